From an optimization exercise on the open Yosys and OpenROAD flow, aimed at small area; shortcuts taken in it are not production practice.
At most, simulation tests tie the RTL to the original design; equivalence was not proved.
The runs stand in the order in which they began. Some may have run side by side, so a run need not build on the results above it, and the first need not be the original design.
Some runs may be left out. An edit can pass the tests and still lose a function that they never use.
The RTL of runs 3 to 5 was laid out without a check of its function.
Power and IR drop assume default switching activity.

File: config.mk
export PLATFORM = sky130hd
export DESIGN_NAME = Cricket
export DESIGN_NICKNAME = Cricket
export VERILOG_FILES = /design/flow/design.v
export SDC_FILE = /design/flow/constraint.sdc
export NUM_CORES = 4
export LEC_CHECK = 0
export CAP_MARGIN = 20
export CORE_MARGIN = 2
export CORE_UTILIZATION = 40
export SLEW_MARGIN = 20
File: constraint.sdc
create_clock -name core_clock -period 12.0 [get_ports {clk_fpga}]
set_input_delay 2.4000 -clock core_clock [delete_from_list [all_inputs] [get_ports {clk_fpga}]]
set_output_delay 2.4000 -clock core_clock [all_outputs]
set_load 0.01 [all_outputs]
File: design.v
`timescale 1ns / 1ps
module lfsr(
    input clk_fpga,
	input reset,
	output [3:0] q
	);
	reg [5:0] shift;  
	wire xor_sum;	
	assign xor_sum = shift[1] ^ shift[4];  
	always @ (posedge clk_fpga) begin	   
	   if(reset)
	       shift <= 6'b111111;
	   else 
	       shift <= {xor_sum, shift[5:1]};  
	end
	assign q = shift[3:0];  
endmodule
`timescale 1ns / 1ps
module score_and_wickets(
    input clk_fpga,     
    input reset,    
    input delivery, 
    input teamSwitch,
    input [3:0] lfsr_out, 
    input gameOver,      
    output reg[7:0] runs,
    output reg [3:0] wickets,  
    output reg [11:0] team1Data,  
    output reg [11:0] team2Data  
    );      
    localparam single = 16;
    localparam double = 32;
    localparam triple = 48;
    localparam four = 64;
    localparam six = 96; 
    always @ (posedge clk_fpga, posedge reset) begin        
        if (reset)
            begin
            runs <= 0; 
            wickets <= 0;
            team1Data <= 0;
            team2Data <= 0;
            end       
        else if (gameOver)
            begin            
            runs <= runs; 
            wickets <= wickets;
            team1Data <= team1Data;
            team2Data <= team2Data;
            end
        else if(delivery)
            begin
            if((~teamSwitch) && (wickets < 10))  
                begin                
                case (lfsr_out)  
                    0,1,2:  team1Data <= team1Data;  
                    3,4,5,6:  team1Data <= team1Data + single;
                    7,8,9:    team1Data <= team1Data + double;                 
                    10:    team1Data <= team1Data + triple;  
                    11:    team1Data <= team1Data + four;   
                    12:  team1Data <= team1Data + six;   
                    13,14:  team1Data <= team1Data;    
                    15: team1Data <= team1Data + 1;    
                endcase
                runs <= team1Data[11:4];
                wickets <= team1Data[3:0];
                end
            else if((teamSwitch) && (wickets < 10))  
                begin
                case (lfsr_out)  
                    0,1,2:  team2Data <= team2Data;  
                    3,4,5,6:  team2Data <= team2Data + single; 
                    7,8,9:    team2Data <= team2Data + double;              
                    10:    team2Data <= team2Data + triple;   
                    11:    team2Data <= team2Data + four;  
                    12:  team2Data <= team2Data + six;   
                    13,14:  team2Data <= team2Data;              
                    15: team2Data <= team2Data + 1;    
                endcase
                runs <= team2Data[11:4];
                wickets <= team2Data[3:0];
                end
            end
        else     
            begin            
            case (teamSwitch)
            0:  begin
                runs <= team1Data[11:4];
                wickets <= team1Data[3:0];
                end 
            1: begin
               runs <= team2Data[11:4];
               wickets <= team2Data[3:0];
               end
            endcase
            end
    end 
endmodule
`timescale 1ns / 1ps
module score_comparator( 
    input clk_fpga, 
    input reset,
    input [11:0] team1Data,
    input [11:0] team2Data,
    input [6:0] team1Balls,
    input [6:0] team2Balls,
    input [3:0] wickets,
    input [15:0] balls,
    output reg inningOver,    
    output reg gameOver,
    output reg winnerLocked    
    );  
    always @ (posedge clk_fpga) begin                            
        if((wickets >= 10) || (balls >= 120))          
            inningOver  <= 1;  
        else
            inningOver <= 0;                 
    end            
    always @ (posedge clk_fpga, posedge reset) begin        
        if (reset)                
            gameOver <= 0;                         
        else if(((team1Data[3:0] >= 10) || (team1Balls >= 120)) && ((team2Data[3:0] >= 10) || (team2Balls >= 120)))               
            gameOver <= 1;              
        else               
            gameOver <= gameOver;               
    end 
    always @ (posedge clk_fpga) begin       
        if (~gameOver && ((team1Data[3:0] >= 10) || (team1Balls >= 120)) && ((team2Data[3:0] >= 10) || (team2Balls >= 120)))
            begin
            if (team1Data[11:4] > team2Data[11:4])  
                winnerLocked  <= 0;  
            else
                winnerLocked  <= 1;  
            end
    end 
endmodule
`timescale 1ns / 1ps
module slowClock_10Hz(
    input clk_fpga,  
    input reset,
    output reg clk_10Hz,  
    output tick     
    );    
    localparam clkdiv = 50_000 - 1;  
    reg [15:0] period_count;  
    assign tick = (period_count == clkdiv) & ~clk_10Hz;  
    always@(posedge clk_fpga, posedge reset) begin
        if (reset)
            begin
            period_count <= 0;
            clk_10Hz <= 0;
            end
        else       
        if (period_count == clkdiv) 
            begin
            period_count <= 0;
            clk_10Hz <= ~clk_10Hz;
            end
        else
            begin
            period_count <= period_count + 1'b1;
            clk_10Hz <= clk_10Hz;
            end
    end      
endmodule
`timescale 1ns / 1ps
module scroll_Leds(
    input clk_fpga,      
    input reset,
    output reg [15:0] led
    );  
    wire clk_10Hz;  
    wire tick_10Hz;  
    always @ (posedge clk_fpga, posedge reset) begin
        if (reset)
            led <= 16'h0000;
        else if (~tick_10Hz)
            led <= led;
        else if (led == 16'hffff)
            led <= 16'hfffe;  
        else
            led <= {led[14:0], 1'b1};  
    end
    slowClock_10Hz c0(clk_fpga, reset, clk_10Hz, tick_10Hz);  
endmodule
`timescale 1ns / 1ps
module led_controller(
    input clk_fpga,
    input reset,
    input teamSwitch,
    input delivery,
    input [3:0] lfsr_out,
    input inningOver,
    input gameOver,      
    output reg [15:0] leds,
    output reg [6:0] team1Balls,
    output reg [6:0] team2Balls   
    );    
    wire [15:0] scroll;  
    always @ (posedge clk_fpga, posedge reset) begin        
        if (reset)
            begin
            leds <= 0;
            team1Balls <= 0;
            team2Balls <= 0;
            end
        else if(gameOver)           
            leds <= scroll;  
        else if(delivery)
            begin                  
            if((teamSwitch == 0) && (inningOver == 0))  
                begin
                case (lfsr_out)  
                    13,14: team1Balls <= team1Balls ;  
                    default: team1Balls <= team1Balls + 1;    
                endcase
                leds <= team1Balls;
                end
            else if ((teamSwitch) && (inningOver == 0))    
                begin
                case (lfsr_out)  
                    13,14: team2Balls <= team2Balls ;  
                    default: team2Balls <= team2Balls + 1;    
                endcase
                leds <= team2Balls;
                end
            end
        else if(~teamSwitch)                       
            leds <= team1Balls;          
        else                       
            leds <= team2Balls;             
    end 
    scroll_Leds g5(clk_fpga, reset, scroll);                   
endmodule
`timescale 1ns / 1ps
module cricketGame(
    input clk_fpga,     
    input reset,    
    input delivery, 
    input teamSwitch,       
    output [7:0] runs,
    output [3:0] wickets, 
    output [15:0] leds, 
    output inningOver,    
    output gameOver,
    output winner  
    );
    wire [11:0] team1Data;  
    wire [11:0] team2Data;  
    wire [6:0] team1Balls;  
    wire [6:0] team2Balls;  
    wire [3:0] lfsr_out;  
    lfsr g1(clk_fpga, reset, lfsr_out);
    score_and_wickets g2(clk_fpga, reset, delivery, teamSwitch, lfsr_out, gameOver, runs, wickets, team1Data, team2Data);                
    score_comparator g3(clk_fpga, reset, team1Data, team2Data, team1Balls, team2Balls, wickets,leds, inningOver, gameOver, winner);
    led_controller g4(clk_fpga, reset, teamSwitch, delivery, lfsr_out, inningOver, gameOver, leds, team1Balls, team2Balls );  
endmodule
`timescale 1ns / 1ps
module debounce(	
	input clk,
	input reset,
	input button_press,
	output pulse_out);
	reg [11:0] count;
	reg new_press;
	reg stable;
	reg now_stable;
	always @(posedge clk, posedge reset) begin
		if (reset) begin
			count <= 0;
			new_press <= 0;
			stable <= 0;
		end
		else if (button_press == new_press) begin
			if (count == 4095)
				stable <= button_press;
			else
				count <= count + 1;
		end
		else begin
			count <= 0;
			new_press <= button_press;
		end
   end
   always @(posedge clk, posedge reset) begin
         if (reset)
            now_stable <= 0;
         else
            now_stable <= stable;
   end
   assign pulse_out = (now_stable == 0 & stable == 1);
endmodule
`timescale 1ns / 1ps
module binary_to_BCD(
    input [7:0] binaryRuns, 
    input [3:0] binaryWickets,  
    input inningOver,    
    input gameOver,
    input winner,          
    output reg [3:0] wickets, ones, tens, hundreds
    );        
    reg [7:0] data;   
    always@(binaryRuns,binaryWickets,inningOver, gameOver,winner) begin               
        data = binaryRuns;
        if(~gameOver)    
            begin  
            if(inningOver)                
                begin               
                hundreds <= 4'b1100;  
                tens <= 4'b1101;  
                ones <= 4'b0000;  
                wickets <= 4'b1110;  
                end                             
            else  
                begin
                data = binaryRuns;          
                hundreds <= data / 100;
                data = data % 100;
                tens <= data / 10;
                ones <= data % 10;                              
                wickets <= (binaryWickets % 10); 
                end  
             end          
        else    
            begin
            case (winner)  
            0:  begin    
                hundreds <= 4'b1111;
                tens <= 4'b0000;
                ones <= 4'b0001;
                wickets <= 4'b0000;
                end                                    
            1:  begin    
                hundreds <= 4'b1111;
                tens <= 4'b0000;
                ones <= 4'b0010;
                wickets <= 4'b0000;
                end                                               
            endcase
            end
    end
endmodule 
`timescale 1ns / 1ps
module slowClock_1kHz(
    input clk_fpga,  
    input reset,
    output reg clk_1kHz,  
    output tick     
    );    
    localparam clkdiv = 500 - 1;  
    reg [8:0] period_count;  
    assign tick = (period_count == clkdiv) & ~clk_1kHz;  
    always@(posedge clk_fpga, posedge reset)   begin
        if (reset)
            begin
            period_count <= 0;
            clk_1kHz <= 0;
            end
        else        
        if (period_count == clkdiv) 
            begin
            period_count <= 0;
            clk_1kHz <= ~clk_1kHz;
            end
        else
            begin
            period_count <= period_count + 1'b1;
            clk_1kHz <= clk_1kHz;
            end
        end      
endmodule
`timescale 1ns / 1ps
module two_bit_counter(
    input clk,   
    input reset,
    input en,    
    output reg [1:0] Q  
    );   
    always @(posedge clk, posedge reset) begin              
        if (reset)
            Q <= 2'b00;
        else if (en)
            Q <= Q + 1'b1; 
    end     
endmodule
`timescale 1ns / 1ps
module decoder2to4(
    input [1:0] en,
    output reg dp,
    output reg [3:0] an
    );    
    always@(en) begin     
        case (en)
            0:  begin
                an = 4'b1110;
                dp = 1'b1;                    
                end
            1:  begin
                an = 4'b1101;                     
                dp = 1'b0;  
                end 
            2:  begin
                an = 4'b1011;
                dp = 1'b1;                    
                end
            3:  begin
                an = 4'b0111;
                dp = 1'b1;                    
                end                
        endcase
    end
endmodule    
`timescale 1ns / 1ps
module mux4to1(
    input [1:0] sel,
    input [3:0] A,B,C,D,
    output [3:0] Y
    );
    assign Y = (sel==0)?A : (sel==1)?B : (sel==2)?C : D;
endmodule
`timescale 1ns / 1ps
module bcd7seg(
    input [3:0] y, 
    output reg [6:0] segs       
    );    
    always @ (y) begin  
        case (y)   
            0: segs = 7'b100_0000;  
            1: segs = 7'b111_1001;  
            2: segs = 7'b010_0100;  
            3: segs = 7'b011_0000;  
            4: segs = 7'b001_1001;  
            5: segs = 7'b001_0010;  
            6: segs = 7'b000_0010;  
            7: segs = 7'b111_1000;  
            8: segs = 7'b000_0000;  
            9: segs = 7'b001_0000;  
            10: segs = 7'b000_1000;  
            11: segs = 7'b000_0011;  
            12: segs = 7'b101_1111;  
            13: segs = 7'b100_1111;  
            14: segs = 7'b111_1101;  
            15: segs = 7'b000_0111;  
        endcase 
   end 
endmodule
`timescale 1ns / 1ps
module bcdDisplay(
    input clk_fpga,               
    input reset,                  
    input [7:0] binaryRuns,       
    input [3:0] binaryWickets,    
    input inningOver,             
    input gameOver,               
    input winner,                 
    output [3:0] an,              
    output dp,                    
    output [6:0] seg              
    ); 
    wire clk_1kHz;      
    wire tick_1kHz;     
    wire [3:0] mux_out;   
    wire [1:0] counter_out;   
    wire [3:0] wickets,ones,tens,hundreds;  
    binary_to_BCD b1(binaryRuns,binaryWickets, inningOver, gameOver,winner, wickets,ones,tens,hundreds);     
    slowClock_1kHz b2(clk_fpga, reset, clk_1kHz, tick_1kHz);   
    two_bit_counter b3(clk_fpga, reset, tick_1kHz, counter_out); 
    decoder2to4  b4(counter_out, dp, an);            
    mux4to1 b5(counter_out,wickets,ones,tens,hundreds,mux_out);     
    bcd7seg b6(mux_out,seg);    
endmodule
`timescale 1ns / 1ps
module Cricket(
    input clk_fpga,      
    input reset,         
    input btnU,          
    input sw,            
    output dp,           
    output [6:0] seg,    
    output [3:0] an,     
    output [15:0] led    
    );     
    wire delivery;   
    wire [7:0] binaryRuns;   
    wire [3:0] binaryWickets;  
    wire inningOver;  
    wire gameOver;   
    wire winner;     
    debounce d0(clk_fpga, reset, btnU, delivery);   
    cricketGame g0(clk_fpga, reset, delivery, sw, binaryRuns, binaryWickets, led, inningOver, gameOver, winner);       
    bcdDisplay b0(clk_fpga, reset, binaryRuns, binaryWickets, inningOver, gameOver, winner, an, dp, seg);    
endmodule
File: run.sh
#!/bin/bash
# synth_recipe.tcl (not shown) runs the flow's synth.tcl, then flattens the netlist and writes it again
# the make line also repeats each setting of config.mk as NAME=value (left out here)
make -C /OpenROAD-flow-scripts/flow DESIGN_CONFIG=/design/flow/config.mk WORK_HOME=/design/flow/orfs CLKGATE_MAP_FILE= SYNTH_SCRIPT=/design/flow/synth_recipe.tcl finish
==> results.toml, run 1 <==
[layout]
fin_util_pct = 45.8
num_antenna_cells = 0
fin_cells = 1280
n_fill_cell = 2128
area.growth.synth_to_final_pct = 12.6
fin_nets = 1036
drive_above_1_share_pct = 9.50

[power_and_ir_drop]
leakage_nw = 4.35
p_clk_share_pct = 49.7
switchingPower_uw = 264
p_seq_share_pct = 43.1
power_frac_comb_pct = 7.2
power.total_mw = 1.09
cellInternalPower_uw = 827
peakVddDrop_mv = 0.0985
p_sw_share_pct = 24.2
power.density_nw_per_um2 = 110

[synthesis]
syn_avg_cell_area_um2 = 9.03
ys_warn_count = 12
synth-main-ff-cell = "dfrtp_1"
synthTopCellsByCount = "127 x dfrtp_1, 96 x nor2_1, 72 x nand2_1, 59 x a21oi_1, 52 x o21ai_0"
synth-seq-area-share_pct = 37.9
synth_top_area_cell = "dfrtp_1"
ys_ff_latch = 135
synth.top_cell.area_share_pct = 35.9
synth_edf_count = 1
synthesis.nets = 1028
syn_inst = 979
yosys.cell_types.count = 92
synth.most_common_cell = "dfrtp_1"
syn-cell-area_um2 = 8840
synth-async-reset-ratio_pct = 94.1
synth_area_leaders = "dfrtp_1 36%, ha_1 5.8%, nor2_1 4.1%"

[timing]
setup_viol_count_final = 0
tightest_slew_ps = 1090
min_period_ps = 9920
max_freq_ghz = 0.101
fin_skew_ps = 7.07
post-route-period-util_pct = 82.6
rsz0062_at_grt = "no"
maxSlewHeadroom_pct = 27.1
final.setup.tns_ps = 0
hold_viol_final = 0
drv_slew = 0

[route]
drt_pre_antenna_iters = 5
wire_per_inst_um = 15.7
drc = 0
drtIter0Drc = 506
vias = 7162
ant_nets = 0
vias_per_cell = 5.60
drt_wl_total_mm = 20.1

[cts]
cts_setup_buffers = 0
root_buffer = "clkbuf_16"
holdBufCountCts = 0
clock_latency_ps = 420
cts_tree = "done"
cts_resized = 0
numCtsBuffers = 17
clk_pin_slew_ps = 60
clock_sinks = 135
cts-htree-levels = 4
ctsLongestPathBuffers = 2

[critical_path]
worstSetupPathType = "reg -> out"
path_max_fanout = 15
crit_path_end_kind = "output port"
cp.required_ps = 9600
cp.arrival_ps = 7520
startpoint_type = "register"

[place]
dp_cells = 1248
place_congestion = 0.846
port-buffer-count = 31
hpwl_mm = 14.1

[job]
cap_violations = 0

[global_route]
grt_max_degree = 76
grt_pass1_vias = 6983
antenna_found_initial = 0
grt_pass1_wl_mm = 35.3
grt-ovfl-total = 0
grtUsageTotal_pct = 17.9

[floorplanning]
design.core.area_um2 = 21800
dieArea_um2 = 23300
die_x_um = 153
io_pins = 32
rows = 54
die_h_um = 153
initial_core_util_pct = 40.6

[worst_hold_path]
hold_class = "reg -> reg"

[status]
status = "no timing/DRC/antenna violations"
-- metrics by stage --
stage / hold slack (ps) / setup slack, ps / cell area [um^2]
detailed placement: 400 / 2620 / 9350
finish: 415 / 2080 / 9960
global route: 438 / 1410 / 9960
global placement: 392 / 2860 / 9340
floorplan: 389 / 3990 / 8840
CTS: 415 / 2170 / 9960
-- cell families after synthesis --
logic type | synth area share (%)
XOR/XNOR | 6.34
buffers and inverters | 4.63
multiplexers | 5.46
adder cells (fa/ha/maj) | 6.71
AO/OA/AOI/OAI | 18.7
AND/OR/NAND/NOR | 20.3
flip-flops | 37.9
-- final cells by class --
cell class	count	area (um^2)	share of cell area, %
clock buffer	19	443	4.45
tap	280	350	3.52
inverter	48	185	1.86
clock inverter	13	169	1.70
multi-input combinational	745	5090	51.1
timing repair buffer	40	375	3.77
sequential	135	3350	33.6
-- worst max-delay path: stages, from the launching register on --
cell,delay (ps)
dfrtp_1,560
o31ai_2,470
inv_2,90
ha_1,320
nand2b_1,190
o21ai_1,330
a21oi_1,140
xnor2_1,170
ha_1,230
nand2b_1,150
ha_1,290
a21o_1,190
a22oi_1,860
o21ai_0,280
a221oi_2,530
a31oi_1,90
or4b_1,520
and3_1,240
inv_1,160
ha_1,250
nor2_1,60
mux2_1,270
mux2i_1,150
clkdlybuf4s50_1,560
-- metal layers --
| metal | vias up | wire, um | part of all wire (%) | global-route usage, % |
|---|---|---|---|---|
| li1 | 3553 | - | - | - |
| met2 | 143 | 9130 | 45 | 28.1 |
| met5 | - | 0 | 0 | 0 |
| met1 | 3441 | 10100 | 50 | 25.7 |
| met4 | 0 | 231 | 1.1 | 5.11 |
| met3 | 25 | 647 | 3.2 | 2.79 |
-- power by group through the flow --
stage	clock [mW]	combinational, mW	sequential, mW
after floorplan	0	0.0597	0.476
after global placement	0	0.0793	0.478
after detailed placement	0	0.0793	0.478
after CTS	0.556	0.0797	0.470
after global routing	0.574	0.0898	0.471
final	0.542	0.0790	0.470
-- cells in the final DEF (no fill, tap or decap), types with 4 or more instances in the layout --
cell type,count
nand4_1,25
or2_2,8
clkdlybuf4s50_1,31
o21ai_1,4
nor2b_1,18
a31oi_1,11
o22ai_1,10
nand2b_1,11
mux2_2,16
nor4_1,6
a22o_1,10
nand3_1,40
dfxtp_1,7
nor2_1,96
and3_1,13
xnor2_1,40
inv_1,46
o31ai_1,6
a21oi_1,59
a21o_1,6
nor4b_1,4
fa_1,4
inv_6,5
or3_1,4
nor3_1,28
nand2_1,72
xor2_1,24
ha_1,41
buf_4,8
o21ai_0,52
a211o_1,4
o211ai_1,12
mux2i_1,28
clkbuf_16,17
a211oi_1,7
dfrtp_1,127
o31a_1,4
a41oi_1,6
-- registers in the layout (all words and copies together) (netlist names), 6 cells and up --
register                  flops
g0.g4.g5.led                 16
g0.g2.team1Data              12
g0.g4.g5.c0.period_count     16
g0.g2.team2Data              12
b0.b2.period_count            9
g0.g1.shift                   6
g0.g4.leds                   16
g0.g4.team2Balls              7
g0.g4.team1Balls              7
d0.count                     12
g0.g2.runs                    8
-- final timing paths --
path / from / end / slack [ps] / cells after the start
min: g0.g1.shift[5] / g0.g1.shift[4] / 420 / 1
max reg2reg: g0.g1.shift[1] / g0.g2.team2Data[11] / 9010 / 9
max: g0.g2.runs[3] / seg[4] / 2080 / 23
max in group asynchronous: reset / d0.count[10] / 8280 / 3
min reg2reg: g0.g1.shift[5] / g0.g1.shift[4] / 420 / 1
min in group asynchronous: reset / g0.g4.g5.c0.period_count[7] / 2560 / 2
==> run 2: changes to the inputs <==
==> design.v (replaced) <==
`timescale 1ns / 1ps
module Cricket(
    input clk_fpga,
    input reset,
    input btnU,
    input sw,
    output dp,
    output [6:0] seg,
    output [3:0] an,
    output [15:0] led
    );
    reg [11:0] count;
    reg new_press, stable, now_stable;
    always @(posedge clk_fpga, posedge reset) begin
        if (reset) begin
            count <= 0;
            new_press <= 0;
            stable <= 0;
        end else if (btnU == new_press) begin
            if (count == 4095)
                stable <= btnU;
            else
                count <= count + 1'b1;
        end else begin
            count <= 0;
            new_press <= btnU;
        end
    end
    always @(posedge clk_fpga, posedge reset)
        if (reset) now_stable <= 0;
        else now_stable <= stable;
    wire delivery = stable & ~now_stable;
    reg [5:0] shift;
    reg shift0_d;    
    always @(posedge clk_fpga) begin
        if (reset) shift <= 6'b111111;
        else shift <= {shift[1] ^ shift[4], shift[5:1]};
        shift0_d <= shift[0];
    end
    wire [3:0] q  = shift[3:0];
    wire [3:0] qp = {shift[2:0], shift0_d};    
    reg [8:0] cnt;      
    reg [7:0] half;     
    wire cnt_end = (cnt == 9'd499);
    always @(posedge clk_fpga, posedge reset) begin
        if (reset) begin
            cnt <= 0;
            half <= 0;
        end else if (cnt_end) begin
            cnt <= 0;
            half <= (half == 8'd199) ? 8'd0 : half + 1'b1;
        end else
            cnt <= cnt + 1'b1;
    end
    wire [2:0] half_p1 = half[2:0] + 1'b1;
    wire [1:0] digit = half_p1[2:1];
    reg [4:0] sc;
    wire sc_step = (half == 8'd100) && (cnt == 9'd0);
    always @(posedge clk_fpga, posedge reset) begin
        if (reset)
            sc <= 0;
        else if (sc_step)
            sc <= (sc == 5'd14) ? 5'd31 : (sc == 5'd31) ? 5'd15 : sc + 1'b1;
    end
    reg [15:0] scroll;
    integer i;
    always @(*) begin
        for (i = 0; i < 16; i = i + 1)
            scroll[i] = sc[4] ? (sc[3:0] != i) : ((sc[3:0] > i) || (sc[3:0] == 4'd15));
    end
    reg [1:0] t1h, t2h;          
    reg [3:0] t1t, t2t;          
    reg [3:0] t1o, t2o;          
    reg [3:0] t1w, t2w;          
    reg [6:0] b1, b2;            
    reg selD;                    
    reg selL;                    
    reg pend;                    
    reg pendb;                   
    reg G;                       
    reg inningOver;
    wire [1:0] ch = selD ? t2h : t1h;
    wire [3:0] ct = selD ? t2t : t1t;
    wire [3:0] co = selD ? t2o : t1o;
    wire [3:0] cw = selD ? t2w : t1w;
    wire [6:0] cb = selL ? b2 : b1;
    wire over1 = (t1w >= 4'd10) || (b1 >= 7'd120);
    wire over2 = (t2w >= 4'd10) || (b2 >= 7'd120);
    wire gameOver = G | (over1 & over2);
    wire winner = ~({t1h, t1t, t1o} > {t2h, t2t, t2o});
    reg [2:0] d;
    always @(*) begin
        case (qp)
            3, 4, 5, 6: d = 3'd1;
            7, 8, 9:    d = 3'd2;
            10:         d = 3'd3;
            11:         d = 3'd4;
            12:         d = 3'd6;
            default:    d = 3'd0;
        endcase
    end
    wire wk = (qp == 4'd15);
    wire [4:0] o_sum = co + d;
    wire o_carry = (o_sum >= 5'd10);
    wire wrap = (ch == 2'd2) && (ct == 4'd5) && (o_sum >= 5'd6);
    wire [3:0] n_o = wrap ? o_sum - 5'd6 : o_carry ? o_sum - 5'd10 : o_sum[3:0];
    wire t_carry = o_carry && (ct == 4'd9);
    wire [3:0] n_t = (wrap || t_carry) ? 4'd0 : ct + o_carry;
    wire [1:0] n_h = wrap ? 2'd0 : ch + t_carry;
    wire [3:0] n_w = cw + wk;
    always @(posedge clk_fpga, posedge reset) begin
        if (reset) begin
            t1h <= 0; t1t <= 0; t1o <= 0; t1w <= 0;
            t2h <= 0; t2t <= 0; t2o <= 0; t2w <= 0;
            b1 <= 0; b2 <= 0;
            selD <= 0; selL <= 0;
            pend <= 0; pendb <= 0;
            G <= 0;
        end else begin
            if (pend && !selD) begin
                t1h <= n_h; t1t <= n_t; t1o <= n_o; t1w <= n_w;
            end
            if (pend && selD) begin
                t2h <= n_h; t2t <= n_t; t2o <= n_o; t2w <= n_w;
            end
            if (pendb && !selL) b1 <= cb + 1'b1;
            if (pendb && selL) b2 <= cb + 1'b1;
            if (!(delivery && cw >= 4'd10)) selD <= sw;
            if (!(delivery && inningOver)) selL <= sw;
            pend <= delivery && !gameOver && (cw < 4'd10);
            pendb <= delivery && !gameOver && !inningOver && (q != 4'd13) && (q != 4'd14);
            G <= gameOver;
        end
    end
    always @(posedge clk_fpga)
        inningOver <= (cw >= 4'd10) || (cb >= 7'd120);
    assign led = G ? scroll : {9'd0, cb};
    reg [3:0] dig;
    always @(*) begin
        if (gameOver)
            case (digit)
                2'd0: dig = 4'd0;
                2'd1: dig = winner ? 4'd2 : 4'd1;
                2'd2: dig = 4'd0;
                2'd3: dig = 4'd15;
            endcase
        else if (inningOver)
            case (digit)
                2'd0: dig = 4'd14;
                2'd1: dig = 4'd0;
                2'd2: dig = 4'd13;
                2'd3: dig = 4'd12;
            endcase
        else
            case (digit)
                2'd0: dig = (cw >= 4'd10) ? cw - 4'd10 : cw;
                2'd1: dig = co;
                2'd2: dig = ct;
                2'd3: dig = {2'b00, ch};
            endcase
    end
    reg [6:0] segs;
    always @(*) begin
        case (dig)
            0: segs = 7'b100_0000;
            1: segs = 7'b111_1001;
            2: segs = 7'b010_0100;
            3: segs = 7'b011_0000;
            4: segs = 7'b001_1001;
            5: segs = 7'b001_0010;
            6: segs = 7'b000_0010;
            7: segs = 7'b111_1000;
            8: segs = 7'b000_0000;
            9: segs = 7'b001_0000;
            10: segs = 7'b000_1000;
            11: segs = 7'b000_0011;
            12: segs = 7'b101_1111;
            13: segs = 7'b100_1111;
            14: segs = 7'b111_1101;
            15: segs = 7'b000_0111;
        endcase
    end
    assign seg = segs;
    assign an = ~(4'b0001 << digit);
    assign dp = ~(digit == 2'd1);
endmodule
==> results.toml, run 2 <==
[synthesis]
synth_top_area_cell = "dfrtp_1"
synth_area_leaders = "dfrtp_1 35%, ha_1 8.4%, nand2_1 4.6%"
synth_edf_count = 0
syn_avg_cell_area_um2 = 9.16
syn-cell-area_um2 = 5970
synthTopCellsByCount = "84 x dfrtp_1, 73 x nand2_1, 62 x nor2_1, 40 x ha_1, 39 x inv_1"
ys_ff_latch = 92
ys_warn_count = 1
yosys.cell_types.count = 75
syn_inst = 652
synth.most_common_cell = "dfrtp_1"
synth-async-reset-ratio_pct = 91.3
synth-seq-area-share_pct = 37.9
synth-main-ff-cell = "dfrtp_1"
synthesis.nets = 697
synth.top_cell.area_share_pct = 35.2

[critical_path]
cp.buffers_inverters = 1
path_max_fanout = 21
startpoint_type = "register"
cp_top_family = "flip-flops"
cp.arrival_ps = 4040
slowest_stage = "dfrtp_1"
path_cells = "mux2_2, or2b_2, a31oi_1, o31a_1, nand2_1, ha_1, or3_1, o211ai_1, clkdlybuf4s50_1"
crit_path_end_kind = "output port"
critPathMaxStageDelay_ps = 1050
worstSetupPathType = "reg -> out"
cp.required_ps = 9600

[cts]
cts_resized = 0
ctsLongestPathBuffers = 2
cts_setup_buffers = 0
clk_pin_slew_ps = 70
numCtsBuffers = 9
holdBufCountCts = 0
cts_tree = "done"
clock_sinks = 92
cts-htree-levels = 3
clock_latency_ps = 350
root_buffer = "clkbuf_16"

[power_and_ir_drop]
peakVddDrop_mv = 0.0733
power.density_nw_per_um2 = 91.1
leakage_nw = 2.90

[layout]
largest_reg_flops = 12
mostFrequentLayoutCell = "dfrtp_1"
regMostFlops = "count"
final_cell_mix = "84 x dfrtp_1, 73 x nand2_1, 62 x nor2_1"
fin_nets = 715
num_antenna_cells = 0
drive_above_1_share_pct = 9.78
largestRegisters = "count (12), cnt (9), half (8)"
area.growth.synth_to_final_pct = 11.6

[route]
drt_wl_total_mm = 12.9
ant_nets = 0
wire_per_inst_um = 15.1
vias = 4613
drtIter0Drc = 377
drt_pre_antenna_iters = 5
drc = 0
vias_per_cell = 5.37

[timing]
drv_slew = 0
min_period_ps = 6440
post-route-period-util_pct = 53.6
rsz0062_at_grt = "no"
tightest_slew_ps = 1070
hold_slack_ps = 415
hold_viol_final = 0
setup_viol_count_final = 0
maxSlewHeadroom_pct = 28.6
final.setup.tns_ps = 0
max_freq_ghz = 0.155
fin_skew_ps = 8.62

[worst_hold_path]
hold_class = "reg -> reg"

[global_route]
grtUsageTotal_pct = 17.0
grt-ovfl-total = 0
grt_pass1_vias = 4626
grt_pass1_wl_mm = 22.4
grt_max_degree = 87
antenna_found_initial = 0

[floorplanning]
initial_core_util_pct = 41.1
dieArea_um2 = 15900
rows = 44
design.core.area_um2 = 14500
io_pins = 32
die_x_um = 126
die_h_um = 126

[place]
port-buffer-count = 31
place_congestion = 0.874
hpwl_mm = 9.25

[status]
status = "no timing/DRC/antenna violations"

[job]
cap_violations = 0
-- run 2: layer usage --
| layer | up-vias | global-route usage [%] | wire [um] |
|---|---|---|---|
| li1 | 2322 | - | - |
| met1 | 2203 | 24.3 | 6600 |
| met5 | - | 0 | 0 |
| met4 | 0 | 5.11 | 163 |
| met2 | 74 | 25.8 | 5730 |
| met3 | 14 | 3.91 | 445 |
-- run 2: layout make-up --
cell class | instances | area, um^2
inverters | 39 | 148
multi-input cells | 496 | 3430
fillers | 1389 | 7870
well taps | 184 | 230
repair buffers | 32 | 322
clock buffers | 10 | 229
flip-flops and latches | 92 | 2260
clock inverters | 6 | 47.5
-- run 2: power by group --
| group | internal (mW) | switching, mW | leakage [nW] |
|---|---|---|---|
| Combinational | 0.00803 | 0.0122 | 1.55 |
| Sequential | 0.313 | 0.00539 | 1.22 |
| Clock | 0.142 | 0.126 | 0.133 |
| Total | 0.463 | 0.144 | 2.90 |
-- run 2: logic make-up (layout without fill, tap and decap cells) --
logic type	after synthesis	after routing	share of synthesized area, %
fa+ha+maj	41	41	8.72
flops	92	92	37.9
mux	32	32	6.01
buf+inv	64	87	4.73
compound gates	135	135	15.6
xor+xnor	44	44	6.89
simple gates	244	244	20.2
-- run 2: stage by stage --
stage	cell area [um^2]	power [mW]	setup WS, ps	cells	util, %
2_1_floorplan	5970	0.339	7050	652	-
3_3_place_gp	6380	0.343	6080	843	43.9
3_5_place_dp	6380	0.345	5970	843	43.9
4_1_cts	6660	0.616	5570	859	45.8
5_1_grt	6670	0.634	5390	859	45.9
6_report	6670	0.607	5560	859	45.9
-- run 2: path summary, 6_finish.rpt --
kind,startpoint,endpoint,slack (ps),cells after the start
setup / recovery,selD,seg[6],5560,9
hold / removal,shift[5],shift[4],410,1
setup reg to reg,selD,t2t[2],7760,12
hold reg to reg,shift[5],shift[4],410,1
max in group asynchronous,reset,t2t[2],8770,3
min in group asynchronous,reset,cnt[7],2660,3
==> run 3: changes to the inputs <==
--- a/design.v
+++ b/design.v
@@ -11,16 +11,18 @@
     );
     reg [11:0] count;
     reg new_press, stable, now_stable;
+    wire cnt_low0 = (count[10:0] == 11'd0);
+    wire cnt_term = count[11] & cnt_low0;
     always @(posedge clk_fpga, posedge reset) begin
         if (reset) begin
             count <= 0;
             new_press <= 0;
             stable <= 0;
         end else if (btnU == new_press) begin
-            if (count == 4095)
+            if (cnt_term)
                 stable <= btnU;
             else
-                count <= count + 1'b1;
+                count <= {count[10:0], count[11] ^ count[7] ^ count[1] ^ count[0] ^ cnt_low0};
         end else begin
             count <= 0;
             new_press <= btnU;
@@ -40,22 +42,24 @@
     wire [3:0] q  = shift[3:0];
     wire [3:0] qp = {shift[2:0], shift0_d};    
     reg [8:0] cnt;      
-    reg [7:0] half;     
-    wire cnt_end = (cnt == 9'd499);
+    reg [2:0] ph;       
+    reg [4:0] hb;       
+    wire cnt_end = (cnt == 9'd33);      
     always @(posedge clk_fpga, posedge reset) begin
         if (reset) begin
             cnt <= 0;
-            half <= 0;
+            ph <= 3'd1;
+            hb <= 0;
         end else if (cnt_end) begin
             cnt <= 0;
-            half <= (half == 8'd199) ? 8'd0 : half + 1'b1;
+            ph <= ph + 1'b1;
+            hb <= (hb == 5'd20) ? 5'd0 : {hb[3:0], ~(hb[4] ^ hb[2])};    
         end else
-            cnt <= cnt + 1'b1;
+            cnt <= {cnt[7:0], ~(cnt[8] ^ cnt[4])};
     end
-    wire [2:0] half_p1 = half[2:0] + 1'b1;
-    wire [1:0] digit = half_p1[2:1];
+    wire [1:0] digit = ph[2:1];
     reg [4:0] sc;
-    wire sc_step = (half == 8'd100) && (cnt == 9'd0);
+    wire sc_step = (ph == 3'd5) && (hb == 5'd0) && (cnt == 9'd0);    
     always @(posedge clk_fpga, posedge reset) begin
         if (reset)
             sc <= 0;
==> results.toml, run 3 <==
[route]
vias = 4369
vias_per_cell = 5.50
drtIter0Drc = 419
drt_wl_total_mm = 12.4
wire_per_inst_um = 15.6
drc = 0
drt_pre_antenna_iters = 5
ant_nets = 0

[critical_path]
cp.required_ps = 9600
worstSetupPathType = "reg -> out"
cp_top_family = "compound AO/OA/AOI/OAI gates"
cp.buffers_inverters = 3
slowest_stage = "a2111oi_0"
path_max_fanout = 5
cp.arrival_ps = 4180
crit_path_end_kind = "output port"
startpoint_type = "register"
critPathMaxStageDelay_ps = 700
path_cells = "inv_1, ha_1, a21oi_1, o21ai_0, a2111oi_0, nor3_1, o21ai_0, inv_1, ha_1, or3b_1, o211ai_1, clkdlybuf4s50_1"

[synthesis]
synth.top_cell.area_share_pct = 37.2
synth_top_area_cell = "dfrtp_1"
ys_warn_count = 1
yosys.cell_types.count = 70
syn_avg_cell_area_um2 = 9.34
synthesis.nets = 638
synth-seq-area-share_pct = 40.6
synth-main-ff-cell = "dfrtp_1"
synth.most_common_cell = "dfrtp_1"
synthTopCellsByCount = "83 x dfrtp_1, 62 x nand2_1, 40 x inv_1"
syn-cell-area_um2 = 5580
synth_area_leaders = "dfrtp_1 37%, ha_1 8.1%, nand2_1 4.2%"
syn_inst = 597
ys_ff_latch = 92
synth-async-reset-ratio_pct = 91.3
synth_edf_count = 0

[cts]
cts_resized = 0
ctsLongestPathBuffers = 2
clk_pin_slew_ps = 70
numCtsBuffers = 9
root_buffer = "clkbuf_16"
clock_latency_ps = 350
clock_sinks = 92
cts-htree-levels = 3
cts_setup_buffers = 0
cts_tree = "done"
holdBufCountCts = 0

[power_and_ir_drop]
cellInternalPower_uw = 473
p_sw_share_pct = 24.5
p_seq_share_pct = 51.1
leakage_nw = 2.85
power.total_uw = 626
switchingPower_uw = 154
power_frac_comb_pct = 5.0
power.density_nw_per_um2 = 99.8
peakVddDrop_mv = 0.0685
p_clk_share_pct = 43.9

[global_route]
grt_pass1_vias = 4192
grt_max_degree = 68
grtUsageTotal_pct = 17.9
grt-ovfl-total = 0
antenna_found_initial = 0
grt_pass1_wl_mm = 21.2

[timing]
fin_ws_ps = 5420
tightest_slew_ps = 979
drv_slew = 0
max_freq_ghz = 0.152
fin_skew_ps = 5.06
min_period_ps = 6580
rsz0062_at_grt = "no"
hold_viol_final = 0
setup_viol_count_final = 0
post-route-period-util_pct = 54.9
final.setup.tns_ps = 0
maxSlewHeadroom_pct = 34.7

[floorplanning]
initial_core_util_pct = 40.5
die_h_um = 122
dieArea_um2 = 14900
design.core.area_um2 = 13800
io_pins = 32
rows = 43
die_x_um = 122

[job]
cap_violations = 0

[layout]
final_cell_mix = "83 x dfrtp_1, 62 x nand2_1, 39 x inv_1"
largest_reg_flops = 12
drive_above_1_share_pct = 8.78
area.growth.synth_to_final_pct = 12.5
fin_cells = 795
regMostFlops = "count"
mostFrequentLayoutCell = "dfrtp_1"
fin_nets = 651
largestRegisters = "count (12), cnt (9)"
num_antenna_cells = 0

[place]
port-buffer-count = 31
place_congestion = 0.897
hpwl_mm = 8.99
dp_cells = 779
place_worst_setup_slack_ps = 5820

[worst_hold_path]
hold_class = "reg -> reg"

[status]
status = "no timing/DRC/antenna violations"
-- run 3: cell count changes in the layout (fill, tap and decap cells not counted), moves of 4 or more --
cell	delta
ha_1	-4
nand3_1	-10
nand4_1	-5
xor2_1	-9
a31oi_1	+6
nor2_1	-26
nand2_1	-11
and2_1	+15
nor3_1	-4
a21oi_1	-6
nor2b_1	+5
-- run 3: path summary, 6_finish.rpt --
kind	from	to	slack [ps]	cells after the start
hold / removal	cnt[6]	cnt[7]	380	0
max in group asynchronous	reset	hb[0]	8400	3
hold reg to reg	cnt[6]	cnt[7]	380	0
min in group asynchronous	reset	t1o[0]	2450	2
setup / recovery	t2t[1]	seg[6]	5420	12
setup reg to reg	selD	t1h[1]	7920	11
-- run 3: logic make-up after synthesis --
| kind of cell | synth area share (%) |
|---|---|
| adders and majority gates | 8.43 |
| buffers and inverters | 5.09 |
| muxes | 7.00 |
| DFF | 40.6 |
| xor gates and xnor gates | 4.71 |
| and+or+nand+nor | 17.6 |
| AOI/OAI and AO/OA | 16.6 |
-- run 3: metrics by stage --
stage          util, %  area, um^2  hold slack, ps
2_1_floorplan        -        5580             388
3_3_place_gp      43.5        5990             358
3_5_place_dp      43.5        5990             368
4_1_cts           45.6        6270             384
5_1_grt           45.6        6270             396
6_report          45.6        6270             380
-- run 3: layout make-up --
type / count / area, um^2
Timing Repair Buffer: 32 / 318
Sequential cell: 92 / 2260
Inverter: 41 / 155
Multi-Input combinational cell: 434 / 3030
Tap cell: 180 / 225
Clock inverter: 6 / 53.8
Clock buffer: 10 / 229
Fill cell: 1340 / 7500
-- run 3: power groups by stage --
stage / registers, mW / logic (mW) / clock network (mW)
6_report: 0.320 / 0.0313 / 0.275
5_1_grt: 0.321 / 0.0358 / 0.298
4_1_cts: 0.320 / 0.0323 / 0.284
3_5_place_dp: 0.326 / 0.0323 / 0
3_3_place_gp: 0.326 / 0.0312 / 0
2_1_floorplan: 0.323 / 0.0263 / 0
-- run 3: layer usage --
metal	wire, um	GRT usage, %	share of wire, %	vias up
li1	-	-	-	2135
met1	6080	25.5	49	2118
met2	5690	27.9	46	102
met3	509	3.51	4.1	14
met4	152	4.67	1.2	0
met5	0	0	0	-
==> run 4: changes to the inputs <==
--- a/design.v
+++ b/design.v
@@ -13,7 +13,7 @@
     reg new_press, stable, now_stable;
     wire cnt_low0 = (count[10:0] == 11'd0);
     wire cnt_term = count[11] & cnt_low0;
-    always @(posedge clk_fpga, posedge reset) begin
+    always @(posedge clk_fpga) begin
         if (reset) begin
             count <= 0;
             new_press <= 0;
@@ -28,7 +28,7 @@
             new_press <= btnU;
         end
     end
-    always @(posedge clk_fpga, posedge reset)
+    always @(posedge clk_fpga)
         if (reset) now_stable <= 0;
         else now_stable <= stable;
     wire delivery = stable & ~now_stable;
@@ -45,7 +45,7 @@
     reg [2:0] ph;       
     reg [4:0] hb;       
     wire cnt_end = (cnt == 9'd33);      
-    always @(posedge clk_fpga, posedge reset) begin
+    always @(posedge clk_fpga) begin
         if (reset) begin
             cnt <= 0;
             ph <= 3'd1;
@@ -60,7 +60,7 @@
     wire [1:0] digit = ph[2:1];
     reg [4:0] sc;
     wire sc_step = (ph == 3'd5) && (hb == 5'd0) && (cnt == 9'd0);    
-    always @(posedge clk_fpga, posedge reset) begin
+    always @(posedge clk_fpga) begin
         if (reset)
             sc <= 0;
         else if (sc_step)
@@ -112,7 +112,7 @@
     wire [3:0] n_t = (wrap || t_carry) ? 4'd0 : ct + o_carry;
     wire [1:0] n_h = wrap ? 2'd0 : ch + t_carry;
     wire [3:0] n_w = cw + wk;
-    always @(posedge clk_fpga, posedge reset) begin
+    always @(posedge clk_fpga) begin
         if (reset) begin
             t1h <= 0; t1t <= 0; t1o <= 0; t1w <= 0;
             t2h <= 0; t2t <= 0; t2o <= 0; t2w <= 0;
@@ -137,7 +137,7 @@
         end
     end
     always @(posedge clk_fpga)
-        inningOver <= (cw >= 4'd10) || (cb >= 7'd120);
+        inningOver <= !reset && ((cw >= 4'd10) || (cb >= 7'd120));
     assign led = G ? scroll : {9'd0, cb};
     reg [3:0] dig;
     always @(*) begin
==> results.toml, run 4 <==
[route]
ant_nets = 0
wire_per_inst_um = 14.9
drc = 0
vias_per_cell = 5.42
vias = 4721
drt_wl_total_mm = 13.0
drt_pre_antenna_iters = 4
drtIter0Drc = 332

[synthesis]
synth-async-reset-ratio_pct = 0
synth_edf_count = 0
synth.most_common_cell = "dfxtp_1"
synth-main-ff-cell = "dfxtp_1"
synth.top_cell.area_share_pct = 32.4
syn_avg_cell_area_um2 = 8.31
ys_ff_latch = 92
syn-cell-area_um2 = 5680
synth_top_area_cell = "dfxtp_1"
syn_inst = 683
synth_area_leaders = "dfxtp_1 32%, ha_1 7.9%, a21oi_1 4.3%"
ys_warn_count = 1
yosys.cell_types.count = 75
synthTopCellsByCount = "92 x dfxtp_1, 61 x nand2_1, 61 x nor2_1, 49 x a21oi_1, 39 x inv_1"
synth-seq-area-share_pct = 32.4
synthesis.nets = 724

[critical_path]
path_max_fanout = 31
cp.required_ps = 9600
crit_path_end_kind = "output port"
rrSetupSlack_ps = 7590
worstSetupPathType = "reg -> out"
cp.arrival_ps = 3820
startpoint_type = "register"

[floorplanning]
dieArea_um2 = 15200
rows = 43
design.core.area_um2 = 13900
io_pins = 32
initial_core_util_pct = 40.9
die_h_um = 123
die_x_um = 123

[global_route]
grt-ovfl-total = 0
grt_pass1_vias = 4584
grtUsageTotal_pct = 18.4
antenna_found_initial = 0
grt_pass1_wl_mm = 22.4
grt_max_degree = 82

[power_and_ir_drop]
p_seq_share_pct = 46.3
p_sw_share_pct = 21.9
power_frac_comb_pct = 4.5
leakage_nw = 2.42
p_clk_share_pct = 49.2
cellInternalPower_uw = 526
power.density_nw_per_um2 = 106
power.total_uw = 674
peakVddDrop_mv = 0.103
switchingPower_uw = 148

[timing]
max_freq_ghz = 0.161
maxSlewHeadroom_pct = 45.1
final.setup.tns_ps = 0
fin_skew_ps = 11.4
rsz0062_at_grt = "no"
post-route-period-util_pct = 51.9
tightest_slew_ps = 824
min_period_ps = 6220
drv_slew = 0
hold_viol_final = 0
setup_viol_count_final = 0

[cts]
root_buffer = "clkbuf_16"
numCtsBuffers = 9
cts-htree-levels = 3
clock_latency_ps = 350
cts_resized = 0
holdBufCountCts = 0
cts_tree = "done"
clk_pin_slew_ps = 70
clock_sinks = 92
cts_setup_buffers = 0
ctsLongestPathBuffers = 2

[layout]
final_cell_mix = "92 x dfxtp_1, 61 x nand2_1, 61 x nor2_1"
regMostFlops = "count"
drive_above_1_share_pct = 7.67
fin_nets = 727
largestRegisters = "count (12), cnt (9)"
area.growth.synth_to_final_pct = 11.9
num_antenna_cells = 0
n_fill_cell = 1408
largest_reg_flops = 12
mostFrequentLayoutCell = "dfxtp_1"

[worst_hold_path]
hold_class = "reg -> reg"

[place]
port-buffer-count = 31
place_congestion = 0.874
hpwl_mm = 9.25

[job]
cap_violations = 0

[status]
status = "no timing/DRC/antenna violations"
==> run 4: final cells by class <==
type | count | area [um^2] | area share [%]
well taps | 180 | 225 | 3.55
repair buffers | 33 | 320 | 5.04
inverters | 39 | 146 | 2.30
clock buffers | 9 | 225 | 3.55
clock inverters | 7 | 121 | 1.91
flip-flops and latches | 92 | 1840 | 29.0
multi-input cells | 511 | 3470 | 54.7
==> run 4: power by group through the flow <==
stage,Combinational [mW],Clock (mW),Sequential (mW)
final,0.0302,0.331,0.312
after global routing,0.0335,0.352,0.313
after CTS,0.0302,0.337,0.312
after detailed placement,0.0302,0,0.319
after global placement,0.0296,0,0.319
after floorplan,0.0250,0,0.317
==> run 4: worst paths after layout <==
path,from,end,cells past startpoint
setup / recovery,selD,seg[4],11
hold / removal,shift[5],shift[4],1
setup reg to reg,shift[2],t2t[2],17
hold reg to reg,shift[5],shift[4],1
==> run 4: cells by family after synthesis <==
group / share of synthesized area [%]
compound gates: 18.0
simple gates: 23.8
mux: 6.72
fa+ha+maj: 8.29
flops: 32.4
buf+inv: 6.44
xor+xnor: 4.30
==> run 4: through the flow <==
stage,hold slack (ps),cells,setup WS (ps),util [%],cell area (um^2)
final,411,871,5780,45.8,6350
after global routing,430,871,5530,45.8,6350
after CTS,414,871,5760,45.8,6350
after detailed placement,397,855,6180,43.3,6010
after global placement,398,855,6250,43.2,6000
after floorplan,389,683,6900,-,5680
==> run 4: per-layer routing <==
metal	routed length [um]	global-route usage, %	vias to the layer above
met4	229	5.75	0
met5	0	0	-
li1	-	-	2405
met2	6110	28.9	57
met1	6150	24.7	2241
met3	511	4.94	18
==> run 4: worst max-delay path, cell delays in order, from the launching register on <==
cell and delay, ps:
dfxtp_1 330, buf_4 340, mux2_2 430, a32oi_1 200
a32o_1 230, nor2_1 60, a31oi_1 350, inv_1 120
ha_1 270, or4_1 530, o211a_1 140, clkdlybuf4s50_1 480
==> run 5: changes to the inputs <==
==> flow/run.sh (new file) <==
#!/bin/bash
# Own layout flow: the standard ORFS flow (standard.sh), with the synthesis
# mapped for area instead of speed (the 12 ns clock leaves ample slack):
#  - abc maps the combinational logic with an area-oriented script (amap),
#  - Yosys's adder cells (ha/fa) are not pre-placed, so abc maps adders too,
#  - the port buffers are the smallest buffer, sky130_fd_sc_hd__buf_1.
# Registers, their names and cell types are the standard synthesis's.
# Every tool's output goes to the ORFS logs under orfs/logs/ and to flow.log here.
set -euo pipefail
WORK=$(pwd)
SC="$WORK/scripts_own"
rm -rf "$SC"
cp -r "$FLOW_HOME/scripts" "$SC"
cp "$WORK/flow/abc_area_own.script" "$SC/abc_speed.script"
bash "$WORK/standard.sh" \
    "SCRIPTS_DIR=$SC" \
    "ADDER_MAP_FILE=" \
    "BUFFER_PORTS_ARGS=-buffer_cell sky130_fd_sc_hd__buf_1" \
    finish > "$WORK/flow.log" 2>&1
==> flow/abc_area_own.script (new file) <==
strash
dch -f
amap
topo
==> standard.sh (new file) <==
#!/bin/bash
# synth_recipe.tcl (not shown) runs the flow's synth.tcl, then flattens the netlist and writes it again
# the make line also repeats each setting of config.mk as NAME=value (left out here)
make -C /OpenROAD-flow-scripts/flow DESIGN_CONFIG=/design/flow/config.mk WORK_HOME=/design/flow/orfs CLKGATE_MAP_FILE= SYNTH_SCRIPT=/design/flow/synth_recipe.tcl "${@:-finish}"
removed: run.sh
==> results.toml, run 5 <==
[status]
status = "no timing/DRC/antenna violations"

[power_and_ir_drop]
p_clk_share_pct = 34.0
switchingPower_uw = 144
power.density_nw_per_um2 = 109
p_seq_share_pct = 57.4
power_frac_comb_pct = 8.6
leakage_nw = 1.67
cellInternalPower_uw = 397
p_sw_share_pct = 26.5
peakVddDrop_mv = 0.0757
power.total_uw = 541

[synthesis]
syn_avg_cell_area_um2 = 7.30
synth_adder_area_share_pct = 0
synth_compound_area_share_pct = 27.7
syn-cell-area_um2 = 4480
ys_warn_count = 1
synth.most_common_cell = "nor2_1"
synth-seq-area-share_pct = 41.1
synth_top_family_by_area = "compound AO/OA/AOI/OAI gates"
synth-main-ff-cell = "dfxtp_1"
yosys.cell_types.count = 37
muxShareOfSynthArea_pct = 0
synth_edf_count = 0
synth_area_leaders = "dfxtp_1 41%, nor2_1 13%, a22oi_1 7.4%"
synthTopCellsByCount = "154 x nor2_1, 92 x dfxtp_1, 82 x clkinv_1, 44 x a22oi_1, 39 x nand2_1"
synth.top_cell.area_share_pct = 41.1
synth_xor_area_share_pct = 0
synth-simple-area-share_pct = 24.1
synth_top_area_cell = "dfxtp_1"
synthesis.nets = 618
synth-async-reset-ratio_pct = 0
syn_inst = 614
ys_ff_latch = 92

[layout]
num_antenna_cells = 0
drive_above_1_share_pct = 2.72
ff_latch_area_um2 = 1840
n_fill_cell = 1098
final_cell_mix = "154 x nor2_1, 92 x dfxtp_1, 82 x clkinv_1"
largestRegisters = "count (12), cnt (9)"
largest_reg_flops = 12
regMostFlops = "count"
mostFrequentLayoutCell = "nor2_1"
fin_nets = 662
design_area_um2 = 4960
fin_cells = 802
area.growth.synth_to_final_pct = 10.6
multi_input_area_um2 = 2330

[cts]
holdBufCountCts = 0
cts_setup_buffers = 0
clock_latency_ps = 380
numCtsBuffers = 9
root_buffer = "clkbuf_8"
cts_tree = "done"
cts-htree-levels = 3
cts_resized = 0
clk_pin_slew_ps = 90
clock_sinks = 92
ctsLongestPathBuffers = 2

[route]
drc = 0
drt_wl_total_mm = 11.0
drtIter0Drc = 334
wire_per_inst_um = 13.7
ant_nets = 0
vias = 4349
vias_per_cell = 5.42
drt_pre_antenna_iters = 5

[timing]
fin_skew_ps = 17.0
setup_viol_count_final = 0
hold_viol_final = 0
final.setup.tns_ps = 0
max_freq_ghz = 0.152
maxSlewHeadroom_pct = 36.2
fin_ws_ps = 5410
tightest_slew_ps = 948
post-route-period-util_pct = 54.9
drv_slew = 0
rsz0062_at_grt = "no"
min_period_ps = 6590

[floorplanning]
io_pins = 32
rows = 38
die_h_um = 110
design.core.area_um2 = 10900
die_x_um = 110
dieArea_um2 = 12100
initial_core_util_pct = 41.2

[global_route]
grt_max_degree = 67
grt_pass1_wl_mm = 18.5
grtUsageTotal_pct = 19.5
grt_pass1_vias = 3946
grt-ovfl-total = 0
antenna_found_initial = 0

[critical_path]
cp_top_family = "buffers and inverters"
cp.arrival_ps = 4190
ff2ff_path_depth = 17
slowest_stage = "dfxtp_1"
cp.buffers_inverters = 4
cp.required_ps = 9600
crit_path_end_kind = "output port"
critPathMaxStageDelay_ps = 710
cp_num_cells = 15
worstSetupPathType = "reg -> out"
path_max_fanout = 17
path_cells = "clkinv_1, o22ai_1, clkinv_1, nor2_1, or3_1, nor2_1, nor3_1, o21ai_0, o21ai_0, clkinv_1, nor3_1, or2_0, nor2_1, a31oi_1, buf_1"
startpoint_type = "register"

[place]
hpwl_mm = 7.94
place_congestion = 0.868
port-buffer-count = 31
place_worst_setup_slack_ps = 5930
placed_area_um2 = 4790
dp_cells = 787

[worst_hold_path]
hold_class = "reg -> reg"
worstHoldPathCells = 0

[job]
cap_violations = 0
[run 5: cell types whose count changed after synthesis, moves of 13 or more]
cell / before / now
xor2_1: 17 / 0
a22oi_1: 3 / 44
clkbuf_1: 25 / 0
mux2i_1: 22 / 0
nor2_1: 61 / 154
clkinv_1: 0 / 82
o22ai_1: 3 / 28
nand2_1: 61 / 39
nand3_1: 33 / 2
a21oi_1: 49 / 36
ha_1: 36 / 0
inv_1: 39 / 0
[run 5: cells by family after synthesis]
group           Yosys count
compound gates          186
buf+inv                  83
flops                    92
simple gates            253
[run 5: worst register-to-register path, cell delays in order, from the launching register on]
cell      delay (ps)
dfxtp_1          710
clkinv_1         570
o22ai_1          390
clkinv_1         180
o21ai_0          240
nor2_1            90
a21oi_1          170
nor2_1            80
a21oi_1          150
or2_0            180
nand2_1          110
o21ai_0          380
clkinv_1         230
nor4_1           370
nand2_1          140
a221oi_1         360
a22oi_1          110
nor2_1           100
[run 5: power groups by stage]
stage	Sequential, mW	Clock, mW	Combinational [mW]
after floorplan	0.317	0	0.0325
after detailed placement	0.317	0	0.0463
after global placement	0.317	0	0.0452
after global routing	0.311	0.204	0.0531
after CTS	0.310	0.192	0.0465
final	0.310	0.184	0.0468
[run 5: area by class of cell]
cell class / instances / area share, %
inverters: 82 / 6.21
repair buffers: 34 / 2.83
multi-input cells: 439 / 46.9
flip-flops and latches: 92 / 37.1
clock inverters: 5 / 0.807
clock buffers: 10 / 2.57
well taps: 140 / 3.53
[run 5: worst paths after layout]
kind                            slack, ps      from        to
worst max-delay path                 5410      selD    seg[3]
worst min-delay path                  400  shift[0]  shift0_d
worst max register to register       7400      selD    t2h[1]
worst min register to register        400  shift[0]  shift0_d
[run 5: stage by stage]
stage	util (%)	hold WS, ps
after floorplan	-	368
after global placement	44.0	389
after detailed placement	44.0	392
after CTS	45.5	405
after global routing	45.5	438
final	45.5	398
[run 5: metal layers]
metal	GRT usage [%]	vias to the layer above	wire length (um)
met1	26.4	1972	5420
met3	4.86	22	438
li1	-	2270	-
met2	29.1	85	4840
met5	0	-	0
met4	9.22	0	255
==> run 6: changes to the inputs <==
--- a/design.v
+++ b/design.v
@@ -139,51 +139,49 @@
     always @(posedge clk_fpga)
         inningOver <= !reset && ((cw >= 4'd10) || (cb >= 7'd120));
     assign led = G ? scroll : {9'd0, cb};
-    reg [3:0] dig;
+    reg [3:0] nd;
     always @(*) begin
-        if (gameOver)
-            case (digit)
-                2'd0: dig = 4'd0;
-                2'd1: dig = winner ? 4'd2 : 4'd1;
-                2'd2: dig = 4'd0;
-                2'd3: dig = 4'd15;
-            endcase
-        else if (inningOver)
-            case (digit)
-                2'd0: dig = 4'd14;
-                2'd1: dig = 4'd0;
-                2'd2: dig = 4'd13;
-                2'd3: dig = 4'd12;
-            endcase
-        else
-            case (digit)
-                2'd0: dig = (cw >= 4'd10) ? cw - 4'd10 : cw;
-                2'd1: dig = co;
-                2'd2: dig = ct;
-                2'd3: dig = {2'b00, ch};
-            endcase
-    end
-    reg [6:0] segs;
-    always @(*) begin
-        case (dig)
-            0: segs = 7'b100_0000;
-            1: segs = 7'b111_1001;
-            2: segs = 7'b010_0100;
-            3: segs = 7'b011_0000;
-            4: segs = 7'b001_1001;
-            5: segs = 7'b001_0010;
-            6: segs = 7'b000_0010;
-            7: segs = 7'b111_1000;
-            8: segs = 7'b000_0000;
-            9: segs = 7'b001_0000;
-            10: segs = 7'b000_1000;
-            11: segs = 7'b000_0011;
-            12: segs = 7'b101_1111;
-            13: segs = 7'b100_1111;
-            14: segs = 7'b111_1101;
-            15: segs = 7'b000_0111;
+        case (digit)
+            2'd0: nd = (cw >= 4'd10) ? cw - 4'd10 : cw;
+            2'd1: nd = co;
+            2'd2: nd = ct;
+            2'd3: nd = {2'b00, ch};
         endcase
     end
+    reg [6:0] seg_n;        
+    always @(*) begin
+        case (nd)
+            0: seg_n = 7'b100_0000;
+            1: seg_n = 7'b111_1001;
+            2: seg_n = 7'b010_0100;
+            3: seg_n = 7'b011_0000;
+            4: seg_n = 7'b001_1001;
+            5: seg_n = 7'b001_0010;
+            6: seg_n = 7'b000_0010;
+            7: seg_n = 7'b111_1000;
+            8: seg_n = 7'b000_0000;
+            9: seg_n = 7'b001_0000;
+            default: seg_n = 7'b000_1000;
+        endcase
+    end
+    reg [6:0] seg_go;       
+    always @(*) begin
+        case (digit)
+            2'd1: seg_go = winner ? 7'b010_0100 : 7'b111_1001;
+            2'd3: seg_go = 7'b000_0111;
+            default: seg_go = 7'b100_0000;
+        endcase
+    end
+    reg [6:0] seg_io;       
+    always @(*) begin
+        case (digit)
+            2'd0: seg_io = 7'b111_1101;
+            2'd1: seg_io = 7'b100_0000;
+            2'd2: seg_io = 7'b100_1111;
+            2'd3: seg_io = 7'b101_1111;
+        endcase
+    end
+    wire [6:0] segs = gameOver ? seg_go : inningOver ? seg_io : seg_n;
     assign seg = segs;
     assign an = ~(4'b0001 << digit);
     assign dp = ~(digit == 2'd1);
==> results.toml, run 6 <==
[critical_path]
worstSetupPathType = "reg -> out"
reg2reg_to = "t2t[3]"
path_max_fanout = 17
crit_path_end_kind = "output port"
path_cells = "clkinv_1, o22ai_1, clkinv_1, nor2_1, a21oi_1, o21ai_0, clkinv_1, nor2_1, nor2_1, o21ai_0, a21o_1, a21oi_1, o21ai_0, buf_1"
critPathMaxStageDelay_ps = 690
cp.required_ps = 9600
reg2reg_from = "selD"
ff2ff_path_depth = 16
startpoint_type = "register"
slowest_stage = "dfxtp_1"
cp.arrival_ps = 3990
rrSetupSlack_ps = 7680

[route]
vias = 4407
ant_nets = 0
drtIter0Drc = 299
drt_wl_total_mm = 11.5
drt_pre_antenna_iters = 5
wire_per_inst_um = 14.4
vias_per_cell = 5.52
drc = 0

[layout]
mostFrequentLayoutCell = "nor2_1"
num_antenna_cells = 0
largestRegisters = "count (12), cnt (9)"
final_cell_mix = "166 x nor2_1, 92 x dfxtp_1, 77 x clkinv_1"
drive_above_1_share_pct = 3.34
regMostFlops = "count"
area.growth.synth_to_final_pct = 11.7
fin_nets = 658
largest_reg_flops = 12

[floorplanning]
rows = 38
initial_core_util_pct = 41.0
die_x_um = 109
die_h_um = 109
dieArea_um2 = 12000
io_pins = 32
design.core.area_um2 = 10800

[cts]
root_buffer = "clkbuf_8"
numCtsBuffers = 9
clock_latency_ps = 390
ctsLongestPathBuffers = 2
cts_setup_buffers = 0
cts_resized = 0
holdBufCountCts = 0
cts_tree = "done"
cts-htree-levels = 3
clk_pin_slew_ps = 90
clock_sinks = 92

[synthesis]
synth-main-ff-cell = "dfxtp_1"
synth.top_cell.area_share_pct = 41.5
synth_area_leaders = "dfxtp_1 41%, nor2_1 14%, a22oi_1 8.5%"
synthTopCellsByCount = "166 x nor2_1, 92 x dfxtp_1, 77 x clkinv_1, 50 x a22oi_1, 31 x a21oi_1"
yosys.cell_types.count = 35
synth_edf_count = 0
synth-async-reset-ratio_pct = 0
syn_inst = 608
synthesis.nets = 612
synth-seq-area-share_pct = 41.5
syn_avg_cell_area_um2 = 7.30
ys_warn_count = 1
synth.most_common_cell = "nor2_1"
synth_top_area_cell = "dfxtp_1"
ys_ff_latch = 92
syn-cell-area_um2 = 4440

[timing]
post-route-period-util_pct = 53.3
final.setup.tns_ps = 0
min_period_ps = 6390
rsz0062_at_grt = "no"
max_freq_ghz = 0.156
fin_ws_ps = 5610
hold_viol_final = 0
setup_viol_count_final = 0
tightest_slew_ps = 703
drv_slew = 0
fin_skew_ps = 11.3
maxSlewHeadroom_pct = 53.0

[place]
port-buffer-count = 31
place_congestion = 0.942
place_worst_setup_slack_ps = 6120
hpwl_mm = 8.39

[global_route]
grt_pass1_vias = 4039
grt_max_degree = 68
grt-ovfl-total = 0
antenna_found_initial = 0
grt_pass1_wl_mm = 19.2
grtUsageTotal_pct = 20.7

[power_and_ir_drop]
power_frac_comb_pct = 7.8
switchingPower_uw = 148
power.density_nw_per_um2 = 114
leakage_nw = 1.68
p_sw_share_pct = 26.1
cellInternalPower_uw = 420
p_seq_share_pct = 54.7
peakVddDrop_mv = 0.0524
p_clk_share_pct = 37.5

[worst_hold_path]
hold_class = "reg -> reg"
worstHoldPathCells = 0
hold_start = "shift[0]"
hold-path-endpoint = "shift0_d"

[job]
cap_violations = 0

[status]
status = "no timing/DRC/antenna violations"
==> run 6: changes by cell type after synthesis, moves of 5 or more <==
cell,delta
nor2_1,+12
nand2_1,-10
a22oi_1,+6
a21oi_1,-5
clkinv_1,-5
o221a_1,-5
==> run 6: cell families after synthesis <==
family | share of synthesized area, %
AOI/OAI and AO/OA | 27.0
buffers and inverters | 6.68
DFF | 41.5
and+or+nand+nor | 24.9
==> run 6: final cells by class <==
type                    instances  area, um^2
clock inverters                 7        73.8
multi-input cells             438        2300
well taps                     140         175
flip-flops and latches         92        1840
clock buffers                   9         124
inverters                      77         289
fillers                      1111        5880
repair buffers                 36         155
==> run 6: metrics by stage <==
stage | power [mW] | area (um^2) | utilization (%) | hold WS, ps | instances
after floorplan | 0.347 | 4440 | - | 368 | 608
final | 0.568 | 4960 | 45.8 | 400 | 799
after CTS | 0.574 | 4960 | 45.8 | 403 | 799
after global routing | 0.595 | 4960 | 45.8 | 414 | 799
after global placement | 0.361 | 4760 | 43.9 | 379 | 783
after detailed placement | 0.362 | 4760 | 43.9 | 386 | 783
==> run 6: how the worst max path moves through the flow <==
stage / start / endpoint / slack (ps) / depth (start not counted)
global placement: selD / seg[3] / 6360 / 17
global route: selD / seg[3] / 5270 / 17
detailed placement: selD / seg[3] / 6120 / 14
floorplan: selD / seg[3] / 6860 / 13
CTS: selD / seg[3] / 5710 / 14
finish: selD / seg[3] / 5610 / 14
==> run 6: per-layer routing <==
metal | vias to the layer above | GRT usage, % | part of all wire, %
met4 | 0 | 8.14 | 1.8
met3 | 20 | 5.81 | 5.4
met1 | 2032 | 29.1 | 48
met2 | 107 | 30.0 | 45
met5 | - | 0 | 0
li1 | 2248 | - | -
==> run 6: power by group through the flow <==
stage	Combinational, mW	Clock [mW]	Sequential [mW]
2_1_floorplan	0.0302	0	0.317
3_3_place_gp	0.0434	0	0.317
3_5_place_dp	0.0441	0	0.317
4_1_cts	0.0444	0.219	0.310
5_1_grt	0.0505	0.233	0.311
6_report	0.0445	0.213	0.310
==> run 6: critical path, delay by kind of cell, from the launching register on <==
family / cells / cell delay [ps]
AOI/OAI and AO/OA: 7 / 1350
buffers and inverters: 4 / 1140
DFF: 1 / 690
and+or+nand+nor: 3 / 430
==> run 7: changes to the inputs <==
==> flow/abc_area_own.script (replaced) <==
strash
dch -f
amap
strash
dch -f
amap
topo
--- a/config.mk
+++ b/config.mk
@@ -8,4 +8,6 @@
 export CAP_MARGIN = 20
 export CORE_MARGIN = 2
 export CORE_UTILIZATION = 40
+export CTS_CLUSTER_DIAMETER = 200
+export CTS_CLUSTER_SIZE = 50
 export SLEW_MARGIN = 20
==> results.toml, run 7 <==
[status]
status = "no timing/DRC/antenna violations"

[job]
cap_violations = 0

[critical_path]
ff2ff_path_depth = 15
worstSetupPathType = "reg -> out"
crit_path_end_kind = "output port"
startpoint_type = "register"
path_max_fanout = 18
cp.required_ps = 9600
reg2reg_from = "selD"
startpoint = "selD"
cp.arrival_ps = 4130

[synthesis]
ys_warn_count = 1
synth_edf_count = 0
synth-main-ff-cell = "dfxtp_1"
synth-async-reset-ratio_pct = 0
ys_ff_latch = 92
synth_area_leaders = "dfxtp_1 42%, nor2_1 13%, a22oi_1 7.5%"
yosys.cell_types.count = 32
synth.top_cell.area_share_pct = 42.0
syn-cell-area_um2 = 4390
synth_top_area_cell = "dfxtp_1"
synthTopCellsByCount = "154 x nor2_1, 92 x dfxtp_1, 85 x clkinv_1, 44 x a22oi_1, 38 x a21oi_1"
synth-seq-area-share_pct = 42.0
synthesis.nets = 609
synth.most_common_cell = "nor2_1"
syn_inst = 605
syn_avg_cell_area_um2 = 7.25

[cts]
clk_pin_slew_ps = 100
cts_setup_buffers = 0
holdBufCountCts = 0
clock_latency_ps = 380
ctsLongestPathBuffers = 2
cts_resized = 0
root_buffer = "clkbuf_8"
clock_sinks = 92
cts-htree-levels = 3
cts_tree = "done"
numCtsBuffers = 9

[timing]
final.setup.tns_ps = 0
fin_skew_ps = 13.8
rsz0062_at_grt = "no"
drv_slew = 0
setup_viol_count_final = 0
tightest_slew_ps = 837
min_period_ps = 6530
max_freq_ghz = 0.153
post-route-period-util_pct = 54.4
maxSlewHeadroom_pct = 43.7
hold_viol_final = 0
hold_slack_ps = 427

[global_route]
grt_max_degree = 65
grt_pass1_wl_mm = 19.0
grt-ovfl-total = 0
grtUsageTotal_pct = 20.4
grt_pass1_vias = 3985
antenna_found_initial = 0

[layout]
design_area_um2 = 4900
largestRegisters = "count (12), cnt (9)"
largest_reg_flops = 12
final_cell_mix = "154 x nor2_1, 92 x dfxtp_1, 85 x clkinv_1"
regMostFlops = "count"
drive_above_1_share_pct = 3.21
mostFrequentLayoutCell = "nor2_1"
num_antenna_cells = 0
fin_nets = 654
area.growth.synth_to_final_pct = 11.8
fin_cells = 795

[route]
wire_per_inst_um = 14.5
vias_per_cell = 5.45
ant_nets = 0
drt_pre_antenna_iters = 4
drc = 0
drtIter0Drc = 271
vias = 4334
drt_wl_total_mm = 11.5

[place]
dp_cells = 779
port-buffer-count = 31
placed_area_um2 = 4700
place_congestion = 0.931
hpwl_mm = 8.41

[floorplanning]
io_pins = 32
initial_core_util_pct = 40.8
dieArea_um2 = 11800
die_x_um = 109
rows = 38
design.core.area_um2 = 10700
die_h_um = 109

[power_and_ir_drop]
p_seq_share_pct = 56.4
power.density_nw_per_um2 = 112
p_clk_share_pct = 38.1
peakVddDrop_mv = 0.0484
leakage_nw = 1.62
power.total_uw = 551
switchingPower_uw = 151
power_frac_comb_pct = 5.6
p_sw_share_pct = 27.4
cellInternalPower_uw = 400

[worst_hold_path]
worstHoldPathCells = 1
hold_start = "shift[5]"
hold_class = "reg -> reg"
## run 7: cell count changes after synthesis, moves of 4 or more
cell / before / now
nand3_1: 5 / 10
a31oi_1: 3 / 7
clkinv_1: 77 / 85
nor2_1: 166 / 154
o22ai_1: 26 / 30
or3_1: 6 / 2
a22oi_1: 50 / 44
nor3_1: 18 / 14
a21oi_1: 31 / 38
a221oi_1: 6 / 2
## run 7: power groups by stage
stage	Combinational [mW]	Clock, mW	Sequential [mW]
2_1_floorplan	0.0202	0	0.317
6_report	0.0306	0.210	0.310
4_1_cts	0.0306	0.215	0.310
3_5_place_dp	0.0304	0	0.317
3_3_place_gp	0.0300	0	0.317
5_1_grt	0.0343	0.231	0.311
## run 7: area by class of cell
| type | count | area [um^2] |
|---|---|---|
| fill | 1116 | 5840 |
| multi-input combinational | 427 | 2220 |
| sequential | 92 | 1840 |
| inverter | 85 | 319 |
| tap | 140 | 175 |
| timing repair buffer | 35 | 148 |
| clock buffer | 9 | 124 |
| clock inverter | 7 | 76.3 |
## run 7: final timing paths
| kind | end | slack [ps] |
|---|---|---|
| worst min-delay path | shift[4] | 430 |
| worst max register to register | t2t[0] | 7790 |
| worst min register to register | shift[4] | 430 |
| worst max-delay path | seg[3] | 5470 |
## run 7: cells by family (layout without fill, tap and decap cells)
group,Yosys count,in the layout,share of synthesized area (%)
compound gates,181,181,26.7
buf+inv,86,136,7.45
simple gates,246,246,23.9
flops,92,92,42.0
## run 7: metal layers
layer  vias up  share of wire [%]  global-route usage, %
met1      1989                 45                   24.6
met2        93                 47                   34.5
met5         -                  0                      0
met3        32                4.0                   4.18
li1       2220                  -                      -
met4         0                3.6                   10.2
## run 7: critical path: stages, from the launching register on
cell and delay, ps:
dfxtp_1 720, clkinv_1 550, o22ai_1 430, clkinv_1 170, nor2_1 260, nand2_1 100
a31oi_1 280, clkinv_1 190, nor2_1 210, nor2_1 60, nor2_1 140, a21oi_1 70
o22ai_1 160, a21oi_1 90, o21ai_0 160, buf_1 170
## run 7: metrics by stage
| step | setup slack (ps) | util (%) |
|---|---|---|
| final | 5470 | 45.6 |
| after CTS | 5590 | 45.6 |
| after global placement | 6230 | 43.7 |
| after global routing | 5100 | 45.6 |
| after floorplan | 6680 | - |
| after detailed placement | 6010 | 43.7 |
==> run 8: changes to the inputs <==
--- a/config.mk
+++ b/config.mk
@@ -7,7 +7,8 @@
 export LEC_CHECK = 0
 export CAP_MARGIN = 20
 export CORE_MARGIN = 2
-export CORE_UTILIZATION = 40
+export CORE_UTILIZATION = 65
+export CTS_BUF_LIST = sky130_fd_sc_hd__clkbuf_8
 export CTS_CLUSTER_DIAMETER = 200
 export CTS_CLUSTER_SIZE = 50
 export SLEW_MARGIN = 20
==> results.toml, run 8 <==
[critical_path]
path_max_fanout = 18
path_cells = "clkinv_1, o22ai_1, clkinv_1, nor2_1, nand2_1, a31oi_1, clkinv_1, nor2_1, nor2_1, nor2_1, a21oi_1, o22ai_1, a21oi_1, o21ai_0, buf_1"
crit_path_end_kind = "output port"
slowest_stage = "dfxtp_1"
cp.arrival_ps = 4280
cp.required_ps = 9600
cp_common_cell = "nor2_1"
worstSetupPathType = "reg -> out"
startpoint_type = "register"
critPathMaxStageDelay_ps = 750

[power_and_ir_drop]
peakVddDrop_mv = 0.102
p_sw_share_pct = 23.8
p_clk_share_pct = 40.6
p_seq_share_pct = 54.1
switchingPower_uw = 136
power.total_uw = 574
power.density_nw_per_um2 = 119
cellInternalPower_uw = 438
power_frac_comb_pct = 5.4
leakage_nw = 1.63

[cts]
clock_sinks = 92
cts_setup_buffers = 0
root_buffer = "clkbuf_8"
ctsLongestPathBuffers = 2
cts_tree = "done"
holdBufCountCts = 0
clock_latency_ps = 360
cts-htree-levels = 3
clk_pin_slew_ps = 90
cts_resized = 0
numCtsBuffers = 9

[synthesis]
yosys.cell_types.count = 32
ys_ff_latch = 92
synth-async-reset-ratio_pct = 0
synth_area_leaders = "dfxtp_1 42%, nor2_1 13%, a22oi_1 7.5%"
synth-main-ff-cell = "dfxtp_1"
synth_edf_count = 0
syn-cell-area_um2 = 4390
synthesis.nets = 609
synth_top_area_cell = "dfxtp_1"
synth.most_common_cell = "nor2_1"
synthTopCellsByCount = "154 x nor2_1, 92 x dfxtp_1, 85 x clkinv_1, 44 x a22oi_1, 38 x a21oi_1"
synth.top_cell.area_share_pct = 42.0
synth-seq-area-share_pct = 42.0
ys_warn_count = 1
syn_inst = 605
syn_avg_cell_area_um2 = 7.25

[floorplanning]
io_pins = 32
dieArea_um2 = 7420
rows = 29
die_x_um = 86.1
die_h_um = 86.1
initial_core_util_pct = 68.3
design.core.area_um2 = 6420

[place]
hpwl_mm = 7.81
place_congestion = 0.923
port-buffer-count = 31

[route]
drtIter0Drc = 339
drt_pre_antenna_iters = 5
wire_per_inst_um = 14.8
drc = 0
vias_per_cell = 6.13
vias = 4482
drt_wl_total_mm = 10.8
ant_nets = 0

[status]
status = "no timing/DRC/antenna violations"

[timing]
post-route-period-util_pct = 55.7
hold_slack_ps = 423
fin_skew_ps = 13.5
hold_viol_final = 0
min_period_ps = 6680
tightest_slew_ps = 882
max_freq_ghz = 0.150
setup_viol_count_final = 0
maxSlewHeadroom_pct = 40.7
rsz0062_at_grt = "no"
final.setup.tns_ps = 0
drv_slew = 0

[worst_hold_path]
hold_class = "reg -> reg"

[layout]
mostFrequentLayoutCell = "nor2_1"
fin_util_pct = 75.4
regMostFlops = "count"
fin_nets = 653
drive_above_1_share_pct = 3.06
area.growth.synth_to_final_pct = 10.4
n_fill_cell = 526
num_antenna_cells = 0
final_cell_mix = "154 x nor2_1, 92 x dfxtp_1, 85 x clkinv_1"
largestRegisters = "count (12), cnt (9)"
largest_reg_flops = 12

[global_route]
antenna_found_initial = 0
grt_pass1_wl_mm = 17.7
grt_max_degree = 65
grt-ovfl-total = 0
grtUsageTotal_pct = 29.7
grt_pass1_vias = 4017

[job]
cap_violations = 0
run 8: cell counts after synthesis:
Identical to the previous run, type by type.
run 8: critical path: cells and delay by family, from the launching register on:
| kind | cells | cell delay, ps |
|---|---|---|
| flops | 1 | 750 |
| buf+inv | 4 | 1130 |
| compound gates | 6 | 1290 |
| simple gates | 5 | 770 |
run 8: path summary, 6_finish.rpt:
check	start	endpoint	slack [ps]	cells after the start
setup / recovery	selD	seg[3]	5320	15
hold / removal	shift[0]	shift0_d	420	0
setup reg to reg	selD	t1t[3]	7780	16
hold reg to reg	shift[0]	shift0_d	420	0
run 8: metrics by stage:
step	cells	worst slack (ps)	instance area (um^2)
global placement	715	6130	4610
global route	731	5030	4840
CTS	731	5520	4840
detailed placement	715	5940	4610
finish	731	5320	4840
floorplan	605	6680	4390
run 8: power groups by stage:
stage,Sequential [mW],Clock (mW),Combinational [mW]
after global routing,0.311,0.247,0.0344
after floorplan,0.317,0,0.0202
after detailed placement,0.317,0,0.0301
final,0.310,0.233,0.0309
after global placement,0.317,0,0.0288
after CTS,0.310,0.237,0.0304
run 8: logic make-up after synthesis:
family	count (synthesis)	share of synthesized area (%)
AOI/OAI and AO/OA	181	26.7
DFF	92	42.0
buffers and inverters	86	7.45
and+or+nand+nor	246	23.9
run 8: cell type report:
| class | count | area, um^2 | area share, % |
|---|---|---|---|
| Multi-Input combinational cell | 427 | 2220 | 45.8 |
| Sequential cell | 92 | 1840 | 38.0 |
| Inverter | 85 | 319 | 6.59 |
| Timing Repair Buffer | 34 | 140 | 2.89 |
| Clock buffer | 9 | 124 | 2.56 |
| Clock inverter | 7 | 103 | 2.12 |
| Tap cell | 77 | 96.3 | 1.99 |
run 8: metal layers:
metal / vias up / global-route usage (%) / share of wire (%)
li1: 2228 / - / -
met1: 2059 / 36.7 / 44
met2: 171 / 51.6 / 49
met3: 24 / 5.58 / 5.6
met4: 0 / 10.8 / 2.0
met5: - / 0 / 0
==> run 9: changes to the inputs <==
==> flow/run.sh (replaced) <==
#!/bin/bash
# Own layout flow: the standard ORFS flow (standard.sh), with the synthesis
# mapped for area instead of speed (the 12 ns clock leaves ample slack):
#  - abc maps the combinational logic with an area-oriented script
#    (abc_area_own.script, used in place of ORFS's abc_speed.script),
#  - Yosys's adder cells (ha/fa) are not pre-placed, so abc maps adders too,
#  - the port buffers are the smallest buffer, sky130_fd_sc_hd__buf_1,
#  - CTS arguments from cts_args.txt, if present.
# Registers, their names and cell types are the standard synthesis's.
# Every tool's output goes to the ORFS logs under orfs/logs/ and to flow.log here.
set -euo pipefail
WORK=$(pwd)
SC="$WORK/scripts_own"
rm -rf "$SC"
cp -r "$FLOW_HOME/scripts" "$SC"
cp "$WORK/flow/abc_area_own.script" "$SC/abc_speed.script"
ARGS=("SCRIPTS_DIR=$SC" "ADDER_MAP_FILE=" "BUFFER_PORTS_ARGS=-buffer_cell sky130_fd_sc_hd__buf_1")
if [[ -f "$WORK/flow/cts_args.txt" ]]; then
    ARGS+=("CTS_ARGS=$(cat "$WORK/flow/cts_args.txt")")
fi
bash "$WORK/standard.sh" "${ARGS[@]}" finish > "$WORK/flow.log" 2>&1
==> flow/cts_args.txt (new file) <==
-sink_clustering_enable -repair_clock_nets -dont_use_dummy_load -sink_clustering_size 50 -sink_clustering_max_diameter 200
--- a/config.mk
+++ b/config.mk
@@ -7,8 +7,7 @@
 export LEC_CHECK = 0
 export CAP_MARGIN = 20
 export CORE_MARGIN = 2
-export CORE_UTILIZATION = 65
-export CTS_BUF_LIST = sky130_fd_sc_hd__clkbuf_8
+export CORE_UTILIZATION = 40
 export CTS_CLUSTER_DIAMETER = 200
 export CTS_CLUSTER_SIZE = 50
 export SLEW_MARGIN = 20
==> results.toml, run 9 <==
[status]
status = "no timing/DRC/antenna violations"

[synthesis]
ys_warn_count = 1
synth_area_leaders = "dfxtp_1 42%, nor2_1 13%, a22oi_1 7.5%"
syn_avg_cell_area_um2 = 7.25
synthTopCellsByCount = "154 x nor2_1, 92 x dfxtp_1, 85 x clkinv_1, 44 x a22oi_1, 38 x a21oi_1"
yosys.cell_types.count = 32
synthesis.nets = 609
syn-cell-area_um2 = 4390
synth-main-ff-cell = "dfxtp_1"
synth-seq-area-share_pct = 42.0
syn_inst = 605
synth-async-reset-ratio_pct = 0
ys_ff_latch = 92
synth.most_common_cell = "nor2_1"
synth.top_cell.area_share_pct = 42.0
synth_top_area_cell = "dfxtp_1"
synth_edf_count = 0

[power_and_ir_drop]
peakVddDrop_mv = 0.0481
power.total_uw = 504
switchingPower_uw = 120
power_frac_comb_pct = 6.1
cellInternalPower_uw = 384
p_clk_share_pct = 32.4
p_seq_share_pct = 61.6
p_sw_share_pct = 23.8
leakage_nw = 1.59
power.density_nw_per_um2 = 104

[route]
wire_per_inst_um = 14.5
drc = 0
ant_nets = 0
drtIter0Drc = 260
drt_pre_antenna_iters = 5
drt_wl_total_mm = 11.5
vias = 4299
vias_per_cell = 5.46

[timing]
post-route-period-util_pct = 53.8
fin_skew_ps = 34.2
rsz0062_at_grt = "no"
setup_viol_count_final = 0
fin_ws_ps = 5540
hold_viol_final = 0
final.setup.tns_ps = 0
maxSlewHeadroom_pct = 42.7
min_period_ps = 6460
tightest_slew_ps = 852
drv_slew = 0
max_freq_ghz = 0.155

[cts]
cts_resized = 0
holdBufCountCts = 0
clock_latency_ps = 390
ctsLongestPathBuffers = 2
clock_sinks = 92
cts_tree = "done"
cts_setup_buffers = 0
cts-htree-levels = 3
numCtsBuffers = 9
clk_pin_slew_ps = 80
root_buffer = "clkbuf_8"

[critical_path]
cp.required_ps = 9600
cp.arrival_ps = 4060
path_max_fanout = 18
worstSetupPathType = "reg -> out"
startpoint_type = "register"
crit_path_end_kind = "output port"

[layout]
final_cell_mix = "154 x nor2_1, 92 x dfxtp_1, 85 x clkinv_1"
regMostFlops = "count"
num_antenna_cells = 0
area.growth.synth_to_final_pct = 10.0
largestRegisters = "count (12), cnt (9)"
mostFrequentLayoutCell = "nor2_1"
fin_nets = 654
n_fill_cell = 1117
drive_above_1_share_pct = 2.16
largest_reg_flops = 12

[floorplanning]
rows = 38
design.core.area_um2 = 10700
die_x_um = 109
io_pins = 32
initial_core_util_pct = 40.8
die_h_um = 109
dieArea_um2 = 11800

[place]
port-buffer-count = 31
place_congestion = 0.931
hpwl_mm = 8.41
place_worst_setup_slack_ps = 6010

[global_route]
antenna_found_initial = 0
grt-ovfl-total = 0
grt_pass1_wl_mm = 18.9
grtUsageTotal_pct = 20.3
grt_max_degree = 65
grt_pass1_vias = 3980

[worst_hold_path]
hold_class = "reg -> reg"

[job]
cap_violations = 0
run 9: logic make-up (layout without fill, tap and decap cells):
group | Yosys count | count (layout) | share of synthesized area (%)
AND/OR/NAND/NOR | 246 | 246 | 23.9
AO/OA/AOI/OAI | 181 | 181 | 26.7
flip-flops | 92 | 92 | 42.0
buffers and inverters | 86 | 129 | 7.45
run 9: cell type report:
type | instances | area, um^2 | area share [%]
Inverter | 85 | 319 | 6.61
Multi-Input combinational cell | 427 | 2220 | 46.0
Tap cell | 140 | 175 | 3.63
Sequential cell | 92 | 1840 | 38.2
Clock buffer | 9 | 124 | 2.57
Timing Repair Buffer | 35 | 148 | 3.06
run 9: worst max-delay path, stage by stage (launching register included):
cell and delay, ps:
dfxtp_1 700, clkinv_1 540, o22ai_1 440, clkinv_1 170, nor2_1 260, nand2_1 100
a31oi_1 280, clkinv_1 190, nor2_1 200, nor2_1 60, nor2_1 130, a21oi_1 70
o22ai_1 160, a21oi_1 90, o21ai_0 160, buf_1 170
run 9: worst paths after layout:
path / from / cells past startpoint / slack, ps / endpoint
worst max-delay path: selD / 15 / 5540 / seg[3]
worst min-delay path: shift[5] / 1 / 410 / shift[4]
worst max register to register: selD / 15 / 7830 / t2t[0]
worst min register to register: shift[5] / 1 / 410 / shift[4]
run 9: routing by layer:
metal	GRT usage (%)	wire length [um]	share of wire, %	up-vias
met3	4.18	567	4.9	27
met4	10.2	336	2.9	0
met1	24.2	5170	45	1965
met2	34.7	5390	47	95
li1	-	-	-	2212
met5	0	0	0	-
run 9: power groups by stage:
stage / Sequential (mW) / Combinational [mW] / Clock [mW]
2_1_floorplan: 0.317 / 0.0202 / 0
3_3_place_gp: 0.317 / 0.0300 / 0
3_5_place_dp: 0.317 / 0.0304 / 0
4_1_cts: 0.310 / 0.0306 / 0.168
5_1_grt: 0.311 / 0.0344 / 0.182
6_report: 0.310 / 0.0307 / 0.163
run 9: metrics by stage:
stage	instance area [um^2]	cells	hold slack (ps)	utilization (%)
2_1_floorplan	4390	605	380	-
3_3_place_gp	4700	779	400	43.7
3_5_place_dp	4700	779	400	43.7
4_1_cts	4820	788	414	44.9
5_1_grt	4820	788	429	44.9
6_report	4820	788	413	44.9
==> run 10: changes to the inputs <==
==> flow/cts_args.txt (replaced) <==
-sink_clustering_enable -repair_clock_nets -dont_use_dummy_load -sink_clustering_size 30 -sink_clustering_max_diameter 100 -buf_list sky130_fd_sc_hd__clkbuf_8
==> results.toml, run 10 <==
[timing]
hold_slack_ps = 413
rsz0062_at_grt = "no"
post-route-period-util_pct = 53.8
fin_ws_ps = 5540
drv_slew = 0
final.setup.tns_ps = 0
tightest_slew_ps = 852
max_freq_ghz = 0.155
fin_skew_ps = 34.2
hold_viol_final = 0
min_period_ps = 6460
maxSlewHeadroom_pct = 42.7
setup_viol_count_final = 0

[layout]
mostFrequentLayoutCell = "nor2_1"
num_antenna_cells = 0
fin_cells = 788
area.growth.synth_to_final_pct = 10.0
largestRegisters = "count (12), cnt (9)"
n_fill_cell = 1117
largest_reg_flops = 12
final_cell_mix = "154 x nor2_1, 92 x dfxtp_1, 85 x clkinv_1"
fin_nets = 654
drive_above_1_share_pct = 2.16
regMostFlops = "count"

[floorplanning]
initial_core_util_pct = 40.8
dieArea_um2 = 11800
die_h_um = 109
die_x_um = 109
rows = 38
io_pins = 32
design.core.area_um2 = 10700

[critical_path]
cp.required_ps = 9600
worstSetupPathType = "reg -> out"
startpoint_type = "register"
path_max_fanout = 18
crit_path_end_kind = "output port"
path_cells = "clkinv_1, o22ai_1, clkinv_1, nor2_1, nand2_1, a31oi_1, clkinv_1, nor2_1, nor2_1, nor2_1, a21oi_1, o22ai_1, a21oi_1, o21ai_0, buf_1"
cp_common_cell = "nor2_1"
slowest_stage = "dfxtp_1"
critPathMaxStageDelay_ps = 700
cp.arrival_ps = 4060

[global_route]
grtUsageTotal_pct = 20.3
grt_max_degree = 65
grt_pass1_wl_mm = 18.9
grt_pass1_vias = 3980
use_met3_pct = 4.18
met1_usage_pct = 24.2
grt_busiest_layer = "met2"
grt-ovfl-total = 0
gr-usage-met2_pct = 34.7
antenna_found_initial = 0

[cts]
root_buffer = "clkbuf_8"
cts_resized = 0
clk_pin_slew_ps = 80
clock_latency_ps = 390
holdBufCountCts = 0
cts_tree = "done"
cts-htree-levels = 3
clock_sinks = 92
numCtsBuffers = 9
cts_setup_buffers = 0
ctsLongestPathBuffers = 2

[route]
drt_wl_total_mm = 11.5
ant_nets = 0
drtIter0Drc = 260
wire_per_inst_um = 14.5
vias_per_cell = 5.46
drt_pre_antenna_iters = 5
vias = 4299
drc = 0

[synthesis]
synth_edf_count = 0
yosys.cell_types.count = 32
synth.most_common_cell = "nor2_1"
synthesis.nets = 609
ys_warn_count = 1
synth_top_area_cell = "dfxtp_1"
syn_avg_cell_area_um2 = 7.25
synth_area_leaders = "dfxtp_1 42%, nor2_1 13%, a22oi_1 7.5%"
synth-async-reset-ratio_pct = 0
synth-main-ff-cell = "dfxtp_1"
syn_inst = 605
syn-cell-area_um2 = 4390
synth-seq-area-share_pct = 42.0
ys_ff_latch = 92
synth.top_cell.area_share_pct = 42.0
synthTopCellsByCount = "154 x nor2_1, 92 x dfxtp_1, 85 x clkinv_1, 44 x a22oi_1, 38 x a21oi_1"

[power_and_ir_drop]
leakage_nw = 1.59
peakVddDrop_mv = 0.0481
power.density_nw_per_um2 = 104

[job]
cap_violations = 0

[place]
place_congestion = 0.931
dp_cells = 779
port-buffer-count = 31
hpwl_mm = 8.41
place_worst_setup_slack_ps = 6010

[worst_hold_path]
hold_class = "reg -> reg"

[status]
status = "no timing/DRC/antenna violations"
==> run 10: cell counts in the layout (fill, tap and decap cells not counted) <==
No cell type changed its count.
==> run 10: through the flow <==
step                power, mW  utilization (%)  area [um^2]
floorplan               0.337                -         4390
global placement        0.347             43.7         4700
detailed placement      0.348             43.7         4700
CTS                     0.509             44.9         4820
global route            0.527             44.9         4820
finish                  0.504             44.9         4820
==> run 10: cells by family (layout without fill, tap and decap cells) <==
group,after synthesis,in the layout,share of synthesized area [%]
and+or+nand+nor,246,246,23.9
buffers and inverters,86,129,7.45
DFF,92,92,42.0
AOI/OAI and AO/OA,181,181,26.7
==> run 10: layer usage <==
layer | wire length [um] | part of all wire (%) | vias to the layer above
li1 | - | - | 2212
met1 | 5170 | 45 | 1965
met2 | 5390 | 47 | 95
met3 | 567 | 4.9 | 27
met4 | 336 | 2.9 | 0
met5 | 0 | 0 | -
==> run 10: cell type report <==
class	count	area, um^2	share of cell area [%]
sequential	92	1840	38.2
clock buffer	9	124	2.57
timing repair buffer	35	148	3.06
inverter	85	319	6.61
multi-input combinational	427	2220	46.0
tap	140	175	3.63
==> run 10: where the power goes <==
| part | total, mW | internal [mW] | leakage, nW | switching (mW) |
|---|---|---|---|---|
| sequential | 0.310 | 0.308 | 0.744 | 0.00260 |
| combinational | 0.0307 | 0.00935 | 0.778 | 0.0213 |
| clock | 0.163 | 0.0673 | 0.0647 | 0.0958 |
| total | 0.504 | 0.384 | 1.59 | 0.120 |
==> run 10: worst paths after layout <==
kind	from	endpoint	slack, ps	cells past startpoint
worst max register to register	selD	t2t[0]	7830	15
worst min-delay path	shift[5]	shift[4]	410	1
worst min register to register	shift[5]	shift[4]	410	1
worst max-delay path	selD	seg[3]	5540	15
==> run 10: worst max-delay path, delay by kind of cell (launching register included) <==
family	cells	cell delay [ps]
compound gates	6	1200
buf+inv	4	1070
simple gates	5	750
flops	1	700
==> run 11: changes to the inputs <==
==> flow/cts_args.txt (replaced) <==
-repair_clock_nets -dont_use_dummy_load
==> results.toml, run 11 <==
[critical_path]
critPathMaxStageDelay_ps = 700
crit_path_end_kind = "output port"
cp_common_cell = "nor2_1"
cp.buffers_inverters = 4
path_cells = "clkinv_1, o22ai_1, clkinv_1, nor2_1, nand2_1, a31oi_1, clkinv_1, nor2_1, nor2_1, nor2_1, a21oi_1, o22ai_1, a21oi_1, o21ai_0, buf_1"
startpoint_type = "register"
worstSetupPathType = "reg -> out"
slowest_stage = "dfxtp_1"
cp.required_ps = 9600
cp.arrival_ps = 4060
cp_top_family = "compound AO/OA/AOI/OAI gates"
path_max_fanout = 18

[timing]
fin_skew_ps = 34.2
final.setup.tns_ps = 0
max_freq_ghz = 0.155
fin_ws_ps = 5540
drv_slew = 0
rsz0062_at_grt = "no"
maxSlewHeadroom_pct = 42.7
min_period_ps = 6460
tightest_slew_ps = 852
setup_viol_count_final = 0
hold_viol_final = 0
post-route-period-util_pct = 53.8

[floorplanning]
initial_core_util_pct = 40.8
rows = 38
dieArea_um2 = 11800
die_h_um = 109
design.core.area_um2 = 10700
die_x_um = 109
io_pins = 32

[layout]
design_area_um2 = 4820
drive_above_1_share_pct = 2.16
largestRegisters = "count (12), cnt (9)"
final_cell_mix = "154 x nor2_1, 92 x dfxtp_1, 85 x clkinv_1"
regMostFlops = "count"
fin_nets = 654
largest_reg_flops = 12
n_fill_cell = 1117
area.growth.synth_to_final_pct = 10.0
mostFrequentLayoutCell = "nor2_1"
num_antenna_cells = 0

[power_and_ir_drop]
leakage_nw = 1.59
power.density_nw_per_um2 = 104
p_clk_share_pct = 32.4
switchingPower_uw = 120
cellInternalPower_uw = 384
peakVddDrop_mv = 0.0481
power_frac_comb_pct = 6.1
p_sw_share_pct = 23.8
p_seq_share_pct = 61.6

[route]
drt_wl_total_mm = 11.5
vias_per_cell = 5.46
wire_per_inst_um = 14.5
drc = 0
drt_pre_antenna_iters = 5
vias = 4299
drtIter0Drc = 260
ant_nets = 0

[place]
hpwl_mm = 8.41
place_congestion = 0.931
port-buffer-count = 31
placed_area_um2 = 4700
place_worst_setup_slack_ps = 6010

[global_route]
grt_max_degree = 65
antenna_found_initial = 0
grt_pass1_wl_mm = 18.9
grt_pass1_vias = 3980
grt-ovfl-total = 0
grtUsageTotal_pct = 20.3

[synthesis]
yosys.cell_types.count = 32
synth_area_leaders = "dfxtp_1 42%, nor2_1 13%, a22oi_1 7.5%"
syn-cell-area_um2 = 4390
synth_edf_count = 0
synthTopCellsByCount = "154 x nor2_1, 92 x dfxtp_1, 85 x clkinv_1, 44 x a22oi_1, 38 x a21oi_1"
ys_warn_count = 1
syn_inst = 605
synth-main-ff-cell = "dfxtp_1"
ys_ff_latch = 92
synth-async-reset-ratio_pct = 0
synth-seq-area-share_pct = 42.0
synth_top_area_cell = "dfxtp_1"
synth.top_cell.area_share_pct = 42.0
synthesis.nets = 609
syn_avg_cell_area_um2 = 7.25
synth.most_common_cell = "nor2_1"

[cts]
cts_resized = 0
cts_tree = "done"
numCtsBuffers = 9
ctsLongestPathBuffers = 2
holdBufCountCts = 0
clock_latency_ps = 390
clk_pin_slew_ps = 80
cts-htree-levels = 3
clock_sinks = 92
cts_setup_buffers = 0
root_buffer = "clkbuf_8"

[worst_hold_path]
hold_class = "reg -> reg"

[status]
status = "no timing/DRC/antenna violations"

[job]
cap_violations = 0
run 11: cell counts in the layout (fill, tap and decap cells not counted):
No cell type changed its count.
run 11: cell type report:
cell class                      count  area (um^2)  area share (%)
Clock buffer                        9          124            2.57
Inverter                           85          319            6.61
Tap cell                          140          175            3.63
Multi-Input combinational cell    427         2220            46.0
Timing Repair Buffer               35          148            3.06
Sequential cell                    92         1840            38.2
run 11: final timing paths:
path	startpoint	end	slack (ps)	depth (start not counted)
max	selD	seg[3]	5540	15
min reg2reg	shift[5]	shift[4]	410	1
max reg2reg	selD	t2t[0]	7830	15
min	shift[5]	shift[4]	410	1
run 11: power by group through the flow:
stage	combinational (mW)	sequential (mW)	clock (mW)
2_1_floorplan	0.0202	0.317	0
3_3_place_gp	0.0300	0.317	0
3_5_place_dp	0.0304	0.317	0
4_1_cts	0.0306	0.310	0.168
5_1_grt	0.0344	0.311	0.182
6_report	0.0307	0.310	0.163
run 11: cells by family after synthesis:
group,after synthesis,synth area share [%]
simple gates,246,23.9
buf+inv,86,7.45
flops,92,42.0
compound gates,181,26.7
run 11: routing by layer:
metal | GRT usage [%] | vias up | wire [um]
li1 | - | 2212 | -
met1 | 24.2 | 1965 | 5170
met2 | 34.7 | 95 | 5390
met3 | 4.18 | 27 | 567
met4 | 10.2 | 0 | 336
met5 | 0 | - | 0
run 11: per-stage QoR:
stage	hold slack, ps	power (mW)	std cells	util, %
floorplan	380	0.337	605	-
global placement	400	0.347	779	43.7
detailed placement	400	0.348	779	43.7
CTS	414	0.509	788	44.9
global route	429	0.527	788	44.9
finish	413	0.504	788	44.9
==> run 12: changes to the inputs <==
--- a/design.v
+++ b/design.v
@@ -12,35 +12,30 @@
     reg [11:0] count;
     reg new_press, stable, now_stable;
     wire cnt_low0 = (count[10:0] == 11'd0);
-    wire cnt_term = count[11] & cnt_low0;
+    wire cnt_term = ~count[11] & cnt_low0;
+    wire cnt_fb = (count[11] & ~cnt_low0) ^ count[7] ^ count[1] ^ count[0];
+    wire cnt_clr = reset | (btnU != new_press);
     always @(posedge clk_fpga) begin
+        count <= cnt_clr ? 12'h001 : {count[10:0], cnt_fb};
         if (reset) begin
-            count <= 0;
             new_press <= 0;
             stable <= 0;
         end else if (btnU == new_press) begin
             if (cnt_term)
                 stable <= btnU;
-            else
-                count <= {count[10:0], count[11] ^ count[7] ^ count[1] ^ count[0] ^ cnt_low0};
-        end else begin
-            count <= 0;
+        end else
             new_press <= btnU;
-        end
     end
     always @(posedge clk_fpga)
-        if (reset) now_stable <= 0;
-        else now_stable <= stable;
+        now_stable <= stable;
     wire delivery = stable & ~now_stable;
-    reg [5:0] shift;
-    reg shift0_d;    
+    reg [5:1] shift;
     always @(posedge clk_fpga) begin
-        if (reset) shift <= 6'b111111;
-        else shift <= {shift[1] ^ shift[4], shift[5:1]};
-        shift0_d <= shift[0];
+        if (reset) shift <= 5'b11111;
+        else shift <= {shift[1] ^ shift[4], shift[5:2]};
     end
-    wire [3:0] q  = shift[3:0];
-    wire [3:0] qp = {shift[2:0], shift0_d};    
+    wire [3:0] q  = {shift[3:1], shift[5] ^ shift[3]};
+    wire [3:0] qp = {shift[2:1], shift[5] ^ shift[3], shift[4] ^ shift[2]};    
     reg [8:0] cnt;      
     reg [2:0] ph;       
     reg [4:0] hb;       
==> flow/cts_args.txt (replaced) <==
-sink_clustering_enable -repair_clock_nets -dont_use_dummy_load -sink_clustering_size 50 -sink_clustering_max_diameter 200
==> results.toml, run 12 <==
[status]
status = "no timing/DRC/antenna violations"

[synthesis]
yosys.cell_types.count = 39
synthesis.nets = 604
synth.most_common_cell = "nor2_1"
synth_edf_count = 0
synth-seq-area-share_pct = 41.2
synth_area_leaders = "dfxtp_1 41%, nor2_1 11%, a22oi_1 7.6%"
synth-main-ff-cell = "dfxtp_1"
syn-cell-area_um2 = 4370
synthTopCellsByCount = "134 x nor2_1, 90 x dfxtp_1, 85 x clkinv_1, 44 x a22oi_1, 39 x a21oi_1"
synth_top_area_cell = "dfxtp_1"
ys_ff_latch = 90
synth-async-reset-ratio_pct = 0
ys_warn_count = 1
syn_inst = 600
syn_avg_cell_area_um2 = 7.29
synth.top_cell.area_share_pct = 41.2

[critical_path]
crit_path_end_kind = "output port"
worstSetupPathType = "reg -> out"
cp.required_ps = 9600
startpoint_type = "register"
path_max_fanout = 16
cp.arrival_ps = 4340

[floorplanning]
dieArea_um2 = 11800
initial_core_util_pct = 40.7
die_h_um = 109
die_x_um = 109
design.core.area_um2 = 10700
rows = 38
io_pins = 32

[cts]
ctsLongestPathBuffers = 2
cts_setup_buffers = 0
cts_tree = "done"
cts-htree-levels = 3
clock_sinks = 90
numCtsBuffers = 9
clk_pin_slew_ps = 80
holdBufCountCts = 0
clock_latency_ps = 370
cts_resized = 0
root_buffer = "clkbuf_8"

[global_route]
grtUsageTotal_pct = 20.0
grt-ovfl-total = 0
antenna_found_initial = 0
grt_pass1_wl_mm = 18.9
grt_pass1_vias = 4079
grt_max_degree = 62

[layout]
drive_above_1_share_pct = 2.18
area.growth.synth_to_final_pct = 10.0
largest_reg_flops = 12
mostFrequentLayoutCell = "nor2_1"
final_cell_mix = "134 x nor2_1, 90 x dfxtp_1, 85 x clkinv_1"
largestRegisters = "count (12), cnt (9)"
fin_nets = 649
fin_util_pct = 44.8
regMostFlops = "count"
num_antenna_cells = 0

[route]
drt_wl_total_mm = 11.3
drtIter0Drc = 370
ant_nets = 0
vias_per_cell = 5.63
drt_pre_antenna_iters = 8
wire_per_inst_um = 14.4
vias = 4410
drc = 0

[timing]
post-route-period-util_pct = 56.2
final.setup.tns_ps = 0
fin_skew_ps = 27.8
drv_slew = 0
fin_ws_ps = 5260
maxSlewHeadroom_pct = 55.5
tightest_slew_ps = 665
rsz0062_at_grt = "no"
setup_viol_count_final = 0
min_period_ps = 6740
max_freq_ghz = 0.148
hold_slack_ps = 383
hold_viol_final = 0

[job]
cap_violations = 0

[place]
place_worst_setup_slack_ps = 5760
hpwl_mm = 8.23
place_congestion = 0.947
port-buffer-count = 31

[power_and_ir_drop]
leakage_nw = 1.57
peakVddDrop_mv = 0.0423
power.density_nw_per_um2 = 104

[worst_hold_path]
hold_class = "reg -> reg"
-- run 12: cell count changes after synthesis, moves of 3 or more --
cell and delta:
nor2_1 -20, nor2b_1 +6, or2_0 -6, or3_1 +5, o22ai_1 +4, o32ai_1 -4
nor3_1 +3
-- run 12: layout make-up --
| class | count | area [um^2] |
|---|---|---|
| Fill cell | 1126 | 5930 |
| Inverter | 85 | 319 |
| Clock buffer | 9 | 124 |
| Timing Repair Buffer | 35 | 148 |
| Sequential cell | 90 | 1800 |
| Multi-Input combinational cell | 424 | 2250 |
| Tap cell | 140 | 175 |
-- run 12: path summary, 6_finish.rpt --
kind                 to  cells after the start  slack, ps    from
max              seg[3]                     16       5260    selD
min          now_stable                      0        380  stable
min reg2reg  now_stable                      0        380  stable
max reg2reg      t1t[0]                     13       7870    selD
-- run 12: layer usage --
layer | track usage (%) | up-vias | wire length (um)
met1 | 26.3 | 2077 | 5360
met4 | 7.60 | 0 | 206
met2 | 32.6 | 96 | 5180
met5 | 0 | - | 0
li1 | - | 2219 | -
met3 | 3.38 | 18 | 502
-- run 12: metrics by stage --
stage / power, mW / area [um^2] / cells
2_1_floorplan: 0.336 / 4370 / 600
3_3_place_gp: 0.347 / 4690 / 774
3_5_place_dp: 0.348 / 4690 / 774
4_1_cts: 0.510 / 4810 / 783
5_1_grt: 0.529 / 4810 / 783
6_report: 0.502 / 4810 / 783
-- run 12: power by group --
| group | leakage (nW) | internal (mW) | total (mW) | switching, mW |
|---|---|---|---|---|
| clock | 0.0647 | 0.0672 | 0.160 | 0.0925 |
| combinational | 0.781 | 0.0107 | 0.0367 | 0.0259 |
| sequential | 0.728 | 0.302 | 0.305 | 0.00328 |
| total | 1.57 | 0.380 | 0.502 | 0.122 |
-- run 12: cell families after synthesis --
group                  Yosys count  share of synthesized area (%)
AO/OA/AOI/OAI                  188                           27.9
buffers and inverters           86                           7.47
flip-flops                      90                           41.2
AND/OR/NAND/NOR                236                           23.5
-- run 12: critical path, cell delays in order (launching register included) --
cell and delay (ps):
dfxtp_1 670, clkinv_1 530, o22ai_1 500, nor2_1 120
nor2_1 200, clkinv_1 110, nor2_1 130, nor2_1 60
a222oi_1 570, clkinv_1 180, nor2b_1 210, nor2_1 70
a31oi_1 170, nor2_1 60, nor2_1 80, o21ai_0 150
buf_1 170
==> run 13: changes to the inputs <==
==> flow/cts_args.txt (replaced) <==
-sink_clustering_enable -repair_clock_nets -dont_use_dummy_load -sink_buffer_max_cap_derate 1 -buf_list sky130_fd_sc_hd__clkbuf_8
==> results.toml, run 13 <==
[route]
vias_per_cell = 5.63
wire_per_inst_um = 14.4
drt_pre_antenna_iters = 8
ant_nets = 0
drc = 0
drt_wl_total_mm = 11.3
vias = 4410
drtIter0Drc = 370

[power_and_ir_drop]
leakage_nw = 1.57
peakVddDrop_mv = 0.0423
power.density_nw_per_um2 = 104

[critical_path]
rrSetupSlack_ps = 7870
startpoint = "selD"
worstSetupPathType = "reg -> out"
path_max_fanout = 16
crit_path_end_kind = "output port"
reg2reg_to = "t1t[0]"
cp_common_cell = "nor2_1"
cp.arrival_ps = 4340
startpoint_type = "register"
path_cells = "clkinv_1, o22ai_1, nor2_1, nor2_1, clkinv_1, nor2_1, nor2_1, a222oi_1, clkinv_1, nor2b_1, nor2_1, a31oi_1, nor2_1, nor2_1, o21ai_0, buf_1"
cp.required_ps = 9600
critPathMaxStageDelay_ps = 670
endpoint = "seg[3]"
reg2reg_from = "selD"
slowest_stage = "dfxtp_1"
ff2ff_path_depth = 13

[synthesis]
synth.top_cell.area_share_pct = 41.2
synth_xor_area_share_pct = 0
synth-async-reset-ratio_pct = 0
synth.most_common_cell = "nor2_1"
synth-main-ff-cell = "dfxtp_1"
synth_compound_area_share_pct = 27.9
ys_ff_latch = 90
synth_area_leaders = "dfxtp_1 41%, nor2_1 11%, a22oi_1 7.6%"
muxShareOfSynthArea_pct = 0
synth-simple-area-share_pct = 23.5
syn_inst = 600
synth_top_family_by_area = "compound AO/OA/AOI/OAI gates"
synth_adder_area_share_pct = 0
synthTopCellsByCount = "134 x nor2_1, 90 x dfxtp_1, 85 x clkinv_1, 44 x a22oi_1, 39 x a21oi_1"
synth-seq-area-share_pct = 41.2
yosys.cell_types.count = 39
ys_warn_count = 1
synth_top_area_cell = "dfxtp_1"
synth_edf_count = 0
syn-cell-area_um2 = 4370
synthesis.nets = 604
syn_avg_cell_area_um2 = 7.29

[cts]
root_buffer = "clkbuf_8"
clock_sinks = 90
numCtsBuffers = 9
ctsLongestPathBuffers = 2
cts_setup_buffers = 0
clk_pin_slew_ps = 80
clock_latency_ps = 370
cts_resized = 0
holdBufCountCts = 0
cts_tree = "done"
cts-htree-levels = 3

[place]
placed_area_um2 = 4690
port-buffer-count = 31
hpwl_mm = 8.23
place_congestion = 0.947

[timing]
max_freq_ghz = 0.148
fin_skew_ps = 27.8
final.setup.tns_ps = 0
maxSlewHeadroom_pct = 55.5
setup_viol_count_final = 0
hold_viol_final = 0
drv_slew = 0
min_period_ps = 6740
post-route-period-util_pct = 56.2
tightest_slew_ps = 665
rsz0062_at_grt = "no"

[global_route]
met1_usage_pct = 26.3
grt_pass1_vias = 4079
grt_busiest_layer = "met2"
grtUsageTotal_pct = 20.0
grt_pass1_wl_mm = 18.9
grt-ovfl-total = 0
gr-usage-met2_pct = 32.6
grt_max_degree = 62
use_met3_pct = 3.38
antenna_found_initial = 0

[floorplanning]
initial_core_util_pct = 40.7
rows = 38
io_pins = 32
die_h_um = 109
die_x_um = 109
design.core.area_um2 = 10700
dieArea_um2 = 11800

[layout]
largest_reg_flops = 12
final_cell_mix = "134 x nor2_1, 90 x dfxtp_1, 85 x clkinv_1"
mostFrequentLayoutCell = "nor2_1"
fin_nets = 649
regMostFlops = "count"
n_fill_cell = 1126
design_area_um2 = 4810
num_antenna_cells = 0
drive_above_1_share_pct = 2.18
largestRegisters = "count (12), cnt (9)"
multi_input_area_um2 = 2250
ff_latch_area_um2 = 1800
area.growth.synth_to_final_pct = 10.0

[worst_hold_path]
hold_class = "reg -> reg"
hold_start = "stable"

[status]
status = "no timing/DRC/antenna violations"

[job]
cap_violations = 0
[run 13: cell counts after synthesis]
Identical to the previous run, type by type.
[run 13: worst min path at each step]
| stage | depth (start not counted) | slack [ps] | end |
|---|---|---|---|
| after floorplan | 0 | 350 | now_stable |
| after global placement | 0 | 370 | now_stable |
| after detailed placement | 0 | 380 | now_stable |
| after CTS | 0 | 390 | now_stable |
| after global routing | 0 | 390 | now_stable |
| final | 0 | 380 | now_stable |
[run 13: metal layers]
metal	vias to the layer above	wire (um)
met2	96	5180
met4	0	206
li1	2219	-
met3	18	502
met5	-	0
met1	2077	5360
[run 13: critical path, delay by kind of cell (launching register included)]
family                 cells  cell delay [ps]
AOI/OAI and AO/OA          4             1390
buffers and inverters      4              990
and+or+nand+nor            8              930
DFF                        1              670
[run 13: power breakdown]
group	switching [mW]	internal, mW
combinational	0.0259	0.0107
sequential	0.00328	0.302
clock	0.0925	0.0672
total	0.122	0.380
[run 13: cell type report]
| cell class | instances | share of cell area (%) |
|---|---|---|
| clock buffers | 9 | 2.57 |
| inverters | 85 | 6.63 |
| flip-flops and latches | 90 | 37.4 |
| multi-input cells | 424 | 46.7 |
| well taps | 140 | 3.64 |
| repair buffers | 35 | 3.07 |
[run 13: cell families after synthesis]
group | Yosys count
AND/OR/NAND/NOR | 236
AO/OA/AOI/OAI | 188
flip-flops | 90
buffers and inverters | 86
[run 13: through the flow]
stage	total power [mW]	std cells	worst slack (ps)	utilization, %	hold slack, ps
2_1_floorplan	0.336	600	6560	-	351
3_3_place_gp	0.347	774	5970	43.6	372
3_5_place_dp	0.348	774	5760	43.6	379
4_1_cts	0.510	783	5350	44.8	389
5_1_grt	0.529	783	4880	44.8	391
6_report	0.502	783	5260	44.8	383
==> run 14: changes to the inputs <==
==> flow/cts_args.txt (replaced) <==
-sink_clustering_enable -repair_clock_nets -dont_use_dummy_load -sink_clustering_size 100 -sink_clustering_max_diameter 500 -sink_buffer_max_cap_derate 1 -buf_list sky130_fd_sc_hd__clkbuf_16 -root_buf sky130_fd_sc_hd__clkbuf_16
==> results.toml, run 14 <==
[status]
status = "no timing/DRC/antenna violations"

[worst_hold_path]
hold_start = "stable"
hold-path-endpoint = "now_stable"
hold_class = "reg -> reg"
worstHoldPathCells = 0

[cts]
cts_setup_buffers = 0
ctsLongestPathBuffers = 2
numCtsBuffers = 9
root_buffer = "clkbuf_16"
holdBufCountCts = 0
clock_sinks = 90
cts_tree = "done"
cts_resized = 0
clk_pin_slew_ps = 60
clock_latency_ps = 350
cts-htree-levels = 3

[timing]
max_freq_ghz = 0.149
post-route-period-util_pct = 55.9
hold_slack_ps = 379
final.setup.tns_ps = 0
fin_skew_ps = 20.2
drv_slew = 0
rsz0062_at_grt = "no"
tightest_slew_ps = 663
setup_viol_count_final = 0
fin_ws_ps = 5300
min_period_ps = 6700
maxSlewHeadroom_pct = 55.6
hold_viol_final = 0

[floorplanning]
design.core.area_um2 = 10700
io_pins = 32
dieArea_um2 = 11800
rows = 38
initial_core_util_pct = 40.7
die_h_um = 109
die_x_um = 109

[critical_path]
cp.required_ps = 9600
cp_common_cell = "nor2_1"
reg2reg_from = "selD"
critPathMaxStageDelay_ps = 660
path_cells = "clkinv_1, o22ai_1, nor2_1, nor2_1, clkinv_1, nor2_1, nor2_1, a222oi_1, clkinv_1, nor2b_1, nor2_1, a31oi_1, nor2_1, nor2_1, o21ai_0, buf_1"
worstSetupPathType = "reg -> out"
cp.arrival_ps = 4300
ff2ff_path_depth = 13
path_max_fanout = 16
reg2reg_to = "t1t[0]"
startpoint = "selD"
slowest_stage = "dfxtp_1"
startpoint_type = "register"
rrSetupSlack_ps = 7890
crit_path_end_kind = "output port"

[layout]
final_cell_mix = "134 x nor2_1, 90 x dfxtp_1, 85 x clkinv_1"
fin_cells = 783
design_area_um2 = 4910
fin_nets = 649
regMostFlops = "count"
area.growth.synth_to_final_pct = 12.4
largest_reg_flops = 12
drive_above_1_share_pct = 2.18
largestRegisters = "count (12), cnt (9)"
mostFrequentLayoutCell = "nor2_1"
num_antenna_cells = 0
fin_util_pct = 45.7

[synthesis]
synth_area_leaders = "dfxtp_1 41%, nor2_1 11%, a22oi_1 7.6%"
synth_edf_count = 0
synth_top_area_cell = "dfxtp_1"
syn-cell-area_um2 = 4370
synth.top_cell.area_share_pct = 41.2
synth-async-reset-ratio_pct = 0
syn_inst = 600
ys_ff_latch = 90
synth-seq-area-share_pct = 41.2
synthesis.nets = 604
syn_avg_cell_area_um2 = 7.29
ys_warn_count = 1
synth-main-ff-cell = "dfxtp_1"
yosys.cell_types.count = 39
synth.most_common_cell = "nor2_1"
synthTopCellsByCount = "134 x nor2_1, 90 x dfxtp_1, 85 x clkinv_1, 44 x a22oi_1, 39 x a21oi_1"

[global_route]
grt_pass1_vias = 4077
grt_max_degree = 62
grtUsageTotal_pct = 20.1
grt-ovfl-total = 0
antenna_found_initial = 0
grt_pass1_wl_mm = 19.0

[power_and_ir_drop]
power.density_nw_per_um2 = 117
leakage_nw = 1.62
power.total_uw = 576
peakVddDrop_mv = 0.0558

[route]
vias_per_cell = 5.65
drt_wl_total_mm = 11.3
drc = 0
vias = 4427
drt_pre_antenna_iters = 6
drtIter0Drc = 425
ant_nets = 0
wire_per_inst_um = 14.5

[place]
hpwl_mm = 8.23
place_congestion = 0.947
port-buffer-count = 31
placed_area_um2 = 4690
place_worst_setup_slack_ps = 5760
dp_cells = 774

[job]
cap_violations = 0
[run 14: cell count changes in the layout (fill, tap and decap cells not counted)]
cell       change
clkbuf_8       -9
clkbuf_16      +9
[run 14: area by class of cell]
| class | instances | area (um^2) |
|---|---|---|
| Timing Repair Buffer | 35 | 148 |
| Sequential cell | 90 | 1800 |
| Tap cell | 140 | 175 |
| Clock buffer | 9 | 225 |
| Fill cell | 1120 | 5830 |
| Inverter | 85 | 319 |
| Multi-Input combinational cell | 424 | 2250 |
[run 14: routing by layer]
layer	up-vias	global-route usage, %	share of wire (%)
met3	22	3.86	5.6
met5	-	0	0
met4	0	7.05	2.0
li1	2217	-	-
met2	125	32.7	47
met1	2063	26.6	46
[run 14: how the worst max path moves through the flow]
stage	end	slack [ps]	depth (start not counted)
global placement	seg[3]	5970	16
CTS	seg[3]	5390	16
detailed placement	seg[3]	5760	16
global route	seg[3]	4910	16
finish	seg[3]	5300	16
floorplan	seg[3]	6560	15
[run 14: worst max-delay path, delay by kind of cell (launching register included)]
kind                   cells  cell delay (ps)
buffers and inverters      4              990
AOI/OAI and AO/OA          4             1380
DFF                        1              660
and+or+nand+nor            8              920
[run 14: power breakdown]
part | total [mW] | switching, mW | internal (mW) | leakage, nW
combinational | 0.0368 | 0.0260 | 0.0107 | 0.781
sequential | 0.306 | 0.00329 | 0.303 | 0.728
clock | 0.233 | 0.101 | 0.132 | 0.111
[run 14: logic make-up after synthesis]
kind of cell	Yosys count	share of synthesized area, %
and+or+nand+nor	236	23.5
AOI/OAI and AO/OA	188	27.9
DFF	90	41.2
buffers and inverters	86	7.47
==> run 15: changes to the inputs <==
==> flow/cts_args.txt (replaced) <==
-repair_clock_nets -dont_use_dummy_load -buf_list sky130_fd_sc_hd__clkbuf_4 -root_buf sky130_fd_sc_hd__clkbuf_8 -sink_clustering_enable -sink_clustering_size 12 -sink_clustering_max_diameter 60
==> results.toml, run 15 <==
[critical_path]
worstSetupPathType = "reg -> out"
crit_path_end_kind = "output port"
startpoint_type = "register"
cp.arrival_ps = 4340
rrSetupSlack_ps = 7870
cp_common_cell = "nor2_1"
cp.required_ps = 9600
cp_top_family = "compound AO/OA/AOI/OAI gates"
reg2reg_from = "selD"
cp.buffers_inverters = 4
ff2ff_path_depth = 13
slowest_stage = "dfxtp_1"
critPathMaxStageDelay_ps = 670
reg2reg_to = "t1t[0]"
path_cells = "clkinv_1, o22ai_1, nor2_1, nor2_1, clkinv_1, nor2_1, nor2_1, a222oi_1, clkinv_1, nor2b_1, nor2_1, a31oi_1, nor2_1, nor2_1, o21ai_0, buf_1"
path_max_fanout = 16

[synthesis]
ys_ff_latch = 90
syn_avg_cell_area_um2 = 7.29
synth.top_cell.area_share_pct = 41.2
syn_inst = 600
ys_warn_count = 1
synth-main-ff-cell = "dfxtp_1"
synth_area_leaders = "dfxtp_1 41%, nor2_1 11%, a22oi_1 7.6%"
synthTopCellsByCount = "134 x nor2_1, 90 x dfxtp_1, 85 x clkinv_1, 44 x a22oi_1, 39 x a21oi_1"
yosys.cell_types.count = 39
synth_edf_count = 0
synth_top_area_cell = "dfxtp_1"
synth-async-reset-ratio_pct = 0
synth.most_common_cell = "nor2_1"
synthesis.nets = 604
synth-seq-area-share_pct = 41.2
syn-cell-area_um2 = 4370

[layout]
mostFrequentLayoutCell = "nor2_1"
final_cell_mix = "134 x nor2_1, 90 x dfxtp_1, 85 x clkinv_1"
fin_nets = 649
regMostFlops = "count"
largestRegisters = "count (12), cnt (9)"
fin_cells = 783
n_fill_cell = 1126
largest_reg_flops = 12
num_antenna_cells = 0
drive_above_1_share_pct = 2.18
fin_util_pct = 44.8
area.growth.synth_to_final_pct = 10.0

[job]
cap_violations = 0

[place]
hpwl_mm = 8.23
place_congestion = 0.947
dp_cells = 774
port-buffer-count = 31

[floorplanning]
dieArea_um2 = 11800
io_pins = 32
rows = 38
die_h_um = 109
design.core.area_um2 = 10700
die_x_um = 109
initial_core_util_pct = 40.7

[status]
status = "no timing/DRC/antenna violations"

[worst_hold_path]
hold-path-endpoint = "now_stable"
hold_start = "stable"
worstHoldPathCells = 0
hold_class = "reg -> reg"

[global_route]
grtUsageTotal_pct = 20.0
grt-ovfl-total = 0
antenna_found_initial = 0
grt_max_degree = 62
grt_pass1_vias = 4079
grt_pass1_wl_mm = 18.9

[timing]
final.setup.tns_ps = 0
fin_skew_ps = 27.8
rsz0062_at_grt = "no"
maxSlewHeadroom_pct = 55.5
tightest_slew_ps = 665
hold_viol_final = 0
post-route-period-util_pct = 56.2
hold_slack_ps = 383
setup_viol_count_final = 0
drv_slew = 0
max_freq_ghz = 0.148
min_period_ps = 6740

[power_and_ir_drop]
power.density_nw_per_um2 = 104
leakage_nw = 1.57
peakVddDrop_mv = 0.0423

[cts]
cts_setup_buffers = 0
ctsLongestPathBuffers = 2
clk_pin_slew_ps = 80
cts-htree-levels = 3
clock_sinks = 90
holdBufCountCts = 0
numCtsBuffers = 9
clock_latency_ps = 370
root_buffer = "clkbuf_8"
cts_tree = "done"
cts_resized = 0

[route]
drtIter0Drc = 370
vias = 4410
wire_per_inst_um = 14.4
drt_wl_total_mm = 11.3
drt_pre_antenna_iters = 8
vias_per_cell = 5.63
ant_nets = 0
drc = 0
## run 15: per-stage QoR
stage               area, um^2  worst slack (ps)  power, mW
floorplan                 4370              6560      0.336
detailed placement        4690              5760      0.348
finish                    4810              5260      0.502
CTS                       4810              5350      0.510
global route              4810              4880      0.529
global placement          4690              5970      0.347
## run 15: layer usage
metal | wire length, um | vias up | track usage (%)
met4 | 206 | 0 | 7.60
met1 | 5360 | 2077 | 26.3
met2 | 5180 | 96 | 32.6
met5 | 0 | - | 0
li1 | - | 2219 | -
met3 | 502 | 18 | 3.38
## run 15: power breakdown
part,internal [mW],switching [mW],total [mW]
Clock,0.0672,0.0925,0.160
Sequential,0.302,0.00328,0.305
Combinational,0.0107,0.0259,0.0367
## run 15: layout make-up
class | instances | area (um^2) | area share (%)
tap | 140 | 175 | 3.64
clock buffer | 9 | 124 | 2.57
multi-input combinational | 424 | 2250 | 46.7
inverter | 85 | 319 | 6.63
timing repair buffer | 35 | 148 | 3.07
sequential | 90 | 1800 | 37.4
## run 15: kinds of logic (layout without fill, tap and decap cells)
kind of cell	Yosys count	in the layout	share of synthesized area, %
and+or+nand+nor	236	236	23.5
AOI/OAI and AO/OA	188	188	27.9
DFF	90	90	41.2
buffers and inverters	86	129	7.47
## run 15: worst max path at each step
stage	slack [ps]	to	cells after the start	startpoint
2_1_floorplan	6560	seg[3]	15	selD
3_3_place_gp	5970	seg[3]	16	selD
3_5_place_dp	5760	seg[3]	16	selD
4_1_cts	5350	seg[3]	16	selD
5_1_grt	4880	seg[3]	16	selD
6_report	5260	seg[3]	16	selD
## run 15: worst reg2reg max path, stage by stage, from the launching register on
cell and delay, ps:
dfxtp_1 670, clkinv_1 530, o22ai_1 470, nor2_1 110
a21oi_1 200, a21oi_1 130, o21ai_0 420, a21oi_1 170
nor2_1 330, nor4_1 140, or2_0 310, a211oi_1 360
a22oi_1 120, nor2_1 90
==> run 16: changes to the inputs <==
==> flow/cts_args.txt (replaced) <==
-sink_clustering_enable -repair_clock_nets -dont_use_dummy_load -sink_clustering_levels 1 -sink_clustering_size 32 -sink_clustering_max_diameter 300 -buf_list sky130_fd_sc_hd__clkbuf_8
==> results.toml, run 16 <==
[status]
status = "no timing/DRC/antenna violations"

[global_route]
grt-ovfl-total = 0
antenna_found_initial = 0
grtUsageTotal_pct = 20.0
grt_pass1_vias = 4079
grt_max_degree = 62
grt_pass1_wl_mm = 18.9

[synthesis]
synth_top_area_cell = "dfxtp_1"
synth-main-ff-cell = "dfxtp_1"
syn_avg_cell_area_um2 = 7.29
synth_area_leaders = "dfxtp_1 41%, nor2_1 11%, a22oi_1 7.6%"
synth-async-reset-ratio_pct = 0
ys_warn_count = 1
syn-cell-area_um2 = 4370
synthesis.nets = 604
ys_ff_latch = 90
synth.most_common_cell = "nor2_1"
syn_inst = 600
synthTopCellsByCount = "134 x nor2_1, 90 x dfxtp_1, 85 x clkinv_1, 44 x a22oi_1, 39 x a21oi_1"
yosys.cell_types.count = 39
synth_edf_count = 0
synth.top_cell.area_share_pct = 41.2
synth-seq-area-share_pct = 41.2

[cts]
clk_pin_slew_ps = 80
clock_latency_ps = 370
root_buffer = "clkbuf_8"
cts_tree = "done"
ctsLongestPathBuffers = 2
cts-htree-levels = 3
clock_sinks = 90
cts_setup_buffers = 0
numCtsBuffers = 9
cts_resized = 0
holdBufCountCts = 0

[timing]
maxSlewHeadroom_pct = 55.5
setup_viol_count_final = 0
fin_skew_ps = 27.8
rsz0062_at_grt = "no"
post-route-period-util_pct = 56.2
tightest_slew_ps = 665
min_period_ps = 6740
fin_ws_ps = 5260
hold_viol_final = 0
final.setup.tns_ps = 0
max_freq_ghz = 0.148
drv_slew = 0

[critical_path]
critPathMaxStageDelay_ps = 670
slowest_stage = "dfxtp_1"
path_max_fanout = 16
cp.required_ps = 9600
cp_common_cell = "nor2_1"
worstSetupPathType = "reg -> out"
path_cells = "clkinv_1, o22ai_1, nor2_1, nor2_1, clkinv_1, nor2_1, nor2_1, a222oi_1, clkinv_1, nor2b_1, nor2_1, a31oi_1, nor2_1, nor2_1, o21ai_0, buf_1"
startpoint_type = "register"
cp.arrival_ps = 4340
crit_path_end_kind = "output port"

[floorplanning]
die_h_um = 109
initial_core_util_pct = 40.7
design.core.area_um2 = 10700
dieArea_um2 = 11800
io_pins = 32
rows = 38
die_x_um = 109

[power_and_ir_drop]
leakage_nw = 1.57
p_seq_share_pct = 60.9
p_sw_share_pct = 24.3
switchingPower_uw = 122
power.density_nw_per_um2 = 104
power_frac_comb_pct = 7.3
cellInternalPower_uw = 380
p_clk_share_pct = 31.8
power.total_uw = 502
peakVddDrop_mv = 0.0423

[worst_hold_path]
hold_class = "reg -> reg"

[route]
drc = 0
vias_per_cell = 5.63
drtIter0Drc = 370
drt_wl_total_mm = 11.3
ant_nets = 0
wire_per_inst_um = 14.4
drt_pre_antenna_iters = 8
vias = 4410

[layout]
mostFrequentLayoutCell = "nor2_1"
area.growth.synth_to_final_pct = 10.0
fin_util_pct = 44.8
design_area_um2 = 4810
num_antenna_cells = 0
multi_input_area_um2 = 2250
final_cell_mix = "134 x nor2_1, 90 x dfxtp_1, 85 x clkinv_1"
drive_above_1_share_pct = 2.18
ff_latch_area_um2 = 1800
regMostFlops = "count"
fin_nets = 649
n_fill_cell = 1126
largestRegisters = "count (12), cnt (9)"
largest_reg_flops = 12

[place]
place_congestion = 0.947
hpwl_mm = 8.23
place_worst_setup_slack_ps = 5760
port-buffer-count = 31
placed_area_um2 = 4690

[job]
cap_violations = 0
-- run 16: cell counts after synthesis --
Identical to the previous run, type by type.
-- run 16: worst paths after layout --
check / to / from / depth (start not counted) / slack, ps
worst max-delay path: seg[3] / selD / 16 / 5260
worst min-delay path: now_stable / stable / 0 / 380
worst max register to register: t1t[0] / selD / 13 / 7870
worst min register to register: now_stable / stable / 0 / 380
-- run 16: per-stage QoR --
stage          std cells  hold WS [ps]
6_report             783           383
3_3_place_gp         774           372
3_5_place_dp         774           379
5_1_grt              783           391
4_1_cts              783           389
2_1_floorplan        600           351
-- run 16: cell type report --
class	count	area share, %
clock buffer	9	2.57
inverter	85	6.63
multi-input combinational	424	46.7
sequential	90	37.4
tap	140	3.64
timing repair buffer	35	3.07
-- run 16: layer usage --
layer / vias up / global-route usage [%] / share of wire [%]
met5: - / 0 / 0
met4: 0 / 7.60 / 1.8
li1: 2219 / - / -
met2: 96 / 32.6 / 46
met3: 18 / 3.38 / 4.5
met1: 2077 / 26.3 / 48
-- run 16: cell families (layout without fill, tap and decap cells) --
family	count (synthesis)	after routing	share of synthesized area (%)
buf+inv	86	129	7.47
simple gates	236	236	23.5
compound gates	188	188	27.9
flops	90	90	41.2
-- run 16: worst max-delay path: cells and delay by family, from the launching register on --
kind	cells	cell delay [ps]
AO/OA/AOI/OAI	4	1390
buffers and inverters	4	990
AND/OR/NAND/NOR	8	930
flip-flops	1	670
-- run 16: power by group through the flow --
| stage | Clock (mW) | Combinational [mW] | Sequential, mW |
|---|---|---|---|
| finish | 0.160 | 0.0367 | 0.305 |
| global route | 0.182 | 0.0413 | 0.306 |
| global placement | 0 | 0.0349 | 0.312 |
| CTS | 0.168 | 0.0363 | 0.305 |
| floorplan | 0 | 0.0246 | 0.311 |
| detailed placement | 0 | 0.0360 | 0.312 |
==> run 17: changes to the inputs <==
--- a/design.v
+++ b/design.v
@@ -99,13 +99,13 @@
         endcase
     end
     wire wk = (qp == 4'd15);
-    wire [4:0] o_sum = co + d;
-    wire o_carry = (o_sum >= 5'd10);
-    wire wrap = (ch == 2'd2) && (ct == 4'd5) && (o_sum >= 5'd6);
-    wire [3:0] n_o = wrap ? o_sum - 5'd6 : o_carry ? o_sum - 5'd10 : o_sum[3:0];
-    wire t_carry = o_carry && (ct == 4'd9);
-    wire [3:0] n_t = (wrap || t_carry) ? 4'd0 : ct + o_carry;
-    wire [1:0] n_h = wrap ? 2'd0 : ch + t_carry;
+    wire [3:0] o_sum = co + d;
+    wire top = ch[1] && (ct == 4'd5);             
+    wire o_carry = top ? (o_sum >= 4'd6) : (o_sum >= 4'd10);
+    wire [3:0] n_o = o_carry ? o_sum - (top ? 4'd6 : 4'd10) : o_sum;
+    wire t_carry = o_carry && (top || ct == 4'd9);
+    wire [3:0] n_t = t_carry ? 4'd0 : ct + o_carry;
+    wire [1:0] n_h = (top && o_carry) ? 2'd0 : ch + t_carry;
     wire [3:0] n_w = cw + wk;
     always @(posedge clk_fpga) begin
         if (reset) begin
==> flow/cts_args.txt (replaced) <==
-sink_clustering_enable -repair_clock_nets -dont_use_dummy_load -sink_clustering_size 50 -sink_clustering_max_diameter 200
==> results.toml, run 17 <==
[timing]
hold_viol_final = 0
final.setup.tns_ps = 0
fin_skew_ps = 19.7
maxSlewHeadroom_pct = 33.8
post-route-period-util_pct = 53.4
tightest_slew_ps = 984
setup_viol_count_final = 0
rsz0062_at_grt = "no"
drv_slew = 0
min_period_ps = 6410
max_freq_ghz = 0.156

[route]
ant_nets = 0
drt_wl_total_mm = 11.0
drtIter0Drc = 362
wire_per_inst_um = 14.1
drc = 0
drt_pre_antenna_iters = 5
vias_per_cell = 5.55
vias = 4321

[cts]
clock_sinks = 90
cts_resized = 0
root_buffer = "clkbuf_8"
holdBufCountCts = 0
clk_pin_slew_ps = 70
numCtsBuffers = 9
cts_tree = "done"
ctsLongestPathBuffers = 2
cts_setup_buffers = 0
clock_latency_ps = 360
cts-htree-levels = 3

[worst_hold_path]
hold-path-endpoint = "now_stable"
hold_class = "reg -> reg"
hold_start = "stable"
worstHoldPathCells = 0

[layout]
regMostFlops = "count"
largestRegisters = "count (12), cnt (9)"
num_antenna_cells = 0
fin_nets = 645
final_cell_mix = "139 x nor2_1, 90 x dfxtp_1, 85 x clkinv_1"
largest_reg_flops = 12
drive_above_1_share_pct = 2.19
mostFrequentLayoutCell = "nor2_1"
fin_cells = 779
area.growth.synth_to_final_pct = 10.0
design_area_um2 = 4810

[critical_path]
startpoint_type = "register"
crit_path_end_kind = "output port"
cp.required_ps = 9600
slowest_stage = "dfxtp_1"
cp.arrival_ps = 4010
rrSetupSlack_ps = 7740
reg2reg_to = "t1h[1]"
worstSetupPathType = "reg -> out"
cp_top_family = "compound AO/OA/AOI/OAI gates"
cp.buffers_inverters = 3
ff2ff_path_depth = 14
reg2reg_from = "selD"
path_max_fanout = 17
path_cells = "clkinv_1, o22ai_1, clkinv_1, nor2_1, a22oi_1, o2111ai_1, a21oi_1, o21ai_0, a221oi_1, o21ai_0, buf_1"
critPathMaxStageDelay_ps = 700

[place]
place_congestion = 0.933
port-buffer-count = 31
hpwl_mm = 8.04
placed_area_um2 = 4690
dp_cells = 770

[power_and_ir_drop]
leakage_nw = 1.59
cellInternalPower_uw = 380
peakVddDrop_mv = 0.0408
power.density_nw_per_um2 = 104
p_seq_share_pct = 60.9
p_clk_share_pct = 31.6
p_sw_share_pct = 23.8
switchingPower_uw = 119
power_frac_comb_pct = 7.5

[synthesis]
synth_area_leaders = "dfxtp_1 41%, nor2_1 12%, a22oi_1 7.9%"
synthTopCellsByCount = "139 x nor2_1, 90 x dfxtp_1, 85 x clkinv_1, 46 x a22oi_1, 35 x a21oi_1"
syn_inst = 596
synth.most_common_cell = "nor2_1"
ys_warn_count = 1
synthesis.nets = 600
synth-seq-area-share_pct = 41.2
syn-cell-area_um2 = 4370
yosys.cell_types.count = 34
synth-async-reset-ratio_pct = 0
syn_avg_cell_area_um2 = 7.33
synth-main-ff-cell = "dfxtp_1"
synth_top_area_cell = "dfxtp_1"
ys_ff_latch = 90
synth.top_cell.area_share_pct = 41.2
synth_edf_count = 0

[global_route]
grt-ovfl-total = 0
grtUsageTotal_pct = 19.2
grt_pass1_vias = 3899
antenna_found_initial = 0
grt_pass1_wl_mm = 18.0
grt_max_degree = 62

[floorplanning]
initial_core_util_pct = 40.7
die_h_um = 109
rows = 38
dieArea_um2 = 11800
io_pins = 32
design.core.area_um2 = 10700
die_x_um = 109

[job]
cap_violations = 0

[status]
status = "no timing/DRC/antenna violations"
==> run 17: cell count changes in the layout (fill, tap and decap cells not counted), sizes merged, moves of 3 or more <==
| cell | change |
|---|---|
| or3 | -3 |
| nor2 | +5 |
| o32ai | +3 |
| a211oi | +3 |
| nor4 | -3 |
| nor3 | +3 |
| a21oi | -4 |
| o21ai | -7 |
| a221oi | +4 |
| nor2b | -5 |
| o22ai | -3 |
==> run 17: layout make-up <==
cell class,instances,area (um^2)
Fill cell,1107,5940
Multi-Input combinational cell,420,2240
Sequential cell,90,1800
Inverter,85,319
Tap cell,140,175
Timing Repair Buffer,35,148
Clock buffer,9,124
==> run 17: worst max-delay path by stage <==
stage | from | to | cells past startpoint
6_report | selD | seg[3] | 11
5_1_grt | selD | seg[3] | 11
4_1_cts | selD | seg[3] | 11
3_5_place_dp | selD | seg[3] | 11
3_3_place_gp | selD | seg[5] | 11
2_1_floorplan | selD | seg[3] | 10
==> run 17: power groups by stage <==
| stage | clock, mW | combinational [mW] | sequential [mW] |
|---|---|---|---|
| final | 0.158 | 0.0374 | 0.304 |
| after global routing | 0.177 | 0.0420 | 0.305 |
| after CTS | 0.164 | 0.0373 | 0.304 |
| after detailed placement | 0 | 0.0371 | 0.311 |
| after global placement | 0 | 0.0365 | 0.311 |
| after floorplan | 0 | 0.0259 | 0.310 |
==> run 17: cell families (layout without fill, tap and decap cells) <==
logic type / Yosys count / count (layout) / share of synthesized area, %
flops: 90 / 90 / 41.2
compound gates: 187 / 187 / 28.6
simple gates: 233 / 233 / 22.7
buf+inv: 86 / 129 / 7.47
==> run 17: stage by stage <==
stage               power, mW  worst slack (ps)  util (%)  hold WS, ps
floorplan               0.336              6830         -          352
global placement        0.348              6370      43.6          363
detailed placement      0.348              6060      43.6          362
CTS                     0.506              5670      44.8          372
global route            0.524              5150      44.8          376
finish                  0.500              5590      44.8          368
==> run 17: metal layers <==
layer	share of wire, %	global-route usage [%]
met1	46	24.3
met4	1.5	6.50
met3	5.7	4.70
met5	0	0
met2	46	31.8
==> run 18: changes to the inputs <==
==> flow/abc_area_own.script (replaced) <==
strash
balance
rewrite -l
refactor -l
balance -l
rewrite -l
rewrite -z -l
balance -l
refactor -z -l
rewrite -z -l
balance -l
dch -f
amap
strash
dch -f
amap
topo
==> results.toml, run 18 <==
[status]
status = "no timing/DRC/antenna violations"

[synthesis]
syn_avg_cell_area_um2 = 7.45
ys_warn_count = 1
yosys.cell_types.count = 41
synth_top_area_cell = "dfxtp_1"
synth-async-reset-ratio_pct = 0
synth_edf_count = 0
synth-seq-area-share_pct = 42.2
syn_inst = 574
ys_ff_latch = 90
synth.most_common_cell = "nor2_1"
syn-cell-area_um2 = 4270
synthesis.nets = 578
synthTopCellsByCount = "117 x nor2_1, 90 x dfxtp_1, 77 x clkinv_1, 49 x o21ai_0, 48 x a21oi_1"
synth.top_cell.area_share_pct = 42.2
synth_area_leaders = "dfxtp_1 42%, nor2_1 10%, clkinv_1 6.8%"
synth-main-ff-cell = "dfxtp_1"

[critical_path]
startpoint_type = "register"
slowest_stage = "dfxtp_1"
cp.required_ps = 9600
reg2reg_from = "selD"
ff2ff_path_depth = 16
cp_top_family = "compound AO/OA/AOI/OAI gates"
path_max_fanout = 16
cp.buffers_inverters = 3
reg2reg_to = "t1t[1]"
path_cells = "clkinv_1, o22ai_1, nor2_1, a21oi_1, nor2_1, a22oi_1, clkinv_1, o21ai_0, o21ai_0, o32a_1, o21ai_0, buf_1"
worstSetupPathType = "reg -> out"
crit_path_end_kind = "output port"
rrSetupSlack_ps = 7540
cp_common_cell = "o21ai_0"
critPathMaxStageDelay_ps = 690
cp.arrival_ps = 3860

[layout]
fin_nets = 623
num_antenna_cells = 0
fin_cells = 753
final_cell_mix = "117 x nor2_1, 90 x dfxtp_1, 77 x clkinv_1"
largest_reg_flops = 12
area.growth.synth_to_final_pct = 10.2
largestRegisters = "count (12), cnt (9)"
regMostFlops = "count"
mostFrequentLayoutCell = "nor2_1"
n_fill_cell = 1043
drive_above_1_share_pct = 2.27

[timing]
min_period_ps = 6260
rsz0062_at_grt = "no"
drv_slew = 0
post-route-period-util_pct = 52.1
tightest_slew_ps = 1060
fin_skew_ps = 25.0
final.setup.tns_ps = 0
max_freq_ghz = 0.160
fin_ws_ps = 5740
maxSlewHeadroom_pct = 28.9
setup_viol_count_final = 0
hold_viol_final = 0

[route]
drtIter0Drc = 296
drt_pre_antenna_iters = 5
vias = 4219
wire_per_inst_um = 14.3
vias_per_cell = 5.60
drt_wl_total_mm = 10.8
ant_nets = 0
drc = 0

[power_and_ir_drop]
p_seq_share_pct = 59.8
peakVddDrop_mv = 0.0444
switchingPower_uw = 127
leakage_nw = 1.60
cellInternalPower_uw = 382
p_sw_share_pct = 24.9
p_clk_share_pct = 31.9
power_frac_comb_pct = 8.3
power.density_nw_per_um2 = 108

[cts]
cts_resized = 0
cts_tree = "done"
cts-htree-levels = 3
holdBufCountCts = 0
numCtsBuffers = 9
ctsLongestPathBuffers = 2
clk_pin_slew_ps = 80
clock_sinks = 90
root_buffer = "clkbuf_8"
cts_setup_buffers = 0
clock_latency_ps = 370

[worst_hold_path]
worstHoldPathCells = 0
hold_class = "reg -> reg"
hold-path-endpoint = "now_stable"
hold_start = "stable"

[global_route]
antenna_found_initial = 0
grtUsageTotal_pct = 19.1
grt_pass1_vias = 3778
grt_max_degree = 41
grt-ovfl-total = 0
grt_pass1_wl_mm = 17.8

[place]
dp_cells = 744
place_worst_setup_slack_ps = 6160
hpwl_mm = 7.83
port-buffer-count = 31
place_congestion = 0.941

[floorplanning]
rows = 37
io_pins = 32
die_h_um = 107
dieArea_um2 = 11500
initial_core_util_pct = 41.2
die_x_um = 107
design.core.area_um2 = 10400

[job]
cap_violations = 0
[run 18: cell types whose count changed after synthesis, sizes merged, moves of 6 or more]
cell,delta
a21oi,+13
a22oi,-39
clkinv,-8
nand2,-6
nand3,-7
nor2,-22
o21ai,+27
o221a,+6
o22ai,+10
[run 18: worst reg2reg max path: cells and delay by family, from the launching register on]
kind | cells | cell delay, ps
AO/OA/AOI/OAI | 9 | 2000
buffers and inverters | 3 | 940
AND/OR/NAND/NOR | 4 | 770
flip-flops | 1 | 690
[run 18: power by group through the flow]
| stage | sequential [mW] | clock, mW | combinational (mW) |
|---|---|---|---|
| 2_1_floorplan | 0.310 | 0 | 0.0292 |
| 4_1_cts | 0.304 | 0.168 | 0.0417 |
| 5_1_grt | 0.305 | 0.177 | 0.0472 |
| 3_5_place_dp | 0.311 | 0 | 0.0415 |
| 3_3_place_gp | 0.311 | 0 | 0.0402 |
| 6_report | 0.304 | 0.162 | 0.0423 |
[run 18: worst max path at each step]
| stage | from | to | slack [ps] | depth (start not counted) |
|---|---|---|---|---|
| 3_3_place_gp | selD | seg[4] | 6390 | 12 |
| 2_1_floorplan | selD | seg[4] | 6800 | 11 |
| 6_report | selD | seg[4] | 5740 | 12 |
| 4_1_cts | selD | seg[4] | 5790 | 12 |
| 3_5_place_dp | selD | seg[4] | 6160 | 12 |
| 5_1_grt | selD | seg[4] | 5300 | 12 |
[run 18: cell families (layout without fill, tap and decap cells)]
family          Yosys count  count (layout)  synth area share, %
buf+inv                  78             121                 6.94
simple gates            204             204                 20.9
flops                    90              90                 42.2
compound gates          202             202                 30.0
[run 18: per-layer routing]
layer | vias up | wire length (um) | GRT usage (%)
met5 | - | 0 | 0
met4 | 0 | 257 | 7.88
met3 | 22 | 461 | 2.66
met2 | 106 | 4790 | 30.6
met1 | 1932 | 5270 | 25.9
li1 | 2159 | - | -
[run 18: layout make-up]
cell class              instances  area (um^2)  share of cell area (%)
clock buffers                   9          124                    2.63
inverters                      77          289                    6.14
flip-flops and latches         90         1800                    38.3
multi-input cells             406         2180                    46.2
repair buffers                 35          148                    3.14
well taps                     136          170                    3.61
[run 18: metrics by stage]
| step | utilization [%] | hold WS, ps | instance area (um^2) | total power, mW |
|---|---|---|---|---|
| 6_report | 45.4 | 363 | 4710 | 0.509 |
| 5_1_grt | 45.4 | 378 | 4710 | 0.529 |
| 4_1_cts | 45.4 | 366 | 4710 | 0.514 |
| 3_5_place_dp | 44.2 | 355 | 4580 | 0.353 |
| 3_3_place_gp | 44.2 | 341 | 4580 | 0.351 |
| 2_1_floorplan | - | 338 | 4270 | 0.340 |
==> run 19: changes to the inputs <==
--- a/flow/abc_area_own.script
+++ b/flow/abc_area_own.script
@@ -14,4 +14,7 @@
 strash
 dch -f
 amap
+strash
+dch -f
+amap
 topo
==> results.toml, run 19 <==
[timing]
min_period_ps = 6120
final.setup.tns_ps = 0
fin_skew_ps = 27.3
hold_viol_final = 0
hold_slack_ps = 356
drv_slew = 0
setup_viol_count_final = 0
maxSlewHeadroom_pct = 32.5
fin_ws_ps = 5880
max_freq_ghz = 0.164
rsz0062_at_grt = "no"
tightest_slew_ps = 1000
post-route-period-util_pct = 51.0

[layout]
area.growth.synth_to_final_pct = 10.3
n_fill_cell = 1068
regMostFlops = "count"
fin_nets = 623
largestRegisters = "count (12), cnt (9)"
drive_above_1_share_pct = 2.43
mostFrequentLayoutCell = "nor2_1"
ff_latch_area_um2 = 1800
final_cell_mix = "130 x nor2_1, 90 x dfxtp_1, 73 x clkinv_1"
largest_reg_flops = 12
num_antenna_cells = 0
multi_input_area_um2 = 2200

[status]
status = "no timing/DRC/antenna violations"

[power_and_ir_drop]
power.density_nw_per_um2 = 109
cellInternalPower_uw = 385
switchingPower_uw = 128
power.total_uw = 513
peakVddDrop_mv = 0.0643
leakage_nw = 1.61
p_seq_share_pct = 59.4
p_sw_share_pct = 25.0
p_clk_share_pct = 31.2
power_frac_comb_pct = 9.4

[synthesis]
syn-cell-area_um2 = 4280
yosys.cell_types.count = 37
synthTopCellsByCount = "130 x nor2_1, 90 x dfxtp_1, 73 x clkinv_1, 43 x a21oi_1, 42 x o22ai_1"
synth_edf_count = 0
synth_top_area_cell = "dfxtp_1"
synth.most_common_cell = "nor2_1"
synth-seq-area-share_pct = 42.1
synth.top_cell.area_share_pct = 42.1
ys_warn_count = 1
synth-async-reset-ratio_pct = 0
synth_area_leaders = "dfxtp_1 42%, nor2_1 11%, clkinv_1 6.4%"
ys_ff_latch = 90
synthesis.nets = 577
synth-main-ff-cell = "dfxtp_1"
syn_inst = 573
syn_avg_cell_area_um2 = 7.48

[floorplanning]
initial_core_util_pct = 41.3
design.core.area_um2 = 10400
rows = 37
dieArea_um2 = 11600
io_pins = 32
die_x_um = 107
die_h_um = 107

[cts]
holdBufCountCts = 0
root_buffer = "clkbuf_8"
clk_pin_slew_ps = 90
cts_setup_buffers = 0
cts_tree = "done"
cts_resized = 0
ctsLongestPathBuffers = 2
cts-htree-levels = 3
clock_latency_ps = 350
clock_sinks = 90
numCtsBuffers = 9

[place]
port-buffer-count = 31
hpwl_mm = 7.82
place_congestion = 0.885
place_worst_setup_slack_ps = 6350

[critical_path]
cp.required_ps = 9600
cp.arrival_ps = 3720
critPathMaxStageDelay_ps = 670
rrSetupSlack_ps = 7550
cp_common_cell = "o21ai_0"
reg2reg_to = "t2h[1]"
worstSetupPathType = "reg -> out"
slowest_stage = "dfxtp_1"
path_max_fanout = 17
ff2ff_path_depth = 16
crit_path_end_kind = "output port"
path_cells = "clkinv_1, o22ai_1, nor2_1, o21ai_0, o221ai_1, clkinv_1, o21ai_0, or2_0, o22ai_1, nor2_1, o21ai_0, buf_1"
reg2reg_from = "selD"
startpoint_type = "register"

[route]
drc = 0
wire_per_inst_um = 14.2
drt_wl_total_mm = 10.7
drt_pre_antenna_iters = 5
ant_nets = 0
vias_per_cell = 5.54
drtIter0Drc = 323
vias = 4173

[job]
cap_violations = 0

[worst_hold_path]
hold_class = "reg -> reg"
worstHoldPathCells = 0
hold_start = "stable"
hold-path-endpoint = "now_stable"

[global_route]
antenna_found_initial = 0
grt_max_degree = 43
grt_pass1_wl_mm = 18.1
grt_pass1_vias = 3936
grt-ovfl-total = 0
grtUsageTotal_pct = 19.3
run 19: changes by cell type in the layout (fill, tap and decap cells not counted), moves of 2 or more:
cell / previous run / this run
nor2_1: 117 / 130
o21ai_0: 48 / 39
o221a_1: 6 / 13
a21oi_1: 48 / 43
o21a_1: 4 / 9
clkinv_1: 77 / 73
a221oi_1: 8 / 5
or2_0: 3 / 6
and2_0: 2 / 0
nand3_1: 3 / 5
nand4_1: 2 / 0
or3_1: 7 / 5
run 19: final cells by class:
cell class | instances | area share [%]
clock buffers | 9 | 2.62
inverters | 73 | 5.80
multi-input cells | 409 | 46.6
flip-flops and latches | 90 | 38.1
well taps | 136 | 3.60
repair buffers | 36 | 3.28
run 19: kinds of logic (layout without fill, tap and decap cells):
group	Yosys count	count (layout)	share of synthesized area, %
flip-flops	90	90	42.1
AND/OR/NAND/NOR	216	216	21.8
AO/OA/AOI/OAI	193	193	29.6
buffers and inverters	74	118	6.57
run 19: power by group through the flow:
stage	combinational (mW)	clock [mW]	sequential (mW)
finish	0.0484	0.160	0.305
floorplan	0.0346	0	0.311
global route	0.0546	0.179	0.305
CTS	0.0484	0.167	0.305
global placement	0.0472	0	0.311
detailed placement	0.0482	0	0.312
run 19: worst max-delay path: cells and delay by family (launching register included):
family                 cells  cell delay (ps)
AO/OA/AOI/OAI              6             1430
AND/OR/NAND/NOR            3              400
flip-flops                 1              670
buffers and inverters      3              870
run 19: per-stage QoR:
stage	util, %	instance area [um^2]	instances
after floorplan	-	4280	573
after CTS	45.6	4730	753
after detailed placement	44.4	4600	744
final	45.6	4730	753
after global placement	44.4	4600	744
after global routing	45.6	4730	753
run 19: worst max-delay path by stage:
stage | from | end | slack, ps | cells after the start
3_5_place_dp | selD | seg[3] | 6350 | 13
6_report | selD | seg[3] | 5880 | 12
4_1_cts | selD | seg[3] | 5960 | 12
3_3_place_gp | selD | seg[3] | 6500 | 13
5_1_grt | selD | seg[3] | 5460 | 13
2_1_floorplan | selD | seg[3] | 6930 | 12
run 19: metal layers:
metal  vias to the layer above  share of wire (%)  routed length (um)  track usage (%)
met5                         -                  0                   0                0
met4                         0                1.5                 161             6.59
met3                        17                4.8                 517             4.12
met2                       122                 47                4990             32.4
met1                      1890                 47                4990             24.6
li1                       2144                  -                   -                -
==> run 20: changes to the inputs <==
==> flow/abc_area_own.script (replaced) <==
strash
dch -f
amap
strash
dch -f
amap
strash
dch -f
amap
topo
==> results.toml, run 20 <==
[critical_path]
cp_top_family = "compound AO/OA/AOI/OAI gates"
crit_path_end_kind = "output port"
startpoint_type = "register"
cp.arrival_ps = 4100
cp.buffers_inverters = 5
slowest_stage = "dfxtp_1"
worstSetupPathType = "reg -> out"
path_cells = "clkinv_1, o22ai_1, clkinv_1, nor2b_1, nor2_1, clkinv_1, nor2_1, a21oi_1, o22ai_1, a21oi_1, o21ai_0, clkinv_1, o21ai_0, o32ai_1, nor2_1, o21ai_0, buf_1"
critPathMaxStageDelay_ps = 650
path_max_fanout = 17
cp_common_cell = "clkinv_1"
cp.required_ps = 9600

[status]
status = "no timing/DRC/antenna violations"

[timing]
fin_skew_ps = 35.3
setup_viol_count_final = 0
drv_slew = 0
post-route-period-util_pct = 54.2
max_freq_ghz = 0.154
min_period_ps = 6500
maxSlewHeadroom_pct = 33.3
hold_viol_final = 0
tightest_slew_ps = 989
rsz0062_at_grt = "no"
final.setup.tns_ps = 0

[layout]
largestRegisters = "count (12), cnt (9)"
fin_nets = 639
final_cell_mix = "143 x nor2_1, 90 x dfxtp_1, 81 x clkinv_1"
mostFrequentLayoutCell = "nor2_1"
design_area_um2 = 4780
drive_above_1_share_pct = 2.05
n_fill_cell = 1120
largest_reg_flops = 12
area.growth.synth_to_final_pct = 9.92
regMostFlops = "count"
multi_input_area_um2 = 2240
ff_latch_area_um2 = 1800
num_antenna_cells = 0
fin_cells = 773

[global_route]
antenna_found_initial = 0
grt_pass1_wl_mm = 18.3
grtUsageTotal_pct = 19.6
grt_pass1_vias = 3837
grt-ovfl-total = 0
grt_max_degree = 63

[route]
drtIter0Drc = 247
drc = 0
ant_nets = 0
wire_per_inst_um = 14.1
drt_wl_total_mm = 10.9
drt_pre_antenna_iters = 5
vias_per_cell = 5.58
vias = 4317

[place]
placed_area_um2 = 4660
port-buffer-count = 31
place_congestion = 0.982
dp_cells = 764
hpwl_mm = 7.90

[synthesis]
synthTopCellsByCount = "143 x nor2_1, 90 x dfxtp_1, 81 x clkinv_1, 47 x a22oi_1, 33 x a21oi_1"
ys_ff_latch = 90
synth_area_leaders = "dfxtp_1 41%, nor2_1 12%, a22oi_1 8.1%"
synth_edf_count = 0
syn-cell-area_um2 = 4350
synthesis.nets = 595
synth.top_cell.area_share_pct = 41.4
synth-main-ff-cell = "dfxtp_1"
yosys.cell_types.count = 39
synth-async-reset-ratio_pct = 0
synth-seq-area-share_pct = 41.4
synth.most_common_cell = "nor2_1"
ys_warn_count = 1
syn_avg_cell_area_um2 = 7.36
synth_top_area_cell = "dfxtp_1"
syn_inst = 591

[floorplanning]
design.core.area_um2 = 10700
dieArea_um2 = 11700
die_h_um = 108
initial_core_util_pct = 40.5
die_x_um = 108
io_pins = 32
rows = 38

[cts]
numCtsBuffers = 9
cts-htree-levels = 3
clock_sinks = 90
cts_setup_buffers = 0
clk_pin_slew_ps = 80
cts_tree = "done"
ctsLongestPathBuffers = 2
cts_resized = 0
root_buffer = "clkbuf_8"
clock_latency_ps = 370
holdBufCountCts = 0

[job]
cap_violations = 0

[power_and_ir_drop]
power.density_nw_per_um2 = 108
leakage_nw = 1.61
peakVddDrop_mv = 0.0781

[worst_hold_path]
hold_class = "reg -> reg"
## run 20: cell type report
cell class / count / area share (%)
Multi-Input combinational cell: 419 / 46.8
Inverter: 81 / 6.36
Sequential cell: 90 / 37.7
Tap cell: 140 / 3.66
Timing Repair Buffer: 34 / 2.93
Clock buffer: 9 / 2.59
## run 20: final timing paths
kind / startpoint / end / slack [ps] / cells past startpoint
worst min register to register: stable / now_stable / 380 / 0
worst min-delay path: stable / now_stable / 380 / 0
worst max-delay path: selD / seg[3] / 5500 / 17
worst max register to register: selD / t2t[3] / 7640 / 16
## run 20: worst register-to-register path, delay by kind of cell (launching register included)
kind,cells,cell delay (ps)
AND/OR/NAND/NOR,5,650
AO/OA/AOI/OAI,7,1950
flip-flops,1,650
buffers and inverters,4,1010
## run 20: cells by family (layout without fill, tap and decap cells)
| group | Yosys count | count (layout) | synth area share, % |
|---|---|---|---|
| compound gates | 184 | 184 | 28.4 |
| simple gates | 235 | 235 | 23.1 |
| flops | 90 | 90 | 41.4 |
| buf+inv | 82 | 124 | 7.16 |
## run 20: report_power, final
group	switching [mW]	internal (mW)	total [mW]
logic	0.0351	0.0165	0.0516
clock network	0.0921	0.0671	0.159
registers	0.00318	0.302	0.305
total	0.130	0.386	0.516
## run 20: stage by stage
stage	worst slack (ps)	hold WS (ps)	total power, mW	util [%]
5_1_grt	5140	391	0.544	44.5
6_report	5500	376	0.516	44.5
3_3_place_gp	6170	363	0.362	43.4
3_5_place_dp	6030	369	0.363	43.4
2_1_floorplan	6710	351	0.347	-
4_1_cts	5610	383	0.523	44.5
## run 20: routing by layer
layer	routed length [um]	GRT usage (%)
met2	4890	29.9
met3	496	3.62
met5	0	0
met4	230	8.42
met1	5250	27.1
==> run 21: changes to the inputs <==
--- a/design.v
+++ b/design.v
@@ -112,7 +112,6 @@
             t1h <= 0; t1t <= 0; t1o <= 0; t1w <= 0;
             t2h <= 0; t2t <= 0; t2o <= 0; t2w <= 0;
             b1 <= 0; b2 <= 0;
-            selD <= 0; selL <= 0;
             pend <= 0; pendb <= 0;
             G <= 0;
         end else begin
@@ -124,12 +123,14 @@
             end
             if (pendb && !selL) b1 <= cb + 1'b1;
             if (pendb && selL) b2 <= cb + 1'b1;
-            if (!(delivery && cw >= 4'd10)) selD <= sw;
-            if (!(delivery && inningOver)) selL <= sw;
             pend <= delivery && !gameOver && (cw < 4'd10);
             pendb <= delivery && !gameOver && !inningOver && (q != 4'd13) && (q != 4'd14);
             G <= gameOver;
         end
+    end
+    always @(posedge clk_fpga) begin
+        if (!(delivery && cw >= 4'd10)) selD <= sw;
+        if (!(delivery && inningOver)) selL <= sw;
     end
     always @(posedge clk_fpga)
         inningOver <= !reset && ((cw >= 4'd10) || (cb >= 7'd120));
==> flow/abc_area_own.script (replaced) <==
strash
balance
rewrite -l
refactor -l
balance -l
rewrite -l
rewrite -z -l
balance -l
refactor -z -l
rewrite -z -l
balance -l
dch -f
amap
strash
dch -f
amap
topo
==> results.toml, run 21 <==
[floorplanning]
design.core.area_um2 = 10400
initial_core_util_pct = 41.4
die_x_um = 108
rows = 37
dieArea_um2 = 11600
io_pins = 32
die_h_um = 108

[worst_hold_path]
hold_class = "reg -> reg"

[layout]
regMostFlops = "count"
area.growth.synth_to_final_pct = 9.76
num_antenna_cells = 0
design_area_um2 = 4710
largestRegisters = "count (12), cnt (9)"
fin_nets = 621
largest_reg_flops = 12
fin_util_pct = 45.4
mostFrequentLayoutCell = "nor2_1"
drive_above_1_share_pct = 1.95
final_cell_mix = "123 x nor2_1, 88 x dfxtp_1, 78 x clkinv_1"

[global_route]
grtUsageTotal_pct = 19.9
grt_pass1_vias = 3894
grt_pass1_wl_mm = 18.5
antenna_found_initial = 0
grt_max_degree = 41
grt-ovfl-total = 0

[power_and_ir_drop]
power.density_nw_per_um2 = 108
leakage_nw = 1.64
power.total_uw = 508
peakVddDrop_mv = 0.0661

[route]
vias_per_cell = 5.60
drtIter0Drc = 266
wire_per_inst_um = 14.4
drc = 0
drt_pre_antenna_iters = 7
vias = 4202
ant_nets = 0
drt_wl_total_mm = 10.8

[timing]
min_period_ps = 6290
maxSlewHeadroom_pct = 36.0
rsz0062_at_grt = "no"
hold_viol_final = 0
drv_slew = 0
fin_skew_ps = 19.6
max_freq_ghz = 0.159
fin_ws_ps = 5710
tightest_slew_ps = 951
post-route-period-util_pct = 52.4
setup_viol_count_final = 0
final.setup.tns_ps = 0

[cts]
clk_pin_slew_ps = 80
holdBufCountCts = 0
clock_sinks = 90
cts_tree = "done"
numCtsBuffers = 9
ctsLongestPathBuffers = 2
cts-htree-levels = 3
cts_resized = 0
root_buffer = "clkbuf_8"
clock_latency_ps = 350
cts_setup_buffers = 0

[status]
status = "no timing/DRC/antenna violations"

[place]
hpwl_mm = 7.79
port-buffer-count = 31
place_worst_setup_slack_ps = 6200
placed_area_um2 = 4590
place_congestion = 0.845

[synthesis]
synthTopCellsByCount = "123 x nor2_1, 88 x dfxtp_1, 78 x clkinv_1, 49 x o21ai_0, 46 x a21oi_1"
synthesis.nets = 578
synth_xor_area_share_pct = 0
syn-cell-area_um2 = 4290
ys_ff_latch = 90
synth_top_area_cell = "dfxtp_1"
synth-seq-area-share_pct = 42.4
synth-simple-area-share_pct = 20.9
yosys.cell_types.count = 39
ys_warn_count = 1
muxShareOfSynthArea_pct = 0
syn_avg_cell_area_um2 = 7.48
synth_area_leaders = "dfxtp_1 41%, nor2_1 11%, clkinv_1 6.8%"
synth_compound_area_share_pct = 29.7
synth_edf_count = 2
syn_inst = 574
synth.most_common_cell = "nor2_1"
synth-async-reset-ratio_pct = 0
synth_adder_area_share_pct = 0
synth.top_cell.area_share_pct = 41.0
synth-main-ff-cell = "dfxtp_1"
synth_top_family_by_area = "compound AO/OA/AOI/OAI gates"

[critical_path]
cp.required_ps = 9600
crit_path_end_kind = "output port"
startpoint = "selD"
path_cells = "clkinv_1, o22ai_1, clkinv_1, nor2_1, a21oi_1, o32ai_1, clkinv_1, o21ai_0, clkinv_1, nor2_1, a221oi_1, a21oi_1, buf_1"
reg2reg_to = "t1h[1]"
path_max_fanout = 16
endpoint = "seg[5]"
cp.arrival_ps = 3890
slowest_stage = "edfxtp_1"
startpoint_type = "register"
reg2reg_from = "selD"
ff2ff_path_depth = 15
critPathMaxStageDelay_ps = 680
worstSetupPathType = "reg -> out"
rrSetupSlack_ps = 7590
cp_common_cell = "clkinv_1"

[job]
cap_violations = 0
run 21: changes by cell type in the layout (fill, tap and decap cells not counted), sizes merged, moves of 3 or more:
cell | before | now
a21oi | 33 | 46
a22oi | 47 | 6
a311oi | 2 | 5
clkinv | 81 | 78
nand2 | 30 | 22
nor2 | 143 | 123
nor3 | 22 | 11
o21ai | 25 | 49
o221a | 0 | 6
o22ai | 29 | 43
or3 | 3 | 7
or4 | 1 | 4
run 21: power by group:
group          switching (mW)  internal [mW]
clock                  0.0935         0.0673
combinational          0.0289         0.0131
sequential            0.00291          0.302
run 21: routing by layer:
layer	routed length, um	track usage, %	vias up
li1	-	-	2140
met1	5150	26.1	1941
met2	5080	32.8	109
met3	465	3.51	12
met4	142	7.05	0
met5	0	0	-
run 21: cell families (layout without fill, tap and decap cells):
family,after synthesis,after routing
DFF,90,90
buffers and inverters,79,120
and+or+nand+nor,204,204
AOI/OAI and AO/OA,201,201
run 21: per-stage QoR:
stage | hold WS, ps | std cells
2_1_floorplan | 338 | 574
3_3_place_gp | 339 | 742
3_5_place_dp | 344 | 742
4_1_cts | 358 | 751
5_1_grt | 367 | 751
6_report | 356 | 751
run 21: how the worst min path moves through the flow:
stage            from         end  cells after the start
6_report       stable  now_stable                      0
5_1_grt        stable  now_stable                      0
4_1_cts        stable  now_stable                      0
3_5_place_dp   stable  now_stable                      0
3_3_place_gp   stable  now_stable                      0
2_1_floorplan  stable  now_stable                      0
run 21: critical path, delay by kind of cell, from the launching register on:
family                 cells  cell delay, ps
AND/OR/NAND/NOR            2             290
buffers and inverters      5            1220
flip-flops                 1             680
AO/OA/AOI/OAI              6            1330
run 21: final cells by class:
type	instances	area (um^2)
timing repair buffer	33	133
multi-input combinational	405	2170
clock buffer	9	124
inverter	78	293
fill	1085	5660
sequential	90	1820
tap	136	170
==> run 22: changes to the inputs <==
==> flow/cts_args.txt (replaced) <==
-sink_clustering_enable -repair_clock_nets -dont_use_dummy_load -buf_list sky130_fd_sc_hd__clkbuf_4 -root_buf sky130_fd_sc_hd__clkbuf_8
--- a/config.mk
+++ b/config.mk
@@ -7,7 +7,7 @@
 export LEC_CHECK = 0
 export CAP_MARGIN = 20
 export CORE_MARGIN = 2
-export CORE_UTILIZATION = 40
+export CORE_UTILIZATION = 70
 export CTS_CLUSTER_DIAMETER = 200
 export CTS_CLUSTER_SIZE = 50
 export SLEW_MARGIN = 20
==> results.toml, run 22 <==
[route]
drc = 0
drt_wl_total_mm = 10.4
vias = 4401
drt_pre_antenna_iters = 5
wire_per_inst_um = 15.0
vias_per_cell = 6.38
ant_nets = 0
drtIter0Drc = 282

[layout]
mostFrequentLayoutCell = "nor2_1"
fin_nets = 621
fin_cells = 690
area.growth.synth_to_final_pct = 7.99
largestRegisters = "count (12), cnt (9)"
regMostFlops = "count"
drive_above_1_share_pct = 1.95
num_antenna_cells = 0
fin_util_pct = 78.3
final_cell_mix = "123 x nor2_1, 88 x dfxtp_1, 78 x clkinv_1"
largest_reg_flops = 12

[synthesis]
syn-cell-area_um2 = 4290
synth-async-reset-ratio_pct = 0
yosys.cell_types.count = 39
syn_inst = 574
synth.most_common_cell = "nor2_1"
synth_top_area_cell = "dfxtp_1"
synth_edf_count = 2
synth-main-ff-cell = "dfxtp_1"
synthTopCellsByCount = "123 x nor2_1, 88 x dfxtp_1, 78 x clkinv_1, 49 x o21ai_0, 46 x a21oi_1"
ys_ff_latch = 90
synth.top_cell.area_share_pct = 41.0
synth-seq-area-share_pct = 42.4
syn_avg_cell_area_um2 = 7.48
ys_warn_count = 1
synthesis.nets = 578
synth_area_leaders = "dfxtp_1 41%, nor2_1 11%, clkinv_1 6.8%"

[global_route]
grt_pass1_vias = 3941
grt_max_degree = 41
grtUsageTotal_pct = 31.9
grt-ovfl-total = 0
grt_pass1_wl_mm = 16.9
antenna_found_initial = 0

[timing]
final.setup.tns_ps = 0
tightest_slew_ps = 940
min_period_ps = 6200
fin_skew_ps = 20.5
maxSlewHeadroom_pct = 36.8
rsz0062_at_grt = "no"
post-route-period-util_pct = 51.7
setup_viol_count_final = 0
hold_slack_ps = 358
max_freq_ghz = 0.161
drv_slew = 0
hold_viol_final = 0

[cts]
clock_latency_ps = 350
clock_sinks = 90
numCtsBuffers = 9
cts-htree-levels = 3
ctsLongestPathBuffers = 2
clk_pin_slew_ps = 90
cts_resized = 0
holdBufCountCts = 0
root_buffer = "clkbuf_8"
cts_setup_buffers = 0
cts_tree = "done"

[critical_path]
cp.required_ps = 9600
startpoint = "selD"
cp.arrival_ps = 3800
crit_path_end_kind = "output port"
startpoint_type = "register"
worstSetupPathType = "reg -> out"
reg2reg_from = "selD"
path_max_fanout = 16

[place]
port-buffer-count = 31
hpwl_mm = 7.36
place_congestion = 0.913
dp_cells = 681

[floorplanning]
die_h_um = 82.3
dieArea_um2 = 6770
die_x_um = 82.3
design.core.area_um2 = 5920
io_pins = 32
rows = 28
initial_core_util_pct = 72.5

[power_and_ir_drop]
leakage_nw = 1.64
power.density_nw_per_um2 = 109
peakVddDrop_mv = 0.0828

[job]
cap_violations = 0

[worst_hold_path]
hold_class = "reg -> reg"
hold_start = "stable"

[status]
status = "no timing/DRC/antenna violations"
==> run 22: cell counts after synthesis <==
No cell type changed its count.
==> run 22: power breakdown <==
part	leakage, nW	total (mW)	switching, mW	internal [mW]
Combinational	0.838	0.0424	0.0293	0.0131
Sequential	0.732	0.306	0.00304	0.303
Clock	0.0647	0.157	0.0901	0.0672
Total	1.64	0.505	0.122	0.383
==> run 22: cell type report <==
class / instances / area [um^2]
multi-input combinational: 405 / 2170
sequential: 90 / 1820
fill: 444 / 1280
inverter: 78 / 293
timing repair buffer: 33 / 133
clock buffer: 9 / 124
tap: 75 / 93.8
==> run 22: critical path: stages (launching register included) <==
cell and delay (ps):
edfxtp_1 650, clkinv_1 500, o22ai_1 370, clkinv_1 190, nor2_1 160, a21oi_1 60, o32ai_1 380, clkinv_1 200
o21ai_0 260, clkinv_1 120, nor2_1 110, a221oi_1 100, a21oi_1 190, buf_1 170
==> run 22: path summary, 6_finish.rpt <==
check	end	slack, ps	cells after the start
min	now_stable	360	0
max	seg[5]	5800	13
max reg2reg	t1t[1]	7590	15
min reg2reg	now_stable	360	0
==> run 22: metrics by stage <==
step	worst slack (ps)	instance area (um^2)	power, mW
floorplan	6840	4290	0.341
global placement	6430	4510	0.352
detailed placement	6290	4510	0.353
CTS	5880	4640	0.505
global route	5490	4640	0.521
finish	5800	4640	0.505
==> run 22: layer usage <==
| metal | share of wire (%) | up-vias | track usage (%) |
|---|---|---|---|
| met5 | 0 | - | 0 |
| li1 | - | 2153 | - |
| met4 | 2.9 | 0 | 16.7 |
| met2 | 47 | 209 | 53.3 |
| met3 | 7.2 | 37 | 5.76 |
| met1 | 42 | 2002 | 39.0 |
==> run 22: cell families (layout without fill, tap and decap cells) <==
logic type	count (synthesis)	count (layout)	synth area share [%]
flops	90	90	42.4
compound gates	201	201	29.7
simple gates	204	204	20.9
buf+inv	79	120	7.00
==> run 23: changes to the inputs <==
==> flow/cts_args.txt (replaced) <==
-sink_clustering_enable -repair_clock_nets -dont_use_dummy_load -sink_clustering_size 50 -sink_clustering_max_diameter 200
==> results.toml, run 23 <==
[synthesis]
synth.most_common_cell = "nor2_1"
synthTopCellsByCount = "123 x nor2_1, 88 x dfxtp_1, 78 x clkinv_1, 49 x o21ai_0, 46 x a21oi_1"
synthesis.nets = 578
synth-main-ff-cell = "dfxtp_1"
synth_top_area_cell = "dfxtp_1"
synth_area_leaders = "dfxtp_1 41%, nor2_1 11%, clkinv_1 6.8%"
ys_warn_count = 1
synth.top_cell.area_share_pct = 41.0
syn-cell-area_um2 = 4290
syn_inst = 574
syn_avg_cell_area_um2 = 7.48
muxShareOfSynthArea_pct = 0
synth-async-reset-ratio_pct = 0
synth_xor_area_share_pct = 0
synth_top_family_by_area = "compound AO/OA/AOI/OAI gates"
synth_compound_area_share_pct = 29.7
yosys.cell_types.count = 39
synth-seq-area-share_pct = 42.4
synth_adder_area_share_pct = 0
synth-simple-area-share_pct = 20.9
ys_ff_latch = 90
synth_edf_count = 2

[cts]
clock_latency_ps = 350
root_buffer = "clkbuf_8"
cts-htree-levels = 3
holdBufCountCts = 0
clk_pin_slew_ps = 90
ctsLongestPathBuffers = 2
numCtsBuffers = 9
cts_tree = "done"
clock_sinks = 90
cts_setup_buffers = 0
cts_resized = 0

[layout]
ff_latch_area_um2 = 1820
final_cell_mix = "123 x nor2_1, 88 x dfxtp_1, 78 x clkinv_1"
multi_input_area_um2 = 2170
area.growth.synth_to_final_pct = 7.99
largest_reg_flops = 12
design_area_um2 = 4640
num_antenna_cells = 0
fin_nets = 621
n_fill_cell = 444
largestRegisters = "count (12), cnt (9)"
mostFrequentLayoutCell = "nor2_1"
drive_above_1_share_pct = 1.95
regMostFlops = "count"
fin_cells = 690
fin_util_pct = 78.3

[global_route]
grt_busiest_layer = "met2"
grtUsageTotal_pct = 31.9
grt_pass1_wl_mm = 16.9
grt_max_degree = 41
antenna_found_initial = 0
grt_pass1_vias = 3941
use_met3_pct = 5.76
gr-usage-met2_pct = 53.3
grt-ovfl-total = 0
met1_usage_pct = 39.0

[job]
cap_violations = 0

[power_and_ir_drop]
power.density_nw_per_um2 = 109
peakVddDrop_mv = 0.0828
power.total_uw = 505
leakage_nw = 1.64

[timing]
post-route-period-util_pct = 51.7
fin_skew_ps = 20.5
tightest_slew_ps = 940
max_freq_ghz = 0.161
drv_slew = 0
setup_viol_count_final = 0
fin_ws_ps = 5800
maxSlewHeadroom_pct = 36.8
hold_slack_ps = 358
rsz0062_at_grt = "no"
final.setup.tns_ps = 0
min_period_ps = 6200
hold_viol_final = 0

[route]
drt_wl_total_mm = 10.4
ant_nets = 0
vias = 4401
wire_per_inst_um = 15.0
drtIter0Drc = 282
drt_pre_antenna_iters = 5
drc = 0
vias_per_cell = 6.38

[critical_path]
cp_common_cell = "clkinv_1"
rrSetupSlack_ps = 7590
cp.required_ps = 9600
crit_path_end_kind = "output port"
cp_top_family = "compound AO/OA/AOI/OAI gates"
worstSetupPathType = "reg -> out"
path_cells = "clkinv_1, o22ai_1, clkinv_1, nor2_1, a21oi_1, o32ai_1, clkinv_1, o21ai_0, clkinv_1, nor2_1, a221oi_1, a21oi_1, buf_1"
slowest_stage = "edfxtp_1"
path_max_fanout = 16
startpoint_type = "register"
cp.arrival_ps = 3800
cp.buffers_inverters = 5
critPathMaxStageDelay_ps = 650

[floorplanning]
rows = 28
dieArea_um2 = 6770
design.core.area_um2 = 5920
io_pins = 32
die_x_um = 82.3
die_h_um = 82.3
initial_core_util_pct = 72.5

[status]
status = "no timing/DRC/antenna violations"

[place]
placed_area_um2 = 4510
port-buffer-count = 31
dp_cells = 681
hpwl_mm = 7.36
place_congestion = 0.913
place_worst_setup_slack_ps = 6290

[worst_hold_path]
hold_class = "reg -> reg"
-- run 23: cell counts in the layout (fill, tap and decap cells not counted) --
Identical to the previous run, type by type.
-- run 23: area by class of cell --
type | instances | area share, %
Timing Repair Buffer | 33 | 2.86
Tap cell | 75 | 2.02
Inverter | 78 | 6.32
Clock buffer | 9 | 2.67
Multi-Input combinational cell | 405 | 46.8
Sequential cell | 90 | 39.3
-- run 23: path summary, 6_finish.rpt --
path	start	endpoint	cells after the start
max reg2reg	selD	t1t[1]	15
min	stable	now_stable	0
min reg2reg	stable	now_stable	0
max	selD	seg[5]	13
-- run 23: routing by layer --
layer	vias to the layer above	routed length [um]	share of wire, %
li1	2153	-	-
met1	2002	4390	42
met2	209	4910	47
met3	37	750	7.2
met4	0	299	2.9
met5	-	0	0
-- run 23: kinds of logic (layout without fill, tap and decap cells) --
family / count (synthesis) / count (layout)
and+or+nand+nor: 204 / 204
DFF: 90 / 90
AOI/OAI and AO/OA: 201 / 201
buffers and inverters: 79 / 120
-- run 23: power by group --
group | switching (mW) | total (mW) | internal [mW]
clock | 0.0901 | 0.157 | 0.0672
sequential | 0.00304 | 0.306 | 0.303
combinational | 0.0293 | 0.0424 | 0.0131
==> run 24: changes to the inputs <==
--- a/flow/abc_area_own.script
+++ b/flow/abc_area_own.script
@@ -1,3 +1,14 @@
+strash
+balance
+rewrite -l
+refactor -l
+balance -l
+rewrite -l
+rewrite -z -l
+balance -l
+refactor -z -l
+rewrite -z -l
+balance -l
 strash
 balance
 rewrite -l
--- a/config.mk
+++ b/config.mk
@@ -7,7 +7,7 @@
 export LEC_CHECK = 0
 export CAP_MARGIN = 20
 export CORE_MARGIN = 2
-export CORE_UTILIZATION = 70
+export CORE_UTILIZATION = 40
 export CTS_CLUSTER_DIAMETER = 200
 export CTS_CLUSTER_SIZE = 50
 export SLEW_MARGIN = 20
==> results.toml, run 24 <==
[synthesis]
synth-async-reset-ratio_pct = 0
synth-main-ff-cell = "dfxtp_1"
ys_warn_count = 1
synth.top_cell.area_share_pct = 41.4
synth_top_area_cell = "dfxtp_1"
yosys.cell_types.count = 37
synth_xor_area_share_pct = 0
synth-seq-area-share_pct = 42.8
synth_edf_count = 2
syn_avg_cell_area_um2 = 7.44
synthesis.nets = 576
synth_area_leaders = "dfxtp_1 41%, nor2_1 9.7%, clkinv_1 6.9%"
muxShareOfSynthArea_pct = 0
synthTopCellsByCount = "110 x nor2_1, 88 x dfxtp_1, 78 x clkinv_1, 58 x a21oi_1, 49 x o21ai_0"
syn-cell-area_um2 = 4260
synth_adder_area_share_pct = 0
synth.most_common_cell = "nor2_1"
ys_ff_latch = 90
syn_inst = 572
synth_top_family_by_area = "compound AO/OA/AOI/OAI gates"
synth_compound_area_share_pct = 30.1
synth-simple-area-share_pct = 20.0

[layout]
drive_above_1_share_pct = 2.11
num_antenna_cells = 0
largestRegisters = "count (12), cnt (9)"
fin_nets = 621
n_fill_cell = 1082
regMostFlops = "count"
final_cell_mix = "110 x nor2_1, 88 x dfxtp_1, 78 x clkinv_1"
area.growth.synth_to_final_pct = 10.2
largest_reg_flops = 12
mostFrequentLayoutCell = "nor2_1"

[job]
cap_violations = 0

[power_and_ir_drop]
peakVddDrop_mv = 0.0646
leakage_nw = 1.58
power.density_nw_per_um2 = 107

[worst_hold_path]
worstHoldPathCells = 0
hold_class = "reg -> reg"

[cts]
root_buffer = "clkbuf_8"
holdBufCountCts = 0
clock_latency_ps = 370
numCtsBuffers = 9
clock_sinks = 90
cts_tree = "done"
cts-htree-levels = 3
cts_setup_buffers = 0
clk_pin_slew_ps = 80
cts_resized = 0
ctsLongestPathBuffers = 2

[timing]
drv_slew = 0
setup_viol_count_final = 0
hold_viol_final = 0
fin_ws_ps = 5630
tightest_slew_ps = 778
rsz0062_at_grt = "no"
maxSlewHeadroom_pct = 47.8
post-route-period-util_pct = 53.1
min_period_ps = 6370
fin_skew_ps = 32.1
final.setup.tns_ps = 0
max_freq_ghz = 0.157

[place]
place_congestion = 0.869
port-buffer-count = 31
hpwl_mm = 7.78
place_worst_setup_slack_ps = 6090

[route]
vias_per_cell = 5.54
drc = 0
drtIter0Drc = 290
drt_wl_total_mm = 10.6
drt_pre_antenna_iters = 5
wire_per_inst_um = 14.1
vias = 4164
ant_nets = 0

[critical_path]
startpoint_type = "register"
ff2ff_path_depth = 20
cp.required_ps = 9600
rrSetupSlack_ps = 7520
path_max_fanout = 16
worstSetupPathType = "reg -> out"
cp.arrival_ps = 3970
crit_path_end_kind = "output port"

[floorplanning]
rows = 37
design.core.area_um2 = 10300
initial_core_util_pct = 41.2
io_pins = 32
die_h_um = 107
die_x_um = 107
dieArea_um2 = 11500

[global_route]
grtUsageTotal_pct = 19.0
grt-ovfl-total = 0
antenna_found_initial = 0
grt_max_degree = 39
grt_pass1_wl_mm = 17.7
grt_pass1_vias = 3881

[status]
status = "no timing/DRC/antenna violations"
## run 24: cell families (layout without fill, tap and decap cells)
kind of cell           Yosys count  count (layout)
buffers and inverters           79             122
DFF                             90              90
and+or+nand+nor                195             195
AOI/OAI and AO/OA              208             208
## run 24: area by class of cell
| cell class | count | area, um^2 | area share (%) |
|---|---|---|---|
| multi-input cells | 403 | 2130 | 45.5 |
| flip-flops and latches | 90 | 1820 | 38.8 |
| inverters | 78 | 293 | 6.24 |
| well taps | 136 | 170 | 3.63 |
| repair buffers | 35 | 146 | 3.12 |
| clock buffers | 9 | 124 | 2.64 |
## run 24: path summary, 6_finish.rpt
check	startpoint	to
worst min-delay path	stable	now_stable
worst max register to register	selD	t2t[3]
worst min register to register	stable	now_stable
worst max-delay path	selD	seg[1]
## run 24: layer usage
layer,GRT usage [%],wire [um],share of wire (%)
met5,0,0,0
met4,6.68,144,1.4
met3,4.32,461,4.3
met2,31.0,4890,46
met1,24.7,5110,48
## run 24: through the flow
step	area [um^2]	total power, mW	hold slack, ps	std cells	util (%)
after floorplan	4260	0.337	338	572	-
after CTS	4690	0.506	362	751	45.4
after global placement	4570	0.348	345	742	44.2
final	4690	0.501	358	751	45.4
after detailed placement	4570	0.349	350	742	44.2
after global routing	4690	0.524	371	751	45.4
## run 24: critical path: stages (launching register included)
cell and delay, ps:
edfxtp_1 700, clkinv_1 540, o22ai_1 480, clkinv_1 190, a21oi_1 160, nor2_1 60
a22oi_1 300, clkinv_1 190, a21oi_1 270, o21ai_0 170, nor2_1 130, a21oi_1 50
o21ai_0 210, buf_1 170
## run 24: power breakdown
part / internal, mW / total [mW] / switching [mW]
combinational: 0.0118 / 0.0366 / 0.0248
sequential: 0.303 / 0.305 / 0.00284
clock: 0.0672 / 0.158 / 0.0912

[afterwards: timing with drivers on the ports]
How much do the figures lean on ideal ports? The routed layouts below were timed once more, with nothing changed but the port constraints. Step 1, drivers: a clkbuf_16 drives clk_fpga and a buf_2 each remaining input, both assumed. Step 2 moves the port delays by t, midway between the first and last clock arrival at a register: inputs arrive t later, outputs are due t later. That takes back most of the time a late clock gives input paths. a / b / c = ideal / step 1 / step 2; a / b = the first two.
run | t, ns | setup WS [ns] | slew at the worst register clock pin (ns) | worst slew at a driven data input, ns | pins driven straight from the clock port
run 1 | 0.461 | 2.083 / 2.040 / 2.501 | 0.06 / 0.06 | 0.06 | 1
run 2 | 0.383 | 5.563 / 5.524 / 5.906 | 0.07 / 0.07 | 0.03 | 1
run 3 | 0.384 | 5.417 / 5.380 / 5.764 | 0.07 / 0.07 | 0.03 | 1
run 4 | 0.384 | 5.775 / 5.735 / 6.119 | 0.07 / 0.07 | 0.03 | 1
run 5 | 0.409 | 5.412 / 5.377 / 5.786 | 0.10 / 0.10 | 0.04 | 1
run 6 | 0.412 | 5.608 / 5.576 / 5.988 | 0.10 / 0.10 | 0.03 | 1
run 7 | 0.412 | 5.474 / 5.442 / 5.854 | 0.11 / 0.11 | 0.05 | 1
run 8 | 0.384 | 5.317 / 5.282 / 5.666 | 0.10 / 0.10 | 0.03 | 1
run 9 | 0.398 | 5.544 / 5.512 / 5.910 | 0.11 / 0.11 | 0.05 | 1
run 10 | 0.398 | 5.544 / 5.512 / 5.910 | 0.11 / 0.11 | 0.05 | 1
run 11 | 0.398 | 5.544 / 5.512 / 5.910 | 0.11 / 0.11 | 0.05 | 1
run 12 | 0.387 | 5.258 / 5.226 / 5.613 | 0.09 / 0.09 | 0.03 | 1
run 13 | 0.387 | 5.258 / 5.226 / 5.613 | 0.09 / 0.09 | 0.03 | 1
run 14 | 0.373 | 5.298 / 5.260 / 5.633 | 0.07 / 0.07 | 0.03 | 1
run 15 | 0.387 | 5.258 / 5.226 / 5.613 | 0.09 / 0.09 | 0.03 | 1
run 16 | 0.387 | 5.258 / 5.226 / 5.613 | 0.09 / 0.09 | 0.03 | 1
run 17 | 0.379 | 5.588 / 5.557 / 5.935 | 0.09 / 0.09 | 0.03 | 1
run 18 | 0.384 | 5.743 / 5.709 / 6.092 | 0.11 / 0.11 | 0.04 | 1
run 19 | 0.374 | 5.884 / 5.850 / 6.224 | 0.09 / 0.09 | 0.05 | 1
run 20 | 0.385 | 5.501 / 5.470 / 5.854 | 0.09 / 0.09 | 0.03 | 1
run 21 | 0.382 | 5.709 / 5.671 / 6.053 | 0.08 / 0.08 | 0.04 | 1
run 22 | 0.374 | 5.800 / 5.769 / 6.143 | 0.09 / 0.09 | 0.03 | 1
run 23 | 0.374 | 5.800 / 5.769 / 6.143 | 0.09 / 0.09 | 0.03 | 1
run 24 | 0.381 | 5.627 / 5.594 / 5.975 | 0.11 / 0.11 | 0.04 | 1
After both steps setup and hold are still met in every run listed.
